This is an optimization exercise on Yosys and OpenROAD, whose aim is small area and a short achievable clock period, not a production implementation. RTL that was checked went through simulation tests only; none was proved equivalent to the original. Runs are listed by start time; runs that overlapped did not see each other's results, and the first one shown may already differ from the original design. Not every run is shown, and edits may drop behaviour that the tests do not exercise. Function not checked in run 12: the RTL went through the layout flow alone. No activity file was given, so power comes from the tool's default toggle rates. No driver is modelled on the clock port, so clocking that relies on it looks cheaper here than on a real chip.

==> design/flow/design.v <==
module sync_fifo #(parameter depth=64,parameter n=8,parameter addr_n=6)(input [n-1:0]din,input clk,rst,w_en,r_en,output reg [n-1:0]dout,output full,empty);
  reg [n-1:0]mem[depth-1:0];
  reg [addr_n-1:0]wptr;
  reg [addr_n-1:0]rptr;
  always @(posedge clk) begin
    if(rst)
      wptr<=6'b0;
    else if(w_en && !full) begin
      mem[wptr]<=din;
      wptr<=wptr+1;
    end
  end
  always @(posedge clk) begin
    if(rst) begin
      rptr<=6'b0;
      dout<=8'b0;
    end
    else if(r_en && !empty) begin
      dout<=mem[rptr];
      rptr<=rptr+1;
    end
  end
  assign empty=(wptr==rptr);
  assign full=(rptr==(wptr+1'b1));
endmodule
==> design/flow/run.sh <==
#!/bin/bash
# synth_recipe.tcl (not shown) runs the flow's synth.tcl, then flattens the netlist and writes it again
# the make line also repeats each setting of config.mk as NAME=value (left out here)
make -C /OpenROAD-flow-scripts/flow DESIGN_CONFIG=/design/flow/config.mk WORK_HOME=/design/flow/orfs CLKGATE_MAP_FILE= SYNTH_SCRIPT=/design/flow/synth_recipe.tcl finish
==> design/flow/config.mk <==
export PLATFORM = sky130hd
export DESIGN_NAME = sync_fifo
export DESIGN_NICKNAME = sync_fifo
export VERILOG_FILES = /design/flow/design.v
export SDC_FILE = /design/flow/constraint.sdc
export NUM_CORES = 4
export LEC_CHECK = 0
export CAP_MARGIN = 20
export CORE_MARGIN = 2
export CORE_UTILIZATION = 40
export SLEW_MARGIN = 20
==> design/flow/constraint.sdc <==
create_clock -name core_clock -period 4.0 [get_ports {clk}]
set_input_delay 0.8000 -clock core_clock [delete_from_list [all_inputs] [get_ports {clk}]]
set_output_delay 0.8000 -clock core_clock [all_outputs]
set_load 0.01 [all_outputs]
==> impl_metrics.csv, run 1 <==
group,metric,value,unit
clocking,cts.hold.buffers_added,0,
cells_and_area,seq_area,15800,µm²
yosys,synth_fp_nets,1110,
timing,final.setup.tns,0,ns
yosys,synthDistinctLibCells,56,
route,via_per_inst,5.72,
clocking,cts_made_buffers,53,
worst_setup_path,r2r_cells,7,
worst_setup_path,end_kind,"output pin",
yosys,syn_inst,1096,
power,leakage,0.00739,µW
clocking,cts_tree,"built",
global_route,antenna_found_initial,0,
global_route,grt_max_degree,63,
route,firstDrtPassIters,5,
place,place_hpwl,32100,µm
cells_and_area,fin_cells,1910,
worst_setup_path,worstSetupStartpoint,"wptr[1]",
worst_setup_path,crit_path_end,"full",
place,dpl_worst_slack,0.414,ns
floorplanning,dieArea,55000,µm²
place,dp.cells,1810,
worst_setup_path,r2r-end,"mem[57][5]",
worst_setup_path,crit_buf_inv,1,
yosys,ys_top_cells_by_area,"edfxtp_1 72%, mux4_2 11%, mux2i_1 2.8%",
timing,rsz0062_at_grt,"no",
place,port_buffers,21,
yosys,synth_top_area_share,72.4,%
route,drt-wirelength-per-cell,26.9,µm
power,vdd_drop_max,340,µV
yosys,yosys.area.top_type,"edfxtp_1",
yosys,synth_edf_count,512,
clocking,path_clk_slew,0.06,ns
timing,fin_crit_sh,96.3,%
worst_setup_path,critPathMaxFanout,9,
yosys,syn_avg_cell_area,19.4,µm²
cells_and_area,nets,1191,
run_status,outcome,"timing/DRC/antenna clean",
route,drc,0,
route,wl,51500,µm
timing,slew_viol_final,0,
yosys,async_flop_share,0,%
power,powerDensity,537,nW/µm²
floorplanning,coreArea,52600,µm²
floorplanning,die_w,234,µm
hold_path,hold_path_class,"register to register",
floorplanning,die_y,234,µm
worst_setup_path,cpPeakStageDelay,0.59,ns
worst_setup_path,path_depth,5,
yosys,yosysWarnings,1,
cells_and_area,drive_gt1_share,28.1,%
timing,tightestPinTransition,1.05,ns
worst_setup_path,r2r_slack,0.79,ns
clocking,htreeDepth,2,
worst_setup_path,crit_arrival,3.05,ns
timing,skew,0.0287,ns
flow_run,cap_violations,0,
place,gp_congestion,0.884,
route,vias,10900,
clocking,cts_sinks,532,
clocking,cts_root_buf,"clkbuf_16",
yosys,ys_seq_elements,532,
global_route,grt_pass1_wl,75800,µm
yosys,ys.flop_type,"edfxtp_1",
cells_and_area,multi_input_comb_area,5290,µm²
worst_setup_path,critPathRequiredTime,3.20,ns
yosys,syn-cell-area,21200,µm²
clocking,clockBufferDepth,3,
worst_setup_path,regToRegStartpoint,"wptr[1]",
route,ant_nets,0,
global_route,grt_pass1_vias,11000,
worst_setup_path,critPathKind,"register to output pin",
worst_setup_path,crit_family,"simple AND/OR/NAND/NOR gates",
timing,relSlewSlack,29.4,%
timing,setup_ws,0.148,ns
timing,max_freq,0.260,GHz
global_route,overflow,0,
timing,setup_viol,0,
global_route,grt_usage,19.2,%
floorplanning,initial_core_util,40.4,%
timing,period_needed,3.85,ns
worst_setup_path,cp-start-kind,"register",
yosys,ys_seq_area_share,74.3,%
cells_and_area,area_growth,15.0,%
worst_setup_path,crit_chain,"nand3_2 > or3_4 > a2111o_1 > nor2_2 > clkdlybuf4s50_1",
hold_path,hold_path_startpoint,"dout[5]",
route,drt-initial-drc-count,1173,
cells_and_area,nFillCells,4397,
clocking,clock_latency,0.61,ns
timing,hold_viol_final,0,
floorplanning,boundaryPins,22,
floorplanning,core.rowCount,84,
cells_and_area,diodes,0,
worst_setup_path,critPathSlowestCell,"clkdlybuf4s50_1",
## worst min path at each step
stage / cells past startpoint / slack [ns] / to
2_1_floorplan: 2 / 0.53 / dout[0]
3_3_place_gp: 2 / 0.55 / dout[1]
3_5_place_dp: 2 / 0.55 / dout[5]
4_1_cts: 2 / 0.56 / dout[5]
5_1_grt: 2 / 0.59 / dout[3]
6_report: 2 / 0.55 / dout[5]
## power by group
part	leakage, µW	internal, µW	total [µW]	switching, µW
combinational	0.00181	889	2120	1230
clock	0.000816	2630	4710	2080
sequential	0.00477	6190	6280	91.9
total	0.00739	9710	13100	3400
## layout make-up
| cell class | count | share of cell area, % |
|---|---|---|
| sequential | 532 | 64.6 |
| tap | 688 | 3.52 |
| clock inverter | 36 | 1.11 |
| multi-input combinational | 483 | 21.7 |
| clock buffer | 64 | 5.60 |
| inverter | 6 | 0.0922 |
| timing repair buffer | 101 | 3.38 |
## synthesized netlist by cell type (14+ instances only)
cell / n
nor2_1: 26
nand2_1: 26
buf_2: 19
clkbuf_1: 31
mux4_2: 104
o211ai_1: 14
mux2_2: 18
edfxtp_1: 512
dfxtp_1: 20
nor4_1: 30
mux2i_1: 59
nor3_1: 36
## cells by family (layout without fill, tap and decap cells)
kind of cell	Yosys count	after routing	synth area share, %
DFF	532	532	74.3
and+or+nand+nor	182	182	4.61
muxes	181	181	14.8
AOI/OAI and AO/OA	108	108	3.87
buffers and inverters	81	207	1.97
xor gates and xnor gates	10	10	0.412
adders and majority gates	2	2	0.118
## tightest hold or removal path, stage by stage (launching register included)
cell	delay [ns]
dfxtp_1	0.33
nand3b_1	0.09
o211ai_1	0.07
## layer usage
layer | GRT usage (%) | wire (µm) | up-vias
met5 | 0 | 0 | -
met4 | 5.09 | 1100 | 0
met3 | 3.84 | 3450 | 76
met2 | 29.5 | 24000 | 358
met1 | 28.0 | 22900 | 5777
li1 | - | - | 4718
## flip-flops by register name (all words and copies together), names as in the netlist
name,count
dout,8
wptr,6
mem,512
rptr,6
## timing repair
action | CTS | global route
endpoints found under the setup margin | 0 | 1
gates resized for setup | 0 | 4
buffers inserted | 0 | 0
## placed cells by master, fill, tap and decap left out, drive strengths merged, types with 8 or more instances in the layout
cell / synthesis / routed
mux2i: 59 / 59
nand4: 13 / 13
o211ai: 14 / 14
clkdlybuf4s50: 0 / 13
clkinv: 0 / 32
clkbuf: 31 / 64
edfxtp: 512 / 512
nor4: 30 / 30
a22oi: 12 / 12
mux4: 104 / 104
nand3b: 12 / 12
a211o: 9 / 9
nor2: 26 / 26
a21oi: 12 / 12
nor3: 36 / 36
nor2b: 8 / 8
nand3: 13 / 13
nand2: 26 / 26
o21ai: 12 / 12
buf: 44 / 88
mux2: 18 / 18
dfxtp: 20 / 20
o22ai: 13 / 13
## per-stage QoR
stage          power, µW  utilization, %  area [µm²]  hold slack, ns
3_3_place_gp        8490            43.2       22700           0.555
5_1_grt            13600            46.5       24400           0.590
2_1_floorplan       7780               -       21200           0.527
3_5_place_dp        8510            43.2       22700           0.552
4_1_cts            13200            46.4       24400           0.563
6_report           13100            46.5       24400           0.555
==> inputs of run 2 (changes only) <==
==> design/flow/design.v (replaced) <==
module sync_fifo #(parameter depth=64,parameter n=8,parameter addr_n=6)(input [n-1:0]din,input clk,rst,w_en,r_en,output reg [n-1:0]dout,output full,empty);
  localparam LO = 9;
  localparam HI = 7;
  reg [n-1:0] mem [0:LO*HI-1];
  reg [LO-1:0] wlo, rlo;
  reg [HI-1:0] whi, rhi;
  reg [addr_n-1:0] cnt;
  reg e_r, f_r;
  assign empty = e_r;
  assign full  = f_r;
  wire wr = w_en & ~f_r;
  wire rd = r_en & ~e_r;
  integer i, j;
  always @(posedge clk) begin
    for (i = 0; i < HI; i = i + 1)
      for (j = 0; j < LO; j = j + 1)
        if (wr & whi[i] & wlo[j])
          mem[i*LO+j] <= din;
  end
  reg [n-1:0] rdata;
  reg [n-1:0] row;
  always @* begin
    rdata = {n{1'b0}};
    for (i = 0; i < HI; i = i + 1) begin
      row = {n{1'b0}};
      for (j = 0; j < LO; j = j + 1)
        row = row | (mem[i*LO+j] & {n{rlo[j]}});
      rdata = rdata | (row & {n{rhi[i]}});
    end
  end
  always @(posedge clk) begin
    if (rst) begin
      wlo <= 1; whi <= 1;
      rlo <= 1; rhi <= 1;
      cnt <= 0; e_r <= 1'b1; f_r <= 1'b0;
      dout <= 0;
    end else begin
      if (wr) begin
        wlo <= {wlo[LO-2:0], wlo[LO-1]};
        if (wlo[LO-1]) whi <= {whi[HI-2:0], whi[HI-1]};
      end
      if (rd) begin
        dout <= rdata;
        rlo <= {rlo[LO-2:0], rlo[LO-1]};
        if (rlo[LO-1]) rhi <= {rhi[HI-2:0], rhi[HI-1]};
      end
      if (wr & ~rd) begin
        cnt <= cnt + 1'b1;
        e_r <= 1'b0;
        f_r <= (cnt == 6'd62);
      end else if (rd & ~wr) begin
        cnt <= cnt - 1'b1;
        f_r <= 1'b0;
        e_r <= (cnt == 6'd1);
      end
    end
  end
endmodule
==> run 2 against run 1 <==
Via count is 7.1% higher. Synthesized cell count is 5.1% higher. Sequential power is 2% higher. Critical path depth is 2 higher. Cell count is 0.10% higher.
==> impl_metrics.csv, run 2 <==
group,metric,value,unit
run_status,outcome,"timing/DRC/antenna clean",
yosys,yosysMostFrequentCell,"edfxtp_1",
worst_setup_path,end_kind,"register",
clocking,clockBufferDepth,3,
place,gp_congestion,0.844,
route,firstDrtPassIters,7,
timing,max_freq,0.325,GHz
worst_setup_path,cp-start-kind,"register",
timing,skew,0.0199,ns
floorplanning,die_y,228,µm
route,ant_nets,0,
cells_and_area,seq_area,16100,µm²
worst_setup_path,critPathRequiredTime,4.44,ns
floorplanning,coreArea,50000,µm²
clocking,cts_setup_buffers,0,
global_route,grt_pass1_vias,11400,
clocking,cts_root_buf,"clkbuf_16",
power,powerDensity,522,nW/µm²
yosys,synth_fp_nets,1169,
global_route,overflow,0,
cells_and_area,nFillCells,4263,
floorplanning,boundaryPins,22,
clocking,clock_latency,0.60,ns
route,via_per_inst,6.12,
worst_setup_path,critPathSlowestCell,"nor4_1",
timing,relSlewSlack,32.9,%
yosys,yosysWarnings,2,
yosys,synth_edf_count,504,
timing,tightestPinTransition,1.01,ns
place,dpl_worst_slack,0.794,ns
clocking,post_cts_resized,0,
route,vias,11700,
worst_setup_path,crit_buf_inv,2,
power,fin_total_pwr,12000,µW
worst_setup_path,critPathKind,"register to register",
worst_setup_path,cpPeakStageDelay,0.79,ns
flow_run,cap_violations,0,
power,vdd_drop_max,416,µV
worst_setup_path,crit_chain,"buf_4 > a22o_1 > a221oi_1 > a31oi_1 > nor4_1 > buf_4 > a311oi_1",
timing,rsz0062_at_grt,"no",
cells_and_area,area_growth,13.7,%
worst_setup_path,cp_common_cell,"buf_4",
cells_and_area,mostFrequentLayoutCells,"504 x edfxtp_1, 63 x nand2_1, 57 x and3_1, 57 x clkbuf_16",
yosys,async_flop_share,0,%
cells_and_area,drive_gt1_share,11.0,%
yosys,ys_top_cells_by_area,"edfxtp_1 75%, dfxtp_1 4.8%, a222oi_1 2.8%",
yosys,ys_seq_elements,552,
route,drc,0,
global_route,grt_pass1_wl,78500,µm
timing,hold_viol_final,0,
timing,setup_ws,0.919,ns
power,leakage,0.00718,µW
yosys,synth_top_area_share,75.1,%
timing,final.setup.tns,0,ns
clocking,cts_sinks,552,
clocking,cts_tree,"built",
worst_setup_path,crit_family,"compound AO/OA/AOI/OAI gates",
yosys,syn-cell-area,20100,µm²
cells_and_area,reg_top3,"mem: 504 flops, rlo: 9 flops, wlo: 9 flops",
route,drt-initial-drc-count,1720,
timing,period_needed,3.08,ns
cells_and_area,layout_commonest_cell,"edfxtp_1",
yosys,ys_seq_area_share,79.9,%
floorplanning,initial_core_util,40.3,%
global_route,antenna_found_initial,4,
timing,fin_crit_sh,77.0,%
global_route,grt_max_degree,64,
route,drt-wirelength-per-cell,28.1,µm
timing,setup_viol,0,
floorplanning,core.rowCount,82,
clocking,cts.hold.buffers_added,0,
yosys,syn_avg_cell_area,17.5,µm²
global_route,grt_usage,20.5,%
place,port_buffers,21,
yosys,synthTopCellsByCount,"504 x edfxtp_1, 63 x nand2_1, 57 x and3_1",
yosys,ys.flop_type,"edfxtp_1",
floorplanning,dieArea,52200,µm²
timing,slew_viol_final,0,
clocking,cts_made_buffers,55,
yosys,synthDistinctLibCells,41,
cells_and_area,largest_reg_flops,504,
worst_setup_path,critPathMaxFanout,34,
cells_and_area,nets,1209,
floorplanning,die_w,228,µm
clocking,htreeDepth,2,
cells_and_area,top_register,"mem",
route,wl,53700,µm
cells_and_area,multi_input_comb_area,3580,µm²
hold_path,hold_path_class,"register to register",
clocking,path_clk_slew,0.06,ns
yosys,yosys.area.top_type,"edfxtp_1",
place,place_hpwl,32600,µm
yosys,syn_inst,1152,
worst_setup_path,crit_arrival,3.52,ns
==> run 2: area by class of cell <==
class | instances | share of cell area (%)
sequential | 552 | 70.3
multi-input combinational | 506 | 15.6
clock buffer | 77 | 6.73
tap | 672 | 3.67
timing repair buffer | 59 | 2.13
clock inverter | 24 | 1.16
inverter | 18 | 0.295
antenna | 4 | 0.0437
==> run 2: kinds of logic (layout without fill, tap and decap cells) <==
group,count (synthesis),count (layout),synth area share (%)
compound gates,329,329,13.0
xor+xnor,5,5,0.217
fa+ha+maj,5,5,0.311
buf+inv,94,178,2.35
flops,552,552,79.9
mux,1,1,0.0497
other cells,0,4,0
simple gates,166,166,4.16
==> run 2: path summary, 6_finish.rpt <==
kind,start,endpoint,slack (ns),cells after the start
setup / recovery,rlo[4],dout[4],0.92,7
hold / removal,rhi[0],rhi[1],0.49,2
setup reg to reg,rlo[4],dout[4],0.92,7
hold reg to reg,rhi[0],rhi[1],0.49,2
==> run 2: worst reg2reg max path, cell delays in order, from the launching register on <==
cell      delay [ns]
dfxtp_2         0.60
buf_4           0.34
a22o_1          0.21
a221oi_1        0.47
a31oi_1         0.16
nor4_1          0.79
buf_4           0.25
a311oi_1        0.09
==> run 2: per-layer routing <==
layer	GRT usage, %	wire [µm]	share of wire (%)	vias up
li1	-	-	-	4943
met1	29.7	22300	41	5983
met4	6.74	1560	2.9	0
met3	4.15	5520	10	106
met2	31.0	24300	45	669
met5	0	0	0	-
==> run 2: power by group <==
group	switching (µW)	internal [µW]	total, µW	leakage (µW)
clock network	2100	3060	5160	0.000873
registers	69.3	6320	6390	0.00493
logic	260	134	394	0.00137
total	2430	9520	12000	0.00718
==> run 2: metrics by stage <==
| stage | area (µm²) | hold WS (ns) | util, % | cells |
|---|---|---|---|---|
| 6_report | 22900 | 0.488 | 45.8 | 1912 |
| 5_1_grt | 22900 | 0.506 | 45.8 | 1908 |
| 4_1_cts | 22900 | 0.479 | 45.8 | 1908 |
| 3_5_place_dp | 21100 | 0.459 | 42.2 | 1807 |
| 3_3_place_gp | 21100 | 0.460 | 42.2 | 1807 |
| 2_1_floorplan | 20100 | 0.436 | - | 1152 |
==> inputs of run 3 (changes only) <==
--- a/design/flow/config.mk
+++ b/design/flow/config.mk
@@ -9,3 +9,3 @@
 export CORE_MARGIN = 2
-export CORE_UTILIZATION = 40
+export CORE_UTILIZATION = 65
 export SLEW_MARGIN = 20
==> run 3 against run 2 <==
Global-route usage rose by 11 points. Clock skew fell by 0.0035 ns. Synthesized cell count did not move. Count of clock-buffer cells in the layout fell by 7.
==> impl_metrics.csv, run 3 <==
group,metric,value,unit
floorplanning,coreArea,30600,µm²
timing,rsz0062_at_grt,"no",
route,ant_nets,0,
yosys,synth_top_area_share,75.1,%
clocking,cts_setup_buffers,0,
global_route,grt_usage,31.9,%
clocking,clock_latency,0.56,ns
route,via_per_inst,7.31,
clocking,cts.hold.buffers_added,0,
route,drt-initial-drc-count,2372,
yosys,synth_xor_area_share,0.217,%
place,dp.cells,1513,
yosys,yosysWarnings,2,
yosys,synth-compound-area-share,13.0,%
yosys,ys_seq_elements,552,
yosys,synthTopCellsByCount,"504 x edfxtp_1, 63 x nand2_1, 57 x and3_1",
floorplanning,die_y,180,µm
timing,period_needed,2.93,ns
clocking,cts_root_buf,"clkbuf_16",
worst_setup_path,critPathRequiredTime,4.40,ns
worst_setup_path,crit_chain,"buf_4 > a22o_1 > a221oi_1 > a31oi_1 > nor4_1 > a311oi_1",
cells_and_area,nets,1188,
yosys,syn_inst,1152,
timing,tightestPinTransition,1.08,ns
cells_and_area,mostFrequentLayoutCells,"504 x edfxtp_1, 63 x nand2_1, 57 x and3_1",
worst_setup_path,crit_family,"simple AND/OR/NAND/NOR gates",
clocking,htreeDepth,2,
clocking,cts_tree,"built",
cells_and_area,drive_gt1_share,9.89,%
yosys,ys.flop_type,"edfxtp_1",
worst_setup_path,cp-start-kind,"register",
cells_and_area,fin_cells,1610,
clocking,cts_made_buffers,51,
floorplanning,die_w,180,µm
route,drc,0,
place,gp_congestion,0.885,
timing,skew,0.0164,ns
floorplanning,initial_core_util,65.9,%
timing,max_freq,0.341,GHz
yosys,yosys.area.top_type,"edfxtp_1",
timing,setup_ws,1.07,ns
timing,slew_viol_final,0,
power,leakage,0.00704,µW
yosys,async_flop_share,0,%
global_route,grt_pass1_vias,11100,
floorplanning,core.rowCount,64,
run_status,outcome,"timing/DRC/antenna clean",
flow_run,cap_violations,0,
floorplanning,dieArea,32400,µm²
timing,final.setup.tns,0,ns
yosys,synthAdderAreaFrac,0.311,%
worst_setup_path,critPathKind,"register to register",
power,powerDensity,517,nW/µm²
cells_and_area,area_growth,10.5,%
cells_and_area,largest_reg_flops,504,
worst_setup_path,end_kind,"register",
hold_path,hold_path_class,"register to register",
cells_and_area,top_register,"mem",
yosys,synth_edf_count,504,
place,dpl_worst_slack,0.926,ns
global_route,grt_max_degree,64,
floorplanning,boundaryPins,22,
worst_setup_path,crit_buf_inv,1,
route,drt-wirelength-per-cell,32.1,µm
global_route,overflow,0,
power,vdd_drop_max,500,µV
cells_and_area,nFillCells,1890,
route,wl,51700,µm
worst_setup_path,critPathSlowestCell,"nor4_1",
cells_and_area,reg_top3,"mem: 504 flops, rlo: 9 flops, wlo: 9 flops",
place,port_buffers,21,
yosys,yosysMostFrequentCell,"edfxtp_1",
clocking,cts_sinks,552,
global_route,antenna_found_initial,1,
timing,fin_crit_sh,73.2,%
yosys,ys_seq_area_share,79.9,%
yosys,syn-cell-area,20100,µm²
worst_setup_path,crit_arrival,3.32,ns
yosys,ys_top_cells_by_area,"edfxtp_1 75%, dfxtp_1 4.8%, a222oi_1 2.8%",
clocking,post_cts_resized,0,
yosys,yosys.area_share.simple,4.16,%
timing,relSlewSlack,27.3,%
cells_and_area,layout_commonest_cell,"edfxtp_1",
yosys,synth_fp_nets,1169,
worst_setup_path,cpPeakStageDelay,0.94,ns
timing,hold_viol_final,0,
worst_setup_path,critPathMaxFanout,35,
route,vias,11800,
yosys,synthMuxAreaShare,0.0497,%
yosys,syn_avg_cell_area,17.5,µm²
global_route,grt_pass1_wl,75800,µm
clocking,path_clk_slew,0.07,ns
route,firstDrtPassIters,8,
place,place_hpwl,30200,µm
timing,setup_viol,0,
clocking,clockBufferDepth,3,
yosys,synth_top_family_by_area,"compound AO/OA/AOI/OAI gates",
yosys,synthDistinctLibCells,41,
## run 3: final cells by class
class | instances | area (µm²) | area share (%)
Timing Repair Buffer | 42 | 370 | 1.66
Clock inverter | 25 | 194 | 0.871
Inverter | 18 | 67.6 | 0.303
Sequential cell | 552 | 16100 | 72.3
Antenna cell | 1 | 2.50 | 0.0112
Clock buffer | 70 | 1450 | 6.51
Multi-Input combinational cell | 506 | 3580 | 16.1
Tap cell | 396 | 495 | 2.23
## run 3: cell families (layout without fill, tap and decap cells)
kind of cell / Yosys count / after routing
multiplexers: 1 / 1
XOR/XNOR: 5 / 5
other: 0 / 1
adder cells (fa/ha/maj): 5 / 5
flip-flops: 552 / 552
AND/OR/NAND/NOR: 166 / 166
AO/OA/AOI/OAI: 329 / 329
buffers and inverters: 94 / 155
## run 3: final timing paths
| check | from | to | slack, ns | cells past startpoint |
|---|---|---|---|---|
| max | rlo[1] | dout[0] | 1.07 | 6 |
| min | rhi[0] | rhi[1] | 0.50 | 2 |
| max reg2reg | rlo[1] | dout[0] | 1.07 | 6 |
| min reg2reg | rhi[0] | rhi[1] | 0.50 | 2 |
## run 3: stage by stage
| step | utilization (%) | total power [µW] | hold WS, ns | area (µm²) |
|---|---|---|---|---|
| finish | 72.8 | 11500 | 0.496 | 22300 |
| global route | 72.8 | 11800 | 0.507 | 22300 |
| CTS | 72.7 | 11500 | 0.491 | 22200 |
| detailed placement | 67.3 | 6900 | 0.474 | 20600 |
| global placement | 67.3 | 6900 | 0.453 | 20600 |
| floorplan | - | 6680 | 0.436 | 20100 |
## run 3: tightest hold or removal path, cell delays in order, from the launching register on
cell and delay, ns:
dfxtp_1 0.32, nand2_1 0.06, a21oi_1 0.05
## run 3: where the power goes
part           internal (µW)  switching (µW)  leakage, µW
Sequential              6320            77.9      0.00493
Clock                   2730            2010     0.000817
Combinational            129             252      0.00130
Total                   9180            2340      0.00704
## run 3: routing by layer
layer,up-vias,track usage [%],wire [µm]
li1,4884,-,-
met1,5926,49.0,20400
met2,859,48.5,23700
met3,99,4.97,6100
met4,0,9.19,1470
met5,-,0,0
==> inputs of run 4 (changes only) <==
--- a/design/flow/config.mk
+++ b/design/flow/config.mk
@@ -7,2 +7,3 @@
 export LEC_CHECK = 0
+export ABC_CLOCK_PERIOD_IN_PS = 1500
 export CAP_MARGIN = 20
@@ -10,2 +11,3 @@
 export CORE_UTILIZATION = 65
+export SETUP_SLACK_MARGIN = 2.3
 export SLEW_MARGIN = 20
==> run 4 against run 3 <==
Global-route usage increased by 3.7 points. Via count increased by 7.1%. Largest power group unchanged. Still clean on timing, DRC and antenna. Critical endpoint is now dout[4]. Cell count increased by 5.0%.
==> impl_metrics.csv, run 4 <==
group,metric,value,unit
timing,final.setup.tns,0,ns
cells_and_area,nFillCells,1606,
floorplanning,dieArea,32400,µm²
timing,tightestPinTransition,0.977,ns
global_route,grt_usage,35.6,%
worst_setup_path,crit_chain,"buf_8 > buf_12 > a22o_1 > a221oi_1 > a31oi_1 > nor3_2 > a311oi_1",
floorplanning,initial_core_util,65.9,%
hold_path,hold_path_class,"register to register",
worst_setup_path,critPathSlowestCell,"a31oi_1",
timing,max_freq,0.495,GHz
floorplanning,coreArea,30600,µm²
cells_and_area,area_growth,20.3,%
worst_setup_path,critPathKind,"register to register",
timing,slew_viol_final,0,
yosys,ys_seq_elements,552,
clocking,path_clk_slew,0.07,ns
cells_and_area,top_register,"mem",
cells_and_area,mostFrequentLayoutCells,"504 x edfxtp_1, 62 x buf_4, 57 x nand2_1, 57 x clkbuf_16",
yosys,synthTopCellsByCount,"504 x edfxtp_1, 63 x nand2_1, 57 x and3_1",
place,placed_cell_area,20900,µm²
floorplanning,boundaryPins,22,
yosys,async_flop_share,0,%
route,drc,0,
place,port_buffers,21,
clocking,htreeDepth,2,
cells_and_area,diodes,0,
cells_and_area,fin_util,79.2,%
cells_and_area,final_area,24200,µm²
cells_and_area,seq_area,16200,µm²
global_route,overflow,0,
cells_and_area,fin_cells,1690,
place,gp_congestion,0.897,
run_status,outcome,"timing/DRC/antenna clean",
yosys,synth_edf_count,504,
flow_run,cap_violations,0,
cells_and_area,nets,1272,
clocking,cts_tree,"built",
power,leakage,0.00772,µW
timing,setup_viol,0,
cells_and_area,drive_gt1_share,28.3,%
route,drt-wirelength-per-cell,34.6,µm
clocking,cts.hold.buffers_added,0,
worst_setup_path,cpPeakStageDelay,0.45,ns
route,firstDrtPassIters,10,
place,dp.cells,1519,
clocking,cts_made_buffers,52,
clocking,clock_latency,0.57,ns
cells_and_area,layout_commonest_cell,"edfxtp_1",
clocking,cts_root_buf,"clkbuf_16",
cells_and_area,reg_top3,"mem: 504 flops, rlo: 9 flops, wlo: 9 flops",
route,wl,58500,µm
clocking,clockBufferDepth,3,
worst_setup_path,cp-start-kind,"register",
yosys,ys.flop_type,"edfxtp_1",
route,drt-initial-drc-count,2380,
timing,relSlewSlack,34.9,%
timing,period_needed,2.02,ns
yosys,yosysWarnings,2,
power,vdd_drop_max,438,µV
yosys,ys_top_cells_by_area,"edfxtp_1 75%, dfxtp_1 4.8%, a222oi_1 2.8%",
yosys,synthDistinctLibCells,41,
global_route,grt_max_degree,64,
yosys,ys_seq_area_share,79.9,%
global_route,antenna_found_initial,1,
cells_and_area,multi_input_comb_area,4370,µm²
route,via_per_inst,7.46,
timing,fin_crit_sh,50.6,%
cells_and_area,largest_reg_flops,504,
worst_setup_path,r2r_slack,1.98,ns
yosys,syn-cell-area,20100,µm²
worst_setup_path,critPathMaxFanout,10,
yosys,yosysMostFrequentCell,"edfxtp_1",
timing,hold_viol_final,0,
floorplanning,core.rowCount,64,
global_route,grt_pass1_vias,12000,
route,vias,12600,
yosys,synth_top_area_share,75.1,%
worst_setup_path,end_kind,"register",
yosys,synth_fp_nets,1169,
floorplanning,die_y,180,µm
power,powerDensity,492,nW/µm²
yosys,syn_avg_cell_area,17.5,µm²
clocking,cts_sinks,552,
place,place_hpwl,31800,µm
yosys,yosys.area.top_type,"edfxtp_1",
worst_setup_path,critPathRequiredTime,4.44,ns
floorplanning,die_w,180,µm
timing,rsz0062_at_grt,"yes",
global_route,grt_pass1_wl,82700,µm
yosys,syn_inst,1152,
worst_setup_path,crit_arrival,2.47,ns
route,ant_nets,0,
timing,skew,0.0280,ns
[run 4: changes by cell type in the layout (fill, tap and decap cells not counted), moves of 20 or more]
cell,change
a221oi_1,-24
a31oi_1,-22
a31oi_2,+21
and3_1,-56
and3_4,+38
buf_4,+40
buf_6,+20
[run 4: worst paths after layout]
kind | start | endpoint | cells past startpoint
setup / recovery | rlo[0] | dout[4] | 7
setup reg to reg | rlo[0] | dout[4] | 7
hold / removal | rhi[4] | rhi[5] | 2
hold reg to reg | rhi[4] | rhi[5] | 2
[run 4: cell families after synthesis]
logic type	synth area share (%)
buffers and inverters	2.35
AO/OA/AOI/OAI	13.0
multiplexers	0.0497
AND/OR/NAND/NOR	4.16
XOR/XNOR	0.217
adder cells (fa/ha/maj)	0.311
flip-flops	79.9
[run 4: power by group]
group	internal [µW]	switching, µW	total (µW)
logic	215	338	553
registers	6320	57.5	6380
clock network	2930	2060	4980
[run 4: layout make-up]
class / instances / area share [%]
clock buffer: 64 / 5.77
timing repair buffer: 124 / 5.63
inverter: 18 / 0.413
multi-input combinational: 506 / 18.1
timing repair inverter: 1 / 0.0361
clock inverter: 29 / 1.33
sequential: 552 / 66.7
tap: 396 / 2.05
[run 4: stage by stage]
| step | setup WS [ns] | power (µW) | hold WS, ns |
|---|---|---|---|
| floorplan | 1.54 | 6700 | 0.436 |
| global placement | 1.06 | 6910 | 0.449 |
| detailed placement | 1.04 | 6910 | 0.449 |
| CTS | 2.02 | 11900 | 0.459 |
| global route | 1.92 | 12200 | 0.510 |
| finish | 1.98 | 11900 | 0.474 |
[run 4: metal layers]
metal | track usage [%] | wire (µm) | up-vias
met5 | 0 | 10 | -
li1 | - | - | 5067
met1 | 50.0 | 20800 | 6329
met3 | 8.65 | 7810 | 163
met4 | 13.5 | 2430 | 2
met2 | 55.1 | 27400 | 1045
[run 4: critical path: cells and delay by family, from the launching register on]
| kind | cells | cell delay, ns |
|---|---|---|
| flops | 1 | 0.44 |
| compound gates | 4 | 1.01 |
| simple gates | 1 | 0.11 |
| buf+inv | 2 | 0.32 |
[run 4: timing repair]
action,CTS,global route
endpoints found under the setup margin,547,134
pin swaps,34,34
hold endpoints to repair,0,0
cloned,2,3
setup buffers,56,17
resized for setup,154,47
==> inputs of run 5 (changes only) <==
--- a/design/flow/config.mk
+++ b/design/flow/config.mk
@@ -7,3 +7,2 @@
 export LEC_CHECK = 0
-export ABC_CLOCK_PERIOD_IN_PS = 1500
 export CAP_MARGIN = 20
==> run 5 against run 4 <==
Sequential power about the same. Die area unchanged. Synthesized cell count unchanged. Worst hold slack unchanged. Sequential share of layout area unchanged. Cell count unchanged. Clock power about the same. Synthesized area unchanged. Non-clock buffer count unchanged. Clock skew unchanged. Sequential cell count unchanged. First-iteration DRC count unchanged. Largest power group unchanged.
==> impl_metrics.csv, run 5 <==
group,metric,value,unit
timing,rsz0062_at_grt,"yes",
route,drc,0,
hold_path,min_to,"rhi[5]",
flow_run,cap_violations,0,
route,ant_nets,0,
place,dpl_worst_slack,1.04,ns
route,wl,58500,µm
cells_and_area,reg_top3,"mem: 504 flops, rlo: 9 flops, wlo: 9 flops",
yosys,syn_inst,1152,
floorplanning,coreArea,30600,µm²
run_status,outcome,"timing/DRC/antenna clean",
global_route,grt_busiest_layer,"met2",
cells_and_area,layout_commonest_cell,"edfxtp_1",
cells_and_area,diodes,0,
route,firstDrtPassIters,10,
timing,relSlewSlack,34.9,%
worst_setup_path,r2r-end,"dout[4]",
yosys,syn_avg_cell_area,17.5,µm²
yosys,synth_fp_nets,1169,
clocking,cts_tree,"built",
cells_and_area,area_growth,20.3,%
clocking,clock_latency,0.57,ns
clocking,cts_root_buf,"clkbuf_16",
cells_and_area,mostFrequentLayoutCells,"504 x edfxtp_1, 62 x buf_4, 57 x nand2_1, 57 x clkbuf_16",
place,place_hpwl,31800,µm
worst_setup_path,cp-start-kind,"register",
worst_setup_path,crit_chain,"buf_8 > buf_12 > a22o_1 > a221oi_1 > a31oi_1 > nor3_2 > a311oi_1",
hold_path,hold_path_class,"register to register",
floorplanning,initial_core_util,65.9,%
cells_and_area,largest_reg_flops,504,
worst_setup_path,crit_buf_inv,2,
yosys,synthTopCellsByCount,"504 x edfxtp_1, 63 x nand2_1, 57 x and3_1",
timing,hold_viol_final,0,
global_route,overflow,0,
worst_setup_path,cpPeakStageDelay,0.45,ns
timing,final.setup.tns,0,ns
place,gp_congestion,0.897,
power,power_frac_seq,53.5,%
worst_setup_path,r2r_slack,1.98,ns
global_route,antenna_found_initial,1,
place,port_buffers,21,
floorplanning,core.rowCount,64,
global_route,met3_usage,8.65,%
worst_setup_path,crit_arrival,2.47,ns
hold_path,min_path_cells,2,
worst_setup_path,critPathKind,"register to register",
yosys,ys_seq_elements,552,
yosys,yosysWarnings,2,
cells_and_area,drive_gt1_share,28.3,%
power,p_sw,2450,µW
timing,fin_crit_sh,50.6,%
worst_setup_path,r2r_cells,7,
global_route,grt_pass1_wl,82700,µm
floorplanning,boundaryPins,22,
yosys,syn-cell-area,20100,µm²
floorplanning,dieArea,32400,µm²
yosys,synth_edf_count,504,
worst_setup_path,crit_family,"compound AO/OA/AOI/OAI gates",
global_route,met1_usage,50.0,%
hold_path,hold_path_startpoint,"rhi[4]",
yosys,synthDistinctLibCells,41,
timing,slew_viol_final,0,
cells_and_area,fin_util,79.2,%
clocking,cts_sinks,552,
timing,setup_viol,0,
global_route,grt_max_degree,64,
power,vdd_drop_max,438,µV
yosys,yosys.area.top_type,"edfxtp_1",
power,fin_total_pwr,11900,µW
power,leakage,0.00772,µW
worst_setup_path,critPathMaxFanout,10,
yosys,ys_top_cells_by_area,"edfxtp_1 75%, dfxtp_1 4.8%, a222oi_1 2.8%",
worst_setup_path,path_depth,7,
timing,period_needed,2.02,ns
cells_and_area,nets,1272,
worst_setup_path,critPathRequiredTime,4.44,ns
clocking,cts_made_buffers,52,
yosys,yosysMostFrequentCell,"edfxtp_1",
cells_and_area,top_register,"mem",
route,drt-initial-drc-count,2380,
yosys,async_flop_share,0,%
route,via_per_inst,7.46,
yosys,ys_seq_area_share,79.9,%
worst_setup_path,critPathSlowestCell,"a31oi_1",
route,vias,12600,
power,swShare,20.6,%
yosys,synth_top_area_share,75.1,%
clocking,clockBufferDepth,3,
timing,hold_ws,0.474,ns
worst_setup_path,regToRegStartpoint,"rlo[0]",
clocking,htreeDepth,2,
timing,setup_ws,1.98,ns
timing,max_freq,0.495,GHz
clocking,path_clk_slew,0.07,ns
floorplanning,die_w,180,µm
yosys,ys.flop_type,"edfxtp_1",
power,p_int,9460,µW
floorplanning,die_y,180,µm
worst_setup_path,end_kind,"register",
power,powerDensity,492,nW/µm²
global_route,grt_usage,35.6,%
route,drt-wirelength-per-cell,34.6,µm
global_route,grtUsageMet2,55.1,%
timing,skew,0.0280,ns
timing,tightestPinTransition,0.977,ns
global_route,grt_pass1_vias,12000,
power,clkPwrFrac,41.8,%
power,p_comb_share,4.6,%
==> run 5: worst max-delay path by stage <==
stage | startpoint | end
final | rlo[0] | dout[4]
after floorplan | w_en | cnt[4]
after detailed placement | w_en | mem[17][5]
after CTS | rlo[4] | dout[5]
after global routing | rlo[0] | dout[4]
after global placement | w_en | mem[60][1]
==> run 5: logic make-up after synthesis <==
logic type / synth area share (%)
AOI/OAI and AO/OA: 13.0
muxes: 0.0497
xor gates and xnor gates: 0.217
DFF: 79.9
buffers and inverters: 2.35
adders and majority gates: 0.311
and+or+nand+nor: 4.16
==> run 5: per-stage QoR <==
stage / instance area (µm²) / std cells
after global routing: 24200 / 1690
after floorplan: 20500 / 1152
after detailed placement: 20900 / 1519
final: 24200 / 1690
after global placement: 20900 / 1519
after CTS: 23700 / 1670
==> run 5: area by class of cell <==
cell class	count	area (µm²)
sequential	552	16200
fill	1606	6360
multi-input combinational	506	4370
clock buffer	64	1400
timing repair buffer	124	1360
tap	396	495
clock inverter	29	323
inverter	18	100
timing repair inverter	1	8.76
==> run 5: timing repair <==
| action | in CTS | in global routing |
|---|---|---|
| endpoints found under the hold margin | 0 | 0 |
| gates cloned | 2 | 3 |
| setup buffers | 56 | 17 |
| resized for setup | 154 | 47 |
| hold buffers | 0 | 0 |
| pin swaps | 34 | 34 |
| setup endpoints to repair | 547 | 134 |
==> run 5: power by group through the flow <==
stage | clock network (µW) | logic (µW) | registers [µW]
global route | 5210 | 580 | 6380
detailed placement | 0 | 392 | 6520
finish | 4980 | 553 | 6380
CTS | 4990 | 505 | 6370
floorplan | 0 | 225 | 6480
global placement | 0 | 389 | 6520
==> run 5: metal layers <==
metal  routed length (µm)  part of all wire, %
met4                 2430                  4.2
met3                 7810                   13
met5                   10                0.017
met1                20800                   36
met2                27400                   47
==> run 5: tightest hold or removal path, delay by kind of cell (launching register included) <==
kind,cells,cell delay (ns)
AOI/OAI and AO/OA,1,0.05
DFF,1,0.33
and+or+nand+nor,1,0.07
==> inputs of run 6 (changes only) <==
--- a/design/flow/config.mk
+++ b/design/flow/config.mk
@@ -9,4 +9,7 @@
 export CORE_MARGIN = 2
-export CORE_UTILIZATION = 65
-export SETUP_SLACK_MARGIN = 2.3
+export CORE_UTILIZATION = 60
+export CTS_BUF_LIST = sky130_fd_sc_hd__clkbuf_8
+export CTS_CLUSTER_SIZE = 25
+export SETUP_SLACK_MARGIN = 2.1
 export SLEW_MARGIN = 20
+export TNS_END_PERCENT = 10
==> run 6 against run 5 <==
Routed wire length down 1.5%. Critical path depth decreased by 2. Clock skew up 0.0014 ns. Sequential cell count is the same. Via count shrank 3.5%. Sequential power is essentially flat. Clock power shrank 17%. First-iteration DRC count fell by 16%. Cell area decreased by 3.4%. Largest cell class unchanged. Highest routed layer is now met4.
==> impl_metrics.csv, run 6 <==
group,metric,value,unit
yosys,yosys.area.top_type,"edfxtp_1",
yosys,synth_edf_count,504,
clocking,cts_sinks,552,
floorplanning,dieArea,35100,µm²
cells_and_area,mostFrequentLayoutCells,"504 x edfxtp_1, 89 x clkbuf_8, 63 x nand2_1",
timing,tightestPinTransition,1.10,ns
clocking,htreeDepth,3,
clocking,path_clk_slew,0.07,ns
yosys,ys_seq_area_share,79.9,%
cells_and_area,area_growth,16.2,%
cells_and_area,reg_top3,"mem: 504 flops, rlo: 9 flops, wlo: 9 flops",
yosys,syn_avg_cell_area,17.5,µm²
yosys,syn_inst,1152,
yosys,ys_top_cells_by_area,"edfxtp_1 75%, dfxtp_1 4.8%, a222oi_1 2.8%",
clocking,clock_latency,0.65,ns
timing,period_needed,2.19,ns
worst_setup_path,cpPeakStageDelay,0.58,ns
worst_setup_path,crit_buf_inv,1,
yosys,ys_seq_elements,552,
worst_setup_path,critPathMaxFanout,6,
global_route,grt_usage,33.3,%
timing,relSlewSlack,26.9,%
yosys,synthDistinctLibCells,41,
timing,fin_crit_sh,54.9,%
clocking,cts_root_buf,"clkbuf_8",
yosys,yosysMostFrequentCell,"edfxtp_1",
timing,setup_viol,0,
route,drt-initial-drc-count,1993,
yosys,syn-cell-area,20100,µm²
place,port_buffers,21,
cells_and_area,top_register,"mem",
floorplanning,die_w,187,µm
global_route,overflow,0,
floorplanning,core.rowCount,67,
route,drc,0,
global_route,antenna_found_initial,2,
route,firstDrtPassIters,6,
cells_and_area,drive_gt1_share,22.3,%
cells_and_area,layout_commonest_cell,"edfxtp_1",
worst_setup_path,critPathRequiredTime,4.48,ns
timing,skew,0.0294,ns
floorplanning,initial_core_util,60.5,%
floorplanning,boundaryPins,22,
power,fin_total_pwr,11000,µW
global_route,grt_max_degree,64,
clocking,clockBufferDepth,3,
cells_and_area,fin_util,70.3,%
worst_setup_path,crit_family,"compound AO/OA/AOI/OAI gates",
yosys,synth_top_area_share,75.1,%
place,gp_congestion,0.859,
route,wl,57600,µm
worst_setup_path,critPathKind,"register to register",
worst_setup_path,crit_chain,"buf_12 > a222oi_1 > a31oi_2 > nor4_4 > a311oi_2",
worst_setup_path,end_kind,"register",
yosys,synth_fp_nets,1169,
run_status,outcome,"timing/DRC/antenna clean",
cells_and_area,nFillCells,2182,
timing,rsz0062_at_grt,"yes",
timing,max_freq,0.456,GHz
floorplanning,coreArea,33300,µm²
timing,slew_viol_final,0,
worst_setup_path,critPathSlowestCell,"a222oi_1",
worst_setup_path,crit_arrival,2.67,ns
cells_and_area,largest_reg_flops,504,
cells_and_area,seq_area,16200,µm²
yosys,ys.flop_type,"edfxtp_1",
worst_setup_path,cp-start-kind,"register",
floorplanning,die_y,187,µm
power,powerDensity,470,nW/µm²
timing,final.setup.tns,0,ns
cells_and_area,multi_input_comb_area,4090,µm²
route,vias,12200,
route,via_per_inst,6.88,
flow_run,cap_violations,0,
global_route,grt_pass1_wl,83300,µm
timing,hold_viol_final,0,
hold_path,hold_path_class,"register to register",
power,leakage,0.00761,µW
cells_and_area,nets,1277,
power,vdd_drop_max,322,µV
route,ant_nets,0,
clocking,cts_tree,"built",
route,drt-wirelength-per-cell,32.6,µm
yosys,yosysWarnings,2,
global_route,grt_pass1_vias,11800,
yosys,async_flop_share,0,%
clocking,cts_made_buffers,85,
yosys,synthTopCellsByCount,"504 x edfxtp_1, 63 x nand2_1, 57 x and3_1",
place,place_hpwl,32500,µm
==> run 6: per-layer routing <==
layer / global-route usage, % / vias to the layer above / wire [µm]
met2: 50.9 / 823 / 26800
met5: 0 / - / 0
met3: 8.01 / 123 / 6460
li1: - / 5074 / -
met4: 13.1 / 0 / 2090
met1: 47.1 / 6141 / 22200
==> run 6: cell type report <==
cell class	instances	area share, %
timing repair buffer	96	4.52
inverter	18	0.364
antenna	1	0.0107
tap	448	2.39
multi-input combinational	506	17.5
clock inverter	56	0.935
sequential	552	69.0
clock buffer	89	5.23
timing repair inverter	1	0.0374
==> run 6: repair_timing <==
item | 4_1_cts | 5_1_grt
endpoints found under the setup margin | 508 | 451
pin swaps | 38 | 14
setup buffers | 24 | 16
gates resized for setup | 171 | 15
cloned | 4 | 1
hold buffers | 0 | 0
hold endpoints to repair | 0 | 0
==> run 6: path summary, 6_finish.rpt <==
kind	start	to	slack, ns	cells after the start
worst max-delay path	rlo[4]	dout[6]	1.81	5
worst min register to register	rhi[0]	rhi[1]	0.45	2
worst min-delay path	rhi[0]	rhi[1]	0.45	2
worst max register to register	rlo[4]	dout[6]	1.81	5
==> run 6: through the flow <==
| step | hold WS (ns) | worst slack [ns] | cells | cell area, µm² |
|---|---|---|---|---|
| 3_5_place_dp | 0.452 | 1.07 | 1576 | 20800 |
| 2_1_floorplan | 0.436 | 1.54 | 1152 | 20300 |
| 5_1_grt | 0.463 | 1.78 | 1766 | 23400 |
| 4_1_cts | 0.454 | 1.88 | 1749 | 23200 |
| 6_report | 0.447 | 1.81 | 1767 | 23400 |
| 3_3_place_gp | 0.448 | 1.09 | 1576 | 20800 |
==> run 6: power breakdown <==
group	internal (µW)	leakage (µW)	switching [µW]	total, µW
Sequential	6320	0.00494	65.1	6390
Combinational	184	0.00180	306	490
Clock	2030	0.000878	2080	4120
Total	8540	0.00761	2460	11000
==> run 6: logic make-up (layout without fill, tap and decap cells) <==
kind of cell	count (synthesis)	in the layout	share of synthesized area, %
compound gates	329	329	13.0
other cells	0	1	0
xor+xnor	5	5	0.217
mux	1	1	0.0497
simple gates	166	166	4.16
flops	552	552	79.9
buf+inv	94	260	2.35
fa+ha+maj	5	5	0.311
==> run 6: worst reg2reg max path: cells and delay by family (launching register included) <==
| kind | cells | cell delay, ns |
|---|---|---|
| AO/OA/AOI/OAI | 3 | 1.09 |
| buffers and inverters | 1 | 0.16 |
| AND/OR/NAND/NOR | 1 | 0.39 |
| flip-flops | 1 | 0.39 |
==> inputs of run 7 (changes only) <==
--- a/design/flow/config.mk
+++ b/design/flow/config.mk
@@ -10,4 +10,3 @@
 export CORE_UTILIZATION = 60
-export CTS_BUF_LIST = sky130_fd_sc_hd__clkbuf_8
-export CTS_CLUSTER_SIZE = 25
+export CTS_BUF_LIST = sky130_fd_sc_hd__clkbuf_4 sky130_fd_sc_hd__clkbuf_8
 export SETUP_SLACK_MARGIN = 2.1
==> run 7 against run 6 <==
Still clean. Cell area increased by 0.78%. Count of clock-buffer cells in the layout is 38 higher. Sequential share of layout area shrank 0.55 points. Clock skew fell by 0.0035 ns. Register-to-register slack improved by 0.06 ns. Maximum frequency up 3.0%. Global-route usage down 0.083 points. First-iteration DRC count grew 6.5%. Synthesized area unchanged. Critical path depth rose by 1. Worst hold slack improved by 0.0054 ns. Via count up 0.61%.
==> impl_metrics.csv, run 7 <==
group,metric,value,unit
run_status,outcome,"timing/DRC/antenna clean",
timing,relSlewSlack,27.0,%
floorplanning,core.rowCount,67,
global_route,grt_pass1_vias,11800,
global_route,grt_max_degree,64,
global_route,grt_usage,33.2,%
flow_run,cap_violations,0,
floorplanning,die_y,187,µm
yosys,synth_top_area_share,75.1,%
cells_and_area,reg_top3,"mem: 504 flops, rlo: 9 flops, wlo: 9 flops",
power,leakage,0.00761,µW
worst_setup_path,cp-start-kind,"register",
timing,final.setup.tns,0,ns
route,firstDrtPassIters,11,
yosys,yosysWarnings,2,
yosys,ys_seq_area_share,79.9,%
place,gp_congestion,0.859,
route,wl,57700,µm
place,port_buffers,21,
timing,rsz0062_at_grt,"yes",
yosys,syn_avg_cell_area,17.5,µm²
floorplanning,dieArea,35100,µm²
cells_and_area,layout_commonest_cell,"edfxtp_1",
worst_setup_path,crit_arrival,2.61,ns
timing,hold_viol_final,0,
worst_setup_path,critPathSlowestCell,"dfxtp_4",
yosys,async_flop_share,0,%
route,vias,12200,
yosys,synthDistinctLibCells,41,
yosys,syn-cell-area,20100,µm²
floorplanning,coreArea,33300,µm²
worst_setup_path,crit_family,"compound AO/OA/AOI/OAI gates",
route,drt-initial-drc-count,2122,
route,ant_nets,0,
timing,skew,0.0259,ns
cells_and_area,fin_cells,1772,
yosys,synth_edf_count,504,
clocking,cts.hold.buffers_added,0,
yosys,yosys.area.top_type,"edfxtp_1",
clocking,cts_made_buffers,85,
route,drt-wirelength-per-cell,32.6,µm
clocking,clock_latency,0.64,ns
yosys,synth_fp_nets,1169,
yosys,ys_seq_elements,552,
cells_and_area,nets,1282,
timing,period_needed,2.13,ns
floorplanning,boundaryPins,22,
worst_setup_path,end_kind,"register",
clocking,htreeDepth,3,
worst_setup_path,critPathMaxFanout,12,
timing,setup_viol,0,
power,powerDensity,481,nW/µm²
power,vdd_drop_max,325,µV
clocking,cts_root_buf,"clkbuf_8",
global_route,antenna_found_initial,4,
timing,tightestPinTransition,1.09,ns
route,drc,0,
worst_setup_path,critPathKind,"register to register",
cells_and_area,top_register,"mem",
timing,fin_crit_sh,53.3,%
clocking,cts_sinks,552,
cells_and_area,drive_gt1_share,25.5,%
floorplanning,initial_core_util,60.5,%
cells_and_area,area_growth,17.1,%
cells_and_area,mostFrequentLayoutCells,"504 x edfxtp_1, 89 x clkbuf_8, 63 x nand2_1",
yosys,yosysMostFrequentCell,"edfxtp_1",
clocking,clockBufferDepth,3,
timing,max_freq,0.469,GHz
clocking,cts_tree,"built",
hold_path,hold_path_class,"register to register",
yosys,syn_inst,1152,
place,dp.cells,1576,
yosys,ys_top_cells_by_area,"edfxtp_1 75%, dfxtp_1 4.8%, a222oi_1 2.8%",
place,place_hpwl,32500,µm
worst_setup_path,crit_buf_inv,2,
yosys,ys.flop_type,"edfxtp_1",
cells_and_area,largest_reg_flops,504,
clocking,path_clk_slew,0.07,ns
yosys,synthTopCellsByCount,"504 x edfxtp_1, 63 x nand2_1, 57 x and3_1",
floorplanning,die_w,187,µm
worst_setup_path,critPathRequiredTime,4.48,ns
timing,slew_viol_final,0,
global_route,overflow,0,
worst_setup_path,crit_chain,"buf_4 > bufbuf_16 > a22oi_1 > a31oi_2 > nor3_1 > a311oi_2",
worst_setup_path,cpPeakStageDelay,0.43,ns
route,via_per_inst,6.90,
global_route,grt_pass1_wl,83000,µm
-- run 7: report_power, final --
group          total, µW  switching, µW  internal, µW
clock network       4470           2080          2390
registers           6390           65.9          6320
logic                492            308           183
-- run 7: logic make-up after synthesis --
family	after synthesis	share of synthesized area (%)
adders and majority gates	5	0.311
muxes	1	0.0497
DFF	552	79.9
xor gates and xnor gates	5	0.217
AOI/OAI and AO/OA	329	13.0
buffers and inverters	94	2.35
and+or+nand+nor	166	4.16
-- run 7: layer usage --
metal | wire (µm) | GRT usage [%] | vias up
li1 | - | - | 5082
met1 | 21700 | 46.9 | 6169
met2 | 27000 | 50.9 | 868
met3 | 6930 | 7.92 | 116
met4 | 2050 | 13.2 | 0
met5 | 0 | 0 | -
-- run 7: worst paths after layout --
path / slack, ns / startpoint / to / cells after the start
max: 1.87 / rlo[1] / dout[6] / 6
min: 0.45 / rhi[0] / rhi[1] / 2
max reg2reg: 1.87 / rlo[1] / dout[6] / 6
min reg2reg: 0.45 / rhi[0] / rhi[1] / 2
-- run 7: what timing repair did --
action,in CTS,in global routing
setup endpoints to repair,500,482
buffers inserted,24,21
pin swaps,38,16
gates cloned,3,2
resized for setup,164,21
-- run 7: stage by stage --
step / hold slack [ns] / utilization [%] / worst slack (ns) / area, µm² / power, µW
CTS: 0.454 / 70.0 / 1.88 / 23300 / 11400
global route: 0.463 / 70.9 / 1.80 / 23600 / 11700
finish: 0.452 / 70.9 / 1.87 / 23600 / 11300
detailed placement: 0.452 / 62.5 / 1.07 / 20800 / 6910
floorplan: 0.436 / - / 1.54 / 20300 / 6700
global placement: 0.448 / 62.5 / 1.09 / 20800 / 6910
-- run 7: layout make-up --
cell class	instances	area (µm²)
Clock buffer	127	1510
Fill cell	2155	9690
Timing Repair Buffer	101	1100
Sequential cell	552	16200
Inverter	18	85.1
Tap cell	448	561
Clock inverter	18	76.3
Timing Repair inverter	1	8.76
Multi-Input combinational cell	506	4100
Antenna cell	1	2.50
-- run 7: worst reg2reg max path, delay by kind of cell, from the launching register on --
family	cells	cell delay, ns
buffers and inverters	2	0.48
AO/OA/AOI/OAI	3	0.66
flip-flops	1	0.43
AND/OR/NAND/NOR	1	0.41
==> inputs of run 8 (changes only) <==
--- a/design/flow/design.v
+++ b/design/flow/design.v
@@ -3,5 +3,7 @@
   localparam HI = 7;
+  localparam H  = n/2;
   reg [n-1:0] mem [0:LO*HI-1];
-  reg [LO-1:0] wlo, rlo;
-  reg [HI-1:0] whi, rhi;
+  reg [3:0] wlo;
+  reg [2:0] whi, rhi;
+  reg [LO-1:0] rloa, rlob;
   reg [addr_n-1:0] cnt;
@@ -16,3 +18,3 @@
       for (j = 0; j < LO; j = j + 1)
-        if (wr & whi[i] & wlo[j])
+        if (wr && whi == i && wlo == j)
           mem[i*LO+j] <= din;
@@ -26,4 +28,4 @@
       for (j = 0; j < LO; j = j + 1)
-        row = row | (mem[i*LO+j] & {n{rlo[j]}});
-      rdata = rdata | (row & {n{rhi[i]}});
+        row = row | (mem[i*LO+j] & {{(n-H){rlob[j]}}, {H{rloa[j]}}});
+      rdata = rdata | (row & {n{rhi == i}});
     end
@@ -32,4 +34,4 @@
     if (rst) begin
-      wlo <= 1; whi <= 1;
-      rlo <= 1; rhi <= 1;
+      wlo <= 0; whi <= 0;
+      rloa <= 1; rlob <= 1; rhi <= 0;
       cnt <= 0; e_r <= 1'b1; f_r <= 1'b0;
@@ -38,4 +40,4 @@
       if (wr) begin
-        wlo <= {wlo[LO-2:0], wlo[LO-1]};
-        if (wlo[LO-1]) whi <= {whi[HI-2:0], whi[HI-1]};
+        wlo <= (wlo == LO-1) ? 4'd0 : wlo + 1'b1;
+        if (wlo == LO-1) whi <= (whi == HI-1) ? 3'd0 : whi + 1'b1;
       end
@@ -43,4 +45,5 @@
         dout <= rdata;
-        rlo <= {rlo[LO-2:0], rlo[LO-1]};
-        if (rlo[LO-1]) rhi <= {rhi[HI-2:0], rhi[HI-1]};
+        rloa <= {rloa[LO-2:0], rloa[LO-1]};
+        rlob <= {rlob[LO-2:0], rlob[LO-1]};
+        if (rloa[LO-1]) rhi <= (rhi == HI-1) ? 3'd0 : rhi + 1'b1;
       end
--- a/design/flow/config.mk
+++ b/design/flow/config.mk
@@ -9,6 +9,4 @@
 export CORE_MARGIN = 2
-export CORE_UTILIZATION = 60
-export CTS_BUF_LIST = sky130_fd_sc_hd__clkbuf_4 sky130_fd_sc_hd__clkbuf_8
-export SETUP_SLACK_MARGIN = 2.1
+export CORE_UTILIZATION = 65
+export SETUP_SLACK_MARGIN = 2.3
 export SLEW_MARGIN = 20
-export TNS_END_PERCENT = 10
==> run 8 against run 7 <==
Cell area increased by 8.1%. Total power increased by 5.0%. Sequential power decreased by 0.8%. Still clean on timing, DRC and antenna. Sequential cell count decreased by 4. Synthesized cell count increased by 1.4%. Routed wire length increased by 8.0%. Largest power group unchanged. Critical path depth unchanged. Maximum frequency decreased by 1.1%. Critical endpoint is now dout[0]. Combinational power increased by 31%. Setup slack got worse by 0.025 ns. Die area decreased by 7.9%.
==> impl_metrics.csv, run 8 <==
group,metric,value,unit
yosys,async_flop_share,0,%
hold_path,hold_path_class,"register to register",
place,gp_congestion,0.916,
route,drc,0,
place,dp.cells,1555,
yosys,yosysMostFrequentCell,"edfxtp_1",
floorplanning,die_y,180,µm
floorplanning,core.rowCount,64,
power,leakage,0.00796,µW
cells_and_area,reg_top3,"mem: 504 flops, rloa: 9 flops, rlob: 9 flops",
cells_and_area,nets,1347,
global_route,grt_usage,36.3,%
timing,period_needed,2.16,ns
yosys,synthDistinctLibCells,41,
route,drt-initial-drc-count,2621,
yosys,synthTopCellsByCount,"504 x edfxtp_1, 86 x nor2_1, 57 x nand2_1",
power,powerDensity,467,nW/µm²
worst_setup_path,critPathSlowestCell,"dfxtp_4",
cells_and_area,layout_commonest_cell,"edfxtp_1",
clocking,clockBufferDepth,3,
yosys,yosys.area_share.simple,4.33,%
timing,rsz0062_at_grt,"yes",
route,via_per_inst,7.41,
timing,skew,0.0251,ns
worst_setup_path,critPathMaxFanout,22,
cells_and_area,top_register,"mem",
power,vdd_drop_max,581,µV
timing,max_freq,0.464,GHz
yosys,ys_seq_area_share,79.9,%
floorplanning,initial_core_util,65.7,%
global_route,grt_pass1_vias,12300,
yosys,syn-cell-area,20100,µm²
place,port_buffers,21,
yosys,synth_edf_count,504,
yosys,ys.flop_type,"edfxtp_1",
route,firstDrtPassIters,10,
yosys,synthAdderAreaFrac,0.686,%
timing,hold_viol_final,0,
place,place_hpwl,35400,µm
global_route,antenna_found_initial,0,
worst_setup_path,end_kind,"register",
yosys,ys_seq_elements,548,
timing,slew_viol_final,0,
floorplanning,die_w,180,µm
yosys,syn_avg_cell_area,17.2,µm²
worst_setup_path,cpPeakStageDelay,0.41,ns
cells_and_area,largest_reg_flops,504,
yosys,synth-compound-area-share,13.0,%
floorplanning,dieArea,32300,µm²
yosys,yosys.area.top_type,"edfxtp_1",
global_route,grt_max_degree,50,
yosys,synth_top_family_by_area,"compound AO/OA/AOI/OAI gates",
clocking,cts_sinks,548,
cells_and_area,fin_util,83.6,%
floorplanning,boundaryPins,22,
place,placed_cell_area,21400,µm²
global_route,overflow,0,
cells_and_area,drive_gt1_share,34.6,%
global_route,grt_pass1_wl,84000,µm
worst_setup_path,critPathKind,"register to register",
clocking,clock_latency,0.58,ns
route,ant_nets,0,
floorplanning,coreArea,30500,µm²
yosys,yosysWarnings,2,
worst_setup_path,crit_chain,"buf_12 > a22o_1 > a221oi_1 > a31oi_2 > nor4_4 > a211oi_2",
power,fin_total_pwr,11900,µW
yosys,syn_inst,1168,
clocking,cts.hold.buffers_added,0,
cells_and_area,final_area,25500,µm²
timing,fin_crit_sh,53.9,%
timing,setup_viol,0,
clocking,cts_made_buffers,52,
clocking,path_clk_slew,0.06,ns
route,vias,13100,
yosys,synth_xor_area_share,0.349,%
cells_and_area,nFillCells,1359,
clocking,cts_root_buf,"clkbuf_16",
worst_setup_path,crit_buf_inv,1,
run_status,outcome,"timing/DRC/antenna clean",
timing,tightestPinTransition,1.10,ns
worst_setup_path,crit_family,"compound AO/OA/AOI/OAI gates",
timing,final.setup.tns,0,ns
route,wl,62300,µm
clocking,htreeDepth,2,
cells_and_area,mostFrequentLayoutCells,"504 x edfxtp_1, 84 x buf_4, 65 x nor2_4",
yosys,synthMuxAreaShare,0,%
clocking,cts_tree,"built",
timing,relSlewSlack,26.9,%
worst_setup_path,crit_arrival,2.55,ns
worst_setup_path,cp-start-kind,"register",
yosys,ys_top_cells_by_area,"edfxtp_1 75%, dfxtp_1 4.4%, a222oi_1 2.8%",
yosys,synth_top_area_share,75.5,%
cells_and_area,area_growth,27.2,%
flow_run,cap_violations,0,
route,drt-wirelength-per-cell,35.4,µm
yosys,synth_fp_nets,1191,
worst_setup_path,critPathRequiredTime,4.40,ns
cells_and_area,fin_cells,1762,
## run 8: changes by cell type after synthesis, sizes merged, moves of 6 or more
cell,change
a211oi,+6
buf,-8
nand2,-6
nor2,+73
a31oi,-7
ha,+6
a2111oi,+8
inv,-9
nand3,+10
a21oi,-6
and3,-55
## run 8: final timing paths
path,start,endpoint,slack [ns],cells past startpoint
worst max-delay path,rloa[2],dout[0],1.84,6
worst min-delay path,wlo[1],wlo[1],0.50,2
worst max register to register,rloa[2],dout[0],1.84,6
worst min register to register,wlo[1],wlo[1],0.50,2
## run 8: metrics by stage
step	hold slack [ns]	setup WS, ns
after floorplan	0.469	1.47
after global placement	0.485	1.06
after detailed placement	0.489	1.10
after CTS	0.497	2.04
after global routing	0.522	1.83
final	0.505	1.84
## run 8: layout make-up
| class | count | area, µm² | area share [%] |
|---|---|---|---|
| Timing Repair inverter | 1 | 6.26 | 0.0245 |
| Sequential cell | 548 | 16100 | 63.3 |
| Timing Repair Buffer | 170 | 1950 | 7.66 |
| Inverter | 8 | 55.1 | 0.216 |
| Multi-Input combinational cell | 543 | 5160 | 20.3 |
| Clock buffer | 64 | 1380 | 5.40 |
| Tap cell | 396 | 495 | 1.94 |
| Antenna cell | 1 | 2.50 | 0.00981 |
| Clock inverter | 31 | 315 | 1.24 |
## run 8: layer usage
| metal | GRT usage (%) | vias to the layer above | routed length (µm) |
|---|---|---|---|
| met4 | 16.2 | 0 | 3520 |
| met5 | 0 | - | 0 |
| met1 | 48.9 | 6460 | 20900 |
| met3 | 9.12 | 236 | 8460 |
| met2 | 57.0 | 1153 | 29400 |
| li1 | - | 5210 | - |
## run 8: timing repair
action | 4_1_cts | 5_1_grt
pin swaps | 76 | 78
setup buffers | 58 | 47
cloned | 4 | 2
gates resized for setup | 232 | 75
setup endpoints to repair | 535 | 515
## run 8: cells by family after synthesis
family / after synthesis
DFF: 548
AOI/OAI and AO/OA: 324
and+or+nand+nor: 198
buffers and inverters: 79
adders and majority gates: 11
xor gates and xnor gates: 8
## run 8: worst reg2reg max path, stage by stage (launching register included)
cell	delay [ns]
dfxtp_4	0.41
buf_12	0.21
a22o_1	0.27
a221oi_1	0.40
a31oi_2	0.26
nor4_4	0.32
a211oi_2	0.13
## run 8: report_power, final
group	switching, µW	total (µW)	internal [µW]
combinational	408	645	237
clock	2040	4920	2880
sequential	59.9	6340	6280
total	2510	11900	9400
==> inputs of run 9 (changes only) <==
--- a/design/flow/config.mk
+++ b/design/flow/config.mk
@@ -9,4 +9,5 @@
 export CORE_MARGIN = 2
-export CORE_UTILIZATION = 65
-export SETUP_SLACK_MARGIN = 2.3
+export CORE_UTILIZATION = 60
+export SETUP_SLACK_MARGIN = 2.1
 export SLEW_MARGIN = 20
+export TNS_END_PERCENT = 10
==> run 9 against run 8 <==
Clock power fell by 3%. Die area rose by 8.1%. Sequential power barely moved. Synthesized cell count did not move. Routed wire length fell by 3.7%. First-iteration DRC count fell by 10%. Maximum frequency rose by 7.2%. Worst hold slack improved by 0.016 ns. Cell area fell by 4.6%. Via count fell by 4.0%. Global-route usage fell by 2.6 points. Total power fell by 2.0%. Highest routed layer unchanged.
==> impl_metrics.csv, run 9 <==
group,metric,value,unit
route,drt-initial-drc-count,2360,
worst_setup_path,crit_chain,"buf_6 > a222oi_1 > a31oi_4 > a2111oi_4 > a311oi_1",
worst_setup_path,r2r-end,"dout[7]",
power,vdd_drop_max,414,µV
timing,period_needed,2.01,ns
clocking,cts_root_buf,"clkbuf_16",
timing,max_freq,0.497,GHz
timing,slew_viol_final,0,
timing,relSlewSlack,23.9,%
worst_setup_path,critPathKind,"register to register",
worst_setup_path,crit_arrival,2.41,ns
worst_setup_path,critPathSlowestCell,"a222oi_1",
timing,setup_viol,0,
cells_and_area,diodes,0,
place,port_buffers,21,
clocking,path_clk_slew,0.06,ns
cells_and_area,nets,1279,
timing,rsz0062_at_grt,"yes",
place,place_hpwl,34900,µm
clocking,cts_sinks,548,
worst_setup_path,critPathMaxFanout,7,
cells_and_area,largest_reg_flops,504,
power,fin_total_pwr,11700,µW
worst_setup_path,critPathRequiredTime,4.40,ns
global_route,grt_pass1_wl,83900,µm
cells_and_area,mostFrequentLayoutCells,"504 x edfxtp_1, 63 x buf_4, 61 x nor2_4",
worst_setup_path,path_depth,5,
timing,hold_viol_final,0,
route,wl,60000,µm
timing,skew,0.0253,ns
global_route,grt_pass1_vias,11800,
worst_setup_path,crit_buf_inv,1,
place,gp_congestion,0.893,
clocking,cts_made_buffers,51,
cells_and_area,reg_top3,"mem: 504 flops, rloa: 9 flops, rlob: 9 flops",
yosys,syn-cell-area,20100,µm²
worst_setup_path,regToRegStartpoint,"rlob[5]",
worst_setup_path,crit_family,"compound AO/OA/AOI/OAI gates",
timing,tightestPinTransition,1.14,ns
yosys,synthDistinctLibCells,41,
clocking,clock_latency,0.59,ns
yosys,ys_seq_elements,548,
route,ant_nets,0,
worst_setup_path,cpPeakStageDelay,0.54,ns
floorplanning,boundaryPins,22,
floorplanning,die_w,187,µm
timing,fin_crit_sh,50.3,%
hold_path,hold_path_class,"register to register",
worst_setup_path,worstSetupStartpoint,"rlob[5]",
cells_and_area,nFillCells,1989,
floorplanning,initial_core_util,61.3,%
yosys,synth_top_area_share,75.5,%
flow_run,cap_violations,0,
route,drt-wirelength-per-cell,34.6,µm
clocking,cts_tree,"built",
yosys,syn_inst,1168,
floorplanning,coreArea,32700,µm²
power,powerDensity,480,nW/µm²
clocking,cts.hold.buffers_added,0,
power,leakage,0.00740,µW
floorplanning,dieArea,34900,µm²
cells_and_area,drive_gt1_share,29.2,%
route,via_per_inst,7.22,
timing,final.setup.tns,0,ns
clocking,htreeDepth,2,
floorplanning,core.rowCount,66,
yosys,yosysMostFrequentCell,"edfxtp_1",
yosys,synth_fp_nets,1191,
yosys,async_flop_share,0,%
global_route,overflow,0,
route,firstDrtPassIters,8,
global_route,grt_usage,33.7,%
yosys,ys_top_cells_by_area,"edfxtp_1 75%, dfxtp_1 4.4%, a222oi_1 2.8%",
worst_setup_path,r2r_cells,5,
cells_and_area,area_growth,21.3,%
yosys,synthTopCellsByCount,"504 x edfxtp_1, 86 x nor2_1, 57 x nand2_1",
route,drc,0,
yosys,syn_avg_cell_area,17.2,µm²
route,vias,12500,
global_route,grt_max_degree,64,
cells_and_area,layout_commonest_cell,"edfxtp_1",
yosys,ys_seq_area_share,79.9,%
yosys,yosysWarnings,2,
worst_setup_path,end_kind,"register",
worst_setup_path,cp-start-kind,"register",
timing,hold_ws,0.521,ns
run_status,outcome,"timing/DRC/antenna clean",
yosys,yosys.area.top_type,"edfxtp_1",
floorplanning,die_y,187,µm
global_route,antenna_found_initial,0,
yosys,synth_edf_count,504,
clocking,clockBufferDepth,3,
yosys,ys.flop_type,"edfxtp_1",
worst_setup_path,crit_path_end,"dout[7]",
cells_and_area,top_register,"mem",
worst_setup_path,r2r_slack,1.99,ns
[run 9: cell counts after synthesis]
No cell type changed its count.
[run 9: repair_timing]
| item | 4_1_cts | 5_1_grt |
|---|---|---|
| setup buffers | 26 | 22 |
| setup endpoints to repair | 529 | 435 |
| gates cloned | 0 | 3 |
| gates resized for setup | 265 | 87 |
| pin swaps | 39 | 51 |
[run 9: logic make-up after synthesis]
kind of cell / Yosys count / synth area share, %
AO/OA/AOI/OAI: 324 / 13.0
XOR/XNOR: 8 / 0.349
adder cells (fa/ha/maj): 11 / 0.686
buffers and inverters: 79 / 1.82
flip-flops: 548 / 79.9
AND/OR/NAND/NOR: 198 / 4.33
[run 9: area by class of cell]
type | instances | area, µm² | share of cell area [%]
timing repair buffer | 106 | 1080 | 4.44
tap | 442 | 553 | 2.27
clock buffer | 65 | 1370 | 5.64
clock inverter | 27 | 256 | 1.05
sequential | 548 | 16100 | 66.1
inverter | 8 | 35.0 | 0.144
multi-input combinational | 541 | 4940 | 20.3
[run 9: per-stage QoR]
step	worst slack [ns]	instance area (µm²)	instances	utilization, %
floorplan	1.47	20200	1168	-
global placement	0.847	20800	1594	63.7
detailed placement	0.795	20800	1594	63.7
CTS	2.00	23600	1712	72.2
global route	1.99	24300	1737	74.4
finish	1.99	24300	1737	74.4
[run 9: worst register-to-register path, cell delays in order, from the launching register on]
cell,delay [ns]
dfxtp_4,0.42
buf_6,0.17
a222oi_1,0.55
a31oi_4,0.19
a2111oi_4,0.39
a311oi_1,0.14
[run 9: how the worst min path moves through the flow]
| stage | end | depth (start not counted) | startpoint | slack [ns] |
|---|---|---|---|---|
| after floorplan | wlo[1] | 2 | wlo[1] | 0.48 |
| after global placement | wlo[1] | 2 | wlo[1] | 0.51 |
| after detailed placement | wlo[1] | 2 | wlo[1] | 0.52 |
| after CTS | rloa[7] | 2 | rloa[6] | 0.50 |
| after global routing | rlob[1] | 2 | rlob[0] | 0.54 |
| final | rloa[7] | 2 | rloa[6] | 0.52 |
[run 9: where the power goes]
part           total (µW)  switching, µW  internal (µW)
Clock                4760           2030           2740
Sequential           6340           50.5           6290
Combinational         568            381            187
[run 9: routing by layer]
| layer | GRT usage, % | wire (µm) |
|---|---|---|
| met3 | 9.08 | 8190 |
| met1 | 48.3 | 22200 |
| met5 | 0 | 0 |
| met4 | 12.3 | 2660 |
| met2 | 50.5 | 27000 |
==> inputs of run 10 (changes only) <==
--- a/design/flow/config.mk
+++ b/design/flow/config.mk
@@ -10,2 +10,4 @@
 export CORE_UTILIZATION = 60
+export CTS_CLUSTER_DIAMETER = 100
+export CTS_CLUSTER_SIZE = 30
 export SETUP_SLACK_MARGIN = 2.1
==> run 10 against run 9 <==
Count of clock-buffer cells in the layout down 26. First-iteration DRC count up 1.7%. Clock skew up 0.0079 ns. Largest cell class unchanged. Cell count down 3.2%. Still clean on timing, DRC and antenna. Critical path type unchanged. Routed wire length down 2.3%. Combinational power about the same.
==> impl_metrics.csv, run 10 <==
group,metric,value,unit
cells_and_area,reg_top3,"mem: 504 flops, rloa: 9 flops, rlob: 9 flops",
worst_setup_path,crit_buf_inv,1,
power,leakage,0.00689,µW
yosys,synth_edf_count,504,
route,vias,12200,
clocking,path_clk_slew,0.11,ns
place,placed_cell_area,20800,µm²
worst_setup_path,critPathMaxFanout,7,
power,power_frac_seq,65.4,%
yosys,async_flop_share,0,%
floorplanning,core.rowCount,66,
global_route,grt_pass1_vias,11500,
floorplanning,die_w,187,µm
timing,skew,0.0332,ns
yosys,ys.flop_type,"edfxtp_1",
power,fin_total_pwr,9680,µW
global_route,grt_usage,33.3,%
cells_and_area,top_register,"mem",
timing,fin_crit_sh,51.7,%
floorplanning,boundaryPins,22,
worst_setup_path,r2r_cells,5,
yosys,synthTopCellsByCount,"504 x edfxtp_1, 86 x nor2_1, 57 x nand2_1",
route,firstDrtPassIters,10,
run_status,outcome,"timing/DRC/antenna clean",
timing,relSlewSlack,35.1,%
timing,setup_viol,0,
global_route,antenna_found_initial,0,
floorplanning,die_y,187,µm
timing,rsz0062_at_grt,"yes",
power,powerDensity,415,nW/µm²
clocking,cts_tree,"built",
clocking,clockBufferDepth,3,
timing,max_freq,0.484,GHz
global_route,overflow,0,
yosys,yosys.area.top_type,"edfxtp_1",
worst_setup_path,cpPeakStageDelay,0.56,ns
yosys,ys_top_cells_by_area,"edfxtp_1 75%, dfxtp_1 4.4%, a222oi_1 2.8%",
worst_setup_path,path_depth,5,
yosys,synthDistinctLibCells,41,
cells_and_area,mostFrequentLayoutCells,"504 x edfxtp_1, 62 x buf_4, 61 x nor2_4",
place,place_hpwl,34900,µm
power,p_comb_share,5.9,%
hold_path,hold_path_startpoint,"wlo[1]",
yosys,yosysWarnings,2,
timing,tightestPinTransition,0.973,ns
timing,hold_viol_final,0,
worst_setup_path,r2r-end,"dout[7]",
cells_and_area,nets,1247,
hold_path,hold_path_class,"register to register",
clocking,cts_root_buf,"clkbuf_16",
power,swShare,21.7,%
floorplanning,dieArea,34900,µm²
power,p_sw,2100,µW
cells_and_area,final_area,23300,µm²
hold_path,min_to,"wlo[1]",
route,wl,58600,µm
clocking,cts.hold.buffers_added,0,
clocking,htreeDepth,1,
worst_setup_path,critPathSlowestCell,"a222oi_1",
route,drt-initial-drc-count,2399,
worst_setup_path,regToRegStartpoint,"rlob[5]",
power,clkPwrFrac,28.7,%
cells_and_area,layout_commonest_cell,"edfxtp_1",
yosys,syn_avg_cell_area,17.2,µm²
worst_setup_path,end_kind,"register",
clocking,clock_latency,0.57,ns
hold_path,min_path_cells,2,
yosys,yosysMostFrequentCell,"edfxtp_1",
power,vdd_drop_max,388,µV
timing,period_needed,2.07,ns
yosys,syn_inst,1168,
yosys,synth_fp_nets,1191,
place,port_buffers,21,
cells_and_area,largest_reg_flops,504,
worst_setup_path,crit_chain,"buf_4 > a222oi_1 > a31oi_4 > a2111oi_4 > a311oi_1",
place,gp_congestion,0.893,
route,drt-wirelength-per-cell,34.9,µm
route,ant_nets,0,
global_route,grt_max_degree,64,
floorplanning,coreArea,32700,µm²
worst_setup_path,r2r_slack,1.93,ns
clocking,cts_sinks,548,
cells_and_area,diodes,0,
worst_setup_path,crit_arrival,2.49,ns
worst_setup_path,critPathRequiredTime,4.42,ns
route,drc,0,
clocking,cts_made_buffers,22,
route,via_per_inst,7.24,
timing,slew_viol_final,0,
yosys,syn-cell-area,20100,µm²
flow_run,cap_violations,0,
global_route,grt_pass1_wl,83200,µm
power,p_int,7580,µW
yosys,ys_seq_area_share,79.9,%
floorplanning,initial_core_util,61.3,%
worst_setup_path,critPathKind,"register to register",
cells_and_area,fin_util,71.3,%
cells_and_area,drive_gt1_share,25.9,%
yosys,synth_top_area_share,75.5,%
yosys,ys_seq_elements,548,
worst_setup_path,cp-start-kind,"register",
timing,final.setup.tns,0,ns
cells_and_area,area_growth,16.3,%
worst_setup_path,crit_family,"compound AO/OA/AOI/OAI gates",
-- run 10: cell counts after synthesis --
Identical to the previous run, type by type.
-- run 10: cells by family (layout without fill, tap and decap cells) --
| logic type | Yosys count | in the layout | synth area share (%) |
|---|---|---|---|
| flops | 548 | 548 | 79.9 |
| compound gates | 324 | 324 | 13.0 |
| simple gates | 198 | 198 | 4.33 |
| buf+inv | 79 | 151 | 1.82 |
| fa+ha+maj | 11 | 11 | 0.686 |
| xor+xnor | 8 | 8 | 0.349 |
-- run 10: final cells by class --
type / count / area [µm²]
sequential: 548 / 16100
fill: 2104 / 9370
multi-input combinational: 541 / 4990
timing repair buffer: 103 / 1000
clock buffer: 39 / 636
tap: 442 / 553
inverter: 8 / 35.0
clock inverter: 1 / 30.0
-- run 10: power groups by stage --
| stage | clock (µW) | combinational, µW | sequential, µW |
|---|---|---|---|
| 2_1_floorplan | 0 | 226 | 6440 |
| 3_3_place_gp | 0 | 451 | 6470 |
| 3_5_place_dp | 0 | 452 | 6470 |
| 4_1_cts | 2780 | 530 | 6330 |
| 5_1_grt | 2970 | 600 | 6330 |
| 6_report | 2780 | 571 | 6330 |
-- run 10: timing repair --
action | in CTS | in global routing
setup endpoints to repair | 528 | 410
pin swaps | 45 | 30
resized for setup | 276 | 64
setup buffers | 33 | 14
-- run 10: metrics by stage --
stage / worst slack (ns) / hold WS, ns / instances
4_1_cts: 1.98 / 0.533 / 1667
6_report: 1.93 / 0.516 / 1682
2_1_floorplan: 1.47 / 0.482 / 1168
5_1_grt: 1.92 / 0.529 / 1682
3_5_place_dp: 0.795 / 0.517 / 1594
3_3_place_gp: 0.847 / 0.506 / 1594
-- run 10: routing by layer --
metal | part of all wire [%] | track usage (%)
met1 | 37 | 49.1
met2 | 47 | 51.1
met3 | 13 | 6.60
met4 | 3.3 | 10.3
met5 | 0 | 0
-- run 10: worst max path at each step --
stage                 end  slack (ns)    start
6_report          dout[7]        1.93  rlob[5]
5_1_grt           dout[1]        1.92   rhi[2]
3_5_place_dp   mem[37][3]        0.79     w_en
2_1_floorplan      cnt[5]        1.47     r_en
3_3_place_gp   mem[48][6]        0.85     w_en
4_1_cts           dout[7]        1.98  rlob[6]
-- run 10: worst register-to-register path: stages, from the launching register on --
cell       delay [ns]
dfxtp_4          0.43
buf_4            0.20
a222oi_1         0.57
a31oi_4          0.20
a2111oi_4        0.39
a311oi_1         0.14
==> inputs of run 11 (changes only) <==
==> design/flow/flow/run.sh (new file) <==
#!/bin/bash
# Standard ORFS layout (standard.sh) with two changes:
#  - ports are buffered with buf_4 instead of the delay cell buffer_ports picks by default;
#  - CTS uses larger sink clusters and no dummy loads.
set -euo pipefail
bash standard.sh \
  "BUFFER_PORTS_ARGS=-buffer_cell sky130_fd_sc_hd__buf_4" \
  "CTS_ARGS=-sink_clustering_enable -repair_clock_nets -sink_clustering_size 25 -sink_clustering_max_diameter 100 -dont_use_dummy_load" \
  finish > standard.log 2>&1
==> design/flow/standard.sh (new file) <==
#!/bin/bash
# synth_recipe.tcl (not shown) runs the flow's synth.tcl, then flattens the netlist and writes it again
# the make line also repeats each setting of config.mk as NAME=value (left out here)
make -C /OpenROAD-flow-scripts/flow DESIGN_CONFIG=/design/flow/config.mk WORK_HOME=/design/flow/orfs CLKGATE_MAP_FILE= SYNTH_SCRIPT=/design/flow/synth_recipe.tcl "${@:-finish}"
--- a/design/flow/config.mk
+++ b/design/flow/config.mk
@@ -10,4 +10,2 @@
 export CORE_UTILIZATION = 60
-export CTS_CLUSTER_DIAMETER = 100
-export CTS_CLUSTER_SIZE = 30
 export SETUP_SLACK_MARGIN = 2.1
removed: design/flow/run.sh
==> run 11 against run 10 <==
Still clean. First-iteration DRC count fell by 15%. Synthesized cell count did not move. Cell count fell by 1.5%. Critical path type unchanged. Largest cell class unchanged.
==> impl_metrics.csv, run 11 <==
group,metric,value,unit
yosys,yosys.area.top_type,"edfxtp_1",
place,gp_congestion,0.890,
floorplanning,dieArea,34900,µm²
clocking,cts.hold.buffers_added,0,
worst_setup_path,critPathKind,"register to register",
run_status,outcome,"timing/DRC/antenna clean",
worst_setup_path,end_kind,"register",
global_route,overflow,0,
clocking,htreeDepth,1,
place,place_hpwl,33200,µm
cells_and_area,layout_commonest_cell,"edfxtp_1",
yosys,syn_avg_cell_area,17.2,µm²
cells_and_area,reg_top3,"mem: 504 flops, rloa: 9 flops, rlob: 9 flops",
floorplanning,coreArea,32700,µm²
timing,final.setup.tns,0,ns
worst_setup_path,cp-start-kind,"register",
cells_and_area,fin_cells,1657,
yosys,synth_fp_nets,1191,
cells_and_area,area_growth,15.7,%
clocking,cts_sinks,548,
yosys,async_flop_share,0,%
route,via_per_inst,7.20,
cells_and_area,mostFrequentLayoutCells,"504 x edfxtp_1, 61 x buf_4, 60 x nor2_4",
yosys,syn_inst,1168,
clocking,cts_made_buffers,25,
floorplanning,die_y,187,µm
clocking,clock_latency,0.59,ns
timing,skew,0.0380,ns
route,firstDrtPassIters,6,
global_route,grtUsageMet2,50.6,%
clocking,clockBufferDepth,3,
timing,relSlewSlack,43.5,%
hold_path,hold_path_class,"register to register",
place,port_buffers,21,
yosys,synth_top_area_share,75.5,%
floorplanning,core.rowCount,66,
route,wl,57100,µm
timing,slew_viol_final,0,
cells_and_area,drive_gt1_share,25.9,%
route,drc,0,
global_route,met1_usage,46.6,%
yosys,syn-cell-area,20100,µm²
cells_and_area,diodes,0,
timing,period_needed,2.05,ns
global_route,grt_pass1_wl,80800,µm
global_route,grt_busiest_layer,"met2",
global_route,grt_max_degree,64,
yosys,ys_seq_elements,548,
route,drt-initial-drc-count,2049,
clocking,cts_root_buf,"clkbuf_16",
worst_setup_path,critPathMaxFanout,22,
global_route,antenna_found_initial,0,
timing,rsz0062_at_grt,"yes",
yosys,yosysMostFrequentCell,"edfxtp_1",
timing,tightestPinTransition,0.848,ns
yosys,synthTopCellsByCount,"504 x edfxtp_1, 86 x nor2_1, 57 x nand2_1",
global_route,met3_usage,5.03,%
power,vdd_drop_max,398,µV
power,powerDensity,415,nW/µm²
yosys,synthDistinctLibCells,41,
global_route,grt_usage,32.2,%
place,dp.cells,1585,
global_route,grt_pass1_vias,11500,
yosys,ys_seq_area_share,79.9,%
cells_and_area,nets,1240,
cells_and_area,top_register,"mem",
floorplanning,boundaryPins,22,
flow_run,cap_violations,0,
yosys,synth_edf_count,504,
timing,fin_crit_sh,51.1,%
power,leakage,0.00684,µW
clocking,cts_tree,"built",
route,drt-wirelength-per-cell,34.5,µm
floorplanning,initial_core_util,61.3,%
route,vias,11900,
yosys,ys.flop_type,"edfxtp_1",
floorplanning,die_w,187,µm
yosys,yosysWarnings,2,
timing,setup_viol,0,
yosys,ys_top_cells_by_area,"edfxtp_1 75%, dfxtp_1 4.4%, a222oi_1 2.8%",
timing,max_freq,0.489,GHz
timing,hold_viol_final,0,
cells_and_area,largest_reg_flops,504,
worst_setup_path,crit_arrival,2.47,ns
clocking,path_clk_slew,0.10,ns
route,ant_nets,0,
worst_setup_path,critPathRequiredTime,4.43,ns
==> run 11: layer usage <==
layer	wire [µm]	share of wire [%]
met1	21500	38
met3	6310	11
met5	0	0
met2	27000	47
met4	2310	4.0
==> run 11: final timing paths <==
kind | depth (start not counted) | end | slack (ns) | from
setup reg to reg | 5 | dout[5] | 1.95 | rlob[1]
hold reg to reg | 2 | f_r | 0.53 | f_r
setup / recovery | 5 | dout[5] | 1.95 | rlob[1]
hold / removal | 2 | f_r | 0.53 | f_r
==> run 11: cells by family (layout without fill, tap and decap cells) <==
family | after synthesis | count (layout) | share of synthesized area, %
AOI/OAI and AO/OA | 324 | 324 | 13.0
xor gates and xnor gates | 8 | 8 | 0.349
adders and majority gates | 11 | 11 | 0.686
buffers and inverters | 79 | 126 | 1.82
DFF | 548 | 548 | 79.9
and+or+nand+nor | 198 | 198 | 4.33
==> run 11: repair_timing <==
item / in CTS / in global routing
pin swaps: 24 / 47
setup buffers: 20 / 24
gates cloned: 0 / 3
setup endpoints to repair: 526 / 473
gates resized for setup: 212 / 94
==> run 11: final cells by class <==
cell class / count / area (µm²)
clock buffers: 25 / 626
fillers: 2102 / 9500
inverters: 8 / 47.5
multi-input cells: 541 / 4920
flip-flops and latches: 548 / 16100
well taps: 442 / 553
repair buffers: 92 / 980
repair inverters: 1 / 8.76
==> run 11: critical path, stage by stage (launching register included) <==
cell	delay, ns
dfxtp_4	0.37
buf_12	0.17
a222oi_1	0.66
a31oi_2	0.30
nor4_2	0.27
a211oi_1	0.13
==> run 11: stage by stage <==
step	util (%)	cell area (µm²)	setup slack [ns]	total power (µW)	hold WS, ns
global route	71.0	23200	1.92	9850	0.561
finish	71.0	23200	1.95	9620	0.531
global placement	63.4	20700	1.29	6900	0.497
floorplan	-	20200	1.47	6670	0.482
detailed placement	63.4	20700	1.24	6900	0.523
CTS	68.6	22400	1.94	9560	0.544
==> run 11: power by group <==
group,internal [µW],leakage [µW],total (µW),switching [µW]
logic,177,0.00163,549,371
clock network,1120,0.000308,2750,1630
registers,6280,0.00490,6320,44.5
total,7570,0.00684,9620,2050
==> inputs of run 12 (changes only) <==
--- a/design/flow/design.v
+++ b/design/flow/design.v
@@ -3,3 +3,4 @@
   localparam HI = 7;
-  localparam H  = n/2;
+  localparam NC = 4;
+  localparam BPC = n/NC;
   reg [n-1:0] mem [0:LO*HI-1];
@@ -7,3 +8,3 @@
   reg [2:0] whi, rhi;
-  reg [LO-1:0] rloa, rlob;
+  reg [LO-1:0] rlo [0:NC-1];
   reg [addr_n-1:0] cnt;
@@ -14,3 +15,3 @@
   wire rd = r_en & ~e_r;
-  integer i, j;
+  integer i, j, k;
   always @(posedge clk) begin
@@ -23,2 +24,3 @@
   reg [n-1:0] row;
+  reg [n-1:0] csel;
   always @* begin
@@ -27,4 +29,7 @@
       row = {n{1'b0}};
-      for (j = 0; j < LO; j = j + 1)
-        row = row | (mem[i*LO+j] & {{(n-H){rlob[j]}}, {H{rloa[j]}}});
+      for (j = 0; j < LO; j = j + 1) begin
+        for (k = 0; k < n; k = k + 1)
+          csel[k] = rlo[k/BPC][j];
+        row = row | (mem[i*LO+j] & csel);
+      end
       rdata = rdata | (row & {n{rhi == i}});
@@ -32,6 +37,10 @@
   end
+  wire [addr_n-1:0] cnt_up = cnt + 1'b1;
+  wire [addr_n-1:0] cnt_dn = cnt - 1'b1;
+  wire cnt_is1  = (cnt == 6'd1);
+  wire cnt_is62 = (cnt == 6'd62);
   always @(posedge clk) begin
     if (rst) begin
-      wlo <= 0; whi <= 0;
-      rloa <= 1; rlob <= 1; rhi <= 0;
+      wlo <= 0; whi <= 0; rhi <= 0;
+      for (k = 0; k < NC; k = k + 1) rlo[k] <= 1;
       cnt <= 0; e_r <= 1'b1; f_r <= 1'b0;
@@ -45,14 +54,13 @@
         dout <= rdata;
-        rloa <= {rloa[LO-2:0], rloa[LO-1]};
-        rlob <= {rlob[LO-2:0], rlob[LO-1]};
-        if (rloa[LO-1]) rhi <= (rhi == HI-1) ? 3'd0 : rhi + 1'b1;
+        for (k = 0; k < NC; k = k + 1) rlo[k] <= {rlo[k][LO-2:0], rlo[k][LO-1]};
+        if (rlo[0][LO-1]) rhi <= (rhi == HI-1) ? 3'd0 : rhi + 1'b1;
       end
       if (wr & ~rd) begin
-        cnt <= cnt + 1'b1;
+        cnt <= cnt_up;
         e_r <= 1'b0;
-        f_r <= (cnt == 6'd62);
+        f_r <= cnt_is62;
       end else if (rd & ~wr) begin
-        cnt <= cnt - 1'b1;
+        cnt <= cnt_dn;
         f_r <= 1'b0;
-        e_r <= (cnt == 6'd1);
+        e_r <= cnt_is1;
       end
--- a/design/flow/flow/run.sh
+++ b/design/flow/flow/run.sh
@@ -7,3 +7,3 @@
   "BUFFER_PORTS_ARGS=-buffer_cell sky130_fd_sc_hd__buf_4" \
-  "CTS_ARGS=-sink_clustering_enable -repair_clock_nets -sink_clustering_size 25 -sink_clustering_max_diameter 100 -dont_use_dummy_load" \
+  "CTS_ARGS=-sink_clustering_enable -repair_clock_nets -sink_clustering_size 30 -sink_clustering_max_diameter 100 -dont_use_dummy_load" \
   finish > standard.log 2>&1
--- a/design/flow/config.mk
+++ b/design/flow/config.mk
@@ -10,3 +10,3 @@
 export CORE_UTILIZATION = 60
-export SETUP_SLACK_MARGIN = 2.1
+export SETUP_SLACK_MARGIN = 2.2
 export SLEW_MARGIN = 20
==> run 12 against run 11 <==
Worst hold slack lost 0.022 ns. Synthesized area grew 3.3%. Non-clock buffer count grew 33. Sequential cell count grew 18. First-iteration DRC count grew 34%. Critical path depth is the same. Largest power group unchanged. Die area grew 3.2%. Combinational power grew 12%. Via count grew 11%. Setup slack gained 0.0067 ns. Still clean on timing, DRC and antenna. Register-to-register slack is essentially flat. Critical path type unchanged. Count of clock-buffer cells in the layout shrank 3.
==> impl_metrics.csv, run 12 <==
group,metric,value,unit
timing,slew_viol_final,0,
worst_setup_path,end_kind,"register",
yosys,yosys.area_share.simple,4.92,%
cells_and_area,reg_top3,"mem: 504 flops, rlo: 36 flops, dout: 8 flops",
cells_and_area,drive_gt1_share,28.3,%
worst_setup_path,crit_family,"compound AO/OA/AOI/OAI gates",
yosys,synth_xor_area_share,0.338,%
route,ant_nets,0,
clocking,path_clk_slew,0.12,ns
timing,rsz0062_at_grt,"yes",
timing,fin_crit_sh,51.0,%
global_route,grt_usage,37.4,%
clocking,cts_root_buf,"clkbuf_16",
power,vdd_drop_max,352,µV
place,dpl_worst_slack,1.08,ns
yosys,syn_inst,1260,
global_route,met3_usage,7.64,%
power,leakage,0.00722,µW
route,drt-wirelength-per-cell,38.1,µm
yosys,synth_top_area_share,73.0,%
timing,final.setup.tns,0,ns
cells_and_area,nFillCells,2229,
worst_setup_path,r2r_cells,5,
route,wl,67500,µm
clocking,cts_tree,"built",
yosys,yosysMostFrequentCell,"edfxtp_1",
global_route,grt_pass1_wl,92900,µm
clocking,cts_made_buffers,22,
timing,tightestPinTransition,0.876,ns
power,power_frac_seq,66.7,%
worst_setup_path,crit_arrival,2.48,ns
yosys,synthDistinctLibCells,41,
timing,period_needed,2.04,ns
floorplanning,coreArea,34300,µm²
global_route,antenna_found_initial,0,
floorplanning,initial_core_util,60.4,%
power,clkPwrFrac,27.1,%
timing,setup_viol,0,
route,vias,13300,
cells_and_area,top_register,"mem",
yosys,ys_top_cells_by_area,"edfxtp_1 73%, dfxtp_1 6.0%, a222oi_1 2.7%",
cells_and_area,largest_reg_flops,504,
yosys,synthMuxAreaShare,0,%
clocking,cts_sinks,566,
timing,relSlewSlack,41.6,%
global_route,grt_pass1_vias,12200,
floorplanning,boundaryPins,22,
run_status,outcome,"timing/DRC/antenna clean",
yosys,syn-cell-area,20700,µm²
worst_setup_path,critPathKind,"register to register",
hold_path,min_to,"wlo[1]",
cells_and_area,diodes,0,
place,gp_congestion,0.937,
cells_and_area,nets,1342,
timing,setup_ws,1.96,ns
worst_setup_path,cp-start-kind,"register",
global_route,grt_max_degree,64,
worst_setup_path,cpPeakStageDelay,0.60,ns
floorplanning,die_w,190,µm
power,swShare,21.9,%
timing,hold_viol_final,0,
route,drt-initial-drc-count,2739,
yosys,synthTopCellsByCount,"504 x edfxtp_1, 93 x nand2_1, 86 x nor2_1, 62 x dfxtp_1, 60 x clkbuf_1",
worst_setup_path,critPathRequiredTime,4.44,ns
floorplanning,die_y,190,µm
global_route,grtUsageMet2,54.3,%
yosys,synth_top_family_by_area,"compound AO/OA/AOI/OAI gates",
power,p_sw,2140,µW
yosys,async_flop_share,0,%
global_route,overflow,0,
yosys,yosysWarnings,3,
worst_setup_path,critPathSlowestCell,"a222oi_1",
route,drc,0,
cells_and_area,area_growth,16.4,%
cells_and_area,mostFrequentLayoutCells,"504 x edfxtp_1, 93 x buf_4, 80 x nand2_1",
timing,max_freq,0.491,GHz
yosys,yosys.area.top_type,"edfxtp_1",
cells_and_area,fin_util,70.3,%
worst_setup_path,r2r_slack,1.96,ns
hold_path,hold_path_class,"register to register",
clocking,htreeDepth,1,
worst_setup_path,critPathMaxFanout,11,
route,firstDrtPassIters,6,
yosys,synth-compound-area-share,12.8,%
place,place_hpwl,39100,µm
route,via_per_inst,7.50,
clocking,clock_latency,0.58,ns
floorplanning,dieArea,36000,µm²
yosys,synthAdderAreaFrac,0.664,%
hold_path,min_path_cells,2,
worst_setup_path,r2r-end,"dout[7]",
worst_setup_path,crit_chain,"buf_6 > a222oi_1 > a31oi_2 > nor4_2 > a211oi_1",
worst_setup_path,crit_buf_inv,1,
global_route,met1_usage,56.5,%
global_route,grt_busiest_layer,"met1",
floorplanning,core.rowCount,68,
power,powerDensity,406,nW/µm²
place,port_buffers,21,
power,p_comb_share,6.3,%
clocking,clockBufferDepth,3,
yosys,ys.flop_type,"edfxtp_1",
flow_run,cap_violations,0,
worst_setup_path,regToRegStartpoint,"rlo[3][1]",
yosys,ys_seq_area_share,79.0,%
yosys,ys_seq_elements,566,
power,p_int,7650,µW
yosys,synth_edf_count,504,
hold_path,hold_path_startpoint,"wlo[1]",
timing,skew,0.0324,ns
yosys,synth_fp_nets,1283,
yosys,syn_avg_cell_area,16.4,µm²
cells_and_area,layout_commonest_cell,"edfxtp_1",
run 12: cell types whose count changed after synthesis, moves of 3 or more:
cell	before	now
a2111oi_1	3	0
a21oi_1	31	47
a221oi_1	53	56
a221oi_2	3	0
buf_2	28	18
buf_4	5	0
buf_6	2	8
clkbuf_1	31	60
dfxtp_1	44	62
nand2_1	57	93
run 12: worst max-delay path by stage:
stage | cells after the start | endpoint | from
floorplan | 11 | cnt[5] | r_en
global placement | 9 | cnt[5] | w_en
detailed placement | 9 | cnt[5] | w_en
CTS | 5 | dout[7] | rlo[3][4]
global route | 5 | dout[0] | rlo[0][6]
finish | 5 | dout[7] | rlo[3][1]
run 12: stage by stage:
stage               power [µW]  hold WS, ns  instances  area, µm²
detailed placement        7140        0.480       1675      21300
finish                    9800        0.509       1772      24100
CTS                       9740        0.497       1748      23500
global placement          7140        0.477       1675      21300
global route              9980        0.525       1772      24100
floorplan                 6870        0.482       1260      20900
run 12: power groups by stage:
stage	combinational (µW)	sequential [µW]	clock [µW]
floorplan	239	6630	0
global placement	454	6690	0
detailed placement	456	6690	0
CTS	562	6530	2660
global route	640	6530	2810
finish	617	6530	2650
run 12: kinds of logic (layout without fill, tap and decap cells):
logic type      after synthesis  after routing
buf+inv                      99            155
xor+xnor                      8              8
simple gates                236            237
fa+ha+maj                    11             11
compound gates              340            340
flops                       566            566
run 12: area by class of cell:
cell class              instances  area [µm²]  share of cell area, %
clock buffers                  22         551                   2.28
inverters                       8        42.5                  0.176
multi-input cells             596        5220                   21.7
flip-flops and latches        566       16500                   68.5
well taps                     455         569                   2.36
repair buffers                125        1220                   5.07
run 12: timing repair:
| item | in CTS | in global routing |
|---|---|---|
| hold buffers | 0 | 0 |
| hold endpoints to repair | 0 | 0 |
| setup endpoints to repair | 536 | 520 |
| gates resized for setup | 294 | 73 |
| pin swaps | 49 | 37 |
| buffers inserted | 50 | 23 |
| cloned | 1 | 1 |
run 12: worst reg2reg max path, stage by stage, from the launching register on:
cell	delay, ns
dfxtp_2	0.40
buf_6	0.21
a222oi_1	0.60
a31oi_2	0.27
nor4_2	0.33
a211oi_1	0.12
run 12: routing by layer:
metal	part of all wire, %	up-vias
li1	-	5236
met1	36	6679
met2	43	1170
met3	15	195
met4	5.4	2
met5	0.090	-
==> inputs of run 13 (changes only) <==
==> design/flow/design.v (replaced) <==
module sync_fifo #(parameter depth=64,parameter n=8,parameter addr_n=6)(input [n-1:0]din,input clk,rst,w_en,r_en,output reg [n-1:0]dout,output full,empty);
  localparam LO = 9;
  localparam HI = 7;
  localparam H  = n/2;
  reg [n-1:0] mem [0:LO*HI-1];
  reg [3:0] wlo;
  reg [2:0] whi, rhi;
  reg [LO-1:0] rloa, rlob;
  reg [addr_n-1:0] cnt;
  reg e_r, f_r;
  assign empty = e_r;
  assign full  = f_r;
  wire wr = w_en & ~f_r;
  wire rd = r_en & ~e_r;
  integer i, j;
  always @(posedge clk) begin
    for (i = 0; i < HI; i = i + 1)
      for (j = 0; j < LO; j = j + 1)
        if (wr && whi == i && wlo == j)
          mem[i*LO+j] <= din;
  end
  reg [n-1:0] rdata;
  reg [n-1:0] row;
  always @* begin
    rdata = {n{1'b0}};
    for (i = 0; i < HI; i = i + 1) begin
      row = {n{1'b0}};
      for (j = 0; j < LO; j = j + 1)
        row = row | (mem[i*LO+j] & {{(n-H){rlob[j]}}, {H{rloa[j]}}});
      rdata = rdata | (row & {n{rhi == i}});
    end
  end
  always @(posedge clk) begin
    if (rst) begin
      wlo <= 0; whi <= 0;
      rloa <= 1; rlob <= 1; rhi <= 0;
      cnt <= 0; e_r <= 1'b1; f_r <= 1'b0;
      dout <= 0;
    end else begin
      if (wr) begin
        wlo <= (wlo == LO-1) ? 4'd0 : wlo + 1'b1;
        if (wlo == LO-1) whi <= (whi == HI-1) ? 3'd0 : whi + 1'b1;
      end
      if (rd) begin
        dout <= rdata;
        rloa <= {rloa[LO-2:0], rloa[LO-1]};
        rlob <= {rlob[LO-2:0], rlob[LO-1]};
        if (rloa[LO-1]) rhi <= (rhi == HI-1) ? 3'd0 : rhi + 1'b1;
      end
      if (wr & ~rd) begin
        cnt <= cnt + 1'b1;
        e_r <= 1'b0;
        f_r <= (cnt == 6'd62);
      end else if (rd & ~wr) begin
        cnt <= cnt - 1'b1;
        f_r <= 1'b0;
        e_r <= (cnt == 6'd1);
      end
    end
  end
endmodule
--- a/design/flow/config.mk
+++ b/design/flow/config.mk
@@ -10,3 +10,3 @@
 export CORE_UTILIZATION = 60
-export SETUP_SLACK_MARGIN = 2.2
+export SETUP_SLACK_MARGIN = 1.8
 export SLEW_MARGIN = 20
==> run 13 against run 12 <==
Still clean. Sequential share of layout area up 6.0 points. Cell area down 11%. Combinational power down 29%. Clock power down 2%. Routed wire length down 16%. Die area down 3.1%. First-iteration DRC count down 18%. Register-to-register slack worse by 0.30 ns. Cell count down 9.2%. Sequential power down 3%.
==> impl_metrics.csv, run 13 <==
group,metric,value,unit
run_status,outcome,"timing/DRC/antenna clean",
worst_setup_path,critPathMaxFanout,8,
floorplanning,core.rowCount,66,
timing,period_needed,2.34,ns
worst_setup_path,cpPeakStageDelay,0.61,ns
clocking,cts_sinks,548,
power,powerDensity,436,nW/µm²
yosys,yosys.area.top_type,"edfxtp_1",
floorplanning,die_w,187,µm
route,vias,11700,
clocking,clockBufferDepth,3,
timing,relSlewSlack,30.0,%
flow_run,cap_violations,0,
yosys,synthTopCellsByCount,"504 x edfxtp_1, 86 x nor2_1, 57 x nand2_1",
yosys,ys.flop_type,"edfxtp_1",
yosys,syn-cell-area,20100,µm²
yosys,syn_avg_cell_area,17.2,µm²
worst_setup_path,critPathSlowestCell,"nand2_1",
yosys,ys_seq_elements,548,
timing,rsz0062_at_grt,"yes",
route,via_per_inst,7.28,
clocking,clock_latency,0.57,ns
clocking,cts_root_buf,"clkbuf_16",
hold_path,hold_path_class,"register to register",
cells_and_area,layout_commonest_cell,"edfxtp_1",
cells_and_area,area_growth,7.41,%
clocking,path_clk_slew,0.12,ns
place,gp_congestion,0.870,
timing,skew,0.0620,ns
cells_and_area,drive_gt1_share,14.7,%
clocking,cts.hold.buffers_added,0,
place,dpl_worst_slack,1.06,ns
worst_setup_path,cp-start-kind,"register",
yosys,synthDistinctLibCells,41,
worst_setup_path,critPathRequiredTime,4.21,ns
timing,setup_ws,1.66,ns
global_route,grt_usage,32.4,%
floorplanning,die_y,187,µm
power,vdd_drop_max,529,µV
worst_setup_path,crit_arrival,2.55,ns
timing,setup_viol,0,
power,leakage,0.00630,µW
floorplanning,coreArea,32700,µm²
global_route,overflow,0,
yosys,yosysMostFrequentCell,"edfxtp_1",
global_route,antenna_found_initial,0,
yosys,async_flop_share,0,%
floorplanning,boundaryPins,22,
timing,tightestPinTransition,1.05,ns
route,drc,0,
cells_and_area,mostFrequentLayoutCells,"504 x edfxtp_1, 56 x a22oi_1, 56 x a222oi_1, 56 x a22o_1, 55 x nand2_1",
yosys,ys_top_cells_by_area,"edfxtp_1 75%, dfxtp_1 4.4%, a222oi_1 2.8%",
floorplanning,dieArea,34900,µm²
route,wl,56400,µm
yosys,yosysWarnings,2,
global_route,grt_max_degree,64,
hold_path,min_path_cells,2,
clocking,htreeDepth,1,
route,ant_nets,0,
floorplanning,initial_core_util,61.3,%
clocking,cts_tree,"built",
worst_setup_path,critPathKind,"register to register",
cells_and_area,reg_top3,"mem: 504 flops, rloa: 9 flops, rlob: 9 flops",
worst_setup_path,crit_chain,"nor2b_1 > nand2_1 > nor2_2",
route,drt-wirelength-per-cell,35.1,µm
cells_and_area,nets,1192,
place,port_buffers,21,
yosys,synth_top_area_share,75.5,%
timing,slew_viol_final,0,
worst_setup_path,r2r_cells,3,
place,place_hpwl,34200,µm
cells_and_area,largest_reg_flops,504,
route,firstDrtPassIters,9,
yosys,syn_inst,1168,
yosys,synth_edf_count,504,
timing,hold_viol_final,0,
timing,final.setup.tns,0,ns
cells_and_area,top_register,"mem",
timing,fin_crit_sh,58.5,%
worst_setup_path,end_kind,"register",
cells_and_area,diodes,0,
global_route,grt_pass1_vias,11100,
route,drt-initial-drc-count,2258,
cells_and_area,nFillCells,2315,
yosys,ys_seq_area_share,79.9,%
global_route,grt_pass1_wl,80200,µm
timing,max_freq,0.427,GHz
clocking,cts_made_buffers,22,
power,fin_total_pwr,9380,µW
yosys,synth_fp_nets,1191,
==> run 13: changes by cell type after synthesis, sizes merged, moves of 2 or more <==
| cell | delta |
|---|---|
| nand2 | -36 |
| buf | +11 |
| nand3b | -2 |
| dfxtp | -18 |
| a21oi | -16 |
| clkbuf | -31 |
==> run 13: path summary, 6_finish.rpt <==
path,slack [ns],startpoint,to
hold / removal,0.53,wlo[1],wlo[1]
setup reg to reg,1.66,wlo[2],mem[31][6]
setup / recovery,1.66,wlo[2],mem[31][6]
hold reg to reg,0.53,wlo[1],wlo[1]
==> run 13: timing repair <==
action,4_1_cts,5_1_grt
gates resized for setup,30,79
buffers inserted,2,0
pin swaps,2,0
setup endpoints to repair,489,490
hold endpoints to repair,0,0
==> run 13: metrics by stage <==
step	utilization (%)	hold WS, ns	instance area, µm²	std cells
finish	65.9	0.533	21500	1609
global placement	63.1	0.507	20600	1585
floorplan	-	0.482	20100	1168
global route	65.9	0.556	21500	1609
CTS	65.1	0.530	21300	1609
detailed placement	63.1	0.514	20600	1585
==> run 13: cells by family (layout without fill, tap and decap cells) <==
group / after synthesis / in the layout / share of synthesized area (%)
AO/OA/AOI/OAI: 324 / 324 / 13.0
XOR/XNOR: 8 / 8 / 0.349
adder cells (fa/ha/maj): 11 / 11 / 0.686
buffers and inverters: 79 / 78 / 1.82
flip-flops: 548 / 548 / 79.9
AND/OR/NAND/NOR: 198 / 198 / 4.33
==> run 13: final cells by class <==
| type | count | area [µm²] | share of cell area, % |
|---|---|---|---|
| inverters | 8 | 30.0 | 0.139 |
| clock buffers | 22 | 551 | 2.56 |
| multi-input cells | 541 | 4000 | 18.6 |
| flip-flops and latches | 548 | 16000 | 74.5 |
| well taps | 442 | 553 | 2.57 |
| repair buffers | 48 | 364 | 1.69 |
==> run 13: layer usage <==
metal	global-route usage [%]	wire length [µm]
met5	0.824	40
met4	10.9	2070
met3	6.75	6850
met2	49.4	25900
met1	47.2	21600
==> run 13: where the power goes <==
group	leakage, µW	internal [µW]	switching, µW
logic	0.00113	132	309
clock network	0.000271	995	1590
registers	0.00490	6280	68.0
total	0.00630	7410	1970
==> run 13: critical path, delay by kind of cell, from the launching register on <==
kind	cells	cell delay, ns
AND/OR/NAND/NOR	3	1.55
flip-flops	1	0.43
==> inputs of run 14 (changes only) <==
--- a/design/flow/config.mk
+++ b/design/flow/config.mk
@@ -10,3 +10,3 @@
 export CORE_UTILIZATION = 60
-export SETUP_SLACK_MARGIN = 1.8
+export SETUP_SLACK_MARGIN = 2.1
 export SLEW_MARGIN = 20
==> run 14 against run 13 <==
Still clean on timing, DRC and antenna. Critical path depth stayed put. Maximum frequency grew 16%. Sequential cell count unchanged. Sequential power about the same. Synthesized cell count is the same. Via count up 2.2%. Total power increased by 1.0%. Sequential share of layout area is 5.0 points lower. Count of clock-buffer cells in the layout stayed put. Setup slack improved by 0.32 ns.
==> impl_metrics.csv, run 14 <==
group,metric,value,unit
hold_path,hold_path_class,"register to register",
cells_and_area,nFillCells,2125,
floorplanning,initial_core_util,61.3,%
clocking,cts_made_buffers,22,
power,vdd_drop_max,346,µV
clocking,clockBufferDepth,3,
floorplanning,boundaryPins,22,
run_status,outcome,"timing/DRC/antenna clean",
worst_setup_path,crit_chain,"nor2_2 > nand2_2 > nor2_4",
cells_and_area,top_register,"mem",
yosys,syn-cell-area,20100,µm²
clocking,clock_latency,0.58,ns
floorplanning,core.rowCount,66,
yosys,synthTopCellsByCount,"504 x edfxtp_1, 86 x nor2_1, 57 x nand2_1",
timing,fin_crit_sh,50.6,%
timing,period_needed,2.02,ns
yosys,synth_edf_count,504,
worst_setup_path,critPathMaxFanout,8,
worst_setup_path,crit_arrival,2.26,ns
worst_setup_path,cp-start-kind,"register",
route,drt-wirelength-per-cell,34.6,µm
hold_path,hold_path_startpoint,"rlob[8]",
route,drt-initial-drc-count,2268,
clocking,path_clk_slew,0.12,ns
timing,relSlewSlack,44.1,%
worst_setup_path,regToRegStartpoint,"wlo[3]",
place,port_buffers,21,
timing,slew_viol_final,0,
global_route,grt_usage,32.4,%
worst_setup_path,critPathRequiredTime,4.23,ns
route,drc,0,
route,firstDrtPassIters,8,
global_route,grt_max_degree,64,
route,via_per_inst,7.23,
timing,max_freq,0.494,GHz
global_route,overflow,0,
timing,hold_viol_final,0,
cells_and_area,fin_util,70.8,%
global_route,grt_pass1_wl,81600,µm
timing,tightestPinTransition,0.838,ns
yosys,yosysMostFrequentCell,"edfxtp_1",
cells_and_area,reg_top3,"mem: 504 flops, rloa: 9 flops, rlob: 9 flops",
cells_and_area,drive_gt1_share,26.3,%
worst_setup_path,critPathKind,"register to register",
timing,rsz0062_at_grt,"yes",
cells_and_area,fin_cells,1656,
place,gp_congestion,0.890,
global_route,antenna_found_initial,0,
floorplanning,die_y,187,µm
worst_setup_path,end_kind,"register",
global_route,grt_pass1_vias,11500,
yosys,ys.flop_type,"edfxtp_1",
timing,final.setup.tns,0,ns
yosys,ys_seq_elements,548,
floorplanning,die_w,187,µm
cells_and_area,area_growth,15.4,%
route,ant_nets,0,
worst_setup_path,worstSetupStartpoint,"wlo[3]",
place,place_hpwl,33200,µm
yosys,ys_top_cells_by_area,"edfxtp_1 75%, dfxtp_1 4.4%, a222oi_1 2.8%",
place,dp.cells,1585,
floorplanning,dieArea,34900,µm²
yosys,yosysWarnings,2,
power,leakage,0.00681,µW
cells_and_area,mostFrequentLayoutCells,"504 x edfxtp_1, 65 x buf_4, 61 x nor2_4",
clocking,cts_root_buf,"clkbuf_16",
yosys,synth_top_area_share,75.5,%
cells_and_area,nets,1239,
power,powerDensity,410,nW/µm²
yosys,syn_avg_cell_area,17.2,µm²
worst_setup_path,cpPeakStageDelay,0.45,ns
yosys,synthDistinctLibCells,41,
clocking,cts.hold.buffers_added,0,
yosys,yosys.area.top_type,"edfxtp_1",
yosys,syn_inst,1168,
worst_setup_path,critPathSlowestCell,"nand2_2",
route,wl,57300,µm
yosys,ys_seq_area_share,79.9,%
clocking,cts_tree,"built",
cells_and_area,diodes,0,
floorplanning,coreArea,32700,µm²
yosys,async_flop_share,0,%
timing,skew,0.0688,ns
route,vias,12000,
clocking,htreeDepth,1,
yosys,synth_fp_nets,1191,
cells_and_area,largest_reg_flops,504,
cells_and_area,layout_commonest_cell,"edfxtp_1",
clocking,cts_sinks,548,
timing,setup_viol,0,
flow_run,cap_violations,0,
[run 14: cell counts after synthesis]
Identical to the previous run, type by type.
[run 14: path summary, 6_finish.rpt]
check | to | slack, ns | cells after the start
worst min register to register | rlob[8] | 0.53 | 2
worst max register to register | mem[54][7] | 1.98 | 3
worst min-delay path | rlob[8] | 0.53 | 2
worst max-delay path | mem[54][7] | 1.98 | 3
[run 14: cell families (layout without fill, tap and decap cells)]
family | count (synthesis) | in the layout | synth area share [%]
xor+xnor | 8 | 8 | 0.349
simple gates | 198 | 198 | 4.33
flops | 548 | 548 | 79.9
buf+inv | 79 | 125 | 1.82
compound gates | 324 | 324 | 13.0
fa+ha+maj | 11 | 11 | 0.686
[run 14: worst max-delay path, delay by kind of cell (launching register included)]
family	cells	cell delay [ns]
and+or+nand+nor	3	1.25
DFF	1	0.41
[run 14: through the flow]
step	cell area [µm²]	total power, µW	hold WS, ns	worst slack (ns)
6_report	23100	9480	0.527	1.98
3_3_place_gp	20700	6900	0.497	1.29
5_1_grt	23100	9690	0.552	1.96
4_1_cts	22600	9430	0.514	1.94
3_5_place_dp	20700	6900	0.523	1.24
2_1_floorplan	20200	6670	0.482	1.47
[run 14: area by class of cell]
class / count / area (µm²) / area share, %
timing repair buffer: 94 / 1000 / 4.32
sequential: 548 / 16100 / 69.5
multi-input combinational: 541 / 4900 / 21.2
inverter: 8 / 47.5 / 0.205
tap: 442 / 553 / 2.39
timing repair inverter: 1 / 8.76 / 0.0379
clock buffer: 22 / 551 / 2.38
[run 14: routing by layer]
metal / part of all wire (%) / track usage [%]
met1: 38 / 47.6
met2: 47 / 51.0
met3: 12 / 4.73
met4: 3.4 / 10.7
met5: 0 / 0
[run 14: report_power, final]
part	leakage (µW)	total [µW]	switching, µW	internal [µW]
Sequential	0.00490	6320	43.6	6280
Clock	0.000271	2590	1600	995
Combinational	0.00163	563	378	185
[run 14: timing repair]
item,CTS,global route
resized for setup,235,79
setup buffers,27,20
pin swaps,31,22
cloned,1,1
setup endpoints to repair,527,506
==> inputs of run 15 (changes only) <==
==> design/flow/design.v (replaced) <==
module sync_fifo #(parameter depth=64,parameter n=8,parameter addr_n=6)(input [n-1:0]din,input clk,rst,w_en,r_en,output reg [n-1:0]dout,output full,empty);
  localparam LO = 9;
  localparam HI = 7;
  localparam NC = 2;
  localparam BPC = n/NC;
  reg [n-1:0] mem [0:LO*HI-1];
  reg [LO-1:0] wlo;
  reg [HI-1:0] whi;
  reg [2:0] rhi;
  reg [LO-1:0] rlo [0:NC-1];
  reg [addr_n-1:0] cnt;
  reg e_r, f_r;
  assign empty = e_r;
  assign full  = f_r;
  wire wr = w_en & ~f_r;
  wire rd = r_en & ~e_r;
  integer i, j, k;
  always @(posedge clk) begin
    for (i = 0; i < HI; i = i + 1)
      for (j = 0; j < LO; j = j + 1)
        if (wr & whi[i] & wlo[j])
          mem[i*LO+j] <= din;
  end
  reg [n-1:0] rdata;
  reg [n-1:0] row;
  reg [n-1:0] csel;
  always @* begin
    rdata = {n{1'b0}};
    for (i = 0; i < HI; i = i + 1) begin
      row = {n{1'b0}};
      for (j = 0; j < LO; j = j + 1) begin
        for (k = 0; k < n; k = k + 1)
          csel[k] = rlo[k/BPC][j];
        row = row | (mem[i*LO+j] & csel);
      end
      rdata = rdata | (row & {n{rhi == i}});
    end
  end
  wire [addr_n-1:0] cnt_up = cnt + 1'b1;
  wire [addr_n-1:0] cnt_dn = cnt - 1'b1;
  wire cnt_is1  = (cnt == 6'd1);
  wire cnt_is62 = (cnt == 6'd62);
  always @(posedge clk) begin
    if (rst) begin
      wlo <= 1; whi <= 1; rhi <= 0;
      for (k = 0; k < NC; k = k + 1) rlo[k] <= 1;
      cnt <= 0; e_r <= 1'b1; f_r <= 1'b0;
      dout <= 0;
    end else begin
      if (wr) begin
        wlo <= {wlo[LO-2:0], wlo[LO-1]};
        if (wlo[LO-1]) whi <= {whi[HI-2:0], whi[HI-1]};
      end
      if (rd) begin
        dout <= rdata;
        for (k = 0; k < NC; k = k + 1) rlo[k] <= {rlo[k][LO-2:0], rlo[k][LO-1]};
        if (rlo[0][LO-1]) rhi <= (rhi == HI-1) ? 3'd0 : rhi + 1'b1;
      end
      if (wr & ~rd) begin
        cnt <= cnt_up;
        e_r <= 1'b0;
        f_r <= cnt_is62;
      end else if (rd & ~wr) begin
        cnt <= cnt_dn;
        f_r <= 1'b0;
        e_r <= cnt_is1;
      end
    end
  end
endmodule
==> run 15 against run 14 <==
Critical path type unchanged. Still clean. Highest routed layer unchanged. Sequential share of layout area is 1.9 points higher. Routed wire length down 0.67%. Worst hold slack lost 0.049 ns.
==> impl_metrics.csv, run 15 <==
group,metric,value,unit
timing,setup_viol,0,
cells_and_area,diodes,0,
yosys,ys_seq_elements,557,
worst_setup_path,end_kind,"register",
cells_and_area,nets,1246,
worst_setup_path,crit_chain,"buf_12 > a222oi_1 > a31oi_2 > a2111oi_4 > a311oi_1",
cells_and_area,final_area,22800,µm²
floorplanning,die_w,188,µm
timing,fin_crit_sh,51.3,%
place,gp_congestion,0.840,
route,vias,12000,
route,drt-wirelength-per-cell,34.0,µm
hold_path,min_path_cells,2,
worst_setup_path,cp-start-kind,"register",
timing,tightestPinTransition,0.721,ns
timing,rsz0062_at_grt,"yes",
global_route,grt_max_degree,69,
global_route,antenna_found_initial,0,
worst_setup_path,r2r_cells,5,
cells_and_area,largest_reg_flops,504,
clocking,cts_sinks,557,
yosys,ys_top_cells_by_area,"edfxtp_1 75%, dfxtp_1 5.2%, a222oi_1 2.8%",
cells_and_area,seq_area,16200,µm²
cells_and_area,layout_commonest_cell,"edfxtp_1",
yosys,syn-cell-area,20300,µm²
worst_setup_path,cpPeakStageDelay,0.52,ns
cells_and_area,nFillCells,2170,
power,leakage,0.00710,µW
floorplanning,boundaryPins,22,
route,drt-initial-drc-count,1914,
worst_setup_path,crit_arrival,2.48,ns
timing,slew_viol_final,0,
yosys,ys_seq_area_share,79.8,%
yosys,ys.flop_type,"edfxtp_1",
clocking,cts_made_buffers,22,
power,vdd_drop_max,330,µV
floorplanning,coreArea,33400,µm²
power,powerDensity,421,nW/µm²
place,place_hpwl,32700,µm
clocking,clock_latency,0.58,ns
power,fin_total_pwr,9570,µW
place,port_buffers,21,
cells_and_area,reg_top3,"mem: 504 flops, rlo: 18 flops, wlo: 9 flops",
yosys,syn_avg_cell_area,17.2,µm²
timing,hold_viol_final,0,
place,placed_cell_area,21000,µm²
floorplanning,die_y,188,µm
global_route,grt_usage,31.8,%
timing,hold_ws,0.478,ns
route,drc,0,
run_status,outcome,"timing/DRC/antenna clean",
yosys,yosysMostFrequentCell,"edfxtp_1",
global_route,grt_pass1_vias,11400,
clocking,path_clk_slew,0.12,ns
cells_and_area,top_register,"mem",
timing,final.setup.tns,0,ns
yosys,yosysWarnings,3,
worst_setup_path,critPathKind,"register to register",
route,firstDrtPassIters,8,
timing,period_needed,2.05,ns
route,via_per_inst,7.15,
yosys,yosys.area.top_type,"edfxtp_1",
cells_and_area,mostFrequentLayoutCells,"504 x edfxtp_1, 77 x buf_4, 69 x nand2_1",
yosys,synthDistinctLibCells,39,
floorplanning,dieArea,35300,µm²
cells_and_area,drive_gt1_share,19.0,%
clocking,htreeDepth,1,
yosys,synthTopCellsByCount,"504 x edfxtp_1, 71 x nand2_1, 57 x and3_1",
clocking,cts.hold.buffers_added,0,
worst_setup_path,critPathRequiredTime,4.43,ns
floorplanning,core.rowCount,67,
yosys,syn_inst,1177,
clocking,cts_root_buf,"clkbuf_16",
global_route,overflow,0,
worst_setup_path,critPathSlowestCell,"a222oi_1",
clocking,cts_tree,"built",
worst_setup_path,critPathMaxFanout,12,
global_route,grt_pass1_wl,80000,µm
yosys,async_flop_share,0,%
yosys,synth_fp_nets,1195,
yosys,synth_top_area_share,74.6,%
yosys,synth_edf_count,504,
timing,relSlewSlack,51.9,%
cells_and_area,area_growth,12.2,%
floorplanning,initial_core_util,60.6,%
timing,max_freq,0.487,GHz
clocking,clockBufferDepth,3,
flow_run,cap_violations,0,
timing,skew,0.0609,ns
hold_path,hold_path_class,"register to register",
route,ant_nets,0,
route,wl,56900,µm
cells_and_area,multi_input_comb_area,4300,µm²
-- run 15: cell count changes after synthesis, sizes merged, moves of 4 or more --
| cell | change |
|---|---|
| ha | -5 |
| nor2 | -67 |
| o21ai | -4 |
| and3 | +55 |
| buf | +4 |
| a21oi | +9 |
| nor3 | -4 |
| dfxtp | +9 |
| nand2 | +14 |
-- run 15: logic make-up (layout without fill, tap and decap cells) --
family	count (synthesis)	after routing	share of synthesized area, %
buffers and inverters	89	138	1.88
DFF	557	557	79.8
adders and majority gates	6	6	0.370
AOI/OAI and AO/OA	332	332	13.0
and+or+nand+nor	187	187	4.63
xor gates and xnor gates	6	6	0.259
-- run 15: worst max-delay path, delay by kind of cell (launching register included) --
kind	cells	cell delay (ns)
AOI/OAI and AO/OA	4	1.37
buffers and inverters	1	0.16
DFF	1	0.36
-- run 15: cell type report --
| cell class | count | share of cell area, % |
|---|---|---|
| timing repair inverter | 2 | 0.0990 |
| timing repair buffer | 103 | 4.41 |
| multi-input combinational | 531 | 18.9 |
| sequential | 557 | 71.4 |
| tap | 448 | 2.46 |
| clock buffer | 22 | 2.42 |
| inverter | 11 | 0.297 |
-- run 15: final timing paths --
check             startpoint  slack (ns)       to
setup / recovery   rlo[0][0]        1.95  dout[0]
hold / removal           f_r        0.48      f_r
setup reg to reg   rlo[0][0]        1.95  dout[0]
hold reg to reg          f_r        0.48      f_r
-- run 15: through the flow --
stage | utilization, % | std cells | setup WS (ns)
2_1_floorplan | - | 1177 | 1.54
3_3_place_gp | 62.7 | 1600 | 0.797
3_5_place_dp | 62.7 | 1600 | 1.10
4_1_cts | 67.0 | 1657 | 2.03
5_1_grt | 68.0 | 1674 | 1.91
6_report | 68.0 | 1674 | 1.95
-- run 15: where the power goes --
part           internal [µW]  switching (µW)  total [µW]  leakage (µW)
Combinational            191             327         518       0.00186
Sequential              6360            53.0        6410       0.00498
Clock                    995            1650        2640      0.000271
Total                   7550            2030        9570       0.00710
-- run 15: routing by layer --
layer  global-route usage [%]  vias to the layer above  wire (µm)
li1                         -                     4985          -
met1                     46.4                     6067      21900
met2                     50.6                      774      26900
met3                     4.06                      143       5940
met4                     10.1                        0       2130
met5                        0                        -          0
-- run 15: what timing repair did --
item | CTS | global route
gates cloned | 1 | 3
endpoints found under the hold margin | 0 | 0
buffers inserted | 34 | 14
pin swaps | 32 | 24
resized for setup | 125 | 28
setup endpoints to repair | 317 | 123
==> inputs of run 16 (changes only) <==
--- a/design/flow/config.mk
+++ b/design/flow/config.mk
@@ -9,4 +9,4 @@
 export CORE_MARGIN = 2
-export CORE_UTILIZATION = 60
-export SETUP_SLACK_MARGIN = 2.1
+export CORE_UTILIZATION = 70
+export SETUP_SLACK_MARGIN = 2.3
 export SLEW_MARGIN = 20
==> run 16 against run 15 <==
Still clean. Die area shrank 14%. Critical path depth grew 1. Routed wire length shrank 0.14%. Largest power group unchanged.
==> impl_metrics.csv, run 16 <==
group,metric,value,unit
worst_setup_path,regToRegStartpoint,"rlo[1][7]",
global_route,grt_pass1_vias,11500,
worst_setup_path,end_kind,"register",
power,vdd_drop_max,426,µV
global_route,antenna_found_initial,0,
yosys,yosysWarnings,3,
route,drt-initial-drc-count,2247,
yosys,ys_top_cells_by_area,"edfxtp_1 75%, dfxtp_1 5.2%, a222oi_1 2.8%",
route,wl,56800,µm
cells_and_area,area_growth,13.8,%
yosys,syn_inst,1177,
floorplanning,dieArea,30400,µm²
global_route,grt_usage,36.2,%
timing,setup_viol,0,
timing,setup_ws,1.85,ns
timing,fin_crit_sh,53.6,%
worst_setup_path,critPathSlowestCell,"a2111oi_4",
cells_and_area,reg_top3,"mem: 504 flops, rlo: 18 flops, wlo: 9 flops",
cells_and_area,layout_commonest_cell,"edfxtp_1",
yosys,yosys.area.top_type,"edfxtp_1",
floorplanning,core.rowCount,62,
timing,rsz0062_at_grt,"yes",
power,powerDensity,415,nW/µm²
worst_setup_path,crit_chain,"buf_4 > buf_4 > a222oi_1 > a31oi_2 > a2111oi_4 > a311oi_1",
worst_setup_path,path_depth,6,
clocking,cts_root_buf,"clkbuf_16",
yosys,synthDistinctLibCells,39,
run_status,outcome,"timing/DRC/antenna clean",
worst_setup_path,cp-start-kind,"register",
worst_setup_path,critPathKind,"register to register",
yosys,syn_avg_cell_area,17.2,µm²
timing,hold_viol_final,0,
place,placed_cell_area,20900,µm²
worst_setup_path,crit_buf_inv,2,
cells_and_area,drive_gt1_share,21.8,%
worst_setup_path,critPathRequiredTime,4.41,ns
yosys,yosysMostFrequentCell,"edfxtp_1",
clocking,cts_sinks,557,
flow_run,cap_violations,0,
yosys,syn-cell-area,20300,µm²
place,place_hpwl,32500,µm
cells_and_area,nFillCells,1443,
timing,relSlewSlack,46.9,%
yosys,synth_edf_count,504,
place,port_buffers,21,
hold_path,hold_path_startpoint,"f_r",
worst_setup_path,worstSetupStartpoint,"rlo[1][7]",
place,dp.cells,1538,
route,drc,0,
route,vias,12400,
yosys,ys_seq_area_share,79.8,%
hold_path,min_path_cells,2,
timing,period_needed,2.15,ns
yosys,async_flop_share,0,%
global_route,grt_max_degree,64,
yosys,synth_fp_nets,1195,
cells_and_area,largest_reg_flops,504,
cells_and_area,nets,1257,
power,leakage,0.00722,µW
worst_setup_path,cp_common_cell,"buf_4",
timing,hold_ws,0.478,ns
yosys,ys.flop_type,"edfxtp_1",
route,firstDrtPassIters,7,
timing,slew_viol_final,0,
cells_and_area,fin_cells,1623,
clocking,cts_made_buffers,22,
cells_and_area,final_area,23100,µm²
clocking,path_clk_slew,0.11,ns
timing,skew,0.0390,ns
timing,final.setup.tns,0,ns
route,drt-wirelength-per-cell,35.0,µm
yosys,ys_seq_elements,557,
floorplanning,coreArea,28600,µm²
clocking,clockBufferDepth,3,
timing,max_freq,0.466,GHz
route,ant_nets,0,
place,gp_congestion,0.950,
worst_setup_path,crit_family,"compound AO/OA/AOI/OAI gates",
floorplanning,initial_core_util,70.9,%
floorplanning,die_w,174,µm
place,dpl_worst_slack,0.897,ns
worst_setup_path,crit_arrival,2.56,ns
clocking,clock_latency,0.56,ns
global_route,grt_pass1_wl,78300,µm
cells_and_area,mostFrequentLayoutCells,"504 x edfxtp_1, 75 x buf_4, 69 x nand2_1",
worst_setup_path,cpPeakStageDelay,0.53,ns
hold_path,hold_path_class,"register to register",
route,via_per_inst,7.65,
global_route,overflow,0,
timing,tightestPinTransition,0.796,ns
floorplanning,boundaryPins,22,
clocking,cts_tree,"built",
yosys,synth_top_area_share,74.6,%
worst_setup_path,r2r_cells,6,
yosys,synthTopCellsByCount,"504 x edfxtp_1, 71 x nand2_1, 57 x and3_1",
cells_and_area,top_register,"mem",
clocking,htreeDepth,1,
worst_setup_path,critPathMaxFanout,8,
floorplanning,die_y,174,µm
[run 16: cell counts after synthesis]
No cell type changed its count.
[run 16: kinds of logic after synthesis]
logic type               synth area share (%)
flip-flops                               79.8
AO/OA/AOI/OAI                            13.0
buffers and inverters                    1.88
AND/OR/NAND/NOR                          4.63
XOR/XNOR                                0.259
adder cells (fa/ha/maj)                 0.370
[run 16: cell type report]
cell class,instances,area [µm²],share of cell area [%]
Inverter,11,87.6,0.379
Timing Repair inverter,3,31.3,0.136
Antenna cell,2,5.00,0.0217
Timing Repair Buffer,113,1180,5.12
Sequential cell,557,16300,70.5
Multi-Input combinational cell,531,4480,19.4
Clock buffer,22,551,2.39
Tap cell,384,480,2.08
[run 16: stage by stage]
stage	utilization [%]	total power, µW
6_report	80.6	9580
5_1_grt	80.6	9780
4_1_cts	77.8	9460
3_5_place_dp	73.1	6960
3_3_place_gp	73.1	6960
2_1_floorplan	-	6760
[run 16: worst min-delay path: cells and delay by family, from the launching register on]
family / cells / cell delay, ns
flip-flops: 1 / 0.34
AO/OA/AOI/OAI: 1 / 0.05
AND/OR/NAND/NOR: 1 / 0.05
[run 16: routing by layer]
| metal | track usage, % | wire (µm) | up-vias |
|---|---|---|---|
| met2 | 55.9 | 26400 | 1052 |
| met3 | 6.76 | 8110 | 178 |
| met1 | 52.5 | 19800 | 6159 |
| li1 | - | - | 5025 |
| met5 | 0 | 0 | - |
| met4 | 14.0 | 2500 | 0 |
[run 16: worst paths after layout]
path	to	slack, ns
max reg2reg	dout[5]	1.85
max	dout[5]	1.85
min	f_r	0.48
min reg2reg	f_r	0.48
[run 16: where the power goes]
part / switching [µW] / internal (µW) / leakage [µW]
registers: 58.6 / 6360 / 0.00498
clock network: 1600 / 995 / 0.000271
logic: 347 / 213 / 0.00196
total: 2010 / 7570 / 0.00722
[run 16: repair_timing]
| action | in CTS | in global routing |
|---|---|---|
| endpoints found under the setup margin | 514 | 240 |
| hold buffers | 0 | 0 |
| hold endpoints to repair | 0 | 0 |
| cloned | 2 | 5 |
| pin swaps | 27 | 44 |
| gates resized for setup | 117 | 95 |
| setup buffers | 27 | 27 |
==> inputs of run 17 (changes only) <==
==> design/flow/flow/run.sh (replaced) <==
#!/bin/bash
# Standard ORFS layout (standard.sh) with three changes:
#  - ports are buffered with buf_4 instead of the delay cell buffer_ports picks by default;
#  - CTS uses larger sink clusters and no dummy loads;
#  - a222oi_1 (only one, weak drive strength) is kept out of mapping; the platform's
#    own don't-use list is repeated since this setting replaces it.
set -euo pipefail
bash standard.sh \
  "BUFFER_PORTS_ARGS=-buffer_cell sky130_fd_sc_hd__buf_4" \
  "CTS_ARGS=-sink_clustering_enable -repair_clock_nets -sink_clustering_size 30 -sink_clustering_max_diameter 100 -dont_use_dummy_load" \
  "DONT_USE_CELLS=sky130_fd_sc_hd__probe_p_8 sky130_fd_sc_hd__probec_p_8 sky130_fd_sc_hd__lpflow_bleeder_1 sky130_fd_sc_hd__lpflow_clkbufkapwr_1 sky130_fd_sc_hd__lpflow_clkbufkapwr_16 sky130_fd_sc_hd__lpflow_clkbufkapwr_2 sky130_fd_sc_hd__lpflow_clkbufkapwr_4 sky130_fd_sc_hd__lpflow_clkbufkapwr_8 sky130_fd_sc_hd__lpflow_clkinvkapwr_1 sky130_fd_sc_hd__lpflow_clkinvkapwr_16 sky130_fd_sc_hd__lpflow_clkinvkapwr_2 sky130_fd_sc_hd__lpflow_clkinvkapwr_4 sky130_fd_sc_hd__lpflow_clkinvkapwr_8 sky130_fd_sc_hd__lpflow_decapkapwr_12 sky130_fd_sc_hd__lpflow_decapkapwr_3 sky130_fd_sc_hd__lpflow_decapkapwr_4 sky130_fd_sc_hd__lpflow_decapkapwr_6 sky130_fd_sc_hd__lpflow_decapkapwr_8 sky130_fd_sc_hd__lpflow_inputiso0n_1 sky130_fd_sc_hd__lpflow_inputiso0p_1 sky130_fd_sc_hd__lpflow_inputiso1n_1 sky130_fd_sc_hd__lpflow_inputiso1p_1 sky130_fd_sc_hd__lpflow_inputisolatch_1 sky130_fd_sc_hd__lpflow_isobufsrc_1 sky130_fd_sc_hd__lpflow_isobufsrc_16 sky130_fd_sc_hd__lpflow_isobufsrc_2 sky130_fd_sc_hd__lpflow_isobufsrc_4 sky130_fd_sc_hd__lpflow_isobufsrc_8 sky130_fd_sc_hd__lpflow_isobufsrckapwr_16 sky130_fd_sc_hd__lpflow_lsbuf_lh_hl_isowell_tap_1 sky130_fd_sc_hd__lpflow_lsbuf_lh_hl_isowell_tap_2 sky130_fd_sc_hd__lpflow_lsbuf_lh_hl_isowell_tap_4 sky130_fd_sc_hd__lpflow_lsbuf_lh_isowell_4 sky130_fd_sc_hd__lpflow_lsbuf_lh_isowell_tap_1 sky130_fd_sc_hd__lpflow_lsbuf_lh_isowell_tap_2 sky130_fd_sc_hd__lpflow_lsbuf_lh_isowell_tap_4 sky130_fd_sc_hd__a222oi_1" \
  finish > standard.log 2>&1
--- a/design/flow/config.mk
+++ b/design/flow/config.mk
@@ -9,4 +9,4 @@
 export CORE_MARGIN = 2
-export CORE_UTILIZATION = 70
-export SETUP_SLACK_MARGIN = 2.3
+export CORE_UTILIZATION = 60
+export SETUP_SLACK_MARGIN = 2.1
 export SLEW_MARGIN = 20
==> run 17 against run 16 <==
Utilization down 13 points. Clock skew fell by 0.0023 ns. Largest power group unchanged. Largest cell class unchanged. Still clean. Cell area shrank 1.8%. Highest routed layer unchanged. Die area increased by 18%. Critical path type unchanged.
==> impl_metrics.csv, run 17 <==
group,metric,value,unit
run_status,outcome,"timing/DRC/antenna clean",
power,leakage,0.00711,µW
global_route,grt_usage,30.6,%
yosys,syn_inst,1234,
timing,setup_viol,0,
power,powerDensity,420,nW/µm²
cells_and_area,area_growth,9.99,%
route,via_per_inst,7.05,
floorplanning,core.rowCount,67,
yosys,ys_seq_elements,557,
clocking,cts_root_buf,"clkbuf_16",
route,drt-initial-drc-count,1412,
yosys,synthDistinctLibCells,45,
power,power_frac_seq,67.3,%
worst_setup_path,end_kind,"register",
timing,skew,0.0367,ns
clocking,htreeDepth,1,
clocking,path_clk_slew,0.11,ns
route,drc,0,
yosys,yosys.area.top_type,"edfxtp_1",
route,wl,55500,µm
global_route,grt_max_degree,69,
floorplanning,dieArea,35800,µm²
global_route,overflow,0,
global_route,grt_pass1_wl,79100,µm
timing,relSlewSlack,48.6,%
floorplanning,initial_core_util,61.1,%
cells_and_area,largest_reg_flops,504,
clocking,cts_made_buffers,22,
worst_setup_path,critPathSlowestCell,"or3_4",
route,firstDrtPassIters,5,
cells_and_area,reg_top3,"mem: 504 flops, rlo: 18 flops, wlo: 9 flops",
timing,hold_viol_final,0,
flow_run,cap_violations,0,
yosys,ys_top_cells_by_area,"edfxtp_1 73%, dfxtp_1 5.1%, a22o_1 4.2%",
yosys,synth_fp_nets,1252,
worst_setup_path,cpPeakStageDelay,0.48,ns
timing,period_needed,1.99,ns
clocking,cts_tree,"built",
clocking,clockBufferDepth,3,
yosys,synth_top_area_share,73.5,%
route,vias,12100,
yosys,yosysMostFrequentCell,"edfxtp_1",
place,place_hpwl,32900,µm
worst_setup_path,crit_chain,"inv_2 > or3_4 > a31oi_1 > a2111oi_2 > buf_4 > a211oi_1",
power,clkPwrFrac,27.6,%
timing,fin_crit_sh,49.8,%
timing,tightestPinTransition,0.771,ns
yosys,syn-cell-area,20600,µm²
hold_path,min_path_cells,2,
worst_setup_path,critPathRequiredTime,4.47,ns
place,gp_congestion,0.847,
yosys,async_flop_share,0,%
floorplanning,coreArea,33700,µm²
cells_and_area,final_area,22700,µm²
power,vdd_drop_max,389,µV
power,p_sw,2000,µW
yosys,ys_seq_area_share,78.6,%
floorplanning,die_y,189,µm
worst_setup_path,critPathMaxFanout,8,
clocking,cts_sinks,557,
power,p_int,7530,µW
yosys,syn_avg_cell_area,16.7,µm²
yosys,synthTopCellsByCount,"504 x edfxtp_1, 98 x a22o_1, 87 x a21oi_1, 81 x nand2_1, 69 x a22oi_1",
yosys,yosysWarnings,3,
yosys,ys.flop_type,"edfxtp_1",
cells_and_area,layout_commonest_cell,"edfxtp_1",
worst_setup_path,critPathKind,"register to register",
global_route,antenna_found_initial,1,
floorplanning,boundaryPins,22,
cells_and_area,nets,1284,
clocking,cts.hold.buffers_added,0,
route,drt-wirelength-per-cell,32.4,µm
clocking,clock_latency,0.57,ns
yosys,synth_edf_count,504,
cells_and_area,mostFrequentLayoutCells,"504 x edfxtp_1, 98 x a22o_1, 82 x a21oi_1",
timing,rsz0062_at_grt,"yes",
hold_path,hold_path_class,"register to register",
cells_and_area,drive_gt1_share,17.2,%
global_route,grt_pass1_vias,11600,
timing,slew_viol_final,0,
place,port_buffers,21,
worst_setup_path,cp-start-kind,"register",
timing,max_freq,0.502,GHz
timing,final.setup.tns,0,ns
route,ant_nets,0,
floorplanning,die_w,189,µm
power,p_comb_share,5.2,%
place,placed_cell_area,21200,µm²
worst_setup_path,r2r_cells,6,
power,swShare,21.0,%
worst_setup_path,crit_arrival,2.46,ns
cells_and_area,top_register,"mem",
[run 17: cell type report]
class | count | area, µm²
Antenna cell | 1 | 2.50
Sequential cell | 557 | 16300
Fill cell | 2340 | 11000
Multi-Input combinational cell | 588 | 4450
Tap cell | 448 | 561
Timing Repair inverter | 2 | 22.5
Clock buffer | 22 | 551
Inverter | 11 | 72.6
Timing Repair Buffer | 84 | 744
[run 17: critical path: cells and delay by family (launching register included)]
| family | cells | cell delay [ns] |
|---|---|---|
| buffers and inverters | 2 | 0.25 |
| DFF | 1 | 0.45 |
| and+or+nand+nor | 1 | 0.48 |
| AOI/OAI and AO/OA | 3 | 0.70 |
[run 17: timing repair]
action | 4_1_cts | 5_1_grt
gates cloned | 0 | 2
gates resized for setup | 111 | 26
buffers inserted | 20 | 13
endpoints found under the setup margin | 420 | 63
pin swaps | 23 | 6
[run 17: worst paths after layout]
path,startpoint,to,slack (ns)
hold reg to reg,rlo[1][4],rlo[1][4],0.51
setup / recovery,rhi[2],dout[4],2.01
setup reg to reg,rhi[2],dout[4],2.01
hold / removal,rlo[1][4],rlo[1][4],0.51
[run 17: metrics by stage]
step	instances	power, µW	util [%]	hold slack (ns)	setup WS (ns)
final	1713	9530	67.2	0.509	2.01
after global routing	1712	9760	67.2	0.527	1.98
after CTS	1697	9520	66.5	0.510	2.04
after detailed placement	1655	6980	62.8	0.499	1.29
after global placement	1655	6970	62.8	0.506	1.18
after floorplan	1234	6770	-	0.454	1.55
[run 17: power by group through the flow]
stage | sequential, µW | combinational, µW | clock [µW]
after floorplan | 6530 | 237 | 0
after CTS | 6410 | 464 | 2640
after detailed placement | 6560 | 413 | 0
after global placement | 6560 | 406 | 0
after global routing | 6420 | 525 | 2810
final | 6410 | 491 | 2630
[run 17: cell families after synthesis]
group	share of synthesized area, %
flops	78.6
compound gates	13.6
simple gates	4.87
buf+inv	2.28
xor+xnor	0.255
fa+ha+maj	0.364
[run 17: routing by layer]
layer,part of all wire (%),GRT usage (%)
met1,41,46.3
met2,47,48.4
met3,9.1,3.43
met4,2.9,7.78
met5,0,0
==> inputs of run 18 (changes only) <==
--- a/design/flow/design.v
+++ b/design/flow/design.v
@@ -8,3 +8,3 @@
   reg [HI-1:0] whi;
-  reg [2:0] rhi;
+  reg [HI-1:0] rhi;
   reg [LO-1:0] rlo [0:NC-1];
@@ -35,3 +35,3 @@
       end
-      rdata = rdata | (row & {n{rhi == i}});
+      rdata = rdata | (row & {n{rhi[i]}});
     end
@@ -44,3 +44,3 @@
     if (rst) begin
-      wlo <= 1; whi <= 1; rhi <= 0;
+      wlo <= 1; whi <= 1; rhi <= 1;
       for (k = 0; k < NC; k = k + 1) rlo[k] <= 1;
@@ -56,3 +56,3 @@
         for (k = 0; k < NC; k = k + 1) rlo[k] <= {rlo[k][LO-2:0], rlo[k][LO-1]};
-        if (rlo[0][LO-1]) rhi <= (rhi == HI-1) ? 3'd0 : rhi + 1'b1;
+        if (rlo[0][LO-1]) rhi <= {rhi[HI-2:0], rhi[HI-1]};
       end
==> run 18 against run 17 <==
Die area increased by 0.41%. Cell area decreased by 2.3%. Setup slack improved by 0.037 ns. Worst hold slack got worse by 0.0022 ns. Critical path type is now register to output pin.
==> impl_metrics.csv, run 18 <==
group,metric,value,unit
cells_and_area,seq_area,16300,µm²
place,dp.cells,1696,
route,drt-wirelength-per-cell,32.1,µm
run_status,outcome,"timing/DRC/antenna clean",
yosys,yosysWarnings,3,
clocking,clock_latency,0.58,ns
yosys,syn_inst,1285,
place,gp_congestion,0.816,
timing,rsz0062_at_grt,"yes",
timing,tightestPinTransition,0.852,ns
route,drt-initial-drc-count,1494,
route,ant_nets,0,
route,firstDrtPassIters,5,
cells_and_area,nets,1297,
worst_setup_path,crit_chain,"buf_4",
place,port_buffers,21,
floorplanning,coreArea,34300,µm²
global_route,grt_pass1_vias,11300,
cells_and_area,fin_cells,1733,
floorplanning,dieArea,36000,µm²
worst_setup_path,critPathKind,"register to output pin",
timing,slew_viol_final,0,
yosys,ys_seq_elements,561,
yosys,synth_top_area_share,73.1,%
global_route,antenna_found_initial,0,
yosys,yosysMostFrequentCell,"edfxtp_1",
yosys,ys_seq_area_share,78.7,%
yosys,syn_avg_cell_area,16.1,µm²
route,wl,55700,µm
cells_and_area,diodes,0,
clocking,cts_tree,"built",
clocking,cts_made_buffers,22,
clocking,path_clk_slew,0.11,ns
cells_and_area,multi_input_comb_area,4130,µm²
yosys,synth_fp_nets,1302,
route,vias,11900,
yosys,yosys.area.top_type,"edfxtp_1",
yosys,ys_top_cells_by_area,"edfxtp_1 73%, a22oi_1 5.8%, dfxtp_1 5.5%",
power,p_comb_share,4.7,%
power,clkPwrFrac,27.6,%
yosys,async_flop_share,0,%
timing,period_needed,1.95,ns
route,via_per_inst,6.86,
cells_and_area,area_growth,6.99,%
cells_and_area,layout_commonest_cell,"edfxtp_1",
timing,relSlewSlack,43.2,%
global_route,grt_pass1_wl,79600,µm
power,swShare,21.0,%
cells_and_area,top_register,"mem",
hold_path,hold_path_class,"register to register",
timing,final.setup.tns,0,ns
global_route,grt_usage,31.3,%
yosys,syn-cell-area,20700,µm²
cells_and_area,reg_top3,"mem: 504 flops, rlo: 18 flops, wlo: 9 flops",
yosys,synth_edf_count,504,
flow_run,cap_violations,0,
floorplanning,initial_core_util,60.3,%
cells_and_area,fin_util,64.6,%
floorplanning,boundaryPins,22,
power,power_frac_seq,67.7,%
yosys,synthTopCellsByCount,"504 x edfxtp_1, 159 x a22oi_1, 138 x nand2_1, 58 x nand4_1",
power,vdd_drop_max,348,µV
cells_and_area,mostFrequentLayoutCells,"504 x edfxtp_1, 143 x a22oi_1, 138 x nand2_1",
place,place_hpwl,33300,µm
worst_setup_path,cpPeakStageDelay,0.43,ns
worst_setup_path,critPathRequiredTime,3.20,ns
worst_setup_path,cp-start-kind,"register",
timing,fin_crit_sh,48.8,%
yosys,ys.flop_type,"edfxtp_1",
clocking,cts.hold.buffers_added,0,
worst_setup_path,critPathMaxFanout,2,
worst_setup_path,crit_family,"flip-flops",
worst_setup_path,end_kind,"output pin",
clocking,cts_sinks,561,
power,powerDensity,431,nW/µm²
floorplanning,core.rowCount,68,
power,fin_total_pwr,9550,µW
global_route,overflow,0,
clocking,clockBufferDepth,3,
global_route,grt_max_degree,69,
timing,max_freq,0.512,GHz
timing,skew,0.0525,ns
power,p_sw,2010,µW
floorplanning,die_w,190,µm
yosys,synthDistinctLibCells,41,
worst_setup_path,critPathSlowestCell,"dfxtp_1",
cells_and_area,drive_gt1_share,10.8,%
power,p_int,7540,µW
clocking,htreeDepth,1,
timing,hold_viol_final,0,
power,leakage,0.00689,µW
worst_setup_path,crit_buf_inv,1,
route,drc,0,
clocking,cts_root_buf,"clkbuf_16",
cells_and_area,nFillCells,2464,
cells_and_area,largest_reg_flops,504,
floorplanning,die_y,190,µm
timing,setup_viol,0,
worst_setup_path,crit_arrival,1.15,ns
==> run 18: changes by cell type after synthesis, sizes merged, moves of 17 or more <==
cell | previous run | this run
a21oi | 87 | 52
a221oi | 55 | 16
a22o | 99 | 49
a22oi | 69 | 159
a31oi | 47 | 5
buf | 42 | 59
nand2 | 81 | 138
nand4 | 12 | 58
o21ai | 1 | 33
==> run 18: layer usage <==
metal | global-route usage, % | routed length (µm)
met5 | 0.137 | 0
met4 | 10.4 | 2020
met3 | 5.61 | 5700
met2 | 47.3 | 25400
met1 | 46.9 | 22500
==> run 18: power groups by stage <==
stage / registers [µW] / logic, µW / clock network, µW
floorplan: 6570 / 231 / 0
global placement: 6600 / 430 / 0
detailed placement: 6600 / 434 / 0
CTS: 6460 / 446 / 2650
global route: 6470 / 487 / 2810
finish: 6460 / 453 / 2630
==> run 18: worst paths after layout <==
kind,depth (start not counted),end,start,slack (ns)
setup / recovery,1,dout[6],dout[6],2.05
hold / removal,2,wlo[8],wlo[8],0.51
setup reg to reg,6,dout[7],rlo[1][2],2.07
hold reg to reg,2,wlo[8],wlo[8],0.51
==> run 18: final cells by class <==
type / count / area share, %
inverters: 11 / 0.283
multi-input cells: 629 / 18.6
repair inverters: 1 / 0.0226
flip-flops and latches: 561 / 73.8
well taps: 455 / 2.57
repair buffers: 54 / 2.19
clock buffers: 22 / 2.49
==> run 18: worst register-to-register path, cell delays in order, from the launching register on <==
cell and delay [ns]:
dfxtp_4 0.44, buf_12 0.19, a22oi_1 0.19, nand4_1 0.21, o21ai_0 0.34, and4_1 0.32, a311oi_1 0.11
==> run 18: logic make-up (layout without fill, tap and decap cells) <==
kind of cell	count (synthesis)	after routing	synth area share [%]
buffers and inverters	95	88	2.24
AO/OA/AOI/OAI	333	333	11.6
multiplexers	1	1	0.0484
flip-flops	561	561	78.7
XOR/XNOR	5	5	0.212
adder cells (fa/ha/maj)	5	5	0.302
AND/OR/NAND/NOR	285	285	6.95
==> run 18: what timing repair did <==
item	4_1_cts	5_1_grt
setup buffers	7	7
pin swaps	2	4
setup endpoints to repair	537	53
cloned	1	0
resized for setup	65	32
==> run 18: metrics by stage <==
step           hold WS [ns]  cell area [µm²]  setup WS [ns]
6_report              0.507            22100           2.05
5_1_grt               0.548            22100           2.04
4_1_cts               0.510            22000           2.06
3_5_place_dp          0.494            21200          0.952
3_3_place_gp          0.477            21200           1.03
2_1_floorplan         0.454            20800           1.50
==> inputs of run 19 (changes only) <==
--- a/design/flow/design.v
+++ b/design/flow/design.v
@@ -3,3 +3,3 @@
   localparam HI = 7;
-  localparam NC = 2;
+  localparam NC = 1;
   localparam BPC = n/NC;
==> run 19 against run 18 <==
Routed wire length is 6.0% lower. Clock skew is 0.018 ns higher. Maximum frequency is 0.67% higher. Synthesized area is 1.6% lower. Utilization is 1.1 points higher. Critical path depth stayed put. Cell area is 0.71% lower. First-iteration DRC count is 11% lower. Count of clock-buffer cells in the layout stayed put. Critical endpoint is now dout[0]. Largest power group unchanged.
==> impl_metrics.csv, run 19 <==
group,metric,value,unit
run_status,outcome,"timing/DRC/antenna clean",
worst_setup_path,crit_buf_inv,1,
worst_setup_path,cpPeakStageDelay,0.42,ns
yosys,synth_top_family_by_area,"compound AO/OA/AOI/OAI gates",
yosys,synthTopCellsByCount,"504 x edfxtp_1, 158 x a22oi_1, 118 x nand2_1, 57 x and3_1, 57 x nand4_1",
clocking,htreeDepth,1,
timing,slew_viol_final,0,
clocking,path_clk_slew,0.11,ns
worst_setup_path,cp-start-kind,"register",
place,port_buffers,21,
yosys,synth-compound-area-share,11.6,%
cells_and_area,mostFrequentLayoutCells,"504 x edfxtp_1, 150 x a22oi_1, 118 x nand2_1",
timing,final.setup.tns,0,ns
yosys,synth_xor_area_share,0.215,%
floorplanning,coreArea,33400,µm²
timing,tightestPinTransition,0.760,ns
route,drt-wirelength-per-cell,30.8,µm
yosys,synthAdderAreaFrac,0.307,%
timing,max_freq,0.515,GHz
global_route,overflow,0,
route,drc,0,
yosys,syn_inst,1246,
hold_path,hold_path_class,"register to register",
yosys,synth_edf_count,504,
clocking,clock_latency,0.58,ns
place,gp_congestion,0.812,
worst_setup_path,critPathMaxFanout,2,
floorplanning,dieArea,35400,µm²
timing,skew,0.0708,ns
yosys,synthMuxAreaShare,0.0492,%
floorplanning,core.rowCount,67,
floorplanning,initial_core_util,60.9,%
worst_setup_path,critPathRequiredTime,3.20,ns
timing,relSlewSlack,49.4,%
place,place_hpwl,27800,µm
yosys,yosys.area_share.simple,6.73,%
yosys,ys.flop_type,"edfxtp_1",
yosys,async_flop_share,0,%
clocking,cts_tree,"built",
worst_setup_path,crit_chain,"buf_4",
yosys,ys_seq_elements,552,
route,top_layer,"met4",
timing,hold_viol_final,0,
global_route,grt_pass1_vias,11200,
clocking,cts_sinks,552,
cells_and_area,drive_gt1_share,10.1,%
route,vias,11600,
cells_and_area,area_growth,7.95,%
yosys,yosys.area.top_type,"edfxtp_1",
yosys,ys_top_cells_by_area,"edfxtp_1 74%, a22oi_1 5.8%, dfxtp_1 4.7%",
yosys,synth_top_area_share,74.3,%
route,wl,52300,µm
clocking,cts_made_buffers,22,
yosys,synthDistinctLibCells,40,
route,wl_met2,25100,µm
timing,fin_crit_sh,48.5,%
flow_run,cap_violations,0,
cells_and_area,diodes,0,
floorplanning,die_w,188,µm
route,drt-initial-drc-count,1329,
global_route,antenna_found_initial,0,
worst_setup_path,critPathKind,"register to output pin",
yosys,yosysMostFrequentCell,"edfxtp_1",
yosys,yosysWarnings,3,
route,drt-met1-wl,21400,µm
cells_and_area,layout_commonest_cell,"edfxtp_1",
yosys,syn-cell-area,20400,µm²
cells_and_area,nets,1269,
cells_and_area,fin_cells,1698,
clocking,clockBufferDepth,3,
clocking,cts.hold.buffers_added,0,
route,wl_met3,4070,µm
floorplanning,die_y,188,µm
clocking,cts_root_buf,"clkbuf_16",
yosys,ys_seq_area_share,79.0,%
yosys,synth_fp_nets,1263,
cells_and_area,reg_top3,"mem: 504 flops, rlo: 9 flops, wlo: 9 flops",
route,firstDrtPassIters,6,
power,vdd_drop_max,430,µV
global_route,grt_max_degree,69,
yosys,syn_avg_cell_area,16.3,µm²
worst_setup_path,critPathSlowestCell,"dfxtp_1",
worst_setup_path,crit_family,"flip-flops",
power,leakage,0.00688,µW
power,powerDensity,428,nW/µm²
place,dp.cells,1642,
worst_setup_path,crit_arrival,1.14,ns
timing,rsz0062_at_grt,"yes",
timing,period_needed,1.94,ns
cells_and_area,largest_reg_flops,504,
timing,setup_viol,0,
cells_and_area,top_register,"mem",
floorplanning,boundaryPins,22,
route,via_per_inst,6.82,
global_route,grt_pass1_wl,75200,µm
route,ant_nets,0,
global_route,grt_usage,29.4,%
worst_setup_path,end_kind,"output pin",
-- run 19: report_power, final --
group | switching [µW] | internal, µW | total (µW)
combinational | 291 | 155 | 446
clock | 1610 | 996 | 2610
sequential | 47.4 | 6310 | 6360
-- run 19: worst paths after layout --
path | cells past startpoint | slack [ns] | startpoint | endpoint
worst max register to register | 6 | 2.08 | rlo[0][7] | dout[4]
worst min-delay path | 2 | 0.49 | f_r | f_r
worst min register to register | 2 | 0.49 | f_r | f_r
worst max-delay path | 1 | 2.06 | dout[0] | dout[0]
-- run 19: cell type report --
class	count	area, µm²
clock buffers	22	551
inverters	10	58.8
fillers	2307	11500
well taps	448	561
multi-input cells	602	3960
repair buffers	64	717
flip-flops and latches	552	16100
-- run 19: routing by layer --
metal | vias to the layer above | global-route usage [%]
met3 | 86 | 3.58
met2 | 506 | 47.7
met5 | - | 0
li1 | 4995 | -
met1 | 5990 | 42.4
met4 | 0 | 9.42
-- run 19: repair_timing --
item,in CTS,in global routing
buffers inserted,19,15
resized for setup,33,19
pin swaps,2,3
setup endpoints to repair,363,63
cloned,0,0
-- run 19: kinds of logic (layout without fill, tap and decap cells) --
family	after synthesis	after routing
DFF	552	552
AOI/OAI and AO/OA	325	325
and+or+nand+nor	266	266
buffers and inverters	92	96
adders and majority gates	5	5
xor gates and xnor gates	5	5
muxes	1	1
-- run 19: metrics by stage --
| stage | setup slack [ns] | total power, µW | area, µm² | util (%) | hold slack, ns |
|---|---|---|---|---|---|
| after floorplan | 1.50 | 6700 | 20500 | - | 0.454 |
| after global placement | 1.32 | 6890 | 20900 | 62.3 | 0.467 |
| after detailed placement | 1.25 | 6900 | 20900 | 62.3 | 0.474 |
| after CTS | 2.04 | 9410 | 21700 | 65.0 | 0.490 |
| after global routing | 2.04 | 9640 | 22000 | 65.7 | 0.505 |
| final | 2.06 | 9410 | 22000 | 65.7 | 0.489 |
==> inputs of run 20 (changes only) <==
--- a/design/flow/flow/run.sh
+++ b/design/flow/flow/run.sh
@@ -9,3 +9,3 @@
   "BUFFER_PORTS_ARGS=-buffer_cell sky130_fd_sc_hd__buf_4" \
-  "CTS_ARGS=-sink_clustering_enable -repair_clock_nets -sink_clustering_size 30 -sink_clustering_max_diameter 100 -dont_use_dummy_load" \
+  "CTS_ARGS=-sink_clustering_enable -repair_clock_nets -sink_clustering_size 25 -sink_clustering_max_diameter 100 -dont_use_dummy_load" \
   "DONT_USE_CELLS=sky130_fd_sc_hd__probe_p_8 sky130_fd_sc_hd__probec_p_8 sky130_fd_sc_hd__lpflow_bleeder_1 sky130_fd_sc_hd__lpflow_clkbufkapwr_1 sky130_fd_sc_hd__lpflow_clkbufkapwr_16 sky130_fd_sc_hd__lpflow_clkbufkapwr_2 sky130_fd_sc_hd__lpflow_clkbufkapwr_4 sky130_fd_sc_hd__lpflow_clkbufkapwr_8 sky130_fd_sc_hd__lpflow_clkinvkapwr_1 sky130_fd_sc_hd__lpflow_clkinvkapwr_16 sky130_fd_sc_hd__lpflow_clkinvkapwr_2 sky130_fd_sc_hd__lpflow_clkinvkapwr_4 sky130_fd_sc_hd__lpflow_clkinvkapwr_8 sky130_fd_sc_hd__lpflow_decapkapwr_12 sky130_fd_sc_hd__lpflow_decapkapwr_3 sky130_fd_sc_hd__lpflow_decapkapwr_4 sky130_fd_sc_hd__lpflow_decapkapwr_6 sky130_fd_sc_hd__lpflow_decapkapwr_8 sky130_fd_sc_hd__lpflow_inputiso0n_1 sky130_fd_sc_hd__lpflow_inputiso0p_1 sky130_fd_sc_hd__lpflow_inputiso1n_1 sky130_fd_sc_hd__lpflow_inputiso1p_1 sky130_fd_sc_hd__lpflow_inputisolatch_1 sky130_fd_sc_hd__lpflow_isobufsrc_1 sky130_fd_sc_hd__lpflow_isobufsrc_16 sky130_fd_sc_hd__lpflow_isobufsrc_2 sky130_fd_sc_hd__lpflow_isobufsrc_4 sky130_fd_sc_hd__lpflow_isobufsrc_8 sky130_fd_sc_hd__lpflow_isobufsrckapwr_16 sky130_fd_sc_hd__lpflow_lsbuf_lh_hl_isowell_tap_1 sky130_fd_sc_hd__lpflow_lsbuf_lh_hl_isowell_tap_2 sky130_fd_sc_hd__lpflow_lsbuf_lh_hl_isowell_tap_4 sky130_fd_sc_hd__lpflow_lsbuf_lh_isowell_4 sky130_fd_sc_hd__lpflow_lsbuf_lh_isowell_tap_1 sky130_fd_sc_hd__lpflow_lsbuf_lh_isowell_tap_2 sky130_fd_sc_hd__lpflow_lsbuf_lh_isowell_tap_4 sky130_fd_sc_hd__a222oi_1" \
--- a/design/flow/config.mk
+++ b/design/flow/config.mk
@@ -10,4 +10,4 @@
 export CORE_UTILIZATION = 60
-export SETUP_SLACK_MARGIN = 2.1
+export SETUP_SLACK_MARGIN = 2.2
 export SLEW_MARGIN = 20
-export TNS_END_PERCENT = 10
+export TNS_END_PERCENT = 20
==> run 20 against run 19 <==
Global-route usage grew 0.79 points. Maximum frequency is 4.1% higher. Clock power increased by 6%. Sequential share of layout area fell by 2.0 points. Count of clock-buffer cells in the layout increased by 4. Sequential cell count did not move. Setup slack improved by 0.076 ns. Cell area increased by 3.0%. Total power increased by 2.6%. Still clean on timing, DRC and antenna. Worst hold slack improved by 0.032 ns. Largest power group unchanged. Critical path depth stayed put.
==> impl_metrics.csv, run 20 <==
group,metric,value,unit
run_status,outcome,"timing/DRC/antenna clean",
global_route,grt_max_degree,64,
timing,skew,0.0649,ns
worst_setup_path,critPathKind,"register to output pin",
yosys,yosys.area.top_type,"edfxtp_1",
yosys,synthMuxAreaShare,0.0492,%
clocking,cts_root_buf,"clkbuf_16",
timing,hold_viol_final,0,
yosys,synth_top_area_share,74.3,%
global_route,grt_pass1_vias,11100,
route,drt-wirelength-per-cell,31.0,µm
route,firstDrtPassIters,5,
timing,fin_crit_sh,46.6,%
cells_and_area,nets,1291,
floorplanning,initial_core_util,60.9,%
clocking,clockBufferDepth,3,
floorplanning,boundaryPins,22,
timing,slew_viol_final,0,
yosys,yosys.area_share.simple,6.73,%
timing,rsz0062_at_grt,"yes",
power,vdd_drop_max,361,µV
route,vias,11600,
yosys,synth_edf_count,504,
place,port_buffers,21,
clocking,cts_made_buffers,26,
yosys,synth_fp_nets,1263,
cells_and_area,layout_commonest_cell,"edfxtp_1",
floorplanning,coreArea,33400,µm²
worst_setup_path,crit_buf_inv,1,
worst_setup_path,crit_chain,"buf_6",
yosys,async_flop_share,0,%
worst_setup_path,cpPeakStageDelay,0.38,ns
cells_and_area,drive_gt1_share,16.0,%
yosys,yosysMostFrequentCell,"edfxtp_1",
route,wl,53300,µm
clocking,cts_sinks,552,
timing,setup_viol,0,
yosys,ys.flop_type,"edfxtp_1",
global_route,antenna_found_initial,0,
worst_setup_path,critPathSlowestCell,"dfxtp_4",
yosys,yosysWarnings,3,
floorplanning,die_y,188,µm
yosys,synthTopCellsByCount,"504 x edfxtp_1, 158 x a22oi_1, 118 x nand2_1, 57 x and3_1, 57 x nand4_1",
timing,final.setup.tns,0,ns
power,fin_total_pwr,9660,µW
route,drc,0,
floorplanning,dieArea,35400,µm²
cells_and_area,top_register,"mem",
worst_setup_path,cp-start-kind,"register",
global_route,overflow,0,
floorplanning,die_w,188,µm
worst_setup_path,critPathRequiredTime,3.20,ns
cells_and_area,reg_top3,"mem: 504 flops, rlo: 9 flops, wlo: 9 flops",
yosys,synth-compound-area-share,11.6,%
global_route,grt_usage,30.2,%
yosys,synthAdderAreaFrac,0.307,%
yosys,ys_seq_elements,552,
yosys,synth_xor_area_share,0.215,%
worst_setup_path,critPathMaxFanout,2,
clocking,path_clk_slew,0.10,ns
yosys,syn_inst,1246,
clocking,clock_latency,0.57,ns
flow_run,cap_violations,0,
hold_path,hold_path_class,"register to register",
clocking,cts_tree,"built",
clocking,htreeDepth,1,
route,via_per_inst,6.76,
cells_and_area,diodes,0,
route,ant_nets,0,
cells_and_area,area_growth,11.1,%
place,place_hpwl,28000,µm
power,leakage,0.00707,µW
yosys,synthDistinctLibCells,40,
clocking,cts.hold.buffers_added,0,
route,drt-initial-drc-count,1520,
worst_setup_path,crit_family,"flip-flops",
yosys,syn-cell-area,20400,µm²
worst_setup_path,end_kind,"output pin",
global_route,grt_pass1_wl,76900,µm
yosys,ys_seq_area_share,79.0,%
timing,hold_ws,0.521,ns
floorplanning,core.rowCount,67,
worst_setup_path,crit_arrival,1.06,ns
timing,period_needed,1.86,ns
cells_and_area,mostFrequentLayoutCells,"504 x edfxtp_1, 131 x a22oi_1, 118 x nand2_1",
yosys,syn_avg_cell_area,16.3,µm²
yosys,ys_top_cells_by_area,"edfxtp_1 74%, a22oi_1 5.8%, dfxtp_1 4.7%",
timing,max_freq,0.536,GHz
place,gp_congestion,0.822,
yosys,synth_top_family_by_area,"compound AO/OA/AOI/OAI gates",
timing,relSlewSlack,47.2,%
power,powerDensity,427,nW/µm²
cells_and_area,largest_reg_flops,504,
timing,tightestPinTransition,0.793,ns
-- run 20: path summary, 6_finish.rpt --
check             from      end  slack, ns  depth (start not counted)
max reg2reg  rlo[0][1]  dout[7]       2.14                          7
min             wlo[8]   wlo[8]       0.52                          2
max            dout[1]  dout[1]       2.14                          1
min reg2reg     wlo[8]   wlo[8]       0.52                          2
-- run 20: logic make-up after synthesis --
logic type,Yosys count
DFF,552
buffers and inverters,92
and+or+nand+nor,266
AOI/OAI and AO/OA,325
xor gates and xnor gates,5
adders and majority gates,5
muxes,1
-- run 20: stage by stage --
| step | worst slack [ns] | util, % | area (µm²) | std cells |
|---|---|---|---|---|
| 3_3_place_gp | 1.30 | 62.5 | 20900 | 1644 |
| 5_1_grt | 2.10 | 67.7 | 22600 | 1720 |
| 6_report | 2.14 | 67.7 | 22600 | 1720 |
| 3_5_place_dp | 1.24 | 62.5 | 20900 | 1644 |
| 2_1_floorplan | 1.50 | - | 20500 | 1246 |
| 4_1_cts | 2.12 | 66.7 | 22300 | 1710 |
-- run 20: repair_timing --
item                                    in CTS  in global routing
resized for setup                           98                 50
endpoints found under the setup margin     440                111
pin swaps                                   16                 35
cloned                                       2                  2
setup buffers                               38                  8
-- run 20: metal layers --
metal / track usage [%] / vias up / wire length, µm
met5: 0 / - / 0
met4: 6.97 / 0 / 1360
met1: 45.8 / 5975 / 22300
li1: - / 5039 / -
met2: 48.1 / 535 / 25500
met3: 3.35 / 71 / 4130
-- run 20: where the power goes --
part | switching (µW) | internal [µW] | total (µW) | leakage, µW
clock network | 1610 | 1160 | 2770 | 0.000320
registers | 56.1 | 6310 | 6370 | 0.00494
logic | 326 | 195 | 520 | 0.00182
total | 1990 | 7670 | 9660 | 0.00707
-- run 20: layout make-up --
| type | count | area (µm²) |
|---|---|---|
| flip-flops and latches | 552 | 16200 |
| fillers | 2255 | 10800 |
| multi-input cells | 602 | 4190 |
| repair buffers | 81 | 977 |
| clock buffers | 26 | 651 |
| well taps | 448 | 561 |
| inverters | 10 | 80.1 |
| repair inverters | 1 | 8.76 |
==> inputs of run 21 (changes only) <==
--- a/design/flow/flow/run.sh
+++ b/design/flow/flow/run.sh
@@ -11,2 +11,3 @@
   "DONT_USE_CELLS=sky130_fd_sc_hd__probe_p_8 sky130_fd_sc_hd__probec_p_8 sky130_fd_sc_hd__lpflow_bleeder_1 sky130_fd_sc_hd__lpflow_clkbufkapwr_1 sky130_fd_sc_hd__lpflow_clkbufkapwr_16 sky130_fd_sc_hd__lpflow_clkbufkapwr_2 sky130_fd_sc_hd__lpflow_clkbufkapwr_4 sky130_fd_sc_hd__lpflow_clkbufkapwr_8 sky130_fd_sc_hd__lpflow_clkinvkapwr_1 sky130_fd_sc_hd__lpflow_clkinvkapwr_16 sky130_fd_sc_hd__lpflow_clkinvkapwr_2 sky130_fd_sc_hd__lpflow_clkinvkapwr_4 sky130_fd_sc_hd__lpflow_clkinvkapwr_8 sky130_fd_sc_hd__lpflow_decapkapwr_12 sky130_fd_sc_hd__lpflow_decapkapwr_3 sky130_fd_sc_hd__lpflow_decapkapwr_4 sky130_fd_sc_hd__lpflow_decapkapwr_6 sky130_fd_sc_hd__lpflow_decapkapwr_8 sky130_fd_sc_hd__lpflow_inputiso0n_1 sky130_fd_sc_hd__lpflow_inputiso0p_1 sky130_fd_sc_hd__lpflow_inputiso1n_1 sky130_fd_sc_hd__lpflow_inputiso1p_1 sky130_fd_sc_hd__lpflow_inputisolatch_1 sky130_fd_sc_hd__lpflow_isobufsrc_1 sky130_fd_sc_hd__lpflow_isobufsrc_16 sky130_fd_sc_hd__lpflow_isobufsrc_2 sky130_fd_sc_hd__lpflow_isobufsrc_4 sky130_fd_sc_hd__lpflow_isobufsrc_8 sky130_fd_sc_hd__lpflow_isobufsrckapwr_16 sky130_fd_sc_hd__lpflow_lsbuf_lh_hl_isowell_tap_1 sky130_fd_sc_hd__lpflow_lsbuf_lh_hl_isowell_tap_2 sky130_fd_sc_hd__lpflow_lsbuf_lh_hl_isowell_tap_4 sky130_fd_sc_hd__lpflow_lsbuf_lh_isowell_4 sky130_fd_sc_hd__lpflow_lsbuf_lh_isowell_tap_1 sky130_fd_sc_hd__lpflow_lsbuf_lh_isowell_tap_2 sky130_fd_sc_hd__lpflow_lsbuf_lh_isowell_tap_4 sky130_fd_sc_hd__a222oi_1" \
+  SKIP_INCREMENTAL_REPAIR=1 \
   finish > standard.log 2>&1
==> run 21 against run 20 <==
Global-route usage did not move. Sequential share of layout area increased by 0.92 points. First-iteration DRC count fell by 9.5%. Maximum frequency fell by 1.9%. Still clean. Register-to-register slack got worse by 0.04 ns. Synthesized area unchanged. Largest power group unchanged. Cell count is 0.58% lower. Clock power about the same. Routed wire length decreased by 1.5%. Total power down 0.53%. Non-clock buffer count down 10. Combinational power down 7.1%.
==> impl_metrics.csv, run 21 <==
group,metric,value,unit
clocking,clockBufferDepth,3,
worst_setup_path,crit_path_end,"dout[7]",
clocking,clock_latency,0.57,ns
yosys,ys_top_cells_by_area,"edfxtp_1 74%, a22oi_1 5.8%, dfxtp_1 4.7%",
cells_and_area,seq_area,16100,µm²
yosys,syn-cell-area,20400,µm²
worst_setup_path,cp-start-kind,"register",
power,p_comb_share,5.0,%
clocking,path_clk_slew,0.10,ns
cells_and_area,nets,1281,
route,firstDrtPassIters,5,
cells_and_area,area_growth,9.62,%
cells_and_area,diodes,0,
yosys,ys_seq_elements,552,
worst_setup_path,r2r_cells,6,
yosys,synth_top_family_by_area,"compound AO/OA/AOI/OAI gates",
clocking,cts.hold.buffers_added,0,
place,port_buffers,21,
clocking,cts_root_buf,"clkbuf_16",
cells_and_area,layout_commonest_cell,"edfxtp_1",
global_route,grt_max_degree,64,
yosys,yosys.area_share.simple,6.73,%
power,clkPwrFrac,28.7,%
worst_setup_path,worstSetupStartpoint,"rlo[0][1]",
place,dp.cells,1644,
cells_and_area,fin_util,66.7,%
worst_setup_path,crit_family,"compound AO/OA/AOI/OAI gates",
yosys,syn_inst,1246,
route,drc,0,
cells_and_area,fin_cells,1710,
power,vdd_drop_max,363,µV
worst_setup_path,end_kind,"register",
yosys,synthDistinctLibCells,40,
power,swShare,20.4,%
yosys,ys.flop_type,"edfxtp_1",
timing,period_needed,1.90,ns
floorplanning,die_y,188,µm
floorplanning,boundaryPins,22,
timing,skew,0.0650,ns
timing,hold_viol_final,0,
power,fin_total_pwr,9610,µW
yosys,yosysWarnings,3,
route,via_per_inst,6.76,
route,wl,52500,µm
floorplanning,die_w,188,µm
cells_and_area,nFillCells,2279,
yosys,synth_fp_nets,1263,
cells_and_area,top_register,"mem",
clocking,cts_setup_buffers,38,
timing,setup_viol,0,
timing,slew_viol_final,0,
yosys,synthMuxAreaShare,0.0492,%
cells_and_area,mostFrequentLayoutCells,"504 x edfxtp_1, 145 x a22oi_1, 118 x nand2_1",
cells_and_area,drive_gt1_share,13.3,%
power,p_int,7640,µW
clocking,cts_sinks,552,
worst_setup_path,critPathMaxFanout,5,
run_status,outcome,"timing/DRC/antenna clean",
timing,relSlewSlack,48.0,%
clocking,post_cts_resized,98,
power,p_sw,1960,µW
worst_setup_path,critPathSlowestCell,"dfxtp_4",
yosys,synth_edf_count,504,
worst_setup_path,critPathKind,"register to register",
yosys,syn_avg_cell_area,16.3,µm²
worst_setup_path,r2r-end,"dout[7]",
yosys,synth_xor_area_share,0.215,%
yosys,yosys.area.top_type,"edfxtp_1",
global_route,grt_usage,30.2,%
worst_setup_path,regToRegStartpoint,"rlo[0][1]",
cells_and_area,multi_input_comb_area,4060,µm²
yosys,synth_top_area_share,74.3,%
floorplanning,dieArea,35400,µm²
power,power_frac_seq,66.3,%
route,drt-initial-drc-count,1376,
clocking,cts_made_buffers,26,
place,place_hpwl,28000,µm
worst_setup_path,crit_buf_inv,1,
clocking,htreeDepth,1,
yosys,synthTopCellsByCount,"504 x edfxtp_1, 158 x a22oi_1, 118 x nand2_1, 57 x and3_1, 57 x nand4_1",
worst_setup_path,crit_arrival,2.34,ns
cells_and_area,largest_reg_flops,504,
global_route,grt_pass1_vias,11100,
yosys,ys_seq_area_share,79.0,%
worst_setup_path,crit_chain,"bufbuf_16 > a22oi_1 > nand4_1 > o21ai_2 > and4_1 > a31oi_1",
worst_setup_path,critPathRequiredTime,4.44,ns
cells_and_area,reg_top3,"mem: 504 flops, rlo: 9 flops, wlo: 9 flops",
power,leakage,0.00697,µW
timing,max_freq,0.526,GHz
clocking,cts_tree,"built",
timing,fin_crit_sh,47.5,%
floorplanning,initial_core_util,60.9,%
worst_setup_path,cpPeakStageDelay,0.43,ns
place,dpl_worst_slack,1.24,ns
yosys,yosysMostFrequentCell,"edfxtp_1",
place,gp_congestion,0.822,
yosys,synthAdderAreaFrac,0.307,%
worst_setup_path,path_depth,6,
global_route,overflow,0,
worst_setup_path,r2r_slack,2.10,ns
hold_path,hold_path_class,"register to register",
route,drt-wirelength-per-cell,30.7,µm
floorplanning,core.rowCount,67,
timing,final.setup.tns,0,ns
route,ant_nets,0,
global_route,antenna_found_initial,0,
global_route,grt_pass1_wl,76900,µm
floorplanning,coreArea,33400,µm²
timing,tightestPinTransition,0.779,ns
power,powerDensity,430,nW/µm²
yosys,async_flop_share,0,%
flow_run,cap_violations,0,
route,vias,11600,
yosys,synth-compound-area-share,11.6,%
timing,setup_ws,2.10,ns
==> run 21: cell counts after synthesis <==
No cell type changed its count.
==> run 21: how the worst min path moves through the flow <==
stage	startpoint	endpoint	slack (ns)	depth (start not counted)
after floorplan	wlo[8]	wlo[8]	0.45	2
after detailed placement	f_r	f_r	0.47	2
final	f_r	f_r	0.48	2
after CTS	f_r	f_r	0.48	2
after global placement	f_r	f_r	0.46	2
after global routing	f_r	f_r	0.50	2
==> run 21: worst reg2reg max path: stages, from the launching register on <==
cell and delay (ns):
dfxtp_4 0.43, bufbuf_16 0.29, a22oi_1 0.23, nand4_1 0.22
o21ai_2 0.27, and4_1 0.26, a31oi_1 0.08
==> run 21: power groups by stage <==
stage	logic (µW)	clock network (µW)	registers, µW
floorplan	226	0	6480
global placement	390	0	6520
detailed placement	393	0	6520
CTS	481	2780	6360
global route	520	2960	6370
finish	483	2760	6370
==> run 21: logic make-up (layout without fill, tap and decap cells) <==
| kind of cell | Yosys count | in the layout |
|---|---|---|
| DFF | 552 | 552 |
| AOI/OAI and AO/OA | 325 | 325 |
| and+or+nand+nor | 266 | 266 |
| buffers and inverters | 92 | 108 |
| adders and majority gates | 5 | 5 |
| xor gates and xnor gates | 5 | 5 |
| muxes | 1 | 1 |
==> run 21: area by class of cell <==
| type | instances | share of cell area (%) |
|---|---|---|
| Inverter | 10 | 0.359 |
| Timing Repair inverter | 1 | 0.0392 |
| Multi-Input combinational cell | 602 | 18.2 |
| Tap cell | 448 | 2.51 |
| Sequential cell | 552 | 72.3 |
| Clock buffer | 26 | 2.91 |
| Timing Repair Buffer | 71 | 3.65 |
==> run 21: metal layers <==
metal  track usage (%)  wire (µm)  share of wire, %
met3              3.35       4200               8.0
met2              48.1      25200                48
met5                 0          0                 0
met1              45.8      21800                42
met4              6.97       1300               2.5
==> run 21: per-stage QoR <==
stage	hold WS [ns]	instance area, µm²
floorplan	0.454	20500
global placement	0.465	20900
detailed placement	0.472	20900
CTS	0.477	22300
global route	0.501	22300
finish	0.479	22300
==> inputs of run 22 (changes only) <==
--- a/design/flow/flow/run.sh
+++ b/design/flow/flow/run.sh
@@ -9,5 +9,4 @@
   "BUFFER_PORTS_ARGS=-buffer_cell sky130_fd_sc_hd__buf_4" \
-  "CTS_ARGS=-sink_clustering_enable -repair_clock_nets -sink_clustering_size 25 -sink_clustering_max_diameter 100 -dont_use_dummy_load" \
+  "CTS_ARGS=-sink_clustering_enable -repair_clock_nets -sink_clustering_size 28 -sink_clustering_max_diameter 100 -dont_use_dummy_load" \
   "DONT_USE_CELLS=sky130_fd_sc_hd__probe_p_8 sky130_fd_sc_hd__probec_p_8 sky130_fd_sc_hd__lpflow_bleeder_1 sky130_fd_sc_hd__lpflow_clkbufkapwr_1 sky130_fd_sc_hd__lpflow_clkbufkapwr_16 sky130_fd_sc_hd__lpflow_clkbufkapwr_2 sky130_fd_sc_hd__lpflow_clkbufkapwr_4 sky130_fd_sc_hd__lpflow_clkbufkapwr_8 sky130_fd_sc_hd__lpflow_clkinvkapwr_1 sky130_fd_sc_hd__lpflow_clkinvkapwr_16 sky130_fd_sc_hd__lpflow_clkinvkapwr_2 sky130_fd_sc_hd__lpflow_clkinvkapwr_4 sky130_fd_sc_hd__lpflow_clkinvkapwr_8 sky130_fd_sc_hd__lpflow_decapkapwr_12 sky130_fd_sc_hd__lpflow_decapkapwr_3 sky130_fd_sc_hd__lpflow_decapkapwr_4 sky130_fd_sc_hd__lpflow_decapkapwr_6 sky130_fd_sc_hd__lpflow_decapkapwr_8 sky130_fd_sc_hd__lpflow_inputiso0n_1 sky130_fd_sc_hd__lpflow_inputiso0p_1 sky130_fd_sc_hd__lpflow_inputiso1n_1 sky130_fd_sc_hd__lpflow_inputiso1p_1 sky130_fd_sc_hd__lpflow_inputisolatch_1 sky130_fd_sc_hd__lpflow_isobufsrc_1 sky130_fd_sc_hd__lpflow_isobufsrc_16 sky130_fd_sc_hd__lpflow_isobufsrc_2 sky130_fd_sc_hd__lpflow_isobufsrc_4 sky130_fd_sc_hd__lpflow_isobufsrc_8 sky130_fd_sc_hd__lpflow_isobufsrckapwr_16 sky130_fd_sc_hd__lpflow_lsbuf_lh_hl_isowell_tap_1 sky130_fd_sc_hd__lpflow_lsbuf_lh_hl_isowell_tap_2 sky130_fd_sc_hd__lpflow_lsbuf_lh_hl_isowell_tap_4 sky130_fd_sc_hd__lpflow_lsbuf_lh_isowell_4 sky130_fd_sc_hd__lpflow_lsbuf_lh_isowell_tap_1 sky130_fd_sc_hd__lpflow_lsbuf_lh_isowell_tap_2 sky130_fd_sc_hd__lpflow_lsbuf_lh_isowell_tap_4 sky130_fd_sc_hd__a222oi_1" \
-  SKIP_INCREMENTAL_REPAIR=1 \
   finish > standard.log 2>&1
==> run 22 against run 21 <==
Still clean. Cell count up 0.94%. Setup slack better by 0.022 ns. Sequential power about the same. First-iteration DRC count up 4.9%. Global-route usage about the same. Die area unchanged. Largest power group unchanged.
==> impl_metrics.csv, run 22 <==
group,metric,value,unit
place,port_buffers,21,
cells_and_area,layout_commonest_cell,"edfxtp_1",
timing,setup_viol,0,
yosys,synth_edf_count,504,
yosys,syn_avg_cell_area,16.3,µm²
yosys,ys_top_cells_by_area,"edfxtp_1 74%, a22oi_1 5.8%, dfxtp_1 4.7%",
yosys,ys_seq_area_share,79.0,%
worst_setup_path,crit_chain,"buf_6",
power,p_sw,1990,µW
worst_setup_path,r2r-end,"dout[0]",
timing,fin_crit_sh,47.0,%
yosys,ys_seq_elements,552,
cells_and_area,final_area,22600,µm²
route,drt-initial-drc-count,1443,
route,wl,53300,µm
cells_and_area,largest_reg_flops,504,
flow_run,cap_violations,0,
worst_setup_path,critPathMaxFanout,2,
hold_path,hold_path_class,"register to register",
hold_path,hold_path_startpoint,"f_r",
global_route,antenna_found_initial,0,
timing,max_freq,0.532,GHz
global_route,grt_pass1_vias,11100,
worst_setup_path,crit_buf_inv,1,
timing,period_needed,1.88,ns
timing,rsz0062_at_grt,"yes",
worst_setup_path,crit_family,"flip-flops",
yosys,yosysWarnings,3,
global_route,overflow,0,
cells_and_area,drive_gt1_share,16.3,%
global_route,grtUsageMet2,47.8,%
place,placed_cell_area,20900,µm²
route,drt-wirelength-per-cell,30.9,µm
global_route,grt_usage,30.2,%
cells_and_area,nets,1297,
cells_and_area,seq_area,16200,µm²
global_route,grt_busiest_layer,"met2",
worst_setup_path,end_kind,"output pin",
clocking,cts_made_buffers,23,
floorplanning,dieArea,35400,µm²
cells_and_area,diodes,0,
hold_path,min_to,"f_r",
cells_and_area,top_register,"mem",
place,place_hpwl,28000,µm
floorplanning,die_y,188,µm
floorplanning,die_w,188,µm
hold_path,min_path_cells,2,
yosys,syn_inst,1246,
floorplanning,boundaryPins,22,
cells_and_area,area_growth,11.0,%
place,gp_congestion,0.822,
yosys,yosys.area.top_type,"edfxtp_1",
clocking,clockBufferDepth,3,
cells_and_area,mostFrequentLayoutCells,"504 x edfxtp_1, 134 x a22oi_1, 118 x nand2_1",
cells_and_area,multi_input_comb_area,4190,µm²
worst_setup_path,critPathRequiredTime,3.20,ns
power,p_int,7540,µW
clocking,htreeDepth,1,
worst_setup_path,critPathKind,"register to output pin",
route,drc,0,
power,powerDensity,422,nW/µm²
yosys,async_flop_share,0,%
yosys,synth_top_area_share,74.3,%
clocking,cts_root_buf,"clkbuf_16",
worst_setup_path,critPathSlowestCell,"dfxtp_4",
yosys,ys.flop_type,"edfxtp_1",
yosys,syn-cell-area,20400,µm²
worst_setup_path,crit_arrival,1.08,ns
timing,skew,0.0327,ns
timing,hold_viol_final,0,
timing,slew_viol_final,0,
clocking,clock_latency,0.57,ns
floorplanning,core.rowCount,67,
global_route,met3_usage,3.58,%
power,swShare,20.8,%
global_route,met1_usage,45.6,%
yosys,synthTopCellsByCount,"504 x edfxtp_1, 158 x a22oi_1, 118 x nand2_1, 57 x and3_1, 57 x nand4_1",
clocking,cts_sinks,552,
timing,final.setup.tns,0,ns
route,vias,11600,
timing,relSlewSlack,47.6,%
run_status,outcome,"timing/DRC/antenna clean",
worst_setup_path,cp-start-kind,"register",
worst_setup_path,regToRegStartpoint,"rlo[0][3]",
timing,tightestPinTransition,0.785,ns
power,clkPwrFrac,27.7,%
yosys,synth_fp_nets,1263,
power,vdd_drop_max,363,µV
power,leakage,0.00708,µW
worst_setup_path,r2r_slack,2.14,ns
cells_and_area,nFillCells,2243,
worst_setup_path,cpPeakStageDelay,0.38,ns
route,ant_nets,0,
cells_and_area,reg_top3,"mem: 504 flops, rlo: 9 flops, wlo: 9 flops",
route,firstDrtPassIters,5,
floorplanning,coreArea,33400,µm²
floorplanning,initial_core_util,60.9,%
power,p_comb_share,5.4,%
yosys,synthDistinctLibCells,40,
route,via_per_inst,6.73,
worst_setup_path,r2r_cells,7,
global_route,grt_pass1_wl,76500,µm
yosys,yosysMostFrequentCell,"edfxtp_1",
global_route,grt_max_degree,64,
clocking,cts_tree,"built",
power,power_frac_seq,66.8,%
clocking,path_clk_slew,0.11,ns
==> run 22: cell counts after synthesis <==
No cell type changed its count.
==> run 22: layout make-up <==
type / count / share of cell area, %
Clock buffer: 23 / 2.55
Inverter: 10 / 0.354
Multi-Input combinational cell: 602 / 18.6
Sequential cell: 552 / 71.5
Tap cell: 448 / 2.48
Timing Repair Buffer: 89 / 4.47
Timing Repair inverter: 2 / 0.0775
==> run 22: logic make-up after synthesis <==
family	synth area share, %
AOI/OAI and AO/OA	11.6
xor gates and xnor gates	0.215
adders and majority gates	0.307
buffers and inverters	2.10
DFF	79.0
muxes	0.0492
and+or+nand+nor	6.73
==> run 22: power by group through the flow <==
stage          clock network, µW  registers [µW]  logic (µW)
3_3_place_gp                   0            6520         390
2_1_floorplan                  0            6480         226
4_1_cts                     2650            6360         474
5_1_grt                     2840            6370         555
3_5_place_dp                   0            6520         393
6_report                    2640            6370         519
==> run 22: routing by layer <==
layer  up-vias  share of wire (%)
met2       527                 48
li1       5058                  -
met5         -                  0
met4         0                2.7
met1      5966                 42
met3        71                7.9
==> run 22: worst max path at each step <==
stage	to	cells after the start	from
2_1_floorplan	cnt[4]	10	r_en
4_1_cts	dout[1]	1	dout[1]
6_report	dout[1]	1	dout[1]
3_3_place_gp	cnt[4]	9	r_en
5_1_grt	dout[1]	1	dout[1]
3_5_place_dp	mem[8][6]	6	w_en
==> run 22: stage by stage <==
stage	setup slack, ns	hold slack (ns)	total power (µW)	utilization [%]	std cells
floorplan	1.50	0.454	6700	-	1246
global placement	1.30	0.465	6910	62.5	1644
detailed placement	1.24	0.472	6910	62.5	1644
CTS	2.12	0.488	9490	66.4	1707
global route	2.11	0.508	9770	67.6	1726
finish	2.12	0.486	9530	67.6	1726
==> run 22: what timing repair did <==
item / CTS / global route
cloned: 1 / 2
pin swaps: 14 / 27
buffers inserted: 39 / 17
gates resized for setup: 95 / 56
hold buffers: 0 / 0
setup endpoints to repair: 440 / 107
==> inputs of run 23 (changes only) <==
==> design/flow/flow/run.sh (replaced) <==
#!/bin/bash
# Standard ORFS layout (standard.sh) with three changes:
#  - ports are buffered with buf_4 instead of the delay cell buffer_ports picks by default;
#  - CTS uses larger sink clusters and no dummy loads;
#  - a222oi_1 (only one, weak drive strength) is kept out of mapping; the platform's
#    own don't-use list is repeated since this setting replaces it.
set -euo pipefail
bash standard.sh \
  "BUFFER_PORTS_ARGS=-buffer_cell sky130_fd_sc_hd__buf_4" \
  "CTS_ARGS=-sink_clustering_enable -repair_clock_nets -sink_clustering_size 25 -sink_clustering_max_diameter 100 -dont_use_dummy_load" \
  "DONT_USE_CELLS=sky130_fd_sc_hd__probe_p_8 sky130_fd_sc_hd__probec_p_8 sky130_fd_sc_hd__lpflow_bleeder_1 sky130_fd_sc_hd__lpflow_clkbufkapwr_1 sky130_fd_sc_hd__lpflow_clkbufkapwr_16 sky130_fd_sc_hd__lpflow_clkbufkapwr_2 sky130_fd_sc_hd__lpflow_clkbufkapwr_4 sky130_fd_sc_hd__lpflow_clkbufkapwr_8 sky130_fd_sc_hd__lpflow_clkinvkapwr_1 sky130_fd_sc_hd__lpflow_clkinvkapwr_16 sky130_fd_sc_hd__lpflow_clkinvkapwr_2 sky130_fd_sc_hd__lpflow_clkinvkapwr_4 sky130_fd_sc_hd__lpflow_clkinvkapwr_8 sky130_fd_sc_hd__lpflow_decapkapwr_12 sky130_fd_sc_hd__lpflow_decapkapwr_3 sky130_fd_sc_hd__lpflow_decapkapwr_4 sky130_fd_sc_hd__lpflow_decapkapwr_6 sky130_fd_sc_hd__lpflow_decapkapwr_8 sky130_fd_sc_hd__lpflow_inputiso0n_1 sky130_fd_sc_hd__lpflow_inputiso0p_1 sky130_fd_sc_hd__lpflow_inputiso1n_1 sky130_fd_sc_hd__lpflow_inputiso1p_1 sky130_fd_sc_hd__lpflow_inputisolatch_1 sky130_fd_sc_hd__lpflow_isobufsrc_1 sky130_fd_sc_hd__lpflow_isobufsrc_16 sky130_fd_sc_hd__lpflow_isobufsrc_2 sky130_fd_sc_hd__lpflow_isobufsrc_4 sky130_fd_sc_hd__lpflow_isobufsrc_8 sky130_fd_sc_hd__lpflow_isobufsrckapwr_16 sky130_fd_sc_hd__lpflow_lsbuf_lh_hl_isowell_tap_1 sky130_fd_sc_hd__lpflow_lsbuf_lh_hl_isowell_tap_2 sky130_fd_sc_hd__lpflow_lsbuf_lh_hl_isowell_tap_4 sky130_fd_sc_hd__lpflow_lsbuf_lh_isowell_4 sky130_fd_sc_hd__lpflow_lsbuf_lh_isowell_tap_1 sky130_fd_sc_hd__lpflow_lsbuf_lh_isowell_tap_2 sky130_fd_sc_hd__lpflow_lsbuf_lh_isowell_tap_4 sky130_fd_sc_hd__a222oi_1 sky130_fd_sc_hd__a2111oi_0 sky130_fd_sc_hd__o21ai_0 sky130_fd_sc_hd__and2_0" \
  finish > standard.log 2>&1
==> run 23 against run 22 <==
Critical endpoint is now dout[3]. Cell area fell by 0.83%. Sequential power barely moved. Largest power group unchanged. Critical path depth did not move. Worst hold slack got worse by 0.0069 ns. Sequential cell count did not move. Synthesized cell count did not move. Combinational power fell by 6.9%. Die area rose by 0.20%. Synthesized area rose by 0.21%. Clock power rose by 5%.
==> impl_metrics.csv, run 23 <==
group,metric,value,unit
run_status,outcome,"timing/DRC/antenna clean",
place,placed_cell_area,20900,µm²
worst_setup_path,cpPeakStageDelay,0.38,ns
power,vdd_drop_max,418,µV
clocking,cts_sinks,552,
clocking,clock_latency,0.57,ns
floorplanning,coreArea,33500,µm²
floorplanning,die_w,188,µm
floorplanning,dieArea,35500,µm²
cells_and_area,top_register,"mem",
floorplanning,die_y,188,µm
timing,period_needed,1.86,ns
clocking,htreeDepth,1,
route,drt-initial-drc-count,1366,
hold_path,hold_path_class,"register to register",
global_route,overflow,0,
cells_and_area,mostFrequentLayoutCells,"504 x edfxtp_1, 126 x a22oi_1, 118 x nand2_1",
yosys,syn_inst,1246,
yosys,ys_seq_area_share,78.9,%
yosys,synth_edf_count,504,
clocking,cts_tree,"built",
global_route,grt_pass1_wl,76400,µm
timing,final.setup.tns,0,ns
power,powerDensity,429,nW/µm²
yosys,ys_top_cells_by_area,"edfxtp_1 74%, a22oi_1 5.6%, dfxtp_1 4.7%",
timing,relSlewSlack,47.0,%
clocking,path_clk_slew,0.10,ns
yosys,ys.flop_type,"edfxtp_1",
yosys,syn_avg_cell_area,16.4,µm²
yosys,ys_seq_elements,552,
timing,rsz0062_at_grt,"yes",
route,wl,52200,µm
cells_and_area,layout_commonest_cell,"edfxtp_1",
worst_setup_path,r2r_cells,6,
worst_setup_path,crit_chain,"buf_6",
cells_and_area,reg_top3,"mem: 504 flops, rlo: 9 flops, wlo: 9 flops",
worst_setup_path,critPathMaxFanout,2,
cells_and_area,diodes,0,
route,firstDrtPassIters,5,
timing,slew_viol_final,0,
global_route,grt_pass1_vias,11200,
flow_run,cap_violations,0,
yosys,yosysMostFrequentCell,"edfxtp_1",
worst_setup_path,cp-start-kind,"register",
route,drc,0,
yosys,async_flop_share,0,%
worst_setup_path,critPathSlowestCell,"dfxtp_2",
place,port_buffers,21,
place,gp_congestion,0.825,
route,vias,11500,
clocking,clockBufferDepth,3,
cells_and_area,largest_reg_flops,504,
global_route,antenna_found_initial,0,
cells_and_area,area_growth,9.85,%
yosys,syn-cell-area,20400,µm²
timing,tightestPinTransition,0.795,ns
worst_setup_path,critPathRequiredTime,3.20,ns
hold_path,min_path_cells,2,
timing,setup_viol,0,
cells_and_area,nets,1277,
yosys,yosys.area.top_type,"edfxtp_1",
floorplanning,initial_core_util,60.9,%
power,leakage,0.00697,µW
yosys,synth_top_area_share,74.2,%
global_route,grt_max_degree,64,
timing,hold_ws,0.479,ns
route,drt-wirelength-per-cell,30.6,µm
worst_setup_path,path_depth,1,
route,ant_nets,0,
timing,hold_viol_final,0,
clocking,cts.hold.buffers_added,0,
clocking,cts_made_buffers,26,
worst_setup_path,critPathKind,"register to output pin",
cells_and_area,drive_gt1_share,15.3,%
floorplanning,core.rowCount,67,
floorplanning,boundaryPins,22,
yosys,yosysWarnings,3,
timing,max_freq,0.537,GHz
worst_setup_path,crit_buf_inv,1,
timing,fin_crit_sh,46.5,%
worst_setup_path,end_kind,"output pin",
worst_setup_path,crit_family,"flip-flops",
yosys,synth_fp_nets,1263,
power,fin_total_pwr,9630,µW
cells_and_area,final_area,22400,µm²
yosys,synthTopCellsByCount,"504 x edfxtp_1, 152 x a22oi_1, 118 x nand2_1, 57 x and3_1, 57 x nand4_1",
place,place_hpwl,27600,µm
global_route,grt_usage,29.9,%
clocking,cts_root_buf,"clkbuf_16",
route,via_per_inst,6.74,
timing,skew,0.0583,ns
worst_setup_path,crit_arrival,1.06,ns
cells_and_area,fin_util,66.8,%
yosys,synthDistinctLibCells,41,
-- run 23: changes by cell type after synthesis --
| cell | previous run | this run |
|---|---|---|
| buf_6 | 3 | 4 |
| o21ai_0 | 33 | 0 |
| a22oi_2 | 1 | 7 |
| o21ai_1 | 0 | 33 |
| buf_2 | 47 | 42 |
| clkbuf_1 | 30 | 31 |
| buf_4 | 0 | 3 |
| a22oi_1 | 158 | 152 |
-- run 23: timing repair --
| action | CTS | global route |
|---|---|---|
| pin swaps | 7 | 18 |
| buffers inserted | 35 | 1 |
| cloned | 1 | 0 |
| gates resized for setup | 61 | 45 |
| setup endpoints to repair | 441 | 124 |
-- run 23: power breakdown --
group	internal, µW	leakage (µW)	switching (µW)
clock	1160	0.000320	1620
sequential	6310	0.00494	51.0
combinational	170	0.00171	314
-- run 23: cells by family after synthesis --
| family | share of synthesized area [%] |
|---|---|
| buffers and inverters | 2.15 |
| xor gates and xnor gates | 0.215 |
| AOI/OAI and AO/OA | 11.7 |
| and+or+nand+nor | 6.71 |
| DFF | 78.9 |
| adders and majority gates | 0.307 |
| muxes | 0.0491 |
-- run 23: final timing paths --
| check | slack, ns | start | end |
|---|---|---|---|
| max reg2reg | 2.17 | rlo[0][2] | dout[1] |
| min | 0.48 | f_r | f_r |
| min reg2reg | 0.48 | f_r | f_r |
| max | 2.14 | dout[3] | dout[3] |
-- run 23: cell type report --
| cell class | instances | area [µm²] |
|---|---|---|
| sequential | 552 | 16200 |
| multi-input combinational | 602 | 4210 |
| timing repair buffer | 67 | 766 |
| timing repair inverter | 1 | 8.76 |
| fill | 2332 | 11100 |
| tap | 448 | 561 |
| inverter | 10 | 66.3 |
| clock buffer | 26 | 651 |
-- run 23: worst register-to-register path: stages (launching register included) --
cell	delay, ns
dfxtp_4	0.42
buf_4	0.21
a22o_1	0.23
a221oi_2	0.32
nand4_1	0.25
a21oi_1	0.20
a31oi_1	0.09
-- run 23: stage by stage --
step	cells	setup slack, ns
finish	1706	2.14
global route	1706	2.11
CTS	1705	2.13
detailed placement	1643	1.20
global placement	1643	1.24
floorplan	1246	1.50
-- run 23: per-layer routing --
metal  part of all wire [%]  track usage, %  vias up  wire length [µm]
li1                       -               -     5022                 -
met1                     43            44.9     5920             22200
met2                     47            46.4      486             24500
met3                    8.0            5.07       75              4190
met4                    2.5            7.27        0              1320
met5                      0               0        -                 0
==> inputs of run 24 (changes only) <==
==> design/flow/flow/run.sh (replaced) <==
#!/bin/bash
# Standard ORFS layout (standard.sh) with three changes:
#  - ports are buffered with buf_4 instead of the delay cell buffer_ports picks by default;
#  - CTS uses larger sink clusters and no dummy loads;
#  - a222oi_1 (only one, weak drive strength) is kept out of mapping; the platform's
#    own don't-use list is repeated since this setting replaces it.
set -euo pipefail
bash standard.sh \
  "BUFFER_PORTS_ARGS=-buffer_cell sky130_fd_sc_hd__buf_4" \
  "CTS_ARGS=-sink_clustering_enable -repair_clock_nets -sink_clustering_size 25 -sink_clustering_max_diameter 100 -dont_use_dummy_load" \
  "DONT_USE_CELLS=sky130_fd_sc_hd__probe_p_8 sky130_fd_sc_hd__probec_p_8 sky130_fd_sc_hd__lpflow_bleeder_1 sky130_fd_sc_hd__lpflow_clkbufkapwr_1 sky130_fd_sc_hd__lpflow_clkbufkapwr_16 sky130_fd_sc_hd__lpflow_clkbufkapwr_2 sky130_fd_sc_hd__lpflow_clkbufkapwr_4 sky130_fd_sc_hd__lpflow_clkbufkapwr_8 sky130_fd_sc_hd__lpflow_clkinvkapwr_1 sky130_fd_sc_hd__lpflow_clkinvkapwr_16 sky130_fd_sc_hd__lpflow_clkinvkapwr_2 sky130_fd_sc_hd__lpflow_clkinvkapwr_4 sky130_fd_sc_hd__lpflow_clkinvkapwr_8 sky130_fd_sc_hd__lpflow_decapkapwr_12 sky130_fd_sc_hd__lpflow_decapkapwr_3 sky130_fd_sc_hd__lpflow_decapkapwr_4 sky130_fd_sc_hd__lpflow_decapkapwr_6 sky130_fd_sc_hd__lpflow_decapkapwr_8 sky130_fd_sc_hd__lpflow_inputiso0n_1 sky130_fd_sc_hd__lpflow_inputiso0p_1 sky130_fd_sc_hd__lpflow_inputiso1n_1 sky130_fd_sc_hd__lpflow_inputiso1p_1 sky130_fd_sc_hd__lpflow_inputisolatch_1 sky130_fd_sc_hd__lpflow_isobufsrc_1 sky130_fd_sc_hd__lpflow_isobufsrc_16 sky130_fd_sc_hd__lpflow_isobufsrc_2 sky130_fd_sc_hd__lpflow_isobufsrc_4 sky130_fd_sc_hd__lpflow_isobufsrc_8 sky130_fd_sc_hd__lpflow_isobufsrckapwr_16 sky130_fd_sc_hd__lpflow_lsbuf_lh_hl_isowell_tap_1 sky130_fd_sc_hd__lpflow_lsbuf_lh_hl_isowell_tap_2 sky130_fd_sc_hd__lpflow_lsbuf_lh_hl_isowell_tap_4 sky130_fd_sc_hd__lpflow_lsbuf_lh_isowell_4 sky130_fd_sc_hd__lpflow_lsbuf_lh_isowell_tap_1 sky130_fd_sc_hd__lpflow_lsbuf_lh_isowell_tap_2 sky130_fd_sc_hd__lpflow_lsbuf_lh_isowell_tap_4 sky130_fd_sc_hd__a222oi_1 sky130_fd_sc_hd__a2111oi_0 sky130_fd_sc_hd__a21boi_0 sky130_fd_sc_hd__and2_0 sky130_fd_sc_hd__einvn_0 sky130_fd_sc_hd__o21ai_0 sky130_fd_sc_hd__o311ai_0 sky130_fd_sc_hd__or2_0 sky130_fd_sc_hd__a2111oi_1 sky130_fd_sc_hd__nor4_1 sky130_fd_sc_hd__o2111ai_1" \
  finish > standard.log 2>&1
==> run 24 against run 23 <==
Routed wire length increased by 3.4%. Worst hold slack improved by 0.017 ns. Maximum frequency decreased by 0.60%. Die area about the same. Utilization increased by 0.72 points. Total power increased by 0.49%. Non-clock buffer count increased by 16. Critical path type unchanged. Largest cell class unchanged.
==> impl_metrics.csv, run 24 <==
group,metric,value,unit
run_status,outcome,"timing/DRC/antenna clean",
clocking,cts_root_buf,"clkbuf_16",
timing,setup_viol,0,
clocking,cts.hold.buffers_added,0,
clocking,path_clk_slew,0.09,ns
worst_setup_path,crit_arrival,1.07,ns
cells_and_area,area_growth,11.0,%
worst_setup_path,crit_buf_inv,1,
yosys,syn-cell-area,20400,µm²
route,ant_nets,0,
yosys,syn_avg_cell_area,16.4,µm²
worst_setup_path,r2r_cells,7,
place,placed_cell_area,21000,µm²
global_route,grt_pass1_wl,78300,µm
yosys,ys_seq_elements,552,
worst_setup_path,worstSetupStartpoint,"dout[2]",
yosys,yosys.area.top_type,"edfxtp_1",
worst_setup_path,critPathSlowestCell,"dfxtp_4",
clocking,clock_latency,0.58,ns
worst_setup_path,critPathRequiredTime,3.20,ns
yosys,synth_top_area_share,74.1,%
place,place_hpwl,29100,µm
route,drc,0,
yosys,synth_edf_count,504,
global_route,met1_usage,45.7,%
yosys,ys.flop_type,"edfxtp_1",
place,port_buffers,21,
power,leakage,0.00708,µW
cells_and_area,fin_util,67.6,%
timing,skew,0.0616,ns
timing,final.setup.tns,0,ns
flow_run,cap_violations,0,
place,gp_congestion,0.807,
worst_setup_path,r2r_slack,2.16,ns
global_route,grt_busiest_layer,"met2",
cells_and_area,mostFrequentLayoutCells,"504 x edfxtp_1, 125 x a22oi_1, 118 x nand2_1",
yosys,yosysWarnings,3,
worst_setup_path,end_kind,"output pin",
yosys,synth_fp_nets,1263,
route,via_per_inst,6.87,
hold_path,hold_path_class,"register to register",
cells_and_area,drive_gt1_share,17.3,%
timing,slew_viol_final,0,
route,drt-wirelength-per-cell,31.3,µm
timing,max_freq,0.534,GHz
clocking,htreeDepth,1,
place,dpl_worst_slack,1.21,ns
global_route,overflow,0,
floorplanning,die_y,188,µm
timing,relSlewSlack,46.5,%
yosys,synthDistinctLibCells,41,
clocking,cts_made_buffers,26,
worst_setup_path,crit_path_end,"dout[2]",
route,drt-initial-drc-count,1293,
power,powerDensity,427,nW/µm²
cells_and_area,top_register,"mem",
floorplanning,core.rowCount,67,
cells_and_area,final_area,22700,µm²
yosys,yosysMostFrequentCell,"edfxtp_1",
timing,rsz0062_at_grt,"yes",
worst_setup_path,critPathKind,"register to output pin",
floorplanning,boundaryPins,22,
clocking,clockBufferDepth,3,
worst_setup_path,crit_family,"flip-flops",
yosys,ys_seq_area_share,78.9,%
yosys,ys_top_cells_by_area,"edfxtp_1 74%, a22oi_1 5.6%, dfxtp_1 4.7%",
global_route,grt_max_degree,64,
route,firstDrtPassIters,6,
worst_setup_path,crit_chain,"buf_6",
global_route,grtUsageMet2,49.0,%
power,vdd_drop_max,398,µV
global_route,antenna_found_initial,1,
timing,period_needed,1.87,ns
yosys,synthTopCellsByCount,"504 x edfxtp_1, 152 x a22oi_1, 118 x nand2_1, 57 x and3_1, 57 x nand4_1",
timing,tightestPinTransition,0.802,ns
floorplanning,coreArea,33500,µm²
global_route,met3_usage,3.24,%
worst_setup_path,cp-start-kind,"register",
global_route,grt_pass1_vias,11400,
route,vias,11900,
timing,fin_crit_sh,46.8,%
clocking,cts_sinks,552,
timing,setup_ws,2.13,ns
worst_setup_path,r2r-end,"dout[6]",
cells_and_area,reg_top3,"mem: 504 flops, rlo: 9 flops, wlo: 9 flops",
timing,hold_ws,0.496,ns
cells_and_area,nets,1294,
cells_and_area,layout_commonest_cell,"edfxtp_1",
worst_setup_path,regToRegStartpoint,"rlo[0][5]",
floorplanning,initial_core_util,60.9,%
clocking,cts_tree,"built",
floorplanning,dieArea,35500,µm²
cells_and_area,largest_reg_flops,504,
worst_setup_path,critPathMaxFanout,2,
route,wl,54000,µm
yosys,async_flop_share,0,%
timing,hold_viol_final,0,
worst_setup_path,path_depth,1,
floorplanning,die_w,188,µm
yosys,syn_inst,1246,
worst_setup_path,cpPeakStageDelay,0.38,ns
global_route,grt_usage,30.6,%
## run 24: final cells by class
cell class	instances	area, µm²
Antenna cell	3	7.51
Timing Repair inverter	2	17.5
Tap cell	448	561
Fill cell	2305	10900
Inverter	10	80.1
Sequential cell	552	16200
Timing Repair Buffer	83	927
Clock buffer	26	651
Multi-Input combinational cell	602	4250
## run 24: worst min-delay path by stage
stage                     slack [ns]  cells after the start  endpoint   start
after floorplan                 0.45                      2    wlo[8]  wlo[8]
after global placement          0.48                      2       f_r     f_r
after detailed placement        0.48                      2       f_r     f_r
after CTS                       0.48                      2       f_r     f_r
after global routing            0.53                      2       f_r     f_r
final                           0.50                      2       f_r     f_r
## run 24: logic make-up after synthesis
group | after synthesis | synth area share, %
flops | 552 | 78.9
compound gates | 325 | 11.7
simple gates | 266 | 6.72
buf+inv | 92 | 2.18
xor+xnor | 5 | 0.215
fa+ha+maj | 5 | 0.306
mux | 1 | 0.0490
## run 24: power by group
group          total (µW)  leakage, µW  switching [µW]  internal, µW
clock                2810     0.000320            1650          1160
combinational         499      0.00182             320           179
sequential           6370      0.00494            54.5          6310
## run 24: what timing repair did
action                                  CTS  global route
buffers inserted                         35            11
pin swaps                                10            26
cloned                                    1             2
gates resized for setup                  69            53
endpoints found under the setup margin  448           127
## run 24: stage by stage
stage / cells / power, µW
after CTS: 1710 / 9660
after global placement: 1648 / 6910
final: 1726 / 9670
after global routing: 1723 / 9890
after floorplan: 1246 / 6710
after detailed placement: 1648 / 6920
## run 24: routing by layer
metal,routed length [µm],vias up
li1,-,5061
met1,22100,6129
met2,25900,576
met3,4590,96
met4,1420,0
met5,0,-
## run 24: worst reg2reg max path: stages, from the launching register on
cell and delay, ns:
dfxtp_4 0.40, buf_4 0.15, buf_8 0.16, a22oi_1 0.19, nand4_1 0.18, o21ai_1 0.25
and4_1 0.29, a311oi_1 0.10
==> inputs of run 25 (changes only) <==
==> design/flow/flow/run.sh (replaced) <==
#!/bin/bash
# Standard ORFS layout (standard.sh) with three changes:
#  - ports are buffered with buf_4 instead of the delay cell buffer_ports picks by default;
#  - CTS uses larger sink clusters and no dummy loads;
#  - a222oi_1 (only one, weak drive strength) is kept out of mapping; the platform's
#    own don't-use list is repeated since this setting replaces it.
set -euo pipefail
bash standard.sh \
  "BUFFER_PORTS_ARGS=-buffer_cell sky130_fd_sc_hd__buf_4" \
  "CTS_ARGS=-sink_clustering_enable -repair_clock_nets -sink_clustering_size 25 -sink_clustering_max_diameter 100 -dont_use_dummy_load" \
  "DONT_USE_CELLS=sky130_fd_sc_hd__probe_p_8 sky130_fd_sc_hd__probec_p_8 sky130_fd_sc_hd__lpflow_bleeder_1 sky130_fd_sc_hd__lpflow_clkbufkapwr_1 sky130_fd_sc_hd__lpflow_clkbufkapwr_16 sky130_fd_sc_hd__lpflow_clkbufkapwr_2 sky130_fd_sc_hd__lpflow_clkbufkapwr_4 sky130_fd_sc_hd__lpflow_clkbufkapwr_8 sky130_fd_sc_hd__lpflow_clkinvkapwr_1 sky130_fd_sc_hd__lpflow_clkinvkapwr_16 sky130_fd_sc_hd__lpflow_clkinvkapwr_2 sky130_fd_sc_hd__lpflow_clkinvkapwr_4 sky130_fd_sc_hd__lpflow_clkinvkapwr_8 sky130_fd_sc_hd__lpflow_decapkapwr_12 sky130_fd_sc_hd__lpflow_decapkapwr_3 sky130_fd_sc_hd__lpflow_decapkapwr_4 sky130_fd_sc_hd__lpflow_decapkapwr_6 sky130_fd_sc_hd__lpflow_decapkapwr_8 sky130_fd_sc_hd__lpflow_inputiso0n_1 sky130_fd_sc_hd__lpflow_inputiso0p_1 sky130_fd_sc_hd__lpflow_inputiso1n_1 sky130_fd_sc_hd__lpflow_inputiso1p_1 sky130_fd_sc_hd__lpflow_inputisolatch_1 sky130_fd_sc_hd__lpflow_isobufsrc_1 sky130_fd_sc_hd__lpflow_isobufsrc_16 sky130_fd_sc_hd__lpflow_isobufsrc_2 sky130_fd_sc_hd__lpflow_isobufsrc_4 sky130_fd_sc_hd__lpflow_isobufsrc_8 sky130_fd_sc_hd__lpflow_isobufsrckapwr_16 sky130_fd_sc_hd__lpflow_lsbuf_lh_hl_isowell_tap_1 sky130_fd_sc_hd__lpflow_lsbuf_lh_hl_isowell_tap_2 sky130_fd_sc_hd__lpflow_lsbuf_lh_hl_isowell_tap_4 sky130_fd_sc_hd__lpflow_lsbuf_lh_isowell_4 sky130_fd_sc_hd__lpflow_lsbuf_lh_isowell_tap_1 sky130_fd_sc_hd__lpflow_lsbuf_lh_isowell_tap_2 sky130_fd_sc_hd__lpflow_lsbuf_lh_isowell_tap_4 sky130_fd_sc_hd__a222oi_1 sky130_fd_sc_hd__a2111oi_0 sky130_fd_sc_hd__o21ai_0 sky130_fd_sc_hd__and2_0" \
  finish > standard.log 2>&1
--- a/design/flow/config.mk
+++ b/design/flow/config.mk
@@ -10,3 +10,3 @@
 export CORE_UTILIZATION = 60
-export SETUP_SLACK_MARGIN = 2.2
+export SETUP_SLACK_MARGIN = 2.3
 export SLEW_MARGIN = 20
==> run 25 against run 24 <==
Still clean. Synthesized area is essentially flat. Register-to-register slack lost 0.03 ns. Setup slack lost 0.0029 ns. Maximum frequency shrank 0.15%. Largest power group unchanged. Highest routed layer unchanged.
==> impl_metrics.csv, run 25 <==
group,metric,value,unit
global_route,grtUsageMet2,48.3,%
worst_setup_path,r2r-end,"dout[6]",
timing,max_freq,0.533,GHz
global_route,antenna_found_initial,0,
worst_setup_path,path_depth,1,
yosys,yosys.area.top_type,"edfxtp_1",
timing,hold_viol_final,0,
global_route,overflow,0,
timing,skew,0.0577,ns
yosys,synth_top_area_share,74.2,%
worst_setup_path,critPathMaxFanout,2,
worst_setup_path,cpPeakStageDelay,0.39,ns
worst_setup_path,r2r_cells,7,
clocking,clock_latency,0.57,ns
place,place_hpwl,27600,µm
hold_path,hold_path_class,"register to register",
cells_and_area,drive_gt1_share,18.4,%
floorplanning,die_w,188,µm
route,drt-wirelength-per-cell,31.5,µm
timing,rsz0062_at_grt,"yes",
power,powerDensity,426,nW/µm²
route,drc,0,
worst_setup_path,regToRegStartpoint,"rlo[0][1]",
global_route,grt_pass1_wl,78500,µm
cells_and_area,diodes,0,
yosys,ys_seq_area_share,78.9,%
clocking,clockBufferDepth,3,
power,leakage,0.00711,µW
global_route,grt_usage,30.7,%
worst_setup_path,crit_buf_inv,1,
hold_path,min_path_cells,2,
route,drt-initial-drc-count,1377,
cells_and_area,top_register,"mem",
global_route,met1_usage,45.5,%
clocking,cts_made_buffers,26,
cells_and_area,mostFrequentLayoutCells,"504 x edfxtp_1, 120 x a22oi_1, 118 x nand2_1",
global_route,grt_busiest_layer,"met2",
timing,setup_viol,0,
cells_and_area,final_area,22800,µm²
worst_setup_path,crit_arrival,1.08,ns
route,ant_nets,0,
yosys,synthAdderAreaFrac,0.307,%
timing,relSlewSlack,46.8,%
yosys,synth_fp_nets,1263,
cells_and_area,nets,1293,
place,port_buffers,21,
timing,final.setup.tns,0,ns
place,gp_congestion,0.825,
worst_setup_path,critPathKind,"register to output pin",
power,vdd_drop_max,425,µV
worst_setup_path,crit_family,"flip-flops",
timing,fin_crit_sh,46.9,%
worst_setup_path,critPathRequiredTime,3.20,ns
worst_setup_path,critPathSlowestCell,"dfxtp_2",
clocking,cts_tree,"built",
cells_and_area,nFillCells,2289,
yosys,synth-compound-area-share,11.7,%
floorplanning,boundaryPins,22,
yosys,ys_top_cells_by_area,"edfxtp_1 74%, a22oi_1 5.6%, dfxtp_1 4.7%",
cells_and_area,multi_input_comb_area,4340,µm²
yosys,synthTopCellsByCount,"504 x edfxtp_1, 152 x a22oi_1, 118 x nand2_1, 57 x and3_1, 57 x nand4_1",
flow_run,cap_violations,0,
worst_setup_path,r2r_slack,2.13,ns
timing,slew_viol_final,0,
clocking,path_clk_slew,0.10,ns
cells_and_area,reg_top3,"mem: 504 flops, rlo: 9 flops, wlo: 9 flops",
yosys,synthMuxAreaShare,0.0491,%
cells_and_area,area_growth,11.8,%
yosys,syn-cell-area,20400,µm²
yosys,syn_avg_cell_area,16.4,µm²
clocking,cts_root_buf,"clkbuf_16",
clocking,cts.hold.buffers_added,0,
route,via_per_inst,6.85,
route,firstDrtPassIters,6,
yosys,yosys.area_share.simple,6.71,%
floorplanning,die_y,188,µm
global_route,grt_pass1_vias,11500,
yosys,synth_edf_count,504,
route,wl,54200,µm
yosys,synth_top_family_by_area,"compound AO/OA/AOI/OAI gates",
yosys,yosysMostFrequentCell,"edfxtp_1",
timing,period_needed,1.88,ns
global_route,grt_max_degree,64,
yosys,ys.flop_type,"edfxtp_1",
run_status,outcome,"timing/DRC/antenna clean",
cells_and_area,seq_area,16200,µm²
cells_and_area,layout_commonest_cell,"edfxtp_1",
global_route,met3_usage,5.55,%
clocking,cts_sinks,552,
floorplanning,initial_core_util,60.9,%
yosys,synth_xor_area_share,0.215,%
yosys,yosysWarnings,3,
hold_path,min_to,"f_r",
floorplanning,core.rowCount,67,
route,vias,11800,
clocking,htreeDepth,1,
floorplanning,coreArea,33500,µm²
yosys,ys_seq_elements,552,
cells_and_area,largest_reg_flops,504,
yosys,syn_inst,1246,
yosys,async_flop_share,0,%
floorplanning,dieArea,35500,µm²
worst_setup_path,end_kind,"output pin",
place,placed_cell_area,20900,µm²
yosys,synthDistinctLibCells,41,
worst_setup_path,cp-start-kind,"register",
timing,tightestPinTransition,0.799,ns
worst_setup_path,crit_chain,"buf_6",
hold_path,hold_path_startpoint,"f_r",
-- run 25: cell count changes after synthesis, sizes merged --
cell | previous run | this run
nor4 | 0 | 1
clkbuf | 27 | 31
a211o | 2 | 1
or4 | 1 | 0
nor4b | 1 | 0
a221o | 8 | 9
nor3b | 0 | 1
buf | 55 | 51
-- run 25: worst max path at each step --
stage | to | slack, ns | start
global placement | cnt[4] | 1.24 | r_en
global route | dout[3] | 2.11 | dout[3]
detailed placement | mem[53][2] | 1.20 | w_en
CTS | dout[7] | 2.13 | dout[7]
floorplan | cnt[4] | 1.50 | r_en
finish | dout[3] | 2.12 | dout[3]
-- run 25: report_power, final --
part | leakage (µW) | switching, µW | internal, µW
clock | 0.000320 | 1640 | 1160
combinational | 0.00185 | 337 | 201
sequential | 0.00494 | 56.4 | 6310
total | 0.00711 | 2030 | 7670
-- run 25: logic make-up (layout without fill, tap and decap cells) --
family / after synthesis / in the layout
AO/OA/AOI/OAI: 325 / 325
multiplexers: 1 / 1
flip-flops: 552 / 552
AND/OR/NAND/NOR: 266 / 266
adder cells (fa/ha/maj): 5 / 5
buffers and inverters: 92 / 120
XOR/XNOR: 5 / 5
-- run 25: area by class of cell --
class / instances / area share (%)
multi-input combinational: 602 / 19.0
tap: 448 / 2.46
clock buffer: 26 / 2.85
timing repair inverter: 2 / 0.0768
timing repair buffer: 82 / 4.45
sequential: 552 / 70.9
inverter: 10 / 0.291
-- run 25: routing by layer --
metal | up-vias | routed length [µm] | part of all wire [%]
li1 | 5055 | - | -
met1 | 6047 | 22400 | 41
met2 | 603 | 25500 | 47
met3 | 84 | 5100 | 9.4
met4 | 0 | 1280 | 2.4
met5 | - | 0 | 0
-- run 25: timing repair --
| item | 4_1_cts | 5_1_grt |
|---|---|---|
| endpoints found under the hold margin | 0 | 0 |
| endpoints found under the setup margin | 467 | 209 |
| gates resized for setup | 109 | 47 |
| pin swaps | 35 | 32 |
| cloned | 2 | 1 |
| setup buffers | 48 | 2 |
-- run 25: worst reg2reg max path, stage by stage, from the launching register on --
cell      delay (ns)
dfxtp_4         0.40
buf_12          0.15
buf_4           0.15
a22oi_1         0.21
nand4_1         0.21
o21ai_1         0.25
and4_1          0.29
a311oi_1        0.10
-- run 25: metrics by stage --
stage / hold slack, ns / setup WS (ns) / total power [µW] / std cells / util [%]
2_1_floorplan: 0.454 / 1.50 / 6710 / 1246 / -
3_3_place_gp: 0.463 / 1.24 / 6910 / 1643 / 62.4
3_5_place_dp: 0.471 / 1.20 / 6910 / 1643 / 62.4
4_1_cts: 0.485 / 2.13 / 9690 / 1719 / 67.3
5_1_grt: 0.526 / 2.11 / 9950 / 1722 / 68.0
6_report: 0.479 / 2.12 / 9700 / 1722 / 68.0
==> inputs of run 26 (changes only) <==
--- a/design/flow/config.mk
+++ b/design/flow/config.mk
@@ -10,3 +10,3 @@
 export CORE_UTILIZATION = 60
-export SETUP_SLACK_MARGIN = 2.3
+export SETUP_SLACK_MARGIN = 2.15
 export SLEW_MARGIN = 20
==> run 26 against run 25 <==
Clock skew up 0.0039 ns. Synthesized area unchanged. Still clean on timing, DRC and antenna. Setup slack worse by 0.0036 ns.
==> impl_metrics.csv, run 26 <==
group,metric,value,unit
worst_setup_path,crit_buf_inv,1,
power,clkPwrFrac,29.0,%
cells_and_area,reg_top3,"mem: 504 flops, rlo: 9 flops, wlo: 9 flops",
yosys,ys_top_cells_by_area,"edfxtp_1 74%, a22oi_1 5.6%, dfxtp_1 4.7%",
route,vias,11600,
floorplanning,core.rowCount,67,
global_route,grt_busiest_layer,"met2",
worst_setup_path,critPathKind,"register to output pin",
power,p_comb_share,4.7,%
cells_and_area,drive_gt1_share,14.0,%
yosys,ys.flop_type,"edfxtp_1",
place,gp_congestion,0.810,
worst_setup_path,crit_chain,"buf_6",
timing,setup_ws,2.12,ns
cells_and_area,fin_cells,1709,
cells_and_area,largest_reg_flops,504,
global_route,met1_usage,42.7,%
worst_setup_path,critPathSlowestCell,"dfxtp_2",
floorplanning,coreArea,33500,µm²
yosys,yosysWarnings,3,
yosys,syn_avg_cell_area,16.4,µm²
clocking,clockBufferDepth,3,
yosys,synthDistinctLibCells,41,
yosys,ys_seq_elements,552,
cells_and_area,nets,1278,
route,drc,0,
hold_path,hold_path_startpoint,"f_r",
route,via_per_inst,6.80,
timing,tightestPinTransition,0.804,ns
yosys,async_flop_share,0,%
timing,hold_viol_final,0,
clocking,clock_latency,0.58,ns
route,ant_nets,0,
power,p_int,7630,µW
global_route,met3_usage,4.36,%
timing,relSlewSlack,46.4,%
timing,slew_viol_final,0,
worst_setup_path,critPathRequiredTime,3.20,ns
global_route,grt_pass1_vias,11000,
floorplanning,boundaryPins,22,
worst_setup_path,cp-start-kind,"register",
clocking,cts_made_buffers,26,
power,p_sw,1980,µW
hold_path,hold_path_class,"register to register",
global_route,grt_pass1_wl,74300,µm
worst_setup_path,worstSetupStartpoint,"dout[4]",
worst_setup_path,critPathMaxFanout,2,
timing,period_needed,1.88,ns
power,powerDensity,431,nW/µm²
cells_and_area,layout_commonest_cell,"edfxtp_1",
place,port_buffers,21,
worst_setup_path,regToRegStartpoint,"rlo[0][4]",
run_status,outcome,"timing/DRC/antenna clean",
route,firstDrtPassIters,5,
timing,final.setup.tns,0,ns
floorplanning,die_y,188,µm
timing,fin_crit_sh,47.0,%
yosys,yosys.area.top_type,"edfxtp_1",
worst_setup_path,crit_family,"flip-flops",
yosys,synth_fp_nets,1263,
yosys,synth_top_area_share,74.2,%
timing,skew,0.0616,ns
global_route,antenna_found_initial,3,
worst_setup_path,cpPeakStageDelay,0.39,ns
power,fin_total_pwr,9610,µW
worst_setup_path,crit_arrival,1.08,ns
floorplanning,dieArea,35500,µm²
power,swShare,20.6,%
floorplanning,initial_core_util,60.9,%
flow_run,cap_violations,0,
yosys,syn-cell-area,20400,µm²
yosys,yosysMostFrequentCell,"edfxtp_1",
global_route,overflow,0,
clocking,cts.hold.buffers_added,0,
clocking,path_clk_slew,0.10,ns
worst_setup_path,end_kind,"output pin",
cells_and_area,mostFrequentLayoutCells,"504 x edfxtp_1, 139 x a22oi_1, 118 x nand2_1",
clocking,cts_sinks,552,
global_route,grtUsageMet2,45.5,%
yosys,ys_seq_area_share,78.9,%
timing,setup_viol,0,
place,place_hpwl,28300,µm
route,drt-wirelength-per-cell,30.0,µm
clocking,cts_root_buf,"clkbuf_16",
clocking,cts_tree,"built",
global_route,grt_max_degree,69,
yosys,synthTopCellsByCount,"504 x edfxtp_1, 152 x a22oi_1, 118 x nand2_1, 57 x and3_1, 57 x nand4_1",
timing,max_freq,0.532,GHz
clocking,htreeDepth,1,
power,power_frac_seq,66.2,%
timing,rsz0062_at_grt,"yes",
route,wl,51200,µm
cells_and_area,top_register,"mem",
place,dpl_worst_slack,1.19,ns
yosys,syn_inst,1246,
power,leakage,0.00695,µW
route,drt-initial-drc-count,1485,
power,vdd_drop_max,408,µV
place,dp.cells,1647,
cells_and_area,area_growth,9.42,%
yosys,synth_edf_count,504,
timing,hold_ws,0.479,ns
global_route,grt_usage,29.0,%
floorplanning,die_w,188,µm
-- run 26: cell count changes in the layout (fill, tap and decap cells not counted), sizes merged --
cell	before	now
clkinvlp	0	1
inv	11	8
clkbuf	26	27
bufbuf	1	0
buf	81	68
diode	0	2
-- run 26: repair_timing --
action / CTS / global route
gates cloned: 0 / 0
pin swaps: 6 / 10
gates resized for setup: 62 / 14
setup buffers: 23 / 11
setup endpoints to repair: 425 / 52
-- run 26: area by class of cell --
cell class	count	area (µm²)
Sequential cell	552	16100
Fill cell	2319	11200
Multi-Input combinational cell	602	4130
Timing Repair Buffer	69	766
Clock buffer	26	651
Tap cell	448	561
Inverter	10	66.3
Antenna cell	2	5.00
-- run 26: logic make-up after synthesis --
| family | share of synthesized area, % |
|---|---|
| adders and majority gates | 0.307 |
| and+or+nand+nor | 6.71 |
| AOI/OAI and AO/OA | 11.7 |
| DFF | 78.9 |
| xor gates and xnor gates | 0.215 |
| muxes | 0.0491 |
| buffers and inverters | 2.15 |
-- run 26: final timing paths --
path | end | slack (ns) | depth (start not counted)
worst max register to register | dout[5] | 2.14 | 6
worst min register to register | f_r | 0.48 | 2
worst min-delay path | f_r | 0.48 | 2
worst max-delay path | dout[4] | 2.12 | 1
-- run 26: stage by stage --
stage	util (%)	area, µm²
detailed placement	62.5	21000
CTS	66.0	22100
floorplan	-	20500
finish	66.6	22300
global route	66.6	22300
global placement	62.5	21000
-- run 26: routing by layer --
| layer | vias to the layer above | part of all wire (%) |
|---|---|---|
| met4 | 4 | 3.8 |
| met3 | 124 | 8.6 |
| met2 | 524 | 47 |
| li1 | 5026 | - |
| met1 | 5948 | 41 |
| met5 | - | 0.053 |
-- run 26: power by group through the flow --
stage / registers, µW / logic (µW) / clock network [µW]
2_1_floorplan: 6480 / 229 / 0
3_3_place_gp: 6510 / 401 / 0
3_5_place_dp: 6510 / 405 / 0
4_1_cts: 6370 / 448 / 2810
5_1_grt: 6370 / 493 / 3010
6_report: 6370 / 456 / 2790
-- run 26: worst reg2reg max path, stage by stage, from the launching register on --
cell	delay [ns]
dfxtp_4	0.43
buf_4	0.23
a22oi_1	0.29
nand4_1	0.19
o21ai_2	0.26
and4_1	0.29
a31oi_1	0.09
==> inputs of run 27 (changes only) <==
--- a/design/flow/config.mk
+++ b/design/flow/config.mk
@@ -10,4 +10,4 @@
 export CORE_UTILIZATION = 60
-export SETUP_SLACK_MARGIN = 2.15
+export SETUP_SLACK_MARGIN = 2.2
 export SLEW_MARGIN = 20
-export TNS_END_PERCENT = 20
+export TNS_END_PERCENT = 30
==> run 27 against run 26 <==
Still clean. Sequential cell count is the same. Routed wire length is 1.2% lower. Sequential power is essentially flat. Clock power is essentially flat. Register-to-register slack gained 0.06 ns. Clock skew grew 0.0036 ns. Non-clock buffer count is 4 lower. Largest cell class unchanged.
==> impl_metrics.csv, run 27 <==
group,metric,value,unit
global_route,grt_pass1_vias,10900,
timing,final.setup.tns,0,ns
power,powerDensity,432,nW/µm²
cells_and_area,layout_commonest_cell,"edfxtp_1",
timing,slew_viol_final,0,
worst_setup_path,critPathMaxFanout,3,
floorplanning,coreArea,33500,µm²
clocking,cts_root_buf,"clkbuf_16",
yosys,ys.flop_type,"edfxtp_1",
yosys,synth_fp_nets,1263,
global_route,overflow,0,
yosys,async_flop_share,0,%
worst_setup_path,r2r_slack,2.20,ns
yosys,syn-cell-area,20400,µm²
cells_and_area,mostFrequentLayoutCells,"504 x edfxtp_1, 134 x a22oi_1, 118 x nand2_1",
flow_run,cap_violations,0,
cells_and_area,reg_top3,"mem: 504 flops, rlo: 9 flops, wlo: 9 flops",
yosys,synthDistinctLibCells,41,
worst_setup_path,r2r_cells,4,
route,firstDrtPassIters,5,
yosys,ys_top_cells_by_area,"edfxtp_1 74%, a22oi_1 5.6%, dfxtp_1 4.7%",
floorplanning,boundaryPins,22,
timing,rsz0062_at_grt,"yes",
hold_path,min_path_cells,2,
yosys,syn_inst,1246,
global_route,grt_usage,28.5,%
worst_setup_path,crit_family,"flip-flops",
yosys,yosys.area.top_type,"edfxtp_1",
place,port_buffers,21,
worst_setup_path,regToRegStartpoint,"f_r",
floorplanning,core.rowCount,67,
clocking,clockBufferDepth,3,
timing,tightestPinTransition,0.834,ns
yosys,yosysMostFrequentCell,"edfxtp_1",
timing,fin_crit_sh,46.4,%
worst_setup_path,crit_arrival,1.06,ns
worst_setup_path,critPathKind,"register to output pin",
route,drc,0,
route,drt-initial-drc-count,1340,
timing,period_needed,1.86,ns
cells_and_area,top_register,"mem",
cells_and_area,fin_util,66.6,%
floorplanning,dieArea,35500,µm²
worst_setup_path,cp-start-kind,"register",
clocking,clock_latency,0.58,ns
power,vdd_drop_max,414,µV
global_route,grt_max_degree,64,
timing,max_freq,0.538,GHz
clocking,cts_tree,"built",
yosys,ys_seq_area_share,78.9,%
place,gp_congestion,0.802,
yosys,synthTopCellsByCount,"504 x edfxtp_1, 152 x a22oi_1, 118 x nand2_1, 57 x and3_1, 57 x nand4_1",
timing,hold_viol_final,0,
clocking,cts_made_buffers,26,
yosys,ys_seq_elements,552,
run_status,outcome,"timing/DRC/antenna clean",
clocking,cts_sinks,552,
power,leakage,0.00692,µW
global_route,grt_pass1_wl,73500,µm
cells_and_area,drive_gt1_share,14.8,%
worst_setup_path,crit_path_end,"empty",
timing,relSlewSlack,44.4,%
cells_and_area,largest_reg_flops,504,
worst_setup_path,end_kind,"output pin",
route,via_per_inst,6.75,
yosys,syn_avg_cell_area,16.4,µm²
yosys,yosysWarnings,3,
route,drt-wirelength-per-cell,29.6,µm
place,place_hpwl,28600,µm
route,vias,11500,
cells_and_area,nets,1276,
cells_and_area,nFillCells,2330,
hold_path,hold_path_class,"register to register",
timing,setup_viol,0,
clocking,path_clk_slew,0.10,ns
worst_setup_path,path_depth,1,
cells_and_area,area_growth,9.40,%
worst_setup_path,crit_buf_inv,1,
yosys,synth_edf_count,504,
worst_setup_path,cpPeakStageDelay,0.37,ns
worst_setup_path,critPathSlowestCell,"dfxtp_2",
global_route,antenna_found_initial,0,
route,ant_nets,0,
worst_setup_path,r2r-end,"mem[38][1]",
clocking,htreeDepth,1,
yosys,synth_top_area_share,74.2,%
floorplanning,die_w,188,µm
floorplanning,die_y,188,µm
worst_setup_path,worstSetupStartpoint,"e_r",
worst_setup_path,crit_chain,"buf_6",
worst_setup_path,critPathRequiredTime,3.20,ns
timing,skew,0.0653,ns
route,wl,50600,µm
floorplanning,initial_core_util,60.9,%
## run 27: cell types whose count changed in the layout (fill, tap and decap cells not counted), moves of 4 or more
cell      before  now
a221oi_1       7   11
a221oi_2       9    5
a22oi_1      139  134
a22oi_2       20   25
and3_1        45   38
and3_4        12   18
and4_1         8    4
buf_4         40   32
buf_6         13   21
## run 27: stage by stage
stage	setup WS [ns]	cell area [µm²]	hold slack [ns]	power [µW]	std cells
floorplan	1.50	20600	0.454	6710	1246
global placement	1.25	21000	0.466	6910	1649
detailed placement	1.23	21000	0.477	6920	1649
CTS	2.13	22100	0.486	9650	1698
global route	2.12	22300	0.493	9890	1705
finish	2.14	22300	0.486	9640	1707
## run 27: logic make-up (layout without fill, tap and decap cells)
logic type | Yosys count | in the layout | synth area share [%]
fa+ha+maj | 5 | 5 | 0.307
simple gates | 266 | 266 | 6.71
buf+inv | 92 | 103 | 2.15
mux | 1 | 1 | 0.0491
flops | 552 | 552 | 78.9
compound gates | 325 | 325 | 11.7
xor+xnor | 5 | 5 | 0.215
other cells | 0 | 2 | 0
## run 27: layout make-up
class | instances | area, µm² | area share, %
Inverter | 10 | 58.8 | 0.263
Timing Repair Buffer | 65 | 712 | 3.19
Timing Repair inverter | 2 | 17.5 | 0.0785
Tap cell | 448 | 561 | 2.51
Antenna cell | 2 | 5.00 | 0.0224
Sequential cell | 552 | 16100 | 72.3
Clock buffer | 26 | 651 | 2.91
Multi-Input combinational cell | 602 | 4170 | 18.7
## run 27: what timing repair did
action / in CTS / in global routing
setup buffers: 21 / 7
hold buffers: 0 / 0
pin swaps: 13 / 20
resized for setup: 54 / 35
setup endpoints to repair: 488 / 84
gates cloned: 2 / 0
## run 27: where the power goes
part | switching (µW) | leakage, µW | internal [µW]
clock network | 1650 | 0.000320 | 1160
logic | 306 | 0.00167 | 163
registers | 49.1 | 0.00493 | 6310
total | 2010 | 0.00692 | 7640
## run 27: layer usage
layer | wire, µm | vias up | part of all wire [%] | global-route usage (%)
met2 | 23900 | 494 | 47 | 44.6
met3 | 3730 | 65 | 7.4 | 3.35
li1 | - | 5016 | - | -
met4 | 1270 | 0 | 2.5 | 7.24
met1 | 21700 | 5942 | 43 | 43.7
met5 | 0 | - | 0 | 0
## run 27: worst min-delay path by stage
stage,from,endpoint,slack [ns]
floorplan,wlo[8],wlo[8],0.45
global placement,f_r,f_r,0.47
detailed placement,f_r,f_r,0.48
CTS,f_r,f_r,0.49
global route,f_r,f_r,0.49
finish,f_r,f_r,0.49
==> inputs of run 28 (changes only) <==
--- a/design/flow/config.mk
+++ b/design/flow/config.mk
@@ -10,3 +10,3 @@
 export CORE_UTILIZATION = 60
-export SETUP_SLACK_MARGIN = 2.2
+export SETUP_SLACK_MARGIN = 2.25
 export SLEW_MARGIN = 20
==> run 28 against run 27 <==
Maximum frequency is essentially flat. Clock power is essentially flat. Setup slack is essentially flat. Cell count grew 0.82%. First-iteration DRC count grew 7.7%. Via count grew 1.5%. Routed wire length grew 4.0%. Largest power group unchanged.
==> impl_metrics.csv, run 28 <==
group,metric,value,unit
yosys,syn_inst,1246,
route,firstDrtPassIters,5,
worst_setup_path,critPathSlowestCell,"dfxtp_2",
yosys,syn_avg_cell_area,16.4,µm²
timing,period_needed,1.86,ns
route,vias,11700,
place,placed_cell_area,21000,µm²
worst_setup_path,end_kind,"output pin",
cells_and_area,nets,1289,
yosys,async_flop_share,0,%
floorplanning,boundaryPins,22,
route,via_per_inst,6.79,
floorplanning,die_w,188,µm
yosys,yosys.area.top_type,"edfxtp_1",
worst_setup_path,critPathMaxFanout,3,
hold_path,hold_path_startpoint,"f_r",
hold_path,min_to,"f_r",
worst_setup_path,cp-start-kind,"register",
timing,fin_crit_sh,46.4,%
floorplanning,dieArea,35500,µm²
yosys,ys_seq_area_share,78.9,%
worst_setup_path,r2r-end,"mem[29][7]",
clocking,cts_made_buffers,26,
route,drt-initial-drc-count,1443,
timing,relSlewSlack,43.3,%
worst_setup_path,crit_family,"flip-flops",
power,vdd_drop_max,415,µV
timing,skew,0.0665,ns
cells_and_area,mostFrequentLayoutCells,"504 x edfxtp_1, 124 x a22oi_1, 118 x nand2_1",
timing,rsz0062_at_grt,"yes",
route,drc,0,
cells_and_area,drive_gt1_share,16.9,%
yosys,synth-compound-area-share,11.7,%
worst_setup_path,crit_chain,"buf_6",
route,wl,52700,µm
timing,max_freq,0.538,GHz
timing,setup_viol,0,
yosys,synthTopCellsByCount,"504 x edfxtp_1, 152 x a22oi_1, 118 x nand2_1, 57 x and3_1, 57 x nand4_1",
worst_setup_path,r2r_slack,2.19,ns
power,leakage,0.00706,µW
global_route,antenna_found_initial,2,
cells_and_area,final_area,22700,µm²
floorplanning,die_y,188,µm
yosys,yosysWarnings,3,
floorplanning,coreArea,33500,µm²
place,port_buffers,21,
global_route,grt_max_degree,64,
yosys,synth_top_area_share,74.2,%
yosys,ys.flop_type,"edfxtp_1",
clocking,cts_tree,"built",
yosys,yosys.area_share.simple,6.71,%
clocking,cts_root_buf,"clkbuf_16",
yosys,synth_edf_count,504,
power,powerDensity,427,nW/µm²
yosys,ys_top_cells_by_area,"edfxtp_1 74%, a22oi_1 5.6%, dfxtp_1 4.7%",
yosys,yosysMostFrequentCell,"edfxtp_1",
timing,final.setup.tns,0,ns
floorplanning,core.rowCount,67,
worst_setup_path,crit_buf_inv,1,
cells_and_area,fin_util,67.6,%
flow_run,cap_violations,0,
timing,tightestPinTransition,0.849,ns
yosys,synth_xor_area_share,0.215,%
worst_setup_path,crit_arrival,1.06,ns
global_route,overflow,0,
hold_path,hold_path_class,"register to register",
yosys,syn-cell-area,20400,µm²
run_status,outcome,"timing/DRC/antenna clean",
cells_and_area,multi_input_comb_area,4240,µm²
cells_and_area,top_register,"mem",
cells_and_area,layout_commonest_cell,"edfxtp_1",
cells_and_area,nFillCells,2288,
yosys,synthAdderAreaFrac,0.307,%
timing,slew_viol_final,0,
cells_and_area,seq_area,16100,µm²
global_route,grt_usage,28.7,%
place,place_hpwl,28600,µm
clocking,clock_latency,0.58,ns
worst_setup_path,r2r_cells,4,
hold_path,min_path_cells,2,
timing,hold_viol_final,0,
global_route,grt_pass1_wl,74000,µm
clocking,clockBufferDepth,3,
yosys,synth_fp_nets,1263,
clocking,htreeDepth,1,
worst_setup_path,critPathKind,"register to output pin",
cells_and_area,reg_top3,"mem: 504 flops, rlo: 9 flops, wlo: 9 flops",
worst_setup_path,cpPeakStageDelay,0.37,ns
cells_and_area,fin_cells,1721,
clocking,cts.hold.buffers_added,0,
cells_and_area,largest_reg_flops,504,
yosys,ys_seq_elements,552,
global_route,grt_pass1_vias,10900,
place,dp.cells,1649,
yosys,synthDistinctLibCells,41,
floorplanning,initial_core_util,60.9,%
clocking,cts_sinks,552,
cells_and_area,area_growth,11.1,%
worst_setup_path,regToRegStartpoint,"f_r",
place,gp_congestion,0.802,
clocking,path_clk_slew,0.10,ns
yosys,synthMuxAreaShare,0.0491,%
yosys,synth_top_family_by_area,"compound AO/OA/AOI/OAI gates",
worst_setup_path,critPathRequiredTime,3.20,ns
route,drt-wirelength-per-cell,30.6,µm
route,ant_nets,0,
==> run 28: repair_timing <==
action                                  in CTS  in global routing
pin swaps                                   29                 22
gates resized for setup                     74                 43
setup buffers                               28                  7
endpoints found under the setup margin     538                 92
gates cloned                                 2                  6
==> run 28: worst max-delay path by stage <==
stage | startpoint | end | slack, ns | cells after the start
after detailed placement | w_en | mem[8][5] | 1.23 | 6
after floorplan | r_en | cnt[4] | 1.50 | 10
after global routing | e_r | empty | 2.12 | 1
after CTS | e_r | empty | 2.13 | 1
after global placement | w_en | mem[8][0] | 1.25 | 6
final | e_r | empty | 2.14 | 1
==> run 28: through the flow <==
stage | total power (µW) | hold WS [ns] | worst slack, ns
floorplan | 6710 | 0.454 | 1.50
global placement | 6910 | 0.466 | 1.25
detailed placement | 6920 | 0.477 | 1.23
CTS | 9650 | 0.486 | 2.13
global route | 9910 | 0.493 | 2.12
finish | 9670 | 0.485 | 2.14
==> run 28: per-layer routing <==
metal	share of wire [%]	up-vias	global-route usage, %
met2	47	575	44.6
met3	7.8	79	4.00
met1	42	5994	43.5
li1	-	5045	-
met4	2.9	0	7.69
met5	0	-	0
==> run 28: cell families (layout without fill, tap and decap cells) <==
kind of cell               after synthesis  count (layout)
other                                    0               3
and+or+nand+nor                        266             266
adders and majority gates                5               5
AOI/OAI and AO/OA                      325             325
buffers and inverters                   92             116
DFF                                    552             552
muxes                                    1               1
xor gates and xnor gates                 5               5
==> run 28: where the power goes <==
group / total, µW / switching (µW) / internal (µW)
combinational: 494 / 317 / 177
clock: 2810 / 1650 / 1160
sequential: 6360 / 51.7 / 6310
==> run 28: layout make-up <==
type                       instances  area share, %
antenna                            3         0.0331
clock buffer                      26           2.87
inverter                          10          0.259
multi-input combinational        602           18.7
sequential                       552           71.2
tap                              448           2.47
timing repair buffer              78           4.34
timing repair inverter             2         0.0773
==> inputs of run 29 (changes only) <==
--- a/design/flow/config.mk
+++ b/design/flow/config.mk
@@ -10,4 +10,4 @@
 export CORE_UTILIZATION = 60
-export SETUP_SLACK_MARGIN = 2.25
+export SETUP_SLACK_MARGIN = 2.2
 export SLEW_MARGIN = 20
-export TNS_END_PERCENT = 30
+export TNS_END_PERCENT = 40
==> run 29 against run 28 <==
Via count fell by 2.2%. Highest routed layer unchanged. Utilization shrank 0.92 points. First-iteration DRC count shrank 14%. Sequential power is essentially flat. Total power is 0.67% lower. Synthesized cell count stayed put. Synthesized area stayed put. Clock power hardly changed. Non-clock buffer count fell by 17.
==> impl_metrics.csv, run 29 <==
group,metric,value,unit
clocking,cts_sinks,552,
floorplanning,initial_core_util,60.9,%
timing,max_freq,0.535,GHz
power,leakage,0.00689,µW
timing,setup_viol,0,
yosys,syn_inst,1246,
yosys,syn-cell-area,20400,µm²
worst_setup_path,cpPeakStageDelay,0.36,ns
route,drc,0,
timing,slew_viol_final,0,
global_route,antenna_found_initial,0,
floorplanning,die_y,188,µm
yosys,yosysWarnings,3,
worst_setup_path,end_kind,"output pin",
worst_setup_path,critPathRequiredTime,3.20,ns
timing,fin_crit_sh,46.7,%
place,place_hpwl,27900,µm
timing,final.setup.tns,0,ns
global_route,grt_usage,28.8,%
yosys,ys_seq_area_share,78.9,%
yosys,synth_top_family_by_area,"compound AO/OA/AOI/OAI gates",
yosys,yosys.area.top_type,"edfxtp_1",
route,drt-wirelength-per-cell,29.8,µm
cells_and_area,nets,1271,
worst_setup_path,critPathMaxFanout,2,
timing,rsz0062_at_grt,"yes",
yosys,ys_top_cells_by_area,"edfxtp_1 74%, a22oi_1 5.6%, dfxtp_1 4.7%",
global_route,grt_pass1_vias,11100,
cells_and_area,fin_util,66.7,%
worst_setup_path,critPathKind,"register to output pin",
yosys,synth_edf_count,504,
floorplanning,coreArea,33500,µm²
worst_setup_path,critPathSlowestCell,"dfxtp_1",
yosys,async_flop_share,0,%
power,p_sw,1980,µW
clocking,htreeDepth,1,
yosys,ys_seq_elements,552,
route,vias,11400,
cells_and_area,area_growth,9.59,%
power,powerDensity,430,nW/µm²
timing,hold_viol_final,0,
route,wl,50700,µm
worst_setup_path,crit_buf_inv,1,
power,swShare,20.6,%
global_route,grt_max_degree,64,
yosys,synth_xor_area_share,0.215,%
floorplanning,core.rowCount,67,
yosys,synth-compound-area-share,11.7,%
floorplanning,boundaryPins,22,
worst_setup_path,cp-start-kind,"register",
yosys,synth_fp_nets,1263,
global_route,grt_pass1_wl,74500,µm
yosys,synth_top_area_share,74.2,%
worst_setup_path,crit_family,"flip-flops",
floorplanning,die_w,188,µm
clocking,clock_latency,0.57,ns
place,gp_congestion,0.778,
clocking,cts_made_buffers,26,
power,power_frac_seq,66.2,%
power,vdd_drop_max,459,µV
place,placed_cell_area,21000,µm²
place,port_buffers,21,
cells_and_area,top_register,"mem",
timing,period_needed,1.87,ns
run_status,outcome,"timing/DRC/antenna clean",
yosys,ys.flop_type,"edfxtp_1",
yosys,synthTopCellsByCount,"504 x edfxtp_1, 152 x a22oi_1, 118 x nand2_1, 57 x and3_1, 57 x nand4_1",
power,p_int,7630,µW
route,firstDrtPassIters,5,
yosys,yosys.area_share.simple,6.71,%
yosys,yosysMostFrequentCell,"edfxtp_1",
clocking,cts.hold.buffers_added,0,
flow_run,cap_violations,0,
cells_and_area,largest_reg_flops,504,
cells_and_area,mostFrequentLayoutCells,"504 x edfxtp_1, 131 x a22oi_1, 118 x nand2_1",
yosys,synthDistinctLibCells,41,
global_route,overflow,0,
clocking,cts_root_buf,"clkbuf_16",
clocking,path_clk_slew,0.10,ns
worst_setup_path,crit_arrival,1.07,ns
cells_and_area,final_area,22400,µm²
clocking,clockBufferDepth,3,
cells_and_area,drive_gt1_share,15.5,%
place,dp.cells,1644,
route,ant_nets,0,
timing,skew,0.0591,ns
cells_and_area,fin_cells,1700,
yosys,synthAdderAreaFrac,0.307,%
floorplanning,dieArea,35500,µm²
cells_and_area,diodes,0,
yosys,synthMuxAreaShare,0.0491,%
timing,hold_ws,0.472,ns
hold_path,hold_path_class,"register to register",
timing,tightestPinTransition,0.773,ns
timing,relSlewSlack,48.4,%
clocking,cts_tree,"built",
cells_and_area,layout_commonest_cell,"edfxtp_1",
route,via_per_inst,6.73,
yosys,syn_avg_cell_area,16.4,µm²
worst_setup_path,crit_chain,"buf_4",
power,clkPwrFrac,29.2,%
power,p_comb_share,4.7,%
route,drt-initial-drc-count,1244,
cells_and_area,reg_top3,"mem: 504 flops, rlo: 9 flops, wlo: 9 flops",
==> run 29: cell counts after synthesis <==
Identical to the previous run, type by type.
==> run 29: what timing repair did <==
action                                  4_1_cts  5_1_grt
pin swaps                                     2       16
endpoints found under the setup margin      368       20
setup buffers                                20        8
cloned                                        1        1
resized for setup                            54       35
==> run 29: final cells by class <==
| cell class | instances | area, µm² |
|---|---|---|
| sequential | 552 | 16100 |
| fill | 2348 | 11200 |
| multi-input combinational | 602 | 4230 |
| timing repair buffer | 61 | 718 |
| clock buffer | 26 | 651 |
| tap | 448 | 561 |
| inverter | 10 | 58.8 |
| timing repair inverter | 1 | 8.76 |
==> run 29: power groups by stage <==
stage               registers, µW  clock network [µW]  logic (µW)
finish                       6360                2800         449
detailed placement           6490                   0         411
floorplan                    6480                   0         232
global placement             6490                   0         407
CTS                          6350                2820         440
global route                 6360                3000         487
==> run 29: metrics by stage <==
stage / setup slack (ns) / total power, µW
3_3_place_gp: 1.23 / 6900
6_report: 2.13 / 9610
2_1_floorplan: 1.50 / 6710
5_1_grt: 2.11 / 9840
3_5_place_dp: 1.19 / 6910
4_1_cts: 2.12 / 9620
==> run 29: worst register-to-register path: stages (launching register included) <==
cell and delay, ns:
dfxtp_4 0.37, nor2b_2 0.20, clkinv_4 0.10, ha_4 0.18, or4b_4 0.51, a21oi_2 0.16, xnor2_1 0.12, nor2_1 0.05
==> run 29: per-layer routing <==
layer  share of wire (%)  up-vias  GRT usage, %
met5                   0        -             0
met4                 3.1        0          8.89
met3                 6.5       73          3.48
met2                  47      447          45.8
met1                  43     5910          42.6
li1                    -     5005             -
==> run 29: cells by family (layout without fill, tap and decap cells) <==
kind of cell    after synthesis  count (layout)
mux                           1               1
buf+inv                      92              98
fa+ha+maj                     5               5
simple gates                266             266
flops                       552             552
xor+xnor                      5               5
compound gates              325             325
==> run 29: worst paths after layout <==
path,cells after the start,start,endpoint,slack [ns]
worst max register to register,7,e_r,cnt[4],2.18
worst min register to register,2,f_r,f_r,0.47
worst max-delay path,1,dout[5],dout[5],2.13
worst min-delay path,2,f_r,f_r,0.47
==> inputs of run 30 (changes only) <==
--- a/design/flow/config.mk
+++ b/design/flow/config.mk
@@ -9,5 +9,5 @@
 export CORE_MARGIN = 2
-export CORE_UTILIZATION = 60
+export CORE_UTILIZATION = 72
 export SETUP_SLACK_MARGIN = 2.2
 export SLEW_MARGIN = 20
-export TNS_END_PERCENT = 40
+export TNS_END_PERCENT = 30
==> run 30 against run 29 <==
Register-to-register slack improved by 0.04 ns. Worst hold slack improved by 0.0054 ns. Clock power decreased by 1%. Via count increased by 4.0%. Sequential cell count unchanged. Still clean on timing, DRC and antenna.
==> impl_metrics.csv, run 30 <==
group,metric,value,unit
run_status,outcome,"timing/DRC/antenna clean",
cells_and_area,drive_gt1_share,15.0,%
timing,slew_viol_final,0,
worst_setup_path,crit_chain,"buf_6",
floorplanning,initial_core_util,73.2,%
route,firstDrtPassIters,5,
worst_setup_path,critPathRequiredTime,3.20,ns
worst_setup_path,critPathSlowestCell,"dfxtp_4",
yosys,yosysWarnings,3,
timing,tightestPinTransition,0.793,ns
global_route,grt_busiest_layer,"met2",
power,leakage,0.00696,µW
place,place_hpwl,27000,µm
route,vias,11900,
clocking,cts_sinks,552,
timing,final.setup.tns,0,ns
clocking,clockBufferDepth,3,
cells_and_area,seq_area,16100,µm²
route,drc,0,
yosys,synth_top_area_share,74.2,%
yosys,synthDistinctLibCells,41,
cells_and_area,nFillCells,1523,
timing,hold_viol_final,0,
cells_and_area,fin_util,80.0,%
timing,max_freq,0.538,GHz
cells_and_area,nets,1280,
global_route,grt_usage,33.8,%
hold_path,hold_path_class,"register to register",
yosys,syn_inst,1246,
floorplanning,core.rowCount,61,
cells_and_area,mostFrequentLayoutCells,"504 x edfxtp_1, 134 x a22oi_1, 118 x nand2_1",
worst_setup_path,crit_arrival,1.06,ns
yosys,ys_top_cells_by_area,"edfxtp_1 74%, a22oi_1 5.6%, dfxtp_1 4.7%",
yosys,ys.flop_type,"edfxtp_1",
worst_setup_path,critPathMaxFanout,2,
floorplanning,coreArea,27900,µm²
route,via_per_inst,7.24,
yosys,syn-cell-area,20400,µm²
yosys,synth_fp_nets,1263,
timing,skew,0.0570,ns
route,ant_nets,0,
yosys,yosysMostFrequentCell,"edfxtp_1",
yosys,synth_edf_count,504,
timing,relSlewSlack,47.1,%
floorplanning,die_w,172,µm
global_route,met1_usage,49.3,%
timing,period_needed,1.86,ns
timing,fin_crit_sh,46.5,%
worst_setup_path,crit_family,"flip-flops",
cells_and_area,area_growth,9.15,%
clocking,cts.hold.buffers_added,0,
flow_run,cap_violations,0,
cells_and_area,top_register,"mem",
yosys,yosys.area.top_type,"edfxtp_1",
power,vdd_drop_max,528,µV
floorplanning,boundaryPins,22,
cells_and_area,multi_input_comb_area,4170,µm²
floorplanning,die_y,172,µm
timing,rsz0062_at_grt,"yes",
route,drt-wirelength-per-cell,30.2,µm
worst_setup_path,cp-start-kind,"register",
global_route,grtUsageMet2,54.8,%
clocking,htreeDepth,1,
power,powerDensity,431,nW/µm²
global_route,grt_max_degree,64,
yosys,synthTopCellsByCount,"504 x edfxtp_1, 152 x a22oi_1, 118 x nand2_1, 57 x and3_1, 57 x nand4_1",
worst_setup_path,end_kind,"output pin",
clocking,cts_tree,"built",
global_route,grt_pass1_wl,71400,µm
clocking,cts_made_buffers,26,
global_route,met3_usage,4.03,%
global_route,overflow,0,
worst_setup_path,critPathKind,"register to output pin",
cells_and_area,largest_reg_flops,504,
global_route,antenna_found_initial,0,
timing,setup_viol,0,
floorplanning,dieArea,29700,µm²
clocking,path_clk_slew,0.09,ns
place,port_buffers,21,
cells_and_area,reg_top3,"mem: 504 flops, rlo: 9 flops, wlo: 9 flops",
yosys,ys_seq_elements,552,
yosys,syn_avg_cell_area,16.4,µm²
worst_setup_path,crit_buf_inv,1,
clocking,clock_latency,0.56,ns
clocking,cts_root_buf,"clkbuf_16",
worst_setup_path,cpPeakStageDelay,0.37,ns
yosys,ys_seq_area_share,78.9,%
global_route,grt_pass1_vias,11100,
route,drt-initial-drc-count,1717,
place,gp_congestion,0.860,
route,wl,49600,µm
yosys,async_flop_share,0,%
cells_and_area,layout_commonest_cell,"edfxtp_1",
==> run 30: changes by cell type in the layout (fill, tap and decap cells not counted), moves of 2 or more <==
cell     delta
buf_4      +10
and3_1      +7
and3_4      -7
buf_12      -4
inv_1       +4
inv_2       -4
a22oi_1     +3
a22oi_2     -3
dfxtp_1     -3
diode_2     +3
and4_1      +2
and4_2      -2
dfxtp_4     +2
==> run 30: per-layer routing <==
| layer | wire, µm | vias up | part of all wire [%] |
|---|---|---|---|
| met3 | 5250 | 110 | 11 |
| met5 | 0 | - | 0 |
| met1 | 18700 | 5974 | 38 |
| li1 | - | 5027 | - |
| met2 | 24000 | 781 | 48 |
| met4 | 1650 | 0 | 3.3 |
==> run 30: cell families (layout without fill, tap and decap cells) <==
group	after synthesis	after routing	synth area share [%]
AO/OA/AOI/OAI	325	325	11.7
other	0	3	0
XOR/XNOR	5	5	0.215
multiplexers	1	1	0.0491
AND/OR/NAND/NOR	266	266	6.71
adder cells (fa/ha/maj)	5	5	0.307
buffers and inverters	92	107	2.15
flip-flops	552	552	78.9
==> run 30: power breakdown <==
group          switching [µW]  internal, µW
registers                50.1          6310
clock network            1600          1160
logic                     306           167
==> run 30: stage by stage <==
step / hold WS [ns] / worst slack, ns / instances / total power (µW) / cell area (µm²)
6_report: 0.478 / 2.14 / 1642 / 9590 / 22300
4_1_cts: 0.479 / 2.14 / 1631 / 9550 / 22000
3_3_place_gp: 0.465 / 1.24 / 1574 / 6890 / 20900
2_1_floorplan: 0.454 / 1.50 / 1246 / 6710 / 20600
5_1_grt: 0.507 / 2.13 / 1639 / 9780 / 22300
3_5_place_dp: 0.474 / 1.24 / 1574 / 6900 / 20900
==> run 30: cell type report <==
type | count | share of cell area (%)
diodes | 3 | 0.0337
clock buffers | 26 | 2.92
inverters | 10 | 0.264
multi-input cells | 602 | 18.7
flip-flops and latches | 552 | 72.5
well taps | 378 | 2.12
repair buffers | 70 | 3.41
repair inverters | 1 | 0.0393
==> run 30: worst paths after layout <==
check / startpoint / endpoint / slack (ns) / cells after the start
min reg2reg: f_r / f_r / 0.48 / 2
min: f_r / f_r / 0.48 / 2
max: dout[1] / dout[1] / 2.14 / 1
max reg2reg: rlo[0][0] / dout[3] / 2.22 / 6
==> run 30: timing repair <==
item	4_1_cts	5_1_grt
cloned	1	1
setup endpoints to repair	393	27
buffers inserted	30	7
pin swaps	7	24
resized for setup	50	35

re-timing with driven ports:
Ports are ideal in the flow. The routed layouts listed here were re-timed in OpenROAD. Step 1 (the two cells are an assumption about what drives the block):
set clk [get_ports {clk}]
set_driving_cell -lib_cell sky130_fd_sc_hd__clkbuf_16 $clk
set_driving_cell -lib_cell sky130_fd_sc_hd__buf_2 [delete_from_list [all_inputs] $clk]
Step 2, shift: input delay + t, output delay - t, t = (earliest + latest rising clock arrival at the registers) / 2. This alone moves slack from input paths to output paths. Slacks: ideal / step 1 / step 2; pairs: ideal / step 1.
| run | t, ns | slack for setup (ns) | worst setup path after step 2 |
|---|---|---|---|
| run 1 | 0.657 | 0.148 / 0.092 / 0.440 | input to register |
| run 2 | 0.649 | 0.919 / 0.919 / 0.761 | input to register |
| run 3 | 0.607 | 1.071 / 1.071 / 0.916 | input to register |
| run 4 | 0.610 | 1.978 / 1.978 / 1.629 | input to register |
| run 5 | 0.610 | 1.978 / 1.978 / 1.629 | input to register |
| run 6 | 0.689 | 1.805 / 1.805 / 1.608 | input to register |
| run 7 | 0.681 | 1.869 / 1.856 / 1.609 | input to register |
| run 8 | 0.619 | 1.844 / 1.844 / 1.663 | input to register |
| run 9 | 0.628 | 1.989 / 1.961 / 1.445 | input to register |
| run 10 | 0.616 | 1.932 / 1.923 / 1.431 | input to register |
| run 11 | 0.623 | 1.955 / 1.955 / 1.594 | input to register |
| run 12 | 0.619 | 1.962 / 1.961 / 1.599 | input to register |
| run 13 | 0.594 | 1.659 / 1.659 / 1.278 | input to register |
| run 14 | 0.603 | 1.975 / 1.975 / 1.614 | input to register |
| run 15 | 0.607 | 1.948 / 1.948 / 1.679 | input to register |
| run 16 | 0.599 | 1.855 / 1.855 / 1.640 | input to register |
| run 17 | 0.605 | 2.010 / 1.974 / 1.715 | input to register |
| run 18 | 0.607 | 2.046 / 1.991 / 1.621 | input to register |
| run 19 | 0.595 | 2.059 / 2.006 / 1.662 | input to register |
| run 20 | 0.589 | 2.136 / 2.083 / 1.658 | input to register |
| run 21 | 0.591 | 2.099 / 2.082 / 1.665 | input to register |
| run 22 | 0.609 | 2.122 / 2.068 / 1.669 | input to register |
| run 23 | 0.595 | 2.139 / 2.085 / 1.712 | input to register |
| run 24 | 0.605 | 2.128 / 2.074 / 1.664 | input to register |
| run 25 | 0.601 | 2.125 / 2.069 / 1.702 | input to register |
| run 26 | 0.602 | 2.121 / 2.065 / 1.597 | input to register |
| run 27 | 0.599 | 2.143 / 2.093 / 1.756 | input to register |
| run 28 | 0.604 | 2.143 / 2.089 / 1.744 | input to register |
| run 29 | 0.595 | 2.132 / 2.080 / 1.658 | input to register |
| run 30 | 0.586 | 2.140 / 2.090 / 1.711 | input to register |
After both steps every run listed still meets setup and hold. The setup slack of run 9, which loses most, moves by -0.028 ns with the drivers and by -0.544 ns with both steps.
